What follows belongs to an exercise in optimizing a design on an open flow for small area; a production flow would make more cautious choices. At most, simulation tests tie the RTL to the original design; equivalence was not proved. Runs are listed by start time; runs that overlapped did not see each other's results, and the first one shown may already differ from the original design. Some runs may be left out. An edit can pass the tests and still lose a function that they never use. For runs 3 to 5 and 9, only the layout was checked, not whether the RTL still works. The clock cells of runs 8 to 18 come from the design's own scripts or RTL, not from TritonCTS. The clock port is modelled as an ideal driver, which makes a skipped or thinned clock tree look cheaper than it is; a real chip needs a root buffer or a tree. Power figures rest on the tool's default switching activity, not on a simulated workload.

**config.mk**
```make
export PLATFORM = sky130hd
export DESIGN_NAME = Top
export DESIGN_NICKNAME = Top
export VERILOG_FILES = /design/flow/design.v
export SDC_FILE = /design/flow/constraint.sdc
export NUM_CORES = 4
export LEC_CHECK = 0
export CAP_MARGIN = 20
export CORE_MARGIN = 2
export CORE_UTILIZATION = 40
export SLEW_MARGIN = 20
```
**run.sh**
```bash
#!/bin/bash
# synth_recipe.tcl (not shown) runs the flow's synth.tcl, then flattens the netlist and writes it again
# the make line also repeats each setting of config.mk as NAME=value (left out here)
make -C /OpenROAD-flow-scripts/flow DESIGN_CONFIG=/design/flow/config.mk WORK_HOME=/design/flow/orfs CLKGATE_MAP_FILE= SYNTH_SCRIPT=/design/flow/synth_recipe.tcl finish
```
**constraint.sdc**
```tcl
create_clock -name core_clock -period 10.0 [get_ports {clk}]
set_input_delay 2.0000 -clock core_clock [delete_from_list [all_inputs] [get_ports {clk}]]
set_output_delay 2.0000 -clock core_clock [all_outputs]
set_load 0.01 [all_outputs]
```
**design.v**
```verilog
`timescale 1ns / 1ps
module Top(
    clk, rst_switch, play_switch, signal_out1, signal_out2, signal_out3, LED, LED_state, mode4_handout_count, LED_switch
);
    input clk, rst_switch, play_switch;
    output [4-1:0] signal_out1, signal_out2, signal_out3;
    output reg [4-1:0] LED;
    output [5-1:0] LED_state;
    output[3-1:0]  mode4_handout_count;
    output LED_switch;
    wire [2-1:0] random_mode;
    wire [2-1:0] mode;
    wire db_rst;
    wire rst;
    wire enable1, enable2 ,direction1, direction2;
    wire play_switch_db;
    assign LED_switch = play_switch;
    debounce db(.pb_debounced(db_rst), .pb(rst_switch), .clk(clk));
    onepulse op(.PB_debounced(db_rst), .clk(clk), .PB_one_pulse(rst));
    GameControl game(
        .clk(clk), .rst(rst), .switch_signal(~play_switch),  .mode(mode), .state(LED_state), .mode4_handout_count(mode4_handout_count),.enable1(enable1), .enable2(enable2) , .direction1(direction1), .direction2(direction2)
    );
    pmod_step_interface_lid_1 lid1(
        .clk(clk), .rst(rst), .direction(~direction1), .en(enable1), .mode(mode), .signal_out(signal_out1)
    );
    pmod_step_interface_lid_2 lid2(
        .clk(clk), .rst(rst), .direction(~direction1), .en(enable1), .mode(mode), .signal_out(signal_out3)
    );
    pmod_step_interface_hand hand(
        .clk(clk), .rst(rst), .direction(direction2), .en(enable2), .mode(mode), .signal_out(signal_out2)
    );
    always@(*)begin
        case(mode)
            2'b00 : LED = 4'b1000;
            2'b01 : LED = 4'b0100;
            2'b10 : LED = 4'b0010;
            2'b11 : LED = 4'b0001;
            default : LED = 4'b1111;
        endcase
    end
endmodule  
module debounce(pb_debounced, pb, clk);
    output pb_debounced;
    input pb;
    input clk;
    reg [3:0] DFF;
    always @(posedge clk ) begin
        DFF[3:1] <= DFF[2:0];
        DFF[0] <= pb;
    end
    assign pb_debounced = &DFF;
endmodule  
module onepulse(PB_debounced, clk, PB_one_pulse);
    input PB_debounced;
    input clk;
    output reg PB_one_pulse;
    reg PB_debounced_delay;
    always @(posedge clk ) begin
        PB_one_pulse <= PB_debounced & (!PB_debounced_delay);
        PB_debounced_delay <= PB_debounced;
    end
endmodule  
`timescale 1ns / 1ps
module counter(
    clk, rst, start, delay, done
);
    input clk;
    input rst;
    input start;
    input [8-1:0] delay;
    output reg done;
    reg [10-1:0] signal, next_signal;
    reg [8-1:0] count, next_count;
    always@(posedge clk) begin
        if (rst == 1) begin
            signal <= 0;
            count <= 0;
        end
        else begin
            signal <= next_signal;
            count <= next_count;
        end
    end
    always@(*) begin
        next_signal = signal;
        if (start) begin
            if (signal == 10'd1000) begin
                next_count = count + 1;
                next_signal = 0;
            end
            else begin
                next_count = count;
                next_signal = signal + 1;   
            end
            if (count == delay) done = 1;
            else done = 0;
        end
        else begin
            done = 0;
            next_signal = 0;
            next_count = 0;
        end
    end
endmodule  
`timescale 1ns / 1ps
module GameControl(
    clk, rst, switch_signal, mode, enable1, enable2 ,direction1, direction2, state, mode4_handout_count
);
    input clk;
    input rst;
    input switch_signal;
    output reg enable1;
    output reg enable2;
    output reg direction1;
    output reg direction2;
    output [3-1:0] mode4_handout_count;
    wire [2-1:0] random_mode; 
    reg [5-1:0] random_mode_count;
    wire [5-1:0] next_random_mode_count;
    parameter mode1 = 2'b00;  
    parameter mode2 = 2'b01; 
    parameter mode3 = 2'b10; 
    parameter mode4 = 2'b11; 
    parameter Wait = 3'b000;
    parameter Open_lid = 3'b001;
    parameter Hand_out = 3'b010;
    parameter Hand_in = 3'b011;
    parameter Close_lid = 3'b100;
    parameter open = 0; 
    parameter close = 1;
    parameter on = 1;
    parameter off = 0;
    output reg [5-1:0] state;
    reg [5-1:0] next_state;
    output reg [2-1:0] mode;
    reg [2-1:0] next_mode;
    reg [3-1:0] mode3_open_count;
    reg [3-1:0] next_mode3_open_count;
    reg [3-1:0] mode4_handout_count;
    reg [3-1:0] next_mode4_handout_count;
    reg start, start_motor, next_start, next_start_motor;
    wire done, done_motor;
    reg [8-1:0] delay, motor_delay;
    reg next_enable1, next_enable2;
    reg next_direction1, next_direction2;
    reg complete, next_complete;
    reg [8-1:0] open_lid_delay, handout_delay, handin_delay, close_lid_delay;
    reg finish_mode3, next_finish_mode3;
    reg finish_mode4, next_finish_mode4;
    counter c(
        clk, rst, start, delay, done
    );
    counter m(
        clk, rst, start_motor, motor_delay, done_motor
    );
    always @(posedge clk ) begin
        if (rst == 1) random_mode_count <= 5'b0;
        else random_mode_count <= next_random_mode_count;
    end 
    assign next_random_mode_count = random_mode_count + 1;
    assign random_mode = random_mode_count % 4;
    always @(posedge clk ) begin
        if (rst == 1) begin
            state <= {2'b00, Wait};
            mode <= 2'b00;
        end else begin
            state <= next_state;
            mode <= next_mode;
        end
    end
    always @(posedge clk ) begin
        if (rst == 1) begin
            enable1 <= 0;
            enable2 <= 0;
            direction1 <= 0;
            direction2 <= 0;
            complete <= 0;
            start <= 0;
            start_motor <= 0;
        end else begin
            enable1 <= next_enable1;
            enable2 <= next_enable2;
            direction1 <= next_direction1;
            direction2 <= next_direction2;
            complete <= next_complete;
            start <= next_start;
            start_motor <= next_start_motor;
        end
    end
    always@(posedge clk)begin
        if(rst == 1)begin
            finish_mode3 <= 1'b0;
            mode3_open_count <= 3'b000;
        end
        else begin
            finish_mode3 <= next_finish_mode3;
            mode3_open_count <= next_mode3_open_count;
        end
    end
    always @(posedge clk ) begin
        if (rst == 1) begin
            finish_mode4 <= 1'b0;
            mode4_handout_count <= 3'b000;
        end else begin
            finish_mode4 <= next_finish_mode4;
            mode4_handout_count <= next_mode4_handout_count;
        end
    end
    always @(*) begin
        case (state[2:0])
            Hand_out: delay = handout_delay;
            Hand_in: delay = handin_delay;
            Close_lid: delay = close_lid_delay;
            default: delay = open_lid_delay;
        endcase
        next_mode3_open_count = mode3_open_count;
        next_mode4_handout_count = mode4_handout_count;
        next_finish_mode3 = finish_mode3;
        next_finish_mode4 = finish_mode4;
        case (state)
            {mode, Wait}: begin
                if (switch_signal == on) begin
                    next_mode = random_mode;
                    next_state = {random_mode, Open_lid};
                    next_start = 0;
                end else begin
                    next_mode = mode;
                    next_state = {mode, Wait};
                    next_start = 0;
                end
                next_mode3_open_count = 3'b000;
                next_mode4_handout_count = 3'b000;
                next_finish_mode3 = 0;
                next_finish_mode4 = 0;
            end
            {mode1, Open_lid}: begin
                if (done == 1) begin 
                    next_state = {mode1, Hand_out};
                    next_start = 0;
                end else begin
                    next_state = {mode1, Open_lid};
                    next_start = 1;
                end  
                next_mode = mode1;
            end
            {mode1, Hand_out}: begin
                if (done == 1) begin
                    next_state = {mode1, Hand_in};
                    next_start = 0;
                end else begin
                    next_state = {mode1, Hand_out};
                    next_start = 1;
                end
                next_mode = mode1;
            end
            {mode1, Hand_in}: begin
                if (done == 1) begin
                    next_state = {mode1, Close_lid};
                    next_start = 0;
                end else begin
                    next_state = {mode1, Hand_in};
                    next_start = 1;
                end
                next_mode = mode1;
            end
            {mode1, Close_lid}: begin
                if (done == 1) begin  
                    next_state = {mode1, Wait};
                    next_start = 0;
                end else begin
                    next_state = {mode1, Close_lid};
                    next_start = 1;
                end
                next_mode = mode1;
            end
            {mode2, Open_lid}: begin
                if (done == 1) begin 
                    next_state = {mode2, Hand_out};
                    next_start = 0;
                end else begin
                    next_state = {mode2, Open_lid};
                    next_start = 1;
                end  
                next_mode = mode2;
            end
            {mode2, Hand_out}: begin
                if (done == 1) begin
                    next_state = {mode2, Hand_in};
                    next_start = 0;
                end else begin
                    next_state = {mode2, Hand_out};
                    next_start = 1;
                end
                next_mode = mode2;
            end
            {mode2, Hand_in}: begin
                if (done == 1) begin
                    next_state = {mode2, Close_lid};
                    next_start = 0;
                end else begin
                    next_state = {mode2, Hand_in};
                    next_start = 1;
                end
                next_mode = mode2;
            end
            {mode2, Close_lid}: begin
                if (done == 1) begin  
                    next_state = {mode2, Wait};
                    next_start = 0;
                end else begin
                    next_state = {mode2, Close_lid};
                    next_start = 1;
                end
                next_mode = mode2;
            end
            {mode3, Open_lid}: begin
                next_finish_mode3 = 1'b0;
                next_mode = mode3;
                if (done == 1) begin 
                    next_state = ((mode3_open_count == 3'b101) || (mode3_open_count == 3'b100) || (mode3_open_count == 3'b011))? {mode3, Hand_out}: {mode3, Close_lid};
                    next_start = 0;
                    next_mode3_open_count = mode3_open_count + 1;
                end else begin
                    next_state = {mode3, Open_lid};
                    next_start = 1;
                end  
            end
            {mode3, Hand_out}: begin
                next_mode3_open_count = 3'b000;
                next_finish_mode3 = 1'b1;
                if (done == 1) begin
                    next_state = {mode3, Hand_in};
                    next_start = 0;
                end else begin
                    next_state = {mode3, Hand_out};
                    next_start = 1;
                end
                next_mode = mode3;
            end
            {mode3, Hand_in}: begin
                next_mode3_open_count = 3'b000;
                next_finish_mode3 = 1'b1;
                if (done == 1) begin
                    next_state = {mode3, Close_lid};
                    next_start = 0;
                end else begin
                    next_state = {mode3, Hand_in};
                    next_start = 1;
                end
                next_mode = mode3;
            end
            {mode3, Close_lid}: begin
                next_finish_mode3 = finish_mode3;
                next_mode3_open_count = mode3_open_count;
                if (done == 1) begin 
                    next_state = (finish_mode3 == 1'b1)? {mode3, Wait}: {mode3, Open_lid};
                    next_start = 0;
                end else begin
                    next_state = {mode3, Close_lid};
                    next_start = 1;
                end
                next_mode = mode3;
            end
            {mode4, Open_lid}: begin
                next_mode4_handout_count = 3'b000;
                next_finish_mode4 = 0;
                next_mode = mode4;
                if (done == 1) begin 
                    next_state = {mode4, Hand_out};
                    next_start = 0;
                end else begin
                    next_state = {mode4, Open_lid};
                    next_start = 1;
                end  
            end
            {mode4, Hand_out}: begin
                if (done == 1) begin
                    next_mode4_handout_count = mode4_handout_count + 1;
                    next_state = {mode4, Hand_in};
                    next_start = 0;
                    next_finish_mode4 = ((mode4_handout_count == 3'b011) || (mode4_handout_count == 3'b100))? 1'b1 : 1'b0;
                end else begin
                    next_state = {mode4, Hand_out};
                    next_start = 1;
                    next_finish_mode4 = finish_mode4;
                end
                next_mode = mode4;
            end
            {mode4, Hand_in}: begin
                next_mode4_handout_count = mode4_handout_count;
                if (done == 1) begin
                    next_state = (finish_mode4 == 1'b1)? {mode4, Close_lid} : {mode4, Hand_out};                                                                        
                    next_start = 0;
                end else begin
                    next_state = {mode4, Hand_in};
                    next_start = 1;
                end
                next_mode = mode4;
            end
            {mode4, Close_lid}: begin
                next_mode4_handout_count = 3'b000;
                next_finish_mode4 = 1'b0;
                if (done == 1) begin 
                    next_state = {mode4, Wait};
                    next_start = 0;
                end else begin
                    next_state = {mode4, Close_lid};
                    next_start = 1;
                end
                next_mode = mode4;
            end
            default: begin
                next_mode = mode;
                next_state = state;
                next_start = 0;
                next_mode3_open_count = mode3_open_count;
                next_mode4_handout_count = mode4_handout_count;
                next_finish_mode3 = finish_mode3;
                next_finish_mode4 = finish_mode4;
            end
        endcase
    end
    always@(*)begin
        motor_delay = ((state[2:0] == Hand_out) || (state[2:0] == Hand_in)) ? 8'd6 : 8'd3;
        case(state)
            {mode, Wait} : begin
                next_enable1 = 1'b0;
                next_enable2 = 1'b0;
                next_direction1 = open;
                next_direction2 = open;
                next_complete = 0;
                next_start_motor = 0;
            end
            {mode1, Open_lid} : begin
                if (done_motor == 1 || complete == 1) begin
                    next_enable1 = 0;
                    next_direction1 = open;
                    next_start_motor = 0;
                    next_complete = (state == next_state)? 1: 0;
                end else begin
                    next_enable1 = 1;
                    next_direction1 = open;
                    next_start_motor = 1;
                    next_complete = 0;
                end
                next_enable2 = 1'b0;
                next_direction2 = open;
            end
            {mode1, Hand_out}: begin
                if (done_motor == 1 || complete == 1) begin
                    next_enable2 = 0;
                    next_direction2 = open;
                    next_start_motor = 0;
                    next_complete = (state == next_state)? 1: 0;
                end else begin
                    next_enable2 = 1;
                    next_direction2 = open;
                    next_start_motor = 1;
                    next_complete = 0;
                end
                next_enable1 = 0;
                next_direction1 = open;
            end
            {mode1, Hand_in}: begin
                if (done_motor == 1 || complete == 1) begin
                    next_enable2 = 0;
                    next_direction2 = open;
                    next_start_motor = 0;
                    next_complete = (state == next_state)? 1: 0;
                end else begin
                    next_enable2 = 1;
                    next_direction2 = close;
                    next_start_motor = 1;
                    next_complete = 0;
                end
                next_enable1 = 0;
                next_direction1 = open;
            end
            {mode1, Close_lid} : begin
                if (done_motor == 1 || complete == 1) begin
                    next_enable1 = 0;
                    next_direction1 = open;
                    next_start_motor = 0;
                    next_complete = (state == next_state)? 1: 0;
                end else begin
                    next_enable1 = 1;
                    next_direction1 = close;
                    next_start_motor = 1;
                    next_complete = 0;
                end
                next_enable2 = 1'b0;
                next_direction2 = open;
            end
            {mode2, Open_lid} : begin
                if (done_motor == 1 || complete == 1) begin
                    next_enable1 = 0;
                    next_direction1 = open;
                    next_start_motor = 0;
                    next_complete = (state == next_state)? 1: 0;
                end else begin
                    next_enable1 = 1;
                    next_direction1 = open;
                    next_start_motor = 1;
                    next_complete = 0;
                end
                next_enable2 = 1'b0;
                next_direction2 = open;
            end
            {mode2, Hand_out}: begin
                if (done_motor == 1 || complete == 1) begin
                    next_enable2 = 0;
                    next_direction2 = open;
                    next_start_motor = 0;
                    next_complete = (state == next_state)? 1: 0;
                end else begin
                    next_enable2 = 1;
                    next_direction2 = open;
                    next_start_motor = 1;
                    next_complete = 0;
                end
                next_enable1 = 0;
                next_direction1 = open;
            end
            {mode2, Hand_in}: begin
                if (done_motor == 1 || complete == 1) begin
                    next_enable2 = 0;
                    next_direction2 = open;
                    next_start_motor = 0;
                    next_complete = (state == next_state)? 1: 0;
                end else begin
                    next_enable2 = 1;
                    next_direction2 = close;
                    next_start_motor = 1;
                    next_complete = 0;
                end
                next_enable1 = 0;
                next_direction1 = open;
            end
            {mode2, Close_lid} : begin
                if (done_motor == 1 || complete == 1) begin
                    next_enable1 = 0;
                    next_direction1 = open;
                    next_start_motor = 0;
                    next_complete = (state == next_state)? 1: 0;
                end else begin
                    next_enable1 = 1;
                    next_direction1 = close;
                    next_start_motor = 1;
                    next_complete = 0;
                end
                next_enable2 = 1'b0;
                next_direction2 = open;
            end
            {mode3, Open_lid} : begin
                if (done_motor == 1 || complete == 1) begin
                    next_enable1 = 0;
                    next_direction1 = open;
                    next_start_motor = 0;
                    next_complete = (state == next_state)? 1: 0;
                end else begin
                    next_enable1 = 1;
                    next_direction1 = open;
                    next_start_motor = 1;
                    next_complete = 0;
                end
                next_enable2 = 1'b0;
                next_direction2 = open;
            end
            {mode3, Hand_out}: begin
                if (done_motor == 1 || complete == 1) begin
                    next_enable2 = 0;
                    next_direction2 = open;
                    next_start_motor = 0;
                    next_complete = (state == next_state)? 1: 0;
                end else begin
                    next_enable2 = 1;
                    next_direction2 = open;
                    next_start_motor = 1;
                    next_complete = 0;
                end
                next_enable1 = 0;
                next_direction1 = open;
            end
            {mode3, Hand_in}: begin
                if (done_motor == 1 || complete == 1) begin
                    next_enable2 = 0;
                    next_direction2 = open;
                    next_start_motor = 0;
                    next_complete = (state == next_state)? 1: 0;
                end else begin
                    next_enable2 = 1;
                    next_direction2 = close;
                    next_start_motor = 1;
                    next_complete = 0;
                end
                next_enable1 = 0;
                next_direction1 = open;
            end
            {mode3, Close_lid} : begin
                if (done_motor == 1 || complete == 1) begin
                    next_enable1 = 0;
                    next_direction1 = open;
                    next_start_motor = 0;
                    next_complete = (state == next_state)? 1: 0;
                end else begin
                    next_enable1 = 1;
                    next_direction1 = close;
                    next_start_motor = 1;
                    next_complete = 0;
                end
                next_enable2 = 1'b0;
                next_direction2 = open;
            end
            {mode4, Open_lid} : begin
                if (done_motor == 1 || complete == 1) begin
                    next_enable1 = 0;
                    next_direction1 = open;
                    next_start_motor = 0;
                    next_complete = (state == next_state)? 1: 0;
                end else begin
                    next_enable1 = 1;
                    next_direction1 = open;
                    next_start_motor = 1;
                    next_complete = 0;
                end
                next_enable2 = 1'b0;
                next_direction2 = open;
            end
            {mode4, Hand_out}: begin
                if (done_motor == 1 || complete == 1) begin
                    next_enable2 = 0;
                    next_direction2 = open;
                    next_start_motor = 0;
                    next_complete = (state == next_state)? 1: 0;
                end else begin
                    next_enable2 = 1;
                    next_direction2 = open;
                    next_start_motor = 1;
                    next_complete = 0;
                end
                next_enable1 = 0;
                next_direction1 = open;
            end
            {mode4, Hand_in}: begin
                if (done_motor == 1 || complete == 1) begin
                    next_enable2 = 0;
                    next_direction2 = open;
                    next_start_motor = 0;
                    next_complete = (state == next_state)? 1: 0;
                end else begin
                    next_enable2 = 1;
                    next_direction2 = close;
                    next_start_motor = 1;
                    next_complete = 0;
                end
                next_enable1 = 0;
                next_direction1 = open;
            end
            {mode4, Close_lid} : begin
                if (done_motor == 1 || complete == 1) begin
                    next_enable1 = 0;
                    next_direction1 = open;
                    next_start_motor = 0;
                    next_complete = (state == next_state)? 1: 0;
                end else begin
                    next_enable1 = 1;
                    next_direction1 = close;
                    next_start_motor = 1;
                    next_complete = 0;
                end
                next_enable2 = 1'b0;
                next_direction2 = open;
            end
            default : begin
                next_enable1 = enable1;
                next_enable2 = enable2;
                next_direction1 = direction1;
                next_direction2 = direction2;
                next_complete = 0;
                next_start_motor = start_motor;
            end
        endcase
    end
    always @(*) begin
        case (mode)
            mode1: begin
                open_lid_delay = 3;
                close_lid_delay = 3;
                handout_delay = 6;
                handin_delay = 6;
            end
            mode2: begin
                open_lid_delay = 15;
                close_lid_delay = 3;
                handout_delay = 10;
                handin_delay = 10;
            end
            mode3: begin
                open_lid_delay = 3;
                close_lid_delay = 3;
                handout_delay = 6;
                handin_delay = 6;
            end
            mode4: begin
                open_lid_delay = 3;
                close_lid_delay = 3;
                handout_delay = 6;
                handin_delay = 6;
            end
            default: begin
                open_lid_delay = 3;
                close_lid_delay = 3;
                handout_delay = 6;
                handin_delay = 6;
            end
        endcase
    end
endmodule  
`timescale 1ns / 1ps
module pmod_step_interface_lid_1(
    input clk,
    input rst,
    input direction,
    input en,
    input [2-1:0] mode,
    output [3:0] signal_out
    );
    wire new_clk_net;
    wire tick_net;
    clock_div_lid_1 div_lid1(
        .clk(clk), 
        .rst(rst),
        .mode(mode),
        .new_clk(new_clk_net),
        .tick(tick_net)
    );
    pmod_step_driver_lid_1 control_lid1(
        .rst(rst),
        .dir(direction),
        .clk(clk),
        .tick(tick_net),
        .en(en),
        .signal(signal_out)
        );    
endmodule
module clock_div_lid_1(
    input clk,
    input rst,
    input [2-1:0] mode,
    output reg new_clk,
    output tick
);
    localparam mode1_speed = 4'd9;
    localparam mode2_speed = 4'd9;
    localparam mode3_speed = 4'd9;
    localparam mode4_speed = 4'd9;
    reg [4-1:0] define_speed;
    reg [4-1:0] count;
    assign tick = (count == define_speed) && (new_clk == 1'b0);
    always @(posedge clk) begin
        if (rst == 1) begin
            count <= {4{1'b0}};
            new_clk <= 1'b0;
        end else if (count == define_speed) begin
            count <= {4{1'b0}};
            new_clk <= ~new_clk;
        end else begin
            count <= count + 1'b1;
            new_clk <= new_clk;
        end
    end
    always @(*) begin
        case (mode)
            2'b00: define_speed = mode1_speed;
            2'b01: define_speed = mode2_speed;
            2'b10: define_speed = mode3_speed;
            2'b11: define_speed = mode4_speed; 
            default: define_speed = mode1_speed;
        endcase
    end
endmodule  
module pmod_step_driver_lid_1(
    input rst,
    input dir,
    input clk,
    input tick,
    input en,
    output reg [3:0] signal
    );
    localparam sig4 = 3'b001;
    localparam sig3 = 3'b011;
    localparam sig2 = 3'b010;
    localparam sig1 = 3'b110;
    localparam sig0 = 3'b000;
    reg [2:0] present_state, next_state;
    always @ (present_state, dir, en)begin
        case(present_state)
        sig4 : begin
            if (dir == 1'b0 && en == 1'b1)
                next_state = sig3;
            else if (dir == 1'b1 && en == 1'b1)
                next_state = sig1;
            else 
                next_state = sig0;
        end  
        sig3 : begin
            if (dir == 1'b0&& en == 1'b1)
                next_state = sig2;
            else if (dir == 1'b1 && en == 1'b1)
                next_state = sig4;
            else 
                next_state = sig0;
        end 
        sig2 : begin
            if (dir == 1'b0&& en == 1'b1)
                next_state = sig1;
            else if (dir == 1'b1 && en == 1'b1)
                next_state = sig3;
            else 
                next_state = sig0;
        end 
        sig1 : begin
            if (dir == 1'b0&& en == 1'b1)
                next_state = sig4;
            else if (dir == 1'b1 && en == 1'b1)
                next_state = sig2;
            else 
                next_state = sig0;
        end
        sig0 : begin
            if (en == 1'b1)
                next_state = sig1;
            else 
                next_state = sig0;
        end
        default:
            next_state = sig0; 
        endcase
    end 
    always @ (posedge clk)begin
        if (rst == 1'b1)
            present_state <= sig0;
        else if (tick)
            present_state <= next_state;
    end
    always @ (posedge clk)
    begin
        if (rst == 1'b1)
            signal <= 4'b0000;
        else if (!tick)
            signal <= signal;
        else if (present_state == sig4)
            signal <= 4'b1000;
        else if (present_state == sig3)
            signal <= 4'b0100;
        else if (present_state == sig2)
            signal <= 4'b0010;
        else if (present_state == sig1)
            signal <= 4'b0001;
        else
            signal <= 4'b0000;
    end
endmodule
`timescale 1ns / 1ps
module pmod_step_interface_lid_2(
    input clk,
    input rst,
    input direction,
    input en,
    input [2-1:0] mode,
    output [3:0] signal_out
    );
    wire new_clk_net;
    wire tick_net;
    clock_div_lid_2 div_lid2(
        .clk(clk), 
        .rst(rst),
        .mode(mode),
        .new_clk(new_clk_net),
        .tick(tick_net)
    );
    pmod_step_driver_lid_2 control_lid2(
        .rst(rst),
        .dir(direction),
        .clk(clk),
        .tick(tick_net),
        .en(en),
        .signal(signal_out)
        );    
endmodule
module clock_div_lid_2(
    input clk,
    input rst,
    input [2-1:0] mode,
    output reg new_clk,
    output tick
);
    localparam mode1_speed = 4'd9;
    localparam mode2_speed = 4'd9;
    localparam mode3_speed = 4'd9;
    localparam mode4_speed = 4'd9;
    reg [4-1:0] define_speed;
    reg [4-1:0] count;
    assign tick = (count == define_speed) && (new_clk == 1'b0);
    always @(posedge clk) begin
        if (rst == 1) begin
            count <= {4{1'b0}};
            new_clk <= 1'b0;
        end else if (count == define_speed) begin
            count <= {4{1'b0}};
            new_clk <= ~new_clk;
        end else begin
            count <= count + 1'b1;
            new_clk <= new_clk;
        end
    end
    always @(*) begin
        case (mode)
            2'b00: define_speed = mode1_speed;
            2'b01: define_speed = mode2_speed;
            2'b10: define_speed = mode3_speed;
            2'b11: define_speed = mode4_speed; 
            default: define_speed = mode1_speed;
        endcase
    end
endmodule  
module pmod_step_driver_lid_2(
    input rst,
    input dir,
    input clk,
    input tick,
    input en,
    output reg [3:0] signal
    );
    localparam sig4 = 3'b001;
    localparam sig3 = 3'b011;
    localparam sig2 = 3'b010;
    localparam sig1 = 3'b110;
    localparam sig0 = 3'b000;
    reg [2:0] present_state, next_state;
    always @ (present_state, dir, en)begin
        case(present_state)
        sig4 : begin
            if (dir == 1'b0 && en == 1'b1)
                next_state = sig3;
            else if (dir == 1'b1 && en == 1'b1)
                next_state = sig1;
            else 
                next_state = sig0;
        end  
        sig3 : begin
            if (dir == 1'b0&& en == 1'b1)
                next_state = sig2;
            else if (dir == 1'b1 && en == 1'b1)
                next_state = sig4;
            else 
                next_state = sig0;
        end 
        sig2 : begin
            if (dir == 1'b0&& en == 1'b1)
                next_state = sig1;
            else if (dir == 1'b1 && en == 1'b1)
                next_state = sig3;
            else 
                next_state = sig0;
        end 
        sig1 : begin
            if (dir == 1'b0&& en == 1'b1)
                next_state = sig4;
            else if (dir == 1'b1 && en == 1'b1)
                next_state = sig2;
            else 
                next_state = sig0;
        end
        sig0 : begin
            if (en == 1'b1)
                next_state = sig1;
            else 
                next_state = sig0;
        end
        default:
            next_state = sig0; 
        endcase
    end 
    always @ (posedge clk)begin
        if (rst == 1'b1)
            present_state <= sig0;
        else if (tick)
            present_state <= next_state;
    end
    always @ (posedge clk)
    begin
        if (rst == 1'b1)
            signal <= 4'b0000;
        else if (!tick)
            signal <= signal;
        else if (present_state == sig4)
            signal <= 4'b1000;
        else if (present_state == sig3)
            signal <= 4'b0100;
        else if (present_state == sig2)
            signal <= 4'b0010;
        else if (present_state == sig1)
            signal <= 4'b0001;
        else
            signal <= 4'b0000;
    end
endmodule
`timescale 1ns / 1ps
module pmod_step_interface_hand(
    input clk,
    input rst,
    input direction,
    input en,
    input [2-1:0] mode,
    output [3:0] signal_out
    );
    wire new_clk_net;
    wire tick_net;
    clock_div_hand div_hand(
        .clk(clk), 
        .rst(rst),
        .mode(mode),
        .new_clk(new_clk_net),
        .tick(tick_net)
    );
    pmod_step_driver_hand control_hand(
        .rst(rst),
        .dir(direction),
        .clk(clk),
        .tick(tick_net),
        .en(en),
        .signal(signal_out)
        );    
endmodule
module clock_div_hand(
    input clk,
    input rst,
    input [2-1:0] mode,
    output reg new_clk,
    output tick
);
    localparam mode1_speed = 4'd9;
    localparam mode2_speed = 4'd9;
    localparam mode3_speed = 4'd9;
    localparam mode4_speed = 4'd9;
    reg [4-1:0] define_speed;
    reg [4-1:0] count;
    assign tick = (count == define_speed) && (new_clk == 1'b0);
    always @(posedge clk) begin
        if (rst == 1) begin
            count <= {4{1'b0}};
            new_clk <= 1'b0;
        end else if (count == define_speed) begin
            count <= {4{1'b0}};
            new_clk <= ~new_clk;
        end else begin
            count <= count + 1'b1;
            new_clk <= new_clk;
        end
    end
    always @(*) begin
        case (mode)
            2'b00: define_speed = mode1_speed;
            2'b01: define_speed = mode2_speed;
            2'b10: define_speed = mode3_speed;
            2'b11: define_speed = mode4_speed; 
            default: define_speed = mode1_speed;
        endcase
    end
endmodule  
module pmod_step_driver_hand(
    input rst,
    input dir,
    input clk,
    input tick,
    input en,
    output reg [3:0] signal
    );
    localparam sig4 = 3'b001;
    localparam sig3 = 3'b011;
    localparam sig2 = 3'b010;
    localparam sig1 = 3'b110;
    localparam sig0 = 3'b000;
    reg [2:0] present_state, next_state;
    always @ (present_state, dir, en)begin
        case(present_state)
        sig4 : begin
            if (dir == 1'b0 && en == 1'b1)
                next_state = sig3;
            else if (dir == 1'b1 && en == 1'b1)
                next_state = sig1;
            else 
                next_state = sig0;
        end  
        sig3 : begin
            if (dir == 1'b0&& en == 1'b1)
                next_state = sig2;
            else if (dir == 1'b1 && en == 1'b1)
                next_state = sig4;
            else 
                next_state = sig0;
        end 
        sig2 : begin
            if (dir == 1'b0&& en == 1'b1)
                next_state = sig1;
            else if (dir == 1'b1 && en == 1'b1)
                next_state = sig3;
            else 
                next_state = sig0;
        end 
        sig1 : begin
            if (dir == 1'b0&& en == 1'b1)
                next_state = sig4;
            else if (dir == 1'b1 && en == 1'b1)
                next_state = sig2;
            else 
                next_state = sig0;
        end
        sig0 : begin
            if (en == 1'b1)
                next_state = sig1;
            else 
                next_state = sig0;
        end
        default:
            next_state = sig0; 
        endcase
    end 
    always @ (posedge clk)begin
        if (rst == 1'b1)
            present_state <= sig0;
        else if (tick)
            present_state <= next_state;
    end
    always @ (posedge clk)
    begin
        if (rst == 1'b1)
            signal <= 4'b0000;
        else if (!tick)
            signal <= signal;
        else if (present_state == sig4)
            signal <= 4'b1000;
        else if (present_state == sig3)
            signal <= 4'b0100;
        else if (present_state == sig2)
            signal <= 4'b0010;
        else if (present_state == sig1)
            signal <= 4'b0001;
        else
            signal <= 4'b0000;
    end
endmodule
```
==> summary.txt, run 1 <==
outcome=complete, no violations; first-pass GRT wire length=15950 um; Rel. slew slack=0.5094; synthesized area per cell=8.607 um2; row count=39; hold crit path type=reg2reg; Hold Fails Final Rpt=0; synth warn=11; Overflow after GRT=0; max incr delay on CP=0.67 ns; Max Slew Vio Count=0; die height=113.2 um; commonest non-fill, non-tap cells in the layout=102 x dfxtp_1, 92 x nor2_1, 36 x a21oi_1; CP max FO=9; Die ar.=0.01281 mm2; critical path depth=2; pin count of the biggest net entering global routing=45; CTS clock-pin slew for the worst setup and hold paths=0.06 ns; vias in the first global route=3521; final setup violation count=0; vias=3733; antenna diode count=0; clock buffer depth=2; Routed Antenna Nets=0; Synth Instances=554; root buf cell=clkbuf_16; Worst EP required=8.00 ns; Power Dens Cells=247.6 mW/mm2; nets@finish=585; Initial Utilization=0.4141; CP arrival=3.29 ns; worst r2r path cells=6; FF-to-FF Start=game.state[2]; CTS tree=built; async set or reset register ratio after synthesis=0; Top delay family on crit path=buffers and inverters; largest area contributor in the netlist=dfxtp_1; WHS=0.3461 ns; gpl congestion=0.7611; Tmin final=5.290 ns; critical path endpoint category=primary output; initial antenna violation count=0; post-synthesis sequential area ratio=0.4282; R2R Path End=game.state[1]; Yosys reg bits=102; most common cell after layout, fill and taps aside=dfxtp_1; CTS Buf Count=9; largest cells by area after synthesis=dfxtp_1 43%, nor2_1 7.2%, ha_1 4.7%, a21oi_1 3.8%, xor2_1 3.5%; CP Class=in2out; worst slew pin tran=0.7291 ns; crit path capture=LED_switch; Max Cap Viol=0; H-tree depth=3; Setup Fix Bufs, Post-CTS=0; Post-synth top flop=dfxtp_1; Total Routed Length=8774 um; R2R Setup Slk=7.35 ns; CP Buf/Inv Count=2; syn nets=575; hold buffers post-CTS=0; vias per cell=5.243; Core ar.=0.01152 mm2; Top cell by count, worst path=clkdlybuf4s50_1; GRT Util Overall=0.1506; top cell type's share of synthesized area=0.4282; fraction of layout cells with a size suffix above 1=0.04921; critical-path cell list=clkdlybuf4s50_1, clkdlybuf4s50_1; Distinct cells, synth=64; first drt pass iteration count=21; fin crit share=0.5290; area delta synth->final=13.64%; CP max-delay cell=clkdlybuf4s50_1; VDD IR max=0.1401 mV; Post-synth EDFFs=0; top-level port count=28; synthesized cell area=0.004768 mm2; RSZ-0062 raised after global routing=no; clock sinks=102; Layout Skew=0.008434 ns; launch point of the worst path=play_switch; HPWL after DPL=6190 um; number of I/O port buffers=27; final setup TNS=0 ns; Highest Clock Rate=0.1890 GHz; Post-route DRC=0; average wire per standard cell=12.32 um; 1st-iter DRT viols=222; leak pwr=0.002077 uW; post_cts resized=0; CP Launch Type=input pin; Clk Latency, worst-skew pair=0.35 ns; die width=113.2 um
[worst min-delay path by stage]
stage / cells after the start / end / slack, ns / from
3_3_place_gp: 0 / db.DFF[2] / 0.33 / db.DFF[1]
3_5_place_dp: 0 / db.DFF[3] / 0.33 / db.DFF[2]
5_1_grt: 0 / db.DFF[3] / 0.35 / db.DFF[2]
6_report: 0 / db.DFF[3] / 0.35 / db.DFF[2]
4_1_cts: 0 / db.DFF[3] / 0.35 / db.DFF[2]
2_1_floorplan: 0 / db.DFF[2] / 0.32 / db.DFF[1]
[cell families after synthesis]
family                   count (synthesis)  synth area share
multiplexers                            10           0.02178
AO/OA/AOI/OAI                           99            0.1357
buffers and inverters                   48           0.03988
XOR/XNOR                                34           0.06245
adder cells (fa/ha/maj)                 18           0.04723
flip-flops                             102            0.4282
AND/OR/NAND/NOR                        243            0.2648
[synth_stat cells, types with 3 or more instances]
master,instances
a211oi_1,6
nand4bb_1,3
nor4b_1,6
nand2b_1,14
o21a_1,4
o22ai_1,5
or3_1,5
inv_1,19
nor3_1,17
nand3b_1,5
a22oi_1,9
mux2i_1,7
ha_1,18
nor2b_1,7
dfxtp_1,102
o31a_1,3
nand4b_1,5
xor2_1,19
nand3_1,20
nor2_1,92
nand2_1,35
o21ai_0,14
clkbuf_1,24
a21oi_1,36
xnor2_1,15
nor3b_1,5
nand4_1,5
mux2_2,3
and3_1,7
[metrics by stage]
stage	area, um2	std cells	setup slack (ns)	utilization	total power (uW)
after floorplan	4768	554	5.881	-	876.5
after global placement	5106	696	4.705	0.4434	977.0
after detailed placement	5106	696	4.695	0.4434	993.1
after CTS	5419	712	4.695	0.4706	1362
after global routing	5419	712	4.651	0.4706	1450
final	5419	712	4.710	0.4706	1342
[where the power goes]
| part | switching [uW] | leakage [uW] | internal (uW) |
|---|---|---|---|
| Sequential | 102 | 0.000835 | 496 |
| Clock | 145 | 0.000153 | 215 |
| Combinational | 195 | 0.00109 | 188 |
| Total | 442 | 0.00208 | 900 |
[layer usage]
metal  GRT usage  wire, um
met4     0.05122       154
met1      0.1894      4277
met3     0.05249       309
met5           0         0
met2      0.2411      4032
[state kept, by name, indices dropped and copies added, names as in the netlist, 5 cells and up]
name / flops
game.m.signal: 10
game.m.count: 8
game.c.signal: 10
game.state: 5
game.c.count: 8
[area by class of cell]
| class | count | area [um2] |
|---|---|---|
| flip-flops and latches | 102 | 2042 |
| repair buffers | 28 | 277.8 |
| inverters | 19 | 71.32 |
| clock buffers | 14 | 274.0 |
| fillers | 1115 | 6097 |
| clock inverters | 2 | 38.79 |
| well taps | 143 | 178.9 |
| multi-input cells | 404 | 2536 |
==> run 2, diff against run 1 <==
==> design.v (replaced) <==
`timescale 1ns / 1ps
module Top(
    clk, rst_switch, play_switch, signal_out1, signal_out2, signal_out3, LED, LED_state, mode4_handout_count, LED_switch
);
    input clk, rst_switch, play_switch;
    output [4-1:0] signal_out1, signal_out2, signal_out3;
    output [4-1:0] LED;
    output [5-1:0] LED_state;
    output [3-1:0] mode4_handout_count;
    output LED_switch;
    assign LED_switch = play_switch;
    reg [3:0] db;
    reg db_d, rst;
    wire db_lvl = &db;
    always @(posedge clk) begin
        db <= {db[2:0], rst_switch};
        db_d <= db_lvl;
        rst <= db_lvl & ~db_d;
    end
    reg [3:0] dcnt;
    reg dhalf;
    wire dwrap = (dcnt[3] & dcnt[0]);            
    wire tick = dwrap & ~dhalf;
    wire [1:0] rnd = {dcnt[1] ^ dhalf, dcnt[0]};
    always @(posedge clk) begin
        if (rst) begin
            dcnt <= 4'd0;
            dhalf <= 1'b0;
        end else if (dwrap) begin
            dcnt <= 4'd0;
            dhalf <= ~dhalf;
        end else begin
            dcnt <= dcnt + 4'd1;
        end
    end
    localparam Wait = 3'd0, Open_lid = 3'd1, Hand_out = 3'd2, Hand_in = 3'd3, Close_lid = 3'd4;
    reg [4:0] state;
    wire [1:0] mode = state[4:3];
    wire [2:0] ph = state[2:0];
    reg start;
    reg [9:0] sig;
    reg [3:0] cnt;
    reg [2:0] m4cnt;
    reg [1:0] m3cnt;
    wire swon = ~play_switch;
    wire wrap = sig[9] & sig[8] & sig[7] & sig[6] & sig[5] & sig[3];   
    reg hit;
    always @(*) begin
        case (ph)
            Open_lid:  hit = (mode == 2'b01) ? (&cnt) : (cnt[1] & cnt[0]);                
            Hand_out,
            Hand_in:   hit = (mode == 2'b01) ? (cnt[3] & cnt[1]) : (cnt[2] & cnt[1]);    
            default:   hit = cnt[1] & cnt[0];                                               
        endcase
    end
    wire done = start & hit;
    reg [4:0] nstate;
    always @(*) begin
        nstate = state;
        case (ph)
            Wait:      if (swon) nstate = {rnd, Open_lid};
            Open_lid:  if (done) nstate = {mode, (mode == 2'b10 && m3cnt != 2'd3) ? Close_lid : Hand_out};
            Hand_out:  if (done) nstate = {mode, Hand_in};
            Hand_in:   if (done) nstate = {mode, (mode == 2'b11 && !m4cnt[2]) ? Hand_out : Close_lid};
            default:   if (done) nstate = {mode, (mode == 2'b10 && m3cnt != 2'd0) ? Open_lid : Wait};
        endcase
    end
    always @(posedge clk) begin
        if (rst) begin
            state <= 5'd0;
            start <= 1'b0;
            sig <= 10'd0;
            cnt <= 4'd0;
            m4cnt <= 3'd0;
            m3cnt <= 2'd0;
        end else begin
            state <= nstate;
            start <= (ph != Wait) & ~done;
            if (start & ~done) begin
                sig <= wrap ? 10'd0 : sig + 10'd1;
                if (wrap) cnt <= cnt + 4'd1;
            end else begin
                sig <= 10'd0;
                cnt <= 4'd0;
            end
            if (ph == Close_lid)
                m4cnt <= 3'd0;
            else if (ph == Hand_out && mode == 2'b11 && done)
                m4cnt <= m4cnt + 3'd1;
            if (ph == Open_lid && mode == 2'b10 && done)
                m3cnt <= m3cnt + 2'd1;
        end
    end
    assign LED_state = state;
    assign mode4_handout_count = m4cnt;
    assign LED = {mode == 2'd0, mode == 2'd1, mode == 2'd2, mode == 2'd3};
    wire s0 = (sig == 10'd0);
    wire lid_ph = (ph == Open_lid) | (ph == Close_lid);
    wire hand_ph = (ph == Hand_out) | (ph == Hand_in);
    wire en_lid = start & lid_ph & ((cnt < 4'd3) | ((cnt == 4'd3) & s0));
    wire en_hand = start & hand_ph & ((cnt < 4'd6) | ((cnt == 4'd6) & s0));
    wire dir_lid = (ph != Close_lid);    
    wire dir_hand = (ph == Hand_in);
    stepper lid(.clk(clk), .rst(rst), .tick(tick), .en(en_lid), .dir(dir_lid), .signal(signal_out1));
    stepper hand(.clk(clk), .rst(rst), .tick(tick), .en(en_hand), .dir(dir_hand), .signal(signal_out2));
    assign signal_out3 = signal_out1;
endmodule  
module stepper(
    input clk,
    input rst,
    input tick,
    input en,
    input dir,
    output [3:0] signal
);
    reg v, e, d;
    reg [1:0] p;
    always @(posedge clk) begin
        if (rst) begin
            v <= 1'b0;
            e <= 1'b0;
            d <= 1'b0;
            p <= 2'd0;
        end else if (tick) begin
            v <= e;
            p[0] <= v & ~p[0];
            p[1] <= v & (p[1] ^ p[0] ^ ~d);
            e <= en;
            d <= dir;
        end
    end
    assign signal = {v & p[1] & p[0], v & p[1] & ~p[0], v & ~p[1] & p[0], v & ~p[1] & ~p[0]};
endmodule
==> run 2 against run 1 <==
  * Count of clock-buffer cells in the layout down 9
  * Cell count down 53%
  * Setup slack better by 0.28 ns
  * Clock skew down 0.0053 ns
  * Cell area down 54%
  * Synthesized area down 55%
  * Largest cell class unchanged
  * Critical path type unchanged
  * Worst hold slack better by 0.0034 ns
==> summary.txt, run 2 <==
Hold Fails Final Rpt=0; largest registers=sig x10, state x5; CTS Buf Count=5; R2R Setup Slk=7.86 ns; area delta synth->final=17.18%; fraction of layout cells with a size suffix above 1=0.04887; leak pwr=0.0009833 uW; nets@finish=276; hold crit path type=reg2reg; row count=26; post-synthesis sequential area ratio=0.4302; fin crit share=0.5010; most common cell after layout, fill and taps aside=dfxtp_1; Tmin final=5.010 ns; HPWL after DPL=2760 um; H-tree depth=2; Tot Pwr=550.1 uW; Highest Clock Rate=0.1996 GHz; Max Cap Viol=0; die height=77.16 um; root buf cell=clkbuf_8; 1st-iter DRT viols=49; Switching Share=0.3395; largest cells by area after synthesis=dfxtp_1 43%, nor2_1 6.0%, ha_1 4.7%, nand2_1 3.7%, xor2_1 3.7%; number of I/O port buffers=27; commonest non-fill, non-tap cells in the layout=46 x dfxtp_1, 34 x nor2_1, 27 x clkdlybuf4s50_1; GRT Util Overall=0.1407; hold buffers post-CTS=0; vias per cell=4.982; top cell type's share of synthesized area=0.4302; Distinct cells, synth=49; Max Slew Vio Count=0; Post-route DRC=0; Clock power frac=0.204; Clk Latency, worst-skew pair=0.29 ns; Rel. slew slack=0.3952; average wire per standard cell=11.42 um; RSZ-0062 raised after global routing=no; max FFs per register=10; sequential power share=0.512; synthesized area per cell=8.738 um2; Top delay family on crit path=buffers and inverters; Setup Fix Bufs, Post-CTS=0; CP max FO=2; syn nets=256; antenna diode count=0; CP arrival=3.01 ns; Overflow after GRT=0; clock sinks=46; clock buffer depth=2; CTS clock-pin slew for the worst setup and hold paths=0.08 ns; count leader, synth=dfxtp_1; Yosys reg bits=46; initial antenna violation count=0; VDD IR max=0.1303 mV; placed instance area=0.002419 mm2; synthesized cell area=0.002141 mm2; Int Power=363.3 uW; Layout Skew=0.003108 ns; worst slew pin tran=0.9059 ns; first drt pass iteration count=4; CP Class=in2out; Worst EP required=8.00 ns; Post-Layout Inst Area=0.002509 mm2; sequential cell area=920.9 um2; die width=77.16 um; Initial Utilization=0.4165; synth warn=2; Psw=186.7 uW; Top cell by count, worst path=clkdlybuf4s50_1; Core ar.=0.005140 mm2; Post-synth EDFFs=0; Synth Instances=245; CP max-delay cell=clkdlybuf4s50_1; Post-synth top flop=dfxtp_1; CP Launch Type=input pin; critical path endpoint category=primary output; vias in the first global route=1635; vias=1674; Total Routed Length=3836 um; Power Dens Cells=219.3 mW/mm2; Fillers=546; largest register by flop count=sig; critical-path cell list=clkdlybuf4s50_1, clkdlybuf4s50_1; final setup TNS=0 ns; final setup violation count=0; CP Buf/Inv Count=2; post_cts resized=0; Synth top cells by count=46 x dfxtp_1, 34 x nor2_1, 21 x nand2_1; first-pass GRT wire length=6996 um; CTS tree=built; Combinational Power Share=0.284; top-level port count=28; async set or reset register ratio after synthesis=0; Die ar.=0.005953 mm2; area of the multi-input gates=0.001087 mm2; pin count of the biggest net entering global routing=27; max incr delay on CP=0.53 ns; largest area contributor in the netlist=dfxtp_1; outcome=complete, no violations; gpl congestion=0.7782; Routed Antenna Nets=0
run 2: final cells by class:
| cell class | instances | share of cell area |
|---|---|---|
| clock inverter | 3 | 0.008479 |
| inverter | 14 | 0.02095 |
| timing repair buffer | 27 | 0.1077 |
| multi-input combinational | 171 | 0.4334 |
| tap | 70 | 0.03491 |
| clock buffer | 5 | 0.02743 |
| sequential | 46 | 0.3671 |
run 2: cells by family (layout without fill, tap and decap cells):
logic type | count (synthesis) | in the layout | share of synthesized area
fa+ha+maj | 8 | 8 | 0.04676
buf+inv | 28 | 49 | 0.06195
compound gates | 32 | 32 | 0.1087
simple gates | 111 | 111 | 0.2671
flops | 46 | 46 | 0.4302
xor+xnor | 15 | 15 | 0.06137
mux | 5 | 5 | 0.02396
run 2: worst register-to-register path: stages (launching register included):
cell and delay, ns:
dfxtp_1 0.57, nand2b_1 0.21, a211oi_2 0.07, o32ai_1 0.54, and3_1 0.32, mux2_1 0.33
run 2: per-stage QoR:
stage / util / std cells / hold WS, ns / setup WS, ns
6_report: 0.4881 / 336 / 0.3494 / 4.990
5_1_grt: 0.4881 / 336 / 0.3627 / 4.967
4_1_cts: 0.4881 / 336 / 0.3513 / 4.988
3_5_place_dp: 0.4705 / 328 / 0.3307 / 4.992
3_3_place_gp: 0.4705 / 328 / 0.3293 / 4.994
2_1_floorplan: - / 245 / 0.3236 / 5.881
run 2: worst paths after layout:
check               end  cells after the start         from
max reg2reg    m3cnt[0]                      5     state[2]
min               db[3]                      0        db[2]
min reg2reg       db[3]                      0        db[2]
max          LED_switch                      2  play_switch
run 2: power groups by stage:
stage	sequential (uW)	combinational, uW	clock (uW)
after global placement	286	154	0
after CTS	282	159	117
final	282	156	112
after detailed placement	287	158	0
after global routing	292	179	124
after floorplan	271	114	0
run 2: layer usage:
metal	global-route usage	wire length (um)
met1	0.1754	1791
met2	0.2443	1902
met3	0.02824	106
met4	0.04107	36
met5	0	0
==> run 3, diff against run 2 <==
==> design.v (replaced) <==
`timescale 1ns / 1ps
module Top(
    clk, rst_switch, play_switch, signal_out1, signal_out2, signal_out3, LED, LED_state, mode4_handout_count, LED_switch
);
    input clk, rst_switch, play_switch;
    output [4-1:0] signal_out1, signal_out2, signal_out3;
    output [4-1:0] LED;
    output [5-1:0] LED_state;
    output [3-1:0] mode4_handout_count;
    output LED_switch;
    assign LED_switch = play_switch;
    reg [3:0] db;
    reg db_d, rst;
    wire db_lvl = &db;
    always @(posedge clk) begin
        db <= {db[2:0], rst_switch};
        db_d <= db_lvl;
        rst <= db_lvl & ~db_d;
    end
    reg [1:0] rnd;
    reg [2:0] q5;
    always @(posedge clk) begin
        if (rst) begin
            rnd <= 2'd0;
            q5 <= 3'b100;
        end else begin
            rnd <= rnd + 2'd1;
            q5 <= {q5[1:0], ~(q5[1] & (q5[2] | ~q5[0]))};
        end
    end
    wire tick = ~rnd[1] & rnd[0] & q5[1] & ~q5[0];
    localparam Wait = 3'd0, Open_lid = 3'd1, Hand_out = 3'd2, Hand_in = 3'd3, Close_lid = 3'd4;
    reg [4:0] state;
    wire [1:0] mode = state[4:3];
    wire [2:0] ph = state[2:0];
    reg start;
    reg [9:0] pre;      
    reg [3:0] cnt;      
    reg [2:0] hcnt;     
    wire swon = ~play_switch;
    wire wrap = (pre == 10'b0101100100);     
    wire s0 = (pre == 10'd0);
    reg done;
    always @(*) begin
        case (ph)
            Open_lid:  done = (mode == 2'b01) ? (&cnt) : (cnt[1] & cnt[0]);                
            Hand_out,
            Hand_in:   done = (mode == 2'b01) ? (cnt[3] & cnt[1]) : (cnt[2] & cnt[1]);    
            default:   done = cnt[1] & cnt[0];                                               
        endcase
    end
    wire m3 = (mode == 2'b10);
    wire m4 = (mode == 2'b11);
    reg [4:0] nstate;
    always @(*) begin
        nstate = state;
        case (ph)
            Wait:      if (swon) nstate = {rnd, Open_lid};
            Open_lid:  if (done) nstate = {mode, (m3 && hcnt[1:0] != 2'd3) ? Close_lid : Hand_out};
            Hand_out:  if (done) nstate = {mode, Hand_in};
            Hand_in:   if (done) nstate = {mode, (m4 && !hcnt[2]) ? Hand_out : Close_lid};
            default:   if (done) nstate = {mode, (m3 && hcnt[1:0] != 2'd0) ? Open_lid : Wait};
        endcase
    end
    wire run = start & ~done;
    always @(posedge clk) begin
        start <= (ph != Wait) & ~done;
        if (run & ~wrap)
            pre <= {pre[8:0], ~(pre[9] ^ pre[6])};
        else
            pre <= 10'd0;
        if (~run)
            cnt <= 4'd0;
        else if (wrap)
            cnt <= cnt + 4'd1;
    end
    wire hinc = done & ((ph == Hand_out & m4) | (ph == Open_lid & m3));
    always @(posedge clk) begin
        if (rst) begin
            state <= 5'd0;
            hcnt <= 3'd0;
        end else begin
            state <= nstate;
            if (ph == Close_lid & mode[0])
                hcnt <= 3'd0;
            else if (hinc)
                hcnt <= {hcnt[2] | (mode[0] & hcnt[1] & hcnt[0]), hcnt[1:0] + 2'd1};
        end
    end
    assign LED_state = state;
    assign mode4_handout_count = {hcnt[2], hcnt[1:0] & {2{mode[0]}}};
    assign LED = {mode == 2'd0, mode == 2'd1, m3, m4};
    wire lid_ph = (ph == Open_lid) | (ph == Close_lid);
    wire hand_ph = (ph == Hand_out) | (ph == Hand_in);
    wire lid_over = (cnt[3] | cnt[2] | (cnt[1] & cnt[0] & ~s0));
    wire hand_over = (cnt[3] | (cnt[2] & cnt[1] & ~s0) | (cnt[2] & cnt[1] & cnt[0]));
    wire en = start & ((lid_ph & ~lid_over) | (hand_ph & ~hand_over));
    wire which = ph[1];
    wire fwd = ph[0];
    reg v, w, e, ew, d;
    reg [1:0] p;
    always @(posedge clk) begin
        if (rst) begin
            v <= 1'b0;
            e <= 1'b0;
        end else if (tick) begin
            v <= e;
            e <= en;
        end
    end
    always @(posedge clk) begin
        if (tick) begin
            w <= ew;
            p[0] <= v & (w == ew) & ~p[0];
            p[1] <= v & (w == ew) & (p[1] ^ p[0] ^ ~d);
            ew <= which;
            d <= fwd;
        end
    end
    wire [3:0] onehot = {p[1] & p[0], p[1] & ~p[0], ~p[1] & p[0], ~p[1] & ~p[0]};
    assign signal_out1 = onehot & {4{v & ~w}};
    assign signal_out2 = onehot & {4{v & w}};
    assign signal_out3 = signal_out1;
endmodule  
==> flow/run.sh (new file) <==
#!/bin/bash
# Standard ORFS layout, except that the port buffers are the smallest
# buffer (buf_1) instead of the cell buffer_ports picks by default.
set -euo pipefail
bash standard.sh BUFFER_PORTS_ARGS="-buffer_cell sky130_fd_sc_hd__buf_1" finish > standard.log 2>&1
==> standard.sh (new file) <==
#!/bin/bash
# synth_recipe.tcl (not shown) runs the flow's synth.tcl, then flattens the netlist and writes it again
# the make line also repeats each setting of config.mk as NAME=value (left out here)
make -C /OpenROAD-flow-scripts/flow DESIGN_CONFIG=/design/flow/config.mk WORK_HOME=/design/flow/orfs CLKGATE_MAP_FILE= SYNTH_SCRIPT=/design/flow/synth_recipe.tcl "${@:-finish}"
removed: run.sh
==> run 3 against run 2 <==
  * Sequential share of layout area is 8.1 points higher
  * Combinational power is about 50% lower
  * Core utilization is 4.2 points lower
  * Clock power is 9% lower
  * Sequential cell count is 5 lower
  * Worst hold slack better by 0.00053 ns
  * Critical path type unchanged
  * Critical endpoint unchanged
==> summary.txt, run 3 <==
outcome=complete, no violations; hold crit path type=reg2reg; H-tree depth=2; gpl congestion=0.7452; Core ar.=0.004354 mm2; Layout Skew=0.005201 ns; Post-route DRC=0; Tmin final=4.279 ns; sequential cell area=870.8 um2; Initial Utilization=0.4147; CP Launch Type=input pin; top cell type's share of synthesized area=0.3992; CTS tree=built; Worst Hold Depth=0; Distinct cells, synth=40; Post-synth EDFFs=5; Top delay family on crit path=buffers and inverters; Hold Fails Final Rpt=0; vias per cell=4.923; largest area contributor in the netlist=dfxtp_1; min-delay src=db[1]; commonest non-fill, non-tap cells in the layout=36 x dfxtp_1, 27 x buf_1, 19 x nor2_1; Max Slew Vio Count=0; syn nets=201; Die ar.=0.005067 mm2; Fillers=437; synth warn=1; synthesized area per cell=9.503 um2; nets@finish=218; Overflow after GRT=0; area delta synth->final=7.692%; VDD IR max=0.1089 mV; largest cells by area after synthesis=dfxtp_1 40%, edfxtp_1 8.3%, ha_1 5.5%, buf_4 4.2%, nor2_1 4.0%; CP max-delay cell=buf_1; first drt pass iteration count=4; final setup TNS=0 ns; post_cts resized=0; worst r2r path cells=5; Yosys reg bits=41; leak pwr=0.0008405 uW; root buf cell=clkbuf_8; hold buffers post-CTS=0; top-level port count=28; row count=24; Synth top cells by count=36 x dfxtp_1, 19 x nor2_1, 14 x inv_1, 14 x nand2_1; Hold EP=db[2]; post-layout util=0.4466; Final Non-Filler Cells=260; clock buffer depth=2; CTS Buf Count=5; Highest Clock Rate=0.2337 GHz; antenna diode count=0; vias in the first global route=1157; number of I/O port buffers=27; most common cell after layout, fill and taps aside=dfxtp_1; Routed Antenna Nets=0; fraction of layout cells with a size suffix above 1=0.06250; Rel. slew slack=0.6310; post-synthesis sequential area ratio=0.4823; synthesized cell area=0.001805 mm2; Synth Instances=190; area of the multi-input gates=772.0 um2; Power Dens Cells=211.0 mW/mm2; placed cell count=252; Top cell by count, worst path=buf_1; count leader, synth=dfxtp_1; CTS clock-pin slew for the worst setup and hold paths=0.07 ns; average wire per standard cell=11.41 um; Total Routed Length=2967 um; Setup Fix Bufs, Post-CTS=0; die width=71.19 um; Clk Latency, worst-skew pair=0.29 ns; Tot Pwr=410.3 uW; GRT Util Overall=0.1322; async set or reset register ratio after synthesis=0; CP arrival=2.28 ns; clock sinks=41; worst slew pin tran=0.5485 ns; Post-synth top flop=dfxtp_1; initial antenna violation count=0; critical path endpoint category=primary output; largest register by flop count=pre; RSZ-0062 raised after global routing=no; R2R Setup Slk=7.92 ns; max FFs per register=10; CP max FO=3; max incr delay on CP=0.16 ns; WHS=0.3500 ns; pin count of the biggest net entering global routing=14; vias=1280; FF-to-FF Start=state[3]; 1st-iter DRT viols=25; fin crit share=0.4279; Max Cap Viol=0; HPWL after DPL=2135 um; CP Buf/Inv Count=2; die height=71.19 um; launch point of the worst path=play_switch; R2R Path End=hcnt[0]; CP Class=in2out; Worst EP required=8.00 ns; critical-path cell list=buf_1, buf_1; final setup violation count=0; first-pass GRT wire length=5244 um; largest registers=pre x10, state x5; critical path depth=2
==> run 3: cell count changes in the layout (fill, tap and decap cells not counted), moves of 9 or more <==
cell             delta
nor2_1             -15
clkdlybuf4s50_1    -27
dfxtp_1            -10
and2_1              +9
buf_1              +27
nor3_1              -9
==> run 3: worst max path at each step <==
stage,endpoint,slack [ns]
2_1_floorplan,LED_switch,5.88
3_3_place_gp,LED_switch,5.73
3_5_place_dp,LED_switch,5.72
4_1_cts,LED_switch,5.71
5_1_grt,LED_switch,5.71
6_report,LED_switch,5.72
==> run 3: where the power goes <==
| group | switching, uW | internal [uW] |
|---|---|---|
| Sequential | 26.2 | 204 |
| Combinational | 37.2 | 41.2 |
| Clock | 53.6 | 48.3 |
| Total | 117 | 293 |
==> run 3: stage by stage <==
stage          instance area (um2)  setup slack (ns)
2_1_floorplan                 1805             5.881
3_3_place_gp                  1862             5.734
3_5_place_dp                  1862             5.717
4_1_cts                       1944             5.714
5_1_grt                       1944             5.711
6_report                      1944             5.721
==> run 3: final cells by class <==
class,count,share of cell area
clock buffer,6,0.03732
clock inverter,2,0.005148
inverter,14,0.02703
multi-input combinational,118,0.3970
sequential,41,0.4479
tap,52,0.03346
timing repair buffer,27,0.05212
==> run 3: routing by layer <==
| metal | track usage | vias up | wire [um] |
|---|---|---|---|
| met5 | 0 | - | 0 |
| met4 | 0.05660 | 0 | 60 |
| met3 | 0.05128 | 6 | 175 |
| met2 | 0.1955 | 34 | 1318 |
| met1 | 0.1720 | 578 | 1412 |
| li1 | - | 662 | - |
==> run 3: logic make-up (layout without fill, tap and decap cells) <==
| family | count (synthesis) | after routing | synth area share |
|---|---|---|---|
| xor gates and xnor gates | 6 | 6 | 0.02911 |
| muxes | 7 | 7 | 0.03881 |
| AOI/OAI and AO/OA | 21 | 21 | 0.07623 |
| and+or+nand+nor | 76 | 76 | 0.2280 |
| DFF | 41 | 41 | 0.4823 |
| buffers and inverters | 31 | 49 | 0.09009 |
| adders and majority gates | 8 | 8 | 0.05544 |
==> run 4, diff against run 3 <==
==> run.sh (new file) <==
#!/bin/bash
# synth_recipe.tcl (not shown) runs the flow's synth.tcl, then flattens the netlist and writes it again
# the make line also repeats each setting of config.mk as NAME=value (left out here)
make -C /OpenROAD-flow-scripts/flow DESIGN_CONFIG=/design/flow/config.mk WORK_HOME=/design/flow/orfs CLKGATE_MAP_FILE= SYNTH_SCRIPT=/design/flow/synth_recipe.tcl finish
removed: flow/run.sh
removed: standard.sh
==> run 4 against run 3 <==
  * Sequential power about the same
  * Combinational power up 19%
  * Cell area rose by 9.0%
  * Register-to-register slack worse by 0.18 ns
  * Clock power is 4% higher
  * Sequential cell count did not move
  * Worst hold slack better by 0.0036 ns
  * Setup slack worse by 0.77 ns
  * Sequential share of layout area fell by 3.7 points
  * Fmax decreased by 15%
  * Non-clock buffer count unchanged
==> summary.txt, run 4 <==
outcome=complete, no violations; Max Slew Vio Count=0; Core ar.=0.004354 mm2; post_cts resized=0; CP Class=in2out; Tot Pwr=433.2 uW; Total Routed Length=3198 um; fraction of layout cells with a size suffix above 1=0.06731; Synth Instances=190; Final Worst Setup Slack=4.947 ns; count leader, synth=dfxtp_1; Top cell by count, worst path=clkdlybuf4s50_1; top-level port count=28; most common cell after layout, fill and taps aside=dfxtp_1; largest register by flop count=pre; hold buffers post-CTS=0; synth warn=1; vias in the first global route=1256; max FFs per register=10; CTS clock-pin slew for the worst setup and hold paths=0.08 ns; final setup TNS=0 ns; CP arrival=3.05 ns; clock sinks=41; async set or reset register ratio after synthesis=0; Setup WS pre-CTS=4.946 ns; max incr delay on CP=0.55 ns; CTS Buf Count=5; row count=24; vias=1309; root buf cell=clkbuf_8; met3 usage=0.04274; worst slew pin tran=0.6217 ns; first drt pass iteration count=4; Max Cap Viol=0; synthesized area per cell=9.503 um2; top cell type's share of synthesized area=0.3992; Initial Utilization=0.4147; 1st-iter DRT viols=38; RSZ-0062 raised after global routing=no; Rel. slew slack=0.5748; Yosys reg bits=41; area delta synth->final=17.39%; CP max FO=3; die height=71.19 um; Tmin final=5.053 ns; post-synthesis sequential area ratio=0.4823; Clk Latency, worst-skew pair=0.29 ns; antenna diode count=0; Overflow after GRT=0; Power Dens Cells=204.4 mW/mm2; GRT Util Overall=0.1386; CP max-delay cell=clkdlybuf4s50_1; initial antenna violation count=0; critical path endpoint category=primary output; Post-synth top flop=dfxtp_1; CP Buf/Inv Count=2; Hold Fails Final Rpt=0; vias per cell=5.035; average wire per standard cell=12.30 um; Post-route DRC=0; Synth top cells by count=36 x dfxtp_1, 19 x nor2_1, 14 x inv_1, 14 x nand2_1; gr busiest metal=met2; Setup Fix Bufs, Post-CTS=0; H-tree depth=2; gpl congestion=0.7910; number of I/O port buffers=27; Post-synth EDFFs=5; HPWL after DPL=2397 um; Distinct cells, synth=40; largest registers=pre x10, state x5; R2R Setup Slk=7.74 ns; CTS tree=built; die width=71.19 um; commonest non-fill, non-tap cells in the layout=36 x dfxtp_1, 27 x clkdlybuf4s50_1, 19 x nor2_1; nets@finish=218; Highest Clock Rate=0.1979 GHz; Fillers=400; first-pass GRT wire length=5582 um; Routed Antenna Nets=0; Top delay family on crit path=buffers and inverters; pin count of the biggest net entering global routing=15; met1 Resource Use GR=0.1644; CP Launch Type=input pin; GR Util met2=0.2315; final setup violation count=0; largest cells by area after synthesis=dfxtp_1 40%, edfxtp_1 8.3%, ha_1 5.5%, buf_4 4.2%, nor2_1 4.0%; fin crit share=0.5053; clock buffer depth=2; largest area contributor in the netlist=dfxtp_1; critical-path cell list=clkdlybuf4s50_1, clkdlybuf4s50_1; VDD IR max=0.09615 mV; Worst EP required=8.00 ns; Layout Skew=0.004771 ns; leak pwr=0.0009083 uW; syn nets=201; Die ar.=0.005067 mm2; hold crit path type=reg2reg; synthesized cell area=0.001805 mm2
==> run 4: stage by stage <==
step | hold WS [ns] | utilization | cells | cell area (um2)
floorplan | 0.3236 | - | 190 | 1805
global placement | 0.3257 | 0.4664 | 252 | 2031
detailed placement | 0.3400 | 0.4664 | 252 | 2031
CTS | 0.3567 | 0.4868 | 260 | 2120
global route | 0.3626 | 0.4868 | 260 | 2120
finish | 0.3535 | 0.4868 | 260 | 2120
==> run 4: cell families after synthesis <==
group | synth area share
AOI/OAI and AO/OA | 0.07623
xor gates and xnor gates | 0.02911
adders and majority gates | 0.05544
buffers and inverters | 0.09009
DFF | 0.4823
muxes | 0.03881
and+or+nand+nor | 0.2280
==> run 4: final timing paths <==
path                    start    endpoint  depth (start not counted)
setup reg to reg     state[3]     hcnt[0]                          5
hold reg to reg         db[1]       db[2]                          0
setup / recovery  play_switch  LED_switch                          2
hold / removal          db[1]       db[2]                          0
==> run 4: where the power goes <==
group          switching [uW]  total (uW)  internal, uW
Sequential               29.5         233           204
Clock                    56.7         106          49.6
Combinational            38.3        93.6          55.3
==> run 4: layout make-up <==
| cell class | count | area, um2 | area share |
|---|---|---|---|
| flip-flops and latches | 41 | 870.8 | 0.4109 |
| multi-input cells | 118 | 772.0 | 0.3642 |
| repair buffers | 27 | 270.3 | 0.1275 |
| inverters | 14 | 52.55 | 0.02479 |
| clock inverters | 3 | 20.02 | 0.009445 |
| well taps | 52 | 65.06 | 0.03070 |
| clock buffers | 5 | 68.82 | 0.03247 |
==> run 4: per-layer routing <==
layer / wire length (um) / vias to the layer above
li1: - / 663
met1: 1444 / 602
met2: 1525 / 40
met3: 184 / 4
met4: 42 / 0
met5: 0 / -
==> run 5, diff against run 4 <==
==> flow/run.sh (new file) <==
#!/bin/bash
# Standard ORFS layout with two changes:
# - after the standard synthesis, the combinational logic is re-mapped for
#   area by yosys/abc (registers untouched: same cells and names);
# - the port buffers are the smallest buffer (buf_1).
set -euo pipefail
HERE=$(pwd)
RES=$HERE/orfs/results/$FLOW_PLATFORM/Top/base
YOSYS=yosys
[ -x "$FLOW_HOME/../tools/install/yosys/bin/yosys" ] && YOSYS=$FLOW_HOME/../tools/install/yosys/bin/yosys

bash standard.sh synth > synth.log 2>&1

mkdir -p resynth
cp $RES/1_2_yosys.v resynth/in.v
cp $FLOW_HOME/platforms/$FLOW_PLATFORM/lib/sky130_fd_sc_hd__tt_025C_1v80.lib resynth/lib.lib
cp flow/resynth.ys flow/abc.script resynth/
(cd resynth && $YOSYS -s resynth.ys > resynth.log 2>&1)
rm -f resynth/lib.lib
cp resynth/out.v $RES/1_2_yosys.v
touch $RES/1_2_yosys.v

bash standard.sh BUFFER_PORTS_ARGS="-buffer_cell sky130_fd_sc_hd__buf_1" finish > standard.log 2>&1
==> flow/abc.script (new file) <==
strash
&get -n
&st
&dch
&nf -R 1000
&put
==> flow/resynth.ys (new file) <==
# Re-map the combinational logic of the standard synthesis netlist for area.
# Registers are kept as they are (same cells, same instance names); every
# other cell is dissolved into its liberty function and re-mapped by abc.
read_liberty -ignore_miss_func lib.lib
read_verilog in.v
hierarchy -top Top
setattr -mod -set keep_hierarchy 1 sky130_fd_sc_hd__dfxtp_1 sky130_fd_sc_hd__edfxtp_1 sky130_fd_sc_hd__dfrtp_1 sky130_fd_sc_hd__dfstp_1 sky130_fd_sc_hd__dfbbp_1
flatten
opt -purge
abc -liberty lib.lib -dont_use *lpflow* -dont_use *probe* -script abc.script
opt_clean -purge
tee -o resynth_stat.txt stat -liberty lib.lib
select Top
write_verilog -noattr -selected out.v
==> standard.sh (new file) <==
#!/bin/bash
# synth_recipe.tcl (not shown) runs the flow's synth.tcl, then flattens the netlist and writes it again
# the make line also repeats each setting of config.mk as NAME=value (left out here)
make -C /OpenROAD-flow-scripts/flow DESIGN_CONFIG=/design/flow/config.mk WORK_HOME=/design/flow/orfs CLKGATE_MAP_FILE= SYNTH_SCRIPT=/design/flow/synth_recipe.tcl "${@:-finish}"
removed: run.sh
==> run 5 against run 4 <==
  * Still clean on timing, DRC and antenna
  * Sequential share of layout area grew 6.5 points
  * Combinational power is 25% lower
  * Synthesized area shrank 14%
  * Core utilization increased by 0.91 points
  * Total power fell by 2.9%
  * Cell count shrank 4.2%
  * Count of clock-buffer cells in the layout is 1 higher
  * Clock power is 14% higher
  * Fmax rose by 18%
  * Critical endpoint unchanged
  * Largest power group unchanged
==> summary.txt, run 5 <==
max incr delay on CP=0.16 ns; CTS clock-pin slew for the worst setup and hold paths=0.08 ns; clock buffer depth=2; vias=1263; critical-path cell list=buf_1, buf_1; Top delay family on crit path=buffers and inverters; synthesized cell area=0.001551 mm2; RSZ-0062 raised after global routing=no; antenna diode count=0; gpl congestion=0.8028; Top cell by count, worst path=buf_1; CP Class=in2out; CP max FO=3; post_cts resized=0; Max Slew Vio Count=0; fraction of layout cells with a size suffix above 1=0.04478; number of I/O port buffers=27; final setup violation count=0; Layout Skew=0.009077 ns; outcome=complete, no violations; syn nets=168; Total Routed Length=2849 um; synth warn=1; max FFs per register=10; worst slew pin tran=0.6901 ns; top-level port count=28; GRT Util Overall=0.1460; Post-route DRC=0; most common cell after layout, fill and taps aside=dfxtp_1; nets@finish=203; H-tree depth=2; critical path endpoint category=primary output; CP Launch Type=input pin; 1st-iter DRT viols=44; VDD IR max=0.1296 mV; Die ar.=0.004393 mm2; CP Buf/Inv Count=2; Hold Fails Final Rpt=0; HPWL after DPL=2075 um; row count=22; Clk Latency, worst-skew pair=0.29 ns; vias in the first global route=1143; die width=66.28 um; root buf cell=clkbuf_8; Worst EP required=8.00 ns; Routed Antenna Nets=0; Highest Clock Rate=0.2340 GHz; commonest non-fill, non-tap cells in the layout=36 x dfxtp_1, 28 x nor2_1, 27 x buf_1; Tmin final=4.274 ns; Final Worst Setup Slack=5.726 ns; largest register by flop count=pre; Core ar.=0.003689 mm2; average wire per standard cell=11.44 um; Initial Utilization=0.4206; placed instance area=0.001720 mm2; fin crit share=0.4274; die height=66.28 um; Power Dens Cells=229.8 mW/mm2; initial antenna violation count=0; pin count of the biggest net entering global routing=16; post-layout util=0.4959; Setup Fix Bufs, Post-CTS=0; final setup TNS=0 ns; clock sinks=41; hold buffers post-CTS=0; Post-Layout Inst Area=0.001829 mm2; hold crit path type=reg2reg; synthesized area per cell=9.403 um2; Rel. slew slack=0.5350; first-pass GRT wire length=4892 um; Overflow after GRT=0; largest registers=pre x10, state x5; Tot Pwr=420.4 uW; CTS Buf Count=5; leak pwr=0.0006671 uW; CP arrival=2.27 ns; first drt pass iteration count=4; CP max-delay cell=buf_1; area delta synth->final=17.90%; CTS tree=built; Max Cap Viol=0; vias per cell=5.072; Synth Instances=165; Setup WS pre-CTS=5.726 ns
==> run 5: cell type report <==
type	count	area, um2
Timing Repair Buffer	28	108.9
Clock buffer	6	93.84
Sequential cell	41	870.8
Fill cell	382	1859
Clock inverter	2	15.01
Multi-Input combinational cell	120	665.6
Inverter	4	15.01
Tap cell	48	60.06
==> run 5: power by group <==
part           switching [uW]  internal (uW)  total, uW
clock network            56.1           64.8        121
registers                25.7            204        230
logic                    37.0           33.0       70.0
==> run 5: path summary, 6_finish.rpt <==
path / depth (start not counted) / endpoint / slack, ns / startpoint
setup / recovery: 2 / LED_switch / 5.73 / play_switch
hold / removal: 0 / db[2] / 0.34 / db[1]
setup reg to reg: 8 / hcnt[0] / 7.71 / state[3]
hold reg to reg: 0 / db[2] / 0.34 / db[1]
==> run 5: per-layer routing <==
layer  wire length (um)  vias to the layer above  GRT usage
li1                   -                      649          -
met1               1292                      577     0.1645
met2               1359                       27     0.2475
met3                126                       10    0.04600
met4                 70                        0    0.07143
met5                  0                        -          0
==> run 5: metrics by stage <==
step | cells | hold WS, ns
3_5_place_dp | 241 | 0.3329
5_1_grt | 249 | 0.3498
2_1_floorplan | 165 | 0.3238
6_report | 249 | 0.3413
3_3_place_gp | 241 | 0.3327
4_1_cts | 249 | 0.3413
==> run 6, diff against run 5 <==
--- a/design.v
+++ b/design.v
@@ -9,13 +9,12 @@
     output [3-1:0] mode4_handout_count;
     output LED_switch;
     assign LED_switch = play_switch;
-    reg [3:0] db;
-    reg db_d, rst;
-    wire db_lvl = &db;
+    reg [2:0] ds;
+    wire rst = ds[2] & ~ds[1];
     always @(posedge clk) begin
-        db <= {db[2:0], rst_switch};
-        db_d <= db_lvl;
-        rst <= db_lvl & ~db_d;
+        ds[2] <= rst_switch ? ((ds[1] & ~ds[0]) | (ds[2] & ds[0])) : (ds[2] & ds[1] & ~ds[0]);
+        ds[1] <= rst_switch & (ds[0] | (ds[1] & ~ds[2]));
+        ds[0] <= rst_switch & (ds[2] | ~ds[1]);
     end
     reg [1:0] rnd;
     reg [2:0] q5;
@@ -64,7 +63,7 @@
     end
     wire run = start & ~done;
     always @(posedge clk) begin
-        start <= (ph != Wait) & ~done;
+        start <= ~rst & (ph != Wait) & ~done;
         if (run & ~wrap)
             pre <= {pre[8:0], ~(pre[9] ^ pre[6])};
         else
--- a/flow/run.sh
+++ b/flow/run.sh
@@ -20,4 +20,4 @@
 cp resynth/out.v $RES/1_2_yosys.v
 touch $RES/1_2_yosys.v
 
-bash standard.sh BUFFER_PORTS_ARGS="-buffer_cell sky130_fd_sc_hd__buf_1" finish > standard.log 2>&1
+bash standard.sh BUFFER_PORTS_ARGS="-buffer_cell sky130_fd_sc_hd__buf_1" CTS_ARGS="-sink_clustering_enable -sink_clustering_size 50 -sink_clustering_max_diameter 1000 -buf_list sky130_fd_sc_hd__clkbuf_8 -root_buf sky130_fd_sc_hd__clkbuf_8 -repair_clock_nets" finish > standard.log 2>&1
==> run 6 against run 5 <==
  * Setup slack better by 0.043 ns
  * Clock skew down 0.00075 ns
  * Global-route usage up 1.4 points
  * Register-to-register slack worse by 0.37 ns
  * Fmax up 1.0%
  * Synthesized cell count up 1.8%
  * Routed wire length up 3.4%
  * Cell area up 0.27%
  * Cell count up 1.2%
  * Sequential power up 5%
  * Die area down 1.4%
  * Total power up 23%
==> summary.txt, run 6 <==
root buf cell=clkbuf_8; max FFs per register=10; CP max FO=2; die height=65.80 um; antenna diode count=0; worst r2r path cells=8; average wire per standard cell=11.69 um; vias per cell=5.179; Synth Instances=168; leak pwr=0.0006669 uW; Top delay family on crit path=buffers and inverters; CP Buf/Inv Count=2; Max Slew Vio Count=0; Clk Latency, worst-skew pair=0.29 ns; post_cts resized=0; Power Dens Cells=282.6 mW/mm2; most common cell after layout, fill and taps aside=dfxtp_1; Worst EP required=8.00 ns; Tmin final=4.231 ns; Rel. slew slack=0.4960; Setup WS pre-CTS=5.768 ns; CTS tree=built; Total Routed Length=2947 um; clock sinks=38; CP max-delay cell=buf_1; outcome=complete, no violations; CP arrival=2.23 ns; worst slew pin tran=0.7369 ns; GRT Util Overall=0.1596; placed cell count=244; HPWL after DPL=2172 um; area delta synth->final=20.07%; Post-route DRC=0; Top cell by count, worst path=buf_1; Final Worst Setup Slack=5.769 ns; Core ar.=0.003661 mm2; synth warn=1; first-pass GRT wire length=5244 um; fin crit share=0.4231; initial antenna violation count=0; critical path endpoint category=primary output; VDD IR max=0.1314 mV; commonest non-fill, non-tap cells in the layout=32 x dfxtp_1, 27 x buf_1, 25 x nor2_1; Routed Antenna Nets=0; Die ar.=0.004330 mm2; hold buffers post-CTS=0; vias in the first global route=1213; H-tree depth=2; fraction of layout cells with a size suffix above 1=0.04412; clock buffer depth=2; synthesized area per cell=9.094 um2; syn nets=171; die width=65.80 um; Worst Hold Depth=1; synthesized cell area=0.001528 mm2; CTS Buf Count=5; CTS clock-pin slew for the worst setup and hold paths=0.08 ns; hold crit path type=reg2reg; RSZ-0062 raised after global routing=no; Layout Skew=0.008327 ns; WHS=0.4427 ns; top-level port count=28; Initial Utilization=0.4173; Setup Fix Bufs, Post-CTS=0; final setup TNS=0 ns; number of I/O port buffers=27; Overflow after GRT=0; Highest Clock Rate=0.2363 GHz; critical path depth=2; Hold Fails Final Rpt=0; 1st-iter DRT viols=20; Final Non-Filler Cells=252; gpl congestion=0.7733; Max Cap Viol=0; largest registers=pre x10, state x5, cnt x4; CP Class=in2out; first drt pass iteration count=4; row count=22; CP Launch Type=input pin; Fillers=364; largest register by flop count=pre; final setup violation count=0; vias=1305; max incr delay on CP=0.15 ns; critical-path cell list=buf_1, buf_1; pin count of the biggest net entering global routing=14; nets@finish=206
run 6: final cells by class:
| class | instances | area [um2] | area share |
|---|---|---|---|
| Clock buffer | 5 | 68.82 | 0.03752 |
| Clock inverter | 3 | 68.82 | 0.03752 |
| Inverter | 6 | 22.52 | 0.01228 |
| Multi-Input combinational cell | 124 | 684.4 | 0.3731 |
| Sequential cell | 38 | 820.8 | 0.4475 |
| Tap cell | 48 | 60.06 | 0.03274 |
| Timing Repair Buffer | 28 | 108.9 | 0.05934 |
run 6: worst paths after layout:
| path | start | to | slack (ns) |
|---|---|---|---|
| worst max-delay path | play_switch | LED_switch | 5.77 |
| worst min register to register | q5[2] | q5[0] | 0.44 |
| worst min-delay path | q5[2] | q5[0] | 0.44 |
| worst max register to register | state[3] | hcnt[1] | 7.34 |
run 6: layer usage:
metal	up-vias	wire length, um	track usage
met1	604	1364	0.1800
met4	0	70	0.08594
met2	34	1331	0.2664
li1	660	-	-
met5	-	0	0
met3	7	181	0.05111
run 6: report_power, final:
group          leakage (uW)  switching (uW)  internal, uW  total (uW)
Combinational      0.000278            71.1          52.0         123
Sequential         0.000321            40.6           202         242
Clock             0.0000683            53.1          99.9         153
Total              0.000667             165           354         518
run 6: per-stage QoR:
| stage | instance area, um2 | util | power [uW] |
|---|---|---|---|
| 6_report | 1834 | 0.5010 | 518.4 |
| 5_1_grt | 1834 | 0.5010 | 556.9 |
| 4_1_cts | 1834 | 0.5010 | 522.8 |
| 3_5_place_dp | 1697 | 0.4634 | 369.4 |
| 3_3_place_gp | 1697 | 0.4634 | 363.4 |
| 2_1_floorplan | 1528 | - | 325.9 |
==> run 7, diff against run 6 <==
--- a/flow/run.sh
+++ b/flow/run.sh
@@ -20,4 +20,4 @@
 cp resynth/out.v $RES/1_2_yosys.v
 touch $RES/1_2_yosys.v
 
-bash standard.sh BUFFER_PORTS_ARGS="-buffer_cell sky130_fd_sc_hd__buf_1" CTS_ARGS="-sink_clustering_enable -sink_clustering_size 50 -sink_clustering_max_diameter 1000 -buf_list sky130_fd_sc_hd__clkbuf_8 -root_buf sky130_fd_sc_hd__clkbuf_8 -repair_clock_nets" finish > standard.log 2>&1
+bash standard.sh BUFFER_PORTS_ARGS="-buffer_cell sky130_fd_sc_hd__buf_1" CTS_ARGS="-sink_clustering_enable -sink_clustering_size 50 -sink_clustering_max_diameter 1000 -buf_list sky130_fd_sc_hd__clkbuf_4 -root_buf sky130_fd_sc_hd__clkbuf_4 -repair_clock_nets" finish > standard.log 2>&1
==> run 7 against run 6 <==
  * Critical path depth stayed put
  * Non-clock buffer count stayed put
  * Die area stayed put
  * Register-to-register slack hardly changed
  * Largest power group unchanged
  * Cell area is 1.7% lower
  * Total power is 4.9% lower
  * Combinational power hardly changed
  * Critical endpoint unchanged
  * Sequential cell count stayed put
  * Still clean on timing, DRC and antenna
  * Sequential share of layout area is 0.78 points higher
  * Worst hold slack better by 0.0089 ns
  * Count of clock-buffer cells in the layout stayed put
  * Clock power is 16% lower
==> summary.txt, run 7 <==
nets@finish=206; Setup Fix Bufs, Post-CTS=0; synthesized area per cell=9.094 um2; Overflow after GRT=0; CP Launch Type=input pin; Final Non-Filler Cells=252; final setup TNS=0 ns; synth warn=1; Total Routed Length=2901 um; number of I/O port buffers=27; Top delay family on crit path=buffers and inverters; hold crit path type=reg2reg; 1st-iter DRT viols=15; Rel. slew slack=0.4976; outcome=complete, no violations; worst slew pin tran=0.7346 ns; most common cell after layout, fill and taps aside=dfxtp_1; commonest non-fill, non-tap cells in the layout=32 x dfxtp_1, 27 x buf_1, 25 x nor2_1; leak pwr=0.0006540 uW; clock sinks=38; Fillers=365; Highest Clock Rate=0.2364 GHz; CTS Buf Count=5; max incr delay on CP=0.15 ns; Psw=161.3 uW; CP Class=in2out; placed cell count=244; Int Power=331.6 uW; sequential power share=0.492; synthesized cell area=0.001528 mm2; average wire per standard cell=11.51 um; Die ar.=0.004330 mm2; first-pass GRT wire length=5244 um; Hold Fails Final Rpt=0; antenna diode count=0; vias in the first global route=1217; Switching Share=0.3272; vias per cell=5.254; fraction of layout cells with a size suffix above 1=0.04412; gr busiest metal=met2; H-tree depth=2; Tot Pwr=492.9 uW; WHS=0.4517 ns; hold buffers post-CTS=0; area delta synth->final=18.02%; root buf cell=clkbuf_4; CP arrival=2.23 ns; Max Cap Viol=0; Core ar.=0.003661 mm2; final setup violation count=0; CP max FO=2; HPWL after DPL=2172 um; syn nets=171; Max Slew Vio Count=0; vias=1324; Routed Antenna Nets=0; first drt pass iteration count=4; Worst EP required=8.00 ns; GR Util met2=0.2677; largest registers=pre x10, state x5, cnt x4; die width=65.80 um; die height=65.80 um; top-level port count=28; Post-route DRC=0; CTS clock-pin slew for the worst setup and hold paths=0.11 ns; Initial Utilization=0.4173; Clk Latency, worst-skew pair=0.34 ns; critical-path cell list=buf_1, buf_1; largest register by flop count=pre; fin crit share=0.4230; RSZ-0062 raised after global routing=no; CP Buf/Inv Count=2; critical path endpoint category=primary output; row count=22; Top cell by count, worst path=buf_1; Layout Skew=0.01290 ns; Combinational Power Share=0.249; VDD IR max=0.1169 mV; initial antenna violation count=0; met3 usage=0.04600; Clock power frac=0.259; CP max-delay cell=buf_1; Synth Instances=168; gpl congestion=0.7733; CTS tree=built; GRT Util Overall=0.1575; Power Dens Cells=273.4 mW/mm2; max FFs per register=10; pin count of the biggest net entering global routing=14; clock buffer depth=2; post_cts resized=0; Tmin final=4.230 ns; met1 Resource Use GR=0.1791
[run 7: per-stage QoR]
stage / setup WS [ns] / instance area, um2 / util
5_1_grt: 5.739 / 1803 / 0.4925
2_1_floorplan: 6.000 / 1528 / -
4_1_cts: 5.766 / 1803 / 0.4925
3_5_place_dp: 5.768 / 1697 / 0.4634
6_report: 5.770 / 1803 / 0.4925
3_3_place_gp: 5.771 / 1697 / 0.4634
[run 7: path summary, 6_finish.rpt]
| check | end | slack, ns | startpoint | cells after the start |
|---|---|---|---|---|
| hold reg to reg | q5[0] | 0.45 | q5[2] | 1 |
| setup / recovery | LED_switch | 5.77 | play_switch | 2 |
| setup reg to reg | hcnt[1] | 7.33 | state[3] | 8 |
| hold / removal | q5[0] | 0.45 | q5[2] | 1 |
[run 7: power by group through the flow]
stage	combinational, uW	sequential (uW)	clock [uW]
2_1_floorplan	88.1	238	0
3_3_place_gp	119	244	0
3_5_place_dp	123	246	0
4_1_cts	124	243	132
5_1_grt	142	251	139
6_report	123	243	128
[run 7: metal layers]
layer,share of wire,up-vias
met2,0.45,39
met3,0.061,6
met4,0.022,0
met5,0,-
met1,0.46,615
li1,-,664
[run 7: final cells by class]
cell class | count | area [um2] | area share
Sequential cell | 38 | 820.8 | 0.4552
Multi-Input combinational cell | 124 | 684.4 | 0.3796
Timing Repair Buffer | 28 | 108.9 | 0.06037
Clock inverter | 3 | 68.82 | 0.03817
Tap cell | 48 | 60.06 | 0.03331
Clock buffer | 5 | 37.54 | 0.02082
Inverter | 6 | 22.52 | 0.01249
==> run 8, diff against run 7 <==
==> flow/run.sh (replaced) <==
#!/bin/bash
# Standard ORFS layout with three changes:
# - after the standard synthesis, the combinational logic is re-mapped for
#   area by yosys/abc (registers untouched: same cells and names), and kept
#   only if yosys proves it equal to the standard netlist;
# - the port buffers are the smallest buffer (buf_1);
# - the clock tree is two clkbuf_8 fed from the clock port (cts_hook.tcl).
set -euo pipefail
HERE=$(pwd)
RES=$HERE/orfs/results/$FLOW_PLATFORM/Top/base
YOSYS=yosys
[ -x "$FLOW_HOME/../tools/install/yosys/bin/yosys" ] && YOSYS=$FLOW_HOME/../tools/install/yosys/bin/yosys

bash standard.sh synth > synth.log 2>&1

mkdir -p resynth
cp $RES/1_2_yosys.v resynth/in.v
cp $FLOW_HOME/platforms/$FLOW_PLATFORM/lib/sky130_fd_sc_hd__tt_025C_1v80.lib resynth/lib.lib
cp flow/resynth.ys flow/equiv.ys flow/abc.script resynth/
if (cd resynth && $YOSYS -s resynth.ys > resynth.log 2>&1 && $YOSYS -s equiv.ys > equiv.log 2>&1) \
   && ! grep -q '^ *assign .*[&|^~]' resynth/out.v; then
  cp resynth/out.v $RES/1_2_yosys.v
  touch $RES/1_2_yosys.v
  echo "resynth: used" > resynth/status.txt
else
  echo "resynth: failed, standard netlist kept" > resynth/status.txt
fi
rm -f resynth/lib.lib

bash standard.sh BUFFER_PORTS_ARGS="-buffer_cell sky130_fd_sc_hd__buf_1" \
  PRE_CTS_TCL=$HERE/flow/cts_hook.tcl finish > standard.log 2>&1
==> flow/abc.script (replaced) <==
strash
&get -n
&st
&deepsyn -T 60
&put
strash
&get -n
&dch
&nf -R 1000
&put
==> flow/cts_hook.tcl (new file) <==
# Clock tree of K buffers fed straight from the clock port: the clock sinks are
# split into K groups by position (k-means) and each group gets one buffer at
# its centroid.
proc my_simple_cts { clk_net_name buf_cell k } {
  set block [ord::get_db_block]
  set net [$block findNet $clk_net_name]
  set pts {}
  foreach it [$net getITerms] {
    if { [$it isInputSignal] || [$it getIoType] == "INPUT" } {
      set i [$it getInst]
      set bb [$i getBBox]
      lappend pts [list [expr {([$bb xMin]+[$bb xMax])/2.0}] [expr {([$bb yMin]+[$bb yMax])/2.0}] [$i getName] [[$it getMTerm] getName]]
    }
  }
  set n [llength $pts]
  if { $k > $n } { set k $n }
  # initial centres: sinks sorted by x+y, evenly spaced
  set sorted [lsort -real -index 0 $pts]
  set cs {}
  for {set j 0} {$j < $k} {incr j} {
    set p [lindex $sorted [expr {int(($j + 0.5) * $n / $k)}]]
    lappend cs [list [lindex $p 0] [lindex $p 1]]
  }
  for {set iter 0} {$iter < 50} {incr iter} {
    set asg {}
    foreach p $pts {
      set best 0; set bd 1e30
      for {set j 0} {$j < $k} {incr j} {
        set c [lindex $cs $j]
        set d [expr {abs([lindex $p 0]-[lindex $c 0]) + abs([lindex $p 1]-[lindex $c 1])}]
        if { $d < $bd } { set bd $d; set best $j }
      }
      lappend asg $best
    }
    set ncs {}
    for {set j 0} {$j < $k} {incr j} {
      set sx 0; set sy 0; set m 0
      foreach p $pts a $asg { if { $a == $j } { set sx [expr {$sx + [lindex $p 0]}]; set sy [expr {$sy + [lindex $p 1]}]; incr m } }
      if { $m > 0 } { lappend ncs [list [expr {$sx/$m}] [expr {$sy/$m}]] } else { lappend ncs [lindex $cs $j] }
    }
    set cs $ncs
  }
  set dbu [$block getDbUnitsPerMicron]
  for {set j 0} {$j < $k} {incr j} {
    set pins {}
    foreach p $pts a $asg { if { $a == $j } { lappend pins [get_pins "[lindex $p 2]/[lindex $p 3]"] } }
    if { [llength $pins] == 0 } { continue }
    set c [lindex $cs $j]
    insert_buffer -buffer_cell $buf_cell -net $clk_net_name -load_pins $pins \
      -location [list [expr {[lindex $c 0]/$dbu}] [expr {[lindex $c 1]/$dbu}]] \
      -buffer_name clkbuf_leaf_$j -net_name clknet_leaf_$j
    puts "clock buffer $j: [llength $pins] sinks"
  }
}

# Used in place of TritonCTS: the design has few registers, so two clkbuf_8
# fed from the clock port, each driving the registers near it, meet the
# clock slew limit with less area than an H-tree with dummy loads.
rename clock_tree_synthesis __tritoncts_clock_tree_synthesis
proc clock_tree_synthesis { args } {
  my_simple_cts clk sky130_fd_sc_hd__clkbuf_8 2
}
==> flow/equiv.ys (new file) <==
# Prove the re-mapped netlist equal to the standard synthesis netlist.
read_liberty -ignore_miss_func lib.lib
read_verilog in.v
rename Top gold
read_verilog out.v
rename Top gate
flatten gold gate
hierarchy -check
opt_clean
equiv_make gold gate equiv
hierarchy -top equiv
equiv_simple -undef
equiv_induct -undef
equiv_status -assert
--- a/flow/resynth.ys
+++ b/flow/resynth.ys
@@ -6,6 +6,7 @@
 hierarchy -top Top
 setattr -mod -set keep_hierarchy 1 sky130_fd_sc_hd__dfxtp_1 sky130_fd_sc_hd__edfxtp_1 sky130_fd_sc_hd__dfrtp_1 sky130_fd_sc_hd__dfstp_1 sky130_fd_sc_hd__dfbbp_1
 flatten
+rename -hide w:*.*
 opt -purge
 abc -liberty lib.lib -dont_use *lpflow* -dont_use *probe* -script abc.script
 opt_clean -purge
==> run 8 against run 7 <==
  * Cell count down 2.4%
  * Global-route usage fell by 1.7 points
  * Via count fell by 8.1%
  * Clock skew is 0.0051 ns lower
  * Largest cell class unchanged
  * Highest routed layer unchanged
==> summary.txt, run 8 <==
outcome=complete, no violations; CP Launch Type=input pin; largest register by flop count=pre; CTS clock-pin slew for the worst setup and hold paths=0.10 ns; Tot Pwr=441.4 uW; synth warn=1; Layout Skew=0.007753 ns; final setup TNS=0 ns; Top delay family on crit path=buffers and inverters; Final Non-Filler Cells=246; Power Dens Cells=259.4 mW/mm2; synthesized area per cell=8.959 um2; largest registers=pre x10, state x5, cnt x4; initial antenna violation count=0; max FFs per register=10; worst r2r path cells=9; Max Cap Viol=0; max incr delay on CP=0.16 ns; Setup Fix Bufs, Post-CTS=0; Total Routed Length=2826 um; 1st-iter DRT viols=23; sequential cell area=820.8 um2; pin count of the biggest net entering global routing=21; syn nets=171; CP max FO=3; hold crit path type=reg2reg; antenna diode count=0; critical path endpoint category=primary output; Core ar.=0.003633 mm2; first drt pass iteration count=4; Hold EP=q5[0]; Worst Hold Depth=1; vias=1217; commonest non-fill, non-tap cells in the layout=32 x dfxtp_1, 31 x nor2_1, 27 x buf_1; Fillers=391; Worst EP required=8.00 ns; fin crit share=0.4288; area of the multi-input gates=661.9 um2; Clk Latency, worst-skew pair=0.16 ns; WHS=0.4353 ns; R2R Setup Slk=7.81 ns; most common cell after layout, fill and taps aside=dfxtp_1; nets@finish=203; Overflow after GRT=0; FF-to-FF Start=state[1]; Initial Utilization=0.4143; VDD IR max=0.09531 mV; vias per cell=4.947; top-level port count=28; vias in the first global route=1183; CP Buf/Inv Count=2; CP arrival=2.29 ns; placed instance area=0.001674 mm2; synthesized cell area=0.001505 mm2; RSZ-0062 raised after global routing=no; fraction of layout cells with a size suffix above 1=0.01515; Tmin final=4.288 ns; post_cts resized=0; Rel. slew slack=0.7334; Top cell by count, worst path=buf_1; Synth Instances=168; placed cell count=244; min-delay src=q5[2]; Routed Antenna Nets=0; Die ar.=0.004270 mm2; Post-Layout Inst Area=0.001702 mm2; first-pass GRT wire length=5050 um; CP max-delay cell=buf_1; HPWL after DPL=2095 um; gpl congestion=0.8542; leak pwr=0.0006368 uW; average wire per standard cell=11.49 um; R2R Path End=pre[3]; final setup violation count=0; worst slew pin tran=0.3994 ns; Hold Fails Final Rpt=0; die height=65.35 um; GRT Util Overall=0.1404; Highest Clock Rate=0.2332 GHz; die width=65.35 um; area delta synth->final=13.05%; row count=22; Post-route DRC=0; number of I/O port buffers=27; critical-path cell list=buf_1, buf_1; Max Slew Vio Count=0; hold buffers post-CTS=0; CP Class=in2out
## run 8: cell count changes in the layout (fill, tap and decap cells not counted), moves of 2 or more
cell,before,now
a211oi_1,2,0
a21oi_1,8,10
a31oi_1,3,1
and2_0,13,10
bufinv_16,2,0
clkbuf_4,5,0
clkbuf_8,0,2
nand2_1,16,18
nor2_1,25,31
nor3_1,7,5
nor4_1,1,3
xnor2_1,2,4
## run 8: metal layers
| layer | track usage | wire length [um] | share of wire |
|---|---|---|---|
| met5 | 0 | 0 | 0 |
| met3 | 0.006849 | 120 | 0.042 |
| met2 | 0.2602 | 1231 | 0.44 |
| met1 | 0.1852 | 1439 | 0.51 |
| met4 | 0.01823 | 35 | 0.012 |
## run 8: worst max-delay path by stage
stage                       endpoint  slack [ns]  cells past startpoint   startpoint
final                     LED_switch        5.71                      2  play_switch
after global routing      LED_switch        5.68                      2  play_switch
after CTS                 LED_switch        5.71                      2  play_switch
after detailed placement  LED_switch        5.71                      2  play_switch
after global placement    LED_switch        5.74                      2  play_switch
after floorplan           LED_switch        6.00                      0  play_switch
## run 8: area by class of cell, without the clock buffers
type | count | area share
sequential | 38 | 0.4824
multi-input combinational | 124 | 0.3890
timing repair buffer | 28 | 0.06397
tap | 48 | 0.03529
inverter | 6 | 0.01324
## run 8: report_power, final
group / internal (uW) / switching (uW) / leakage (uW)
logic: 57.7 / 81.3 / 0.000301
clock network: 18.6 / 35.1 / 0.0000144
registers: 204 / 44.8 / 0.000322
## run 8: per-stage QoR
step,utilization,setup WS (ns)
floorplan,-,6.000
global route,0.4683,5.679
global placement,0.4607,5.739
finish,0.4683,5.712
CTS,0.4683,5.710
detailed placement,0.4607,5.710
==> run 9, diff against run 8 <==
==> design.v (replaced) <==
`timescale 1ns / 1ps
module Top(
    clk, rst_switch, play_switch, signal_out1, signal_out2, signal_out3, LED, LED_state, mode4_handout_count, LED_switch
);
    input clk, rst_switch, play_switch;
    output [4-1:0] signal_out1, signal_out2, signal_out3;
    output [4-1:0] LED;
    output [5-1:0] LED_state;
    output [3-1:0] mode4_handout_count;
    output LED_switch;
    assign LED_switch = play_switch;
    reg [2:0] ds;
    wire rst = ds[2] & ~ds[1];
    always @(posedge clk) begin
        ds[2] <= rst_switch ? ((ds[1] & ~ds[0]) | (ds[2] & ds[0])) : (ds[2] & ds[1] & ~ds[0]);
        ds[1] <= rst_switch & (ds[0] | (ds[1] & ~ds[2]));
        ds[0] <= rst_switch & (ds[2] | ~ds[1]);
    end
    reg [1:0] rnd;
    reg [2:0] q5;
    always @(posedge clk) begin
        if (rst) begin
            rnd <= 2'd0;
            q5 <= 3'b100;
        end else begin
            rnd <= rnd + 2'd1;
            q5 <= {q5[1:0], ~(q5[1] & (q5[2] | ~q5[0]))};
        end
    end
    wire tick = ~rnd[1] & rnd[0] & q5[1] & ~q5[0];
    reg [4:0] state;
    wire [1:0] mode = state[4:3];
    wire P2 = state[2], P1 = state[1], P0 = state[0];
    wire ph_wait = ~(P2 | P1 | P0);
    wire ph_open = P0 & ~P1;
    wire ph_close = P2;
    wire m2 = ~mode[1] & mode[0];
    wire m3 = mode[1] & ~mode[0];
    wire m4 = mode[1] & mode[0];
    reg start;
    localparam [9:0] INV = 10'b1010101010;
    reg [9:0] pn;
    wire [9:0] pre = pn ^ INV;
    reg [3:0] cnt;      
    reg [2:0] hcnt;     
    wire swon = ~play_switch;
    wire wrap = (pre == 10'b0101100100);     
    wire s0 = (pre == 10'd0);
    wire done = P1 ? (cnt[1] & (m2 ? cnt[3] : cnt[2]))
                   : (cnt[1] & cnt[0] & (~m2 | P2 | (cnt[3] & cnt[2])));
    wire h_ne3 = ~(hcnt[1] & hcnt[0]);
    wire h_ne0 = hcnt[1] | hcnt[0];
    reg [2:0] np;
    always @(*) begin
        np[2] = P2 ? ~done
              : P1 ? (P0 & done & ~(m4 & ~hcnt[2]))
              : (P0 & done & m3 & h_ne3);
        np[1] = P1 ? (~(P0 & done) | (m4 & ~hcnt[2]))
              : (ph_open & done & ~(m3 & h_ne3));
        np[0] = P1 ? (P0 ^ done)
              : P2 ? (done & m3 & h_ne0)
              : P0 ? ~done
              : swon;
    end
    wire take = ph_wait & swon;
    wire run = start & ~done;
    wire step = run & ~wrap;
    always @(posedge clk) begin
        start <= ~rst & ~ph_wait & ~done;
        pn <= ({pre[8:0], ~(pre[9] ^ pre[6])} & {10{step}}) ^ INV;
        if (~run)
            cnt <= 4'd0;
        else if (wrap)
            cnt <= cnt + 4'd1;
    end
    wire hinc = done & ((P1 & ~P0 & m4) | (ph_open & m3));
    always @(posedge clk) begin
        if (rst) begin
            state <= 5'd0;
            hcnt <= 3'd0;
        end else begin
            state[2:0] <= np;
            if (take)
                state[4:3] <= rnd;
            if (ph_close & mode[0])
                hcnt <= 3'd0;
            else if (hinc)
                hcnt <= {hcnt[2] | (mode[0] & hcnt[1] & hcnt[0]), hcnt[1:0] + 2'd1};
        end
    end
    assign LED_state = state;
    assign mode4_handout_count = {hcnt[2], hcnt[1:0] & {2{mode[0]}}};
    assign LED = {~mode[1] & ~mode[0], m2, m3, m4};
    wire lid_over = (cnt[3] | cnt[2] | (cnt[1] & cnt[0] & ~s0));
    wire hand_over = (cnt[3] | (cnt[2] & cnt[1] & (cnt[0] | ~s0)));
    wire en_lid = start & ~P1 & ~lid_over;
    wire en_hand = start & P1 & ~hand_over;
    wire fwd = P0;
    reg vl, vh, el, eh, d;
    reg [1:0] p;
    always @(posedge clk) begin
        if (rst) begin
            vl <= 1'b0;
            vh <= 1'b0;
            el <= 1'b0;
            eh <= 1'b0;
        end else if (tick) begin
            vl <= el;
            vh <= eh;
            el <= en_lid;
            eh <= en_hand;
        end
    end
    wire cont = el ? vl : vh;
    always @(posedge clk) begin
        if (tick) begin
            p[0] <= cont & ~p[0];
            p[1] <= cont & (p[1] ^ p[0] ^ ~d);
            d <= fwd;
        end
    end
    wire [3:0] onehot = {p[1] & p[0], p[1] & ~p[0], ~p[1] & p[0], ~p[1] & ~p[0]};
    assign signal_out1 = onehot & {4{vl}};
    assign signal_out2 = onehot & {4{vh}};
    assign signal_out3 = signal_out1;
endmodule  
==> run 9 against run 8 <==
  * Cell count fell by 5.3%
  * Still clean
  * Die area fell by 2.7%
  * Setup slack improved by 0.026 ns
  * Clock skew rose by 0.010 ns
  * Register-to-register slack improved by 0.13 ns
  * Routed wire length fell by 4.8%
  * Synthesized cell count fell by 6.0%
  * Via count fell by 4.0%
  * Critical path depth did not move
  * Synthesized area fell by 2.9%
==> summary.txt, run 9 <==
launch point of the worst path=play_switch; commonest non-fill, non-tap cells in the layout=34 x dfxtp_1, 27 x nor2_1, 27 x buf_1; GRT Util Overall=0.1325; Core ar.=0.003416 mm2; Top delay family on crit path=buffers and inverters; Die ar.=0.004153 mm2; final setup TNS=0 ns; Power Dens Cells=218.7 mW/mm2; Worst EP required=8.00 ns; Rel. slew slack=0.3271; Setup Fix Bufs, Post-CTS=0; R2R Setup Slk=7.94 ns; synthesized cell area=0.001461 mm2; Final Worst Setup Slack=5.738 ns; first-pass GRT wire length=4754 um; die width=64.45 um; critical-path cell list=buf_1, buf_1; Max Slew Vio Count=0; CTS clock-pin slew for the worst setup and hold paths=0.12 ns; RSZ-0062 raised after global routing=no; Initial Utilization=0.4278; fin crit share=0.4262; R2R Path End=pn[0]; fraction of layout cells with a size suffix above 1=0.01070; worst slew pin tran=0.9958 ns; area of the multi-input gates=641.9 um2; number of I/O port buffers=27; leak pwr=0.0005901 uW; placed instance area=0.001620 mm2; Layout Skew=0.01772 ns; Worst Hold Depth=1; post_cts resized=0; worst r2r path cells=6; final setup violation count=0; vias per cell=5.013; Clk Latency, worst-skew pair=0.17 ns; pin count of the biggest net entering global routing=22; Synth Instances=158; die height=64.45 um; vias=1168; critical path endpoint category=primary output; Highest Clock Rate=0.2346 GHz; largest register by flop count=pn; CP arrival=2.26 ns; Tmin final=4.262 ns; sequential cell area=800.8 um2; gpl congestion=0.8017; Post-Layout Inst Area=0.001648 mm2; hold buffers post-CTS=0; Overflow after GRT=0; Hold Fails Final Rpt=0; CP max FO=3; Post-route DRC=0; antenna diode count=0; top-level port count=28; initial antenna violation count=0; outcome=complete, no violations; most common cell after layout, fill and taps aside=dfxtp_1; vias in the first global route=1086; min-delay src=pn[4]; hold crit path type=reg2reg; CP max-delay cell=buf_1; average wire per standard cell=11.55 um; max FFs per register=10; Routed Antenna Nets=0; largest registers=pn x10, state x5, cnt x4; FF-to-FF Start=state[1]; 1st-iter DRT viols=35; row count=21; HPWL after DPL=2079 um; synth warn=1; Top cell by count, worst path=buf_1; Fillers=359; syn nets=161; max incr delay on CP=0.16 ns; Total Routed Length=2690 um; Setup WS pre-CTS=5.737 ns; nets@finish=192; CP Launch Type=input pin; VDD IR max=0.1422 mV; Max Cap Viol=0; CP Class=in2out; CP Buf/Inv Count=2; Hold EP=pn[5]; synthesized area per cell=9.249 um2; area delta synth->final=12.76%; first drt pass iteration count=4
run 9: cell count changes in the layout (fill, tap and decap cells not counted), sizes merged, moves of 3 or more:
cell    previous run  this run
nand2b             6         1
nand2             18        12
a21oi             10         6
a211oi             0         4
nor3               5         8
o21ai             11         7
nor2              31        27
run 9: worst max-delay path by stage:
stage,endpoint,cells after the start
4_1_cts,LED_switch,2
3_5_place_dp,LED_switch,2
5_1_grt,LED_switch,2
3_3_place_gp,LED_switch,2
6_report,LED_switch,2
2_1_floorplan,LED_switch,0
run 9: cell type report, without the clock buffers:
cell class | instances | area share
Multi-Input combinational cell | 115 | 0.3895
Timing Repair Buffer | 27 | 0.06150
Sequential cell | 38 | 0.4860
Tap cell | 46 | 0.03493
Inverter | 5 | 0.01139
run 9: where the power goes:
group | total [uW] | switching, uW | internal [uW]
sequential | 215 | 28.2 | 186
clock | 54.2 | 35.5 | 18.7
combinational | 91.7 | 54.3 | 37.4
total | 360 | 118 | 242
run 9: per-layer routing:
layer  up-vias  GRT usage  routed length, um
met1       532     0.1807               1340
li1        615          -                  -
met5         -          0                  0
met2        19     0.2422               1236
met4         0   0.007979                 23
met3         2   0.008681                 90
run 9: through the flow:
stage          power [uW]  std cells  hold slack [ns]    util
3_5_place_dp        311.6        231           0.3620  0.4744
5_1_grt             388.3        233           0.4074  0.4824
2_1_floorplan       279.3        158           0.3527       -
4_1_cts             353.2        233           0.3614  0.4824
6_report            360.4        233           0.3881  0.4824
3_3_place_gp        307.5        231           0.3631  0.4744
==> run 10, diff against run 9 <==
==> design.v (replaced) <==
`timescale 1ns / 1ps
module Top(
    clk, rst_switch, play_switch, signal_out1, signal_out2, signal_out3, LED, LED_state, mode4_handout_count, LED_switch
);
    input clk, rst_switch, play_switch;
    output [4-1:0] signal_out1, signal_out2, signal_out3;
    output [4-1:0] LED;
    output [5-1:0] LED_state;
    output [3-1:0] mode4_handout_count;
    output LED_switch;
    assign LED_switch = play_switch;
    localparam [2:0] I_DS = 3'b100;
    reg [2:0] ds_q;
    wire [2:0] ds = ds_q ^ I_DS;
    wire rst = ds[2] & ~ds[1];
    wire [2:0] ds_n;
    assign ds_n[2] = rst_switch ? ((ds[1] & ~ds[0]) | (ds[2] & ds[0])) : (ds[2] & ds[1] & ~ds[0]);
    assign ds_n[1] = rst_switch & (ds[0] | (ds[1] & ~ds[2]));
    assign ds_n[0] = rst_switch & (ds[2] | ~ds[1]);
    always @(posedge clk)
        ds_q <= ds_n ^ I_DS;
    localparam [1:0] I_RND = 2'b10;
    localparam [2:0] I_Q5 = 3'b000;
    reg [1:0] rnd_q;
    reg [2:0] q5_q;
    wire [1:0] rnd = rnd_q ^ I_RND;
    wire [2:0] q5 = q5_q ^ I_Q5;
    always @(posedge clk) begin
        if (rst) begin
            rnd_q <= 2'd0 ^ I_RND;
            q5_q <= 3'b100 ^ I_Q5;
        end else begin
            rnd_q <= (rnd + 2'd1) ^ I_RND;
            q5_q <= {q5[1:0], ~(q5[1] & (q5[2] | ~q5[0]))} ^ I_Q5;
        end
    end
    wire tick = ~rnd[1] & rnd[0] & q5[1] & ~q5[0];
    reg [4:0] state;
    wire [1:0] mode = state[4:3];
    wire P2 = state[2], P1 = state[1], P0 = state[0];
    wire ph_wait = ~(P2 | P1 | P0);
    wire ph_open = P0 & ~P1;
    wire ph_close = P2;
    wire m2 = ~mode[1] & mode[0];
    wire m3 = mode[1] & ~mode[0];
    wire m4 = mode[1] & mode[0];
    localparam I_START = 1'b0;
    reg start_q;
    wire start = start_q ^ I_START;
    localparam [9:0] PSEED = 10'd65;
    localparam [9:0] PLAST = 10'd128;        
    localparam [9:0] I_PRE = 10'b1010101010;
    reg [9:0] pre_q;
    wire [9:0] pre = pre_q ^ I_PRE;
    localparam [3:0] I_CNT = 4'b0000;
    reg [3:0] cnt_q;    
    wire [3:0] cnt = cnt_q ^ I_CNT;
    localparam [2:0] I_HC = 3'b000;
    reg [2:0] hcnt_q;   
    wire [2:0] hcnt = hcnt_q ^ I_HC;
    wire swon = ~play_switch;
    wire wrap = (((pre ^ PLAST) & 10'b1101110111) == 10'd0);    
    wire s0 = (((pre ^ PSEED) & 10'b1110111110) == 10'd0);      
    wire done = P1 ? (cnt[1] & (m2 ? cnt[3] : cnt[2]))
                   : (cnt[1] & cnt[0] & (~m2 | P2 | (cnt[3] & cnt[2])));
    wire h_ne3 = ~(hcnt[1] & hcnt[0]);
    wire h_ne0 = hcnt[1] | hcnt[0];
    reg [2:0] np;
    always @(*) begin
        np[2] = P2 ? ~done
              : P1 ? (P0 & done & ~(m4 & ~hcnt[2]))
              : (P0 & done & m3 & h_ne3);
        np[1] = P1 ? (~(P0 & done) | (m4 & ~hcnt[2]))
              : (ph_open & done & ~(m3 & h_ne3));
        np[0] = P1 ? (P0 ^ done)
              : P2 ? (done & m3 & h_ne0)
              : P0 ? ~done
              : swon;
    end
    wire take = ph_wait & swon;
    wire run = start & ~done;
    wire step = run & ~wrap;
    always @(posedge clk) begin
        start_q <= (~rst & ~ph_wait & ~done) ^ I_START;
        pre_q <= (step ? {pre[8:0], pre[9] ^ pre[6]} : PSEED) ^ I_PRE;
        cnt_q <= (~run ? 4'd0 : wrap ? cnt + 4'd1 : cnt) ^ I_CNT;
    end
    wire hinc = done & ((P1 & ~P0 & m4) | (ph_open & m3));
    wire [2:0] hcnt_n = (ph_close & mode[0]) ? 3'd0
                      : hinc ? {hcnt[2] | (mode[0] & hcnt[1] & hcnt[0]), hcnt[1:0] + 2'd1}
                      : hcnt;
    always @(posedge clk) begin
        if (rst) begin
            state <= 5'd0;
            hcnt_q <= 3'd0 ^ I_HC;
        end else begin
            state[2:0] <= np;
            if (take)
                state[4:3] <= rnd;
            hcnt_q <= hcnt_n ^ I_HC;
        end
    end
    assign LED_state = state;
    assign mode4_handout_count = {hcnt[2], hcnt[1:0] & {2{mode[0]}}};
    assign LED = {~mode[1] & ~mode[0], m2, m3, m4};
    wire lid_over = (cnt[3] | cnt[2] | (cnt[1] & cnt[0] & ~s0));
    wire hand_over = (cnt[3] | (cnt[2] & cnt[1] & (cnt[0] | ~s0)));
    wire en_lid = start & ~P1 & ~lid_over;
    wire en_hand = start & P1 & ~hand_over;
    wire fwd = P0;
    localparam [6:0] I_DRV = 7'b0000000;     
    reg vl_q, vh_q, el_q, eh_q, d_q;
    reg [1:0] p_q;
    wire vl = vl_q ^ I_DRV[6], vh = vh_q ^ I_DRV[5], el = el_q ^ I_DRV[4], eh = eh_q ^ I_DRV[3];
    wire d = d_q ^ I_DRV[2];
    wire [1:0] p = p_q ^ I_DRV[1:0];
    always @(posedge clk) begin
        if (rst) begin
            vl_q <= I_DRV[6];
            vh_q <= I_DRV[5];
            el_q <= I_DRV[4];
            eh_q <= I_DRV[3];
        end else if (tick) begin
            vl_q <= el ^ I_DRV[6];
            vh_q <= eh ^ I_DRV[5];
            el_q <= en_lid ^ I_DRV[4];
            eh_q <= en_hand ^ I_DRV[3];
        end
    end
    wire cont = el ? vl : vh;
    always @(posedge clk) begin
        if (tick) begin
            p_q <= {cont & (p[1] ^ p[0] ^ ~d), cont & ~p[0]} ^ I_DRV[1:0];
            d_q <= fwd ^ I_DRV[2];
        end
    end
    wire [3:0] onehot = {p[1] & p[0], p[1] & ~p[0], ~p[1] & p[0], ~p[1] & ~p[0]};
    assign signal_out1 = onehot & {4{vl}};
    assign signal_out2 = onehot & {4{vh}};
    assign signal_out3 = signal_out1;
endmodule  
==> flow/run.sh (replaced) <==
#!/bin/bash
# Standard ORFS layout with three changes:
# - after the standard synthesis, the combinational logic is re-mapped for
#   area by yosys/abc (registers untouched: same cells and names); four abc
#   runs with different seeds, and the smallest netlist that yosys proves
#   equal to the standard netlist is used (else the standard netlist);
# - the port buffers are the smallest buffer (buf_1);
# - the clock tree is two clkbuf_8 fed from the clock port (cts_hook.tcl).
# Each tool's output goes to its own log file in this folder.
set -euo pipefail
HERE=$(pwd)
RES=$HERE/orfs/results/$FLOW_PLATFORM/Top/base
YOSYS=yosys
[ -x "$FLOW_HOME/../tools/install/yosys/bin/yosys" ] && YOSYS=$FLOW_HOME/../tools/install/yosys/bin/yosys
LIB=$FLOW_HOME/platforms/$FLOW_PLATFORM/lib/sky130_fd_sc_hd__tt_025C_1v80.lib

bash standard.sh synth > synth.log 2>&1

resynth_one() {
  local d=resynth/s$1
  mkdir -p $d
  cp $RES/1_2_yosys.v $d/in.v
  cp $LIB $d/lib.lib
  cp flow/resynth.ys flow/equiv.ys $d/
  printf 'strash\n&get -n\n&st\n&deepsyn -T 60 -S %s\n&put\nstrash\n&get -n\n&dch\n&nf -R 1000\n&put\n' $1 > $d/abc.script
  if (cd $d && $YOSYS -s resynth.ys > resynth.log 2>&1 && $YOSYS -s equiv.ys > equiv.log 2>&1) \
     && ! grep -q '^ *assign .*[&|^~]' $d/out.v; then
    grep 'Chip area for top' $d/resynth_stat.txt | awk '{print $NF}' > $d/area.txt
  fi
  rm -f $d/lib.lib
}
mkdir -p resynth
for s in 1 2 3 4; do resynth_one $s & done
wait
best=""; barea=""
for s in 1 2 3 4; do
  f=resynth/s$s/area.txt
  [ -s $f ] || continue
  a=$(cat $f)
  if [ -z "$barea" ] || awk -v a=$a -v b=$barea 'BEGIN{exit !(a<b)}'; then best=$s; barea=$a; fi
done
if [ -n "$best" ]; then
  cp resynth/s$best/out.v $RES/1_2_yosys.v
  touch $RES/1_2_yosys.v
  echo "resynth: used seed $best, area $barea" > resynth/status.txt
else
  echo "resynth: failed, standard netlist kept" > resynth/status.txt
fi

bash standard.sh BUFFER_PORTS_ARGS="-buffer_cell sky130_fd_sc_hd__buf_1" \
  PRE_CTS_TCL=$HERE/flow/cts_hook.tcl finish > standard.log 2>&1
--- a/flow/cts_hook.tcl
+++ b/flow/cts_hook.tcl
@@ -59,4 +59,23 @@
 rename clock_tree_synthesis __tritoncts_clock_tree_synthesis
 proc clock_tree_synthesis { args } {
   my_simple_cts clk sky130_fd_sc_hd__clkbuf_8 2
+  # upsize a buffer whose registers would see a slow clock edge
+  estimate_parasitics -placement
+  foreach j {0 1} {
+    set inst [get_cells -quiet clkbuf_leaf_$j]
+    if { [llength $inst] == 0 } { continue }
+    set maxs 0
+    foreach pin [get_pins -of_objects [get_nets clknet_leaf_$j]] {
+      foreach rf {rise fall} {
+        set s [get_property $pin slew_max_$rf]
+        if { $s > $maxs } { set maxs $s }
+      }
+    }
+    set ps [expr {$maxs < 1e-6 ? $maxs * 1e12 : $maxs * 1e3}]
+    puts "clock buffer $j: estimated slew [format %.1f $ps] ps"
+    if { $ps > 118 } {
+      replace_cell $inst sky130_fd_sc_hd__clkbuf_16
+      puts "clock buffer $j: upsized to clkbuf_16"
+    }
+  }
 }
removed: flow/abc.script
==> run 10 against run 9 <==
  * Cell count fell by 1.7%
  * Total power rose by 10%
  * Sequential cell count stayed put
  * Synthesized cell count shrank 2.5%
  * Cell area fell by 0.84%
  * Synthesized area is 0.94% lower
  * Worst hold slack got worse by 0.0042 ns
  * Combinational power rose by 19%
==> summary.txt, run 10 <==
most common cell after layout, fill and taps aside=dfxtp_1; syn nets=157; Total Routed Length=2683 um; Int Power=259.8 uW; min-delay src=pre_q[8]; Overflow after GRT=0; CP max FO=2; average wire per standard cell=11.72 um; Setup WS pre-CTS=5.750 ns; Final Worst Setup Slack=5.753 ns; RSZ-0062 raised after global routing=no; top-level port count=28; post-layout util=0.4784; hold crit path type=reg2reg; R2R Setup Slk=7.77 ns; Die ar.=0.004117 mm2; fraction of layout cells with a size suffix above 1=0.01093; Tmin final=4.247 ns; sequential power share=0.588; Worst Hold Depth=1; CP max-delay cell=buf_1; commonest non-fill, non-tap cells in the layout=34 x dfxtp_1, 27 x buf_1, 26 x nor2_1; post_cts resized=0; pin count of the biggest net entering global routing=20; Post-route DRC=0; critical path endpoint category=primary output; Rel. slew slack=0.5540; Clock power frac=0.138; first drt pass iteration count=4; vias=1185; FF-to-FF Start=state[4]; Top cell by count, worst path=buf_1; gpl congestion=0.7940; synthesized cell area=0.001448 mm2; Top delay family on crit path=buffers and inverters; VDD IR max=0.1035 mV; Synth Instances=154; 1st-iter DRT viols=51; CP Buf/Inv Count=2; Fillers=334; antenna diode count=0; Worst EP required=8.00 ns; largest register by flop count=pre_q; Clk Latency, worst-skew pair=0.16 ns; Switching Share=0.3469; final setup violation count=0; hold buffers post-CTS=0; fin crit share=0.4247; sequential cell area=800.8 um2; CP Class=in2out; Routed Antenna Nets=0; nets@finish=188; die width=64.16 um; CTS clock-pin slew for the worst setup and hold paths=0.10 ns; worst r2r path cells=10; max incr delay on CP=0.15 ns; Power Dens Cells=243.4 mW/mm2; initial antenna violation count=0; worst slew pin tran=0.6629 ns; synthesized area per cell=9.400 um2; critical-path cell list=buf_1, buf_1; CP Launch Type=input pin; die height=64.16 um; Initial Utilization=0.4238; GRT Util Overall=0.1247; leak pwr=0.0006238 uW; area of the multi-input gates=631.9 um2; vias per cell=5.175; max FFs per register=10; synth warn=1; HPWL after DPL=2016 um; vias in the first global route=1034; Highest Clock Rate=0.2355 GHz; final setup TNS=0 ns; R2R Path End=state[2]; number of I/O port buffers=27; Max Slew Vio Count=0; Core ar.=0.003416 mm2; Psw=138.0 uW; Layout Skew=0.007583 ns; Max Cap Viol=0; first-pass GRT wire length=4443 um; area delta synth->final=12.88%; CP arrival=2.25 ns; outcome=complete, no violations; Hold Fails Final Rpt=0; Setup Fix Bufs, Post-CTS=0; largest registers=pre_q x10, state x5, cnt_q x4; row count=21; Combinational Power Share=0.274; Hold EP=pre_q[9]
## run 10: worst max-delay path by stage
stage | from | to | slack, ns | cells past startpoint
floorplan | play_switch | LED_switch | 6.00 | 0
global placement | play_switch | LED_switch | 5.76 | 2
detailed placement | play_switch | LED_switch | 5.75 | 2
CTS | play_switch | LED_switch | 5.75 | 2
global route | play_switch | LED_switch | 5.72 | 2
finish | play_switch | LED_switch | 5.75 | 2
## run 10: power groups by stage
stage,sequential [uW],combinational (uW),clock [uW]
floorplan,230,80.8,0
global placement,236,108,0
detailed placement,237,109,0
CTS,238,110,41.4
global route,241,124,60.8
finish,234,109,54.8
## run 10: metrics by stage
stage / std cells / instance area [um2] / hold slack [ns] / total power (uW)
6_report: 229 / 1634 / 0.3839 / 397.8
3_3_place_gp: 227 / 1607 / 0.3564 / 343.9
3_5_place_dp: 227 / 1607 / 0.3604 / 346.9
2_1_floorplan: 154 / 1448 / 0.3527 / 310.4
4_1_cts: 229 / 1634 / 0.3604 / 389.5
5_1_grt: 229 / 1634 / 0.4115 / 425.8
## run 10: cell type report, without the clock buffers
cell class                 instances  area share
timing repair buffer              27     0.06202
multi-input combinational        112      0.3867
tap                               46     0.03522
inverter                           4    0.009188
sequential                        38      0.4900
## run 10: per-layer routing
| layer | track usage | part of all wire |
|---|---|---|
| met5 | 0 | 0 |
| met4 | 0.01330 | 0.012 |
| met3 | 0.008803 | 0.043 |
| met2 | 0.2057 | 0.42 |
| met1 | 0.1846 | 0.52 |
==> run 11, diff against run 10 <==
--- a/flow/cts_hook.tcl
+++ b/flow/cts_hook.tcl
@@ -60,22 +60,28 @@
 proc clock_tree_synthesis { args } {
   my_simple_cts clk sky130_fd_sc_hd__clkbuf_8 2
   # upsize a buffer whose registers would see a slow clock edge
+  set_propagated_clock [all_clocks]
   estimate_parasitics -placement
-  foreach j {0 1} {
-    set inst [get_cells -quiet clkbuf_leaf_$j]
-    if { [llength $inst] == 0 } { continue }
-    set maxs 0
-    foreach pin [get_pins -of_objects [get_nets clknet_leaf_$j]] {
-      foreach rf {rise fall} {
-        set s [get_property $pin slew_max_$rf]
-        if { $s > $maxs } { set maxs $s }
+  set block [ord::get_db_block]
+  foreach it [[$block findNet clk] getITerms] {
+    set inst [$it getInst]
+    foreach ot [$inst getITerms] {
+      if { ![$ot isOutputSignal] } { continue }
+      set onet [$ot getNet]
+      if { $onet == "NULL" } { continue }
+      set maxs 0
+      foreach pin [get_pins -of_objects [get_nets [$onet getName]]] {
+        foreach rf {rise fall} {
+          set s [get_property $pin slew_max_$rf]
+          if { $s > $maxs } { set maxs $s }
+        }
       }
-    }
-    set ps [expr {$maxs < 1e-6 ? $maxs * 1e12 : $maxs * 1e3}]
-    puts "clock buffer $j: estimated slew [format %.1f $ps] ps"
-    if { $ps > 118 } {
-      replace_cell $inst sky130_fd_sc_hd__clkbuf_16
-      puts "clock buffer $j: upsized to clkbuf_16"
+      set ps [expr {$maxs < 1e-6 ? $maxs * 1e12 : $maxs * 1e3}]
+      puts "clock buffer [$inst getName]: estimated slew [format %.1f $ps] ps"
+      if { $ps > 118 } {
+        replace_cell [get_cells [$inst getName]] sky130_fd_sc_hd__clkbuf_16
+        puts "clock buffer [$inst getName]: upsized to clkbuf_16"
+      }
     }
   }
 }
==> run 11 against run 10 <==
  * Still clean
  * First-iteration DRC count did not move
  * Sequential power barely moved
  * Fmax did not move
  * Setup slack did not move
  * Cell count did not move
  * Combinational power barely moved
  * Via count did not move
  * Clock skew did not move
  * Critical path depth did not move
  * Synthesized cell count did not move
  * Die area did not move
  * Global-route usage did not move
  * Largest cell class unchanged
  * Largest power group unchanged
==> summary.txt, run 11 <==
outcome=complete, no violations; Post-route DRC=0; area delta synth->final=12.88%; Tot Pwr=397.8 uW; CP max FO=2; CP Launch Type=input pin; largest register by flop count=pre_q; GRT Util Overall=0.1247; final setup violation count=0; Core ar.=0.003416 mm2; vias per cell=5.175; critical-path cell list=buf_1, buf_1; met1 Resource Use GR=0.1846; Worst EP required=8.00 ns; HPWL after DPL=2016 um; top-level port count=28; Rel. slew slack=0.5540; max incr delay on CP=0.15 ns; first-pass GRT wire length=4443 um; initial antenna violation count=0; die height=64.16 um; die width=64.16 um; Die ar.=0.004117 mm2; Power Dens Cells=243.4 mW/mm2; CP arrival=2.25 ns; 1st-iter DRT viols=51; fin crit share=0.4247; final setup TNS=0 ns; largest registers=pre_q x10, state x5, cnt_q x4; post_cts resized=0; Hold Fails Final Rpt=0; worst slew pin tran=0.6629 ns; Max Cap Viol=0; nets@finish=188; gpl congestion=0.7940; Overflow after GRT=0; synthesized area per cell=9.400 um2; leak pwr=0.0006238 uW; Clk Latency, worst-skew pair=0.16 ns; Top delay family on crit path=buffers and inverters; CP Buf/Inv Count=2; number of I/O port buffers=27; RSZ-0062 raised after global routing=no; fraction of layout cells with a size suffix above 1=0.01093; Top cell by count, worst path=buf_1; GR Util met2=0.2057; pin count of the biggest net entering global routing=20; Synth Instances=154; CP Class=in2out; hold buffers post-CTS=0; vias=1185; critical path endpoint category=primary output; synth warn=1; CP max-delay cell=buf_1; Initial Utilization=0.4238; VDD IR max=0.1035 mV; first drt pass iteration count=4; met3 usage=0.008803; Max Slew Vio Count=0; Tmin final=4.247 ns; Setup Fix Bufs, Post-CTS=0; Layout Skew=0.007583 ns; commonest non-fill, non-tap cells in the layout=34 x dfxtp_1, 27 x buf_1, 26 x nor2_1; gr busiest metal=met2; hold crit path type=reg2reg; Highest Clock Rate=0.2355 GHz; max FFs per register=10; Routed Antenna Nets=0; Total Routed Length=2683 um; vias in the first global route=1034; synthesized cell area=0.001448 mm2; row count=21; syn nets=157; average wire per standard cell=11.72 um; CTS clock-pin slew for the worst setup and hold paths=0.10 ns; most common cell after layout, fill and taps aside=dfxtp_1; antenna diode count=0
## run 11: cell counts in the layout (fill, tap and decap cells not counted)
Identical to the previous run, type by type.
## run 11: final cells by class, without the clock buffers
class                   instances  area [um2]
inverters                       4       15.01
flip-flops and latches         38       800.8
well taps                      46       57.56
fillers                       334        1782
multi-input cells             112       631.9
repair buffers                 27       101.3
## run 11: report_power, final
group / internal, uW / leakage (uW) / switching, uW
sequential: 195 / 0.000316 / 38.8
combinational: 46.1 / 0.000293 / 63.0
clock: 18.7 / 0.0000144 / 36.2
## run 11: metal layers
metal / routed length, um / part of all wire / up-vias
li1: - / - / 602
met1: 1399 / 0.52 / 553
met2: 1135 / 0.42 / 26
met3: 115 / 0.043 / 4
met4: 33 / 0.012 / 0
met5: 0 / 0 / -
## run 11: final timing paths
check | start | to | slack [ns] | cells after the start
max | play_switch | LED_switch | 5.75 | 2
min reg2reg | pre_q[8] | pre_q[9] | 0.38 | 1
min | pre_q[8] | pre_q[9] | 0.38 | 1
max reg2reg | state[4] | state[2] | 7.77 | 10
## run 11: through the flow
step           worst slack (ns)    util  hold slack, ns  instance area (um2)  cells
3_3_place_gp              5.758  0.4703          0.3564                 1607    227
2_1_floorplan             6.000       -          0.3527                 1448    154
4_1_cts                   5.748  0.4784          0.3861                 1634    229
6_report                  5.753  0.4784          0.3839                 1634    229
3_5_place_dp              5.750  0.4703          0.3604                 1607    227
5_1_grt                   5.722  0.4784          0.4115                 1634    229
==> run 12, diff against run 11 <==
--- a/design.v
+++ b/design.v
@@ -44,11 +44,9 @@
     wire m2 = ~mode[1] & mode[0];
     wire m3 = mode[1] & ~mode[0];
     wire m4 = mode[1] & mode[0];
-    localparam I_START = 1'b0;
-    reg start_q;
-    wire start = start_q ^ I_START;
-    localparam [9:0] PSEED = 10'd65;
-    localparam [9:0] PLAST = 10'd128;        
+    localparam [9:0] PZERO = 10'd2;
+    localparam [9:0] PSEED = 10'd4;
+    localparam [9:0] PLAST = 10'd520;        
     localparam [9:0] I_PRE = 10'b1010101010;
     reg [9:0] pre_q;
     wire [9:0] pre = pre_q ^ I_PRE;
@@ -59,8 +57,9 @@
     reg [2:0] hcnt_q;   
     wire [2:0] hcnt = hcnt_q ^ I_HC;
     wire swon = ~play_switch;
-    wire wrap = (((pre ^ PLAST) & 10'b1101110111) == 10'd0);    
-    wire s0 = (((pre ^ PSEED) & 10'b1110111110) == 10'd0);      
+    wire wrap = (((pre ^ PLAST) & 10'b0111110111) == 10'd0);    
+    wire s0 = (((pre ^ PSEED) & 10'b0111111011) == 10'd0);      
+    wire t0 = (((pre ^ PZERO) & 10'b1011111101) == 10'd0);      
     wire done = P1 ? (cnt[1] & (m2 ? cnt[3] : cnt[2]))
                    : (cnt[1] & cnt[0] & (~m2 | P2 | (cnt[3] & cnt[2])));
     wire h_ne3 = ~(hcnt[1] & hcnt[0]);
@@ -78,12 +77,10 @@
               : swon;
     end
     wire take = ph_wait & swon;
-    wire run = start & ~done;
-    wire step = run & ~wrap;
+    wire clear = ph_wait | done;
     always @(posedge clk) begin
-        start_q <= (~rst & ~ph_wait & ~done) ^ I_START;
-        pre_q <= (step ? {pre[8:0], pre[9] ^ pre[6]} : PSEED) ^ I_PRE;
-        cnt_q <= (~run ? 4'd0 : wrap ? cnt + 4'd1 : cnt) ^ I_CNT;
+        pre_q <= (clear ? PZERO : wrap ? PSEED : {pre[8:0], pre[9] ^ pre[2]}) ^ I_PRE;
+        cnt_q <= (clear ? 4'd0 : wrap ? cnt + 4'd1 : cnt) ^ I_CNT;
     end
     wire hinc = done & ((P1 & ~P0 & m4) | (ph_open & m3));
     wire [2:0] hcnt_n = (ph_close & mode[0]) ? 3'd0
@@ -105,8 +102,8 @@
     assign LED = {~mode[1] & ~mode[0], m2, m3, m4};
     wire lid_over = (cnt[3] | cnt[2] | (cnt[1] & cnt[0] & ~s0));
     wire hand_over = (cnt[3] | (cnt[2] & cnt[1] & (cnt[0] | ~s0)));
-    wire en_lid = start & ~P1 & ~lid_over;
-    wire en_hand = start & P1 & ~hand_over;
+    wire en_lid = ~t0 & ~P1 & ~lid_over;
+    wire en_hand = ~t0 & P1 & ~hand_over;
     wire fwd = P0;
     localparam [6:0] I_DRV = 7'b0000000;     
     reg vl_q, vh_q, el_q, eh_q, d_q;
==> run 12 against run 11 <==
  * Core utilization about the same
  * Total power down 0.92%
  * Cell area down 0.84%
  * Clock power down 4.2%
==> summary.txt, run 12 <==
average wire per standard cell=12.05 um; Max Slew Vio Count=0; Final Non-Filler Cells=233; most common cell after layout, fill and taps aside=dfxtp_1; Core ar.=0.003390 mm2; placed cell count=231; Fillers=337; fraction of layout cells with a size suffix above 1=0.01070; nets@finish=192; antenna diode count=0; Layout Skew=0.003631 ns; CP max FO=2; row count=21; CTS clock-pin slew for the worst setup and hold paths=0.10 ns; Total Routed Length=2807 um; fin crit share=0.4241; Post-Layout Inst Area=0.001620 mm2; first drt pass iteration count=4; syn nets=161; placed instance area=0.001593 mm2; area of the multi-input gates=641.9 um2; post_cts resized=0; worst r2r path cells=8; Synth Instances=158; VDD IR max=0.1593 mV; final setup violation count=0; pin count of the biggest net entering global routing=20; CP Launch Type=input pin; HPWL after DPL=2136 um; synthesized area per cell=9.075 um2; critical path endpoint category=primary output; RSZ-0062 raised after global routing=no; hold buffers post-CTS=0; Clk Latency, worst-skew pair=0.16 ns; Routed Antenna Nets=0; initial antenna violation count=0; critical-path cell list=buf_1, buf_1; CP Class=in2out; Power Dens Cells=243.3 mW/mm2; worst slew pin tran=0.6961 ns; sequential cell area=780.7 um2; final setup TNS=0 ns; max incr delay on CP=0.15 ns; vias per cell=5.107; leak pwr=0.0005827 uW; Worst Hold Depth=1; first-pass GRT wire length=4781 um; outcome=complete, no violations; Highest Clock Rate=0.2358 GHz; CP max-delay cell=buf_1; vias=1190; Overflow after GRT=0; 1st-iter DRT viols=74; Worst EP required=8.00 ns; die height=63.87 um; die width=63.87 um; hold crit path type=reg2reg; largest registers=pre_q x10, state x5, cnt_q x4; Post-route DRC=0; Die ar.=0.004079 mm2; CP arrival=2.24 ns; area delta synth->final=13.00%; Hold Fails Final Rpt=0; Final Worst Setup Slack=5.759 ns; commonest non-fill, non-tap cells in the layout=33 x dfxtp_1, 27 x nor2_1, 27 x buf_1; Setup Fix Bufs, Post-CTS=0; Setup WS pre-CTS=5.752 ns; GRT Util Overall=0.1382; Top delay family on crit path=buffers and inverters; synthesized cell area=0.001434 mm2; synth warn=1; Rel. slew slack=0.5320; Top cell by count, worst path=buf_1; number of I/O port buffers=27; critical path depth=2; Tmin final=4.241 ns; max FFs per register=10; gpl congestion=0.7951; Max Cap Viol=0; CP Buf/Inv Count=2; largest register by flop count=pre_q; top-level port count=28; Tot Pwr=394.2 uW; Initial Utilization=0.4230; vias in the first global route=1075
[run 12: power breakdown]
part	internal [uW]	switching, uW	total [uW]
Clock	18.6	33.9	52.5
Combinational	44.1	71.8	116
Sequential	188	37.5	226
[run 12: metrics by stage]
| step | utilization | hold WS, ns |
|---|---|---|
| final | 0.4780 | 0.3888 |
| after global routing | 0.4780 | 0.4076 |
| after CTS | 0.4780 | 0.3939 |
| after detailed placement | 0.4699 | 0.3732 |
| after global placement | 0.4699 | 0.3599 |
| after floorplan | - | 0.3528 |
[run 12: worst paths after layout]
kind	start	endpoint	slack, ns
max	play_switch	LED_switch	5.76
min	pre_q[8]	pre_q[9]	0.39
max reg2reg	state[3]	cnt_q[3]	7.85
min reg2reg	pre_q[8]	pre_q[9]	0.39
[run 12: layer usage]
metal / GRT usage / part of all wire
met1: 0.1933 / 0.48
met4: 0.01087 / 0.0096
met3: 0.01232 / 0.049
met5: 0 / 0
met2: 0.2409 / 0.46
[run 12: final cells by class, without the clock buffers]
type / count / area share
flip-flops and latches: 37 / 0.4819
inverters: 3 / 0.006950
repair buffers: 27 / 0.06255
well taps: 46 / 0.03552
multi-input cells: 118 / 0.3961
==> run 13, diff against run 12 <==
--- a/design.v
+++ b/design.v
@@ -47,7 +47,7 @@
     localparam [9:0] PZERO = 10'd2;
     localparam [9:0] PSEED = 10'd4;
     localparam [9:0] PLAST = 10'd520;        
-    localparam [9:0] I_PRE = 10'b1010101010;
+    localparam [9:0] I_PRE = 10'b0010101010;
     reg [9:0] pre_q;
     wire [9:0] pre = pre_q ^ I_PRE;
     localparam [3:0] I_CNT = 4'b0000;
==> run 13 against run 12 <==
  * Still clean
  * Routed wire length is 2.1% lower
  * Combinational power is essentially flat
  * Synthesized area is 0.70% lower
  * Clock power increased by 6.1%
  * Sequential power up 2%
  * Largest cell class unchanged
  * Largest power group unchanged
==> summary.txt, run 13 <==
outcome=complete, no violations; synth warn=1; leak pwr=0.0005579 uW; syn nets=156; Top delay family on crit path=buffers and inverters; pin count of the biggest net entering global routing=20; area of the multi-input gates=620.6 um2; max FFs per register=10; CP Buf/Inv Count=2; CP Launch Type=input pin; CP Class=in2out; hold crit path type=reg2reg; row count=21; max incr delay on CP=0.16 ns; Highest Clock Rate=0.2340 GHz; critical-path cell list=buf_1, buf_1; Hold Fails Final Rpt=0; Worst EP required=8.00 ns; die width=63.66 um; most common cell after layout, fill and taps aside=dfxtp_1; Power Dens Cells=247.7 mW/mm2; largest registers=pre_q x10, state x5, cnt_q x4; initial antenna violation count=0; RSZ-0062 raised after global routing=no; critical path endpoint category=primary output; Rel. slew slack=0.4233; CP max-delay cell=buf_1; Routed Antenna Nets=0; Die ar.=0.004053 mm2; fraction of layout cells with a size suffix above 1=0.01099; average wire per standard cell=12.05 um; nets@finish=187; 1st-iter DRT viols=26; sequential cell area=780.7 um2; Setup Fix Bufs, Post-CTS=0; Tmin final=4.274 ns; R2R Setup Slk=7.60 ns; Total Routed Length=2748 um; vias per cell=5.048; Initial Utilization=0.4201; Core ar.=0.003390 mm2; Overflow after GRT=0; Max Slew Vio Count=0; synthesized area per cell=9.306 um2; largest register by flop count=pre_q; first-pass GRT wire length=4864 um; worst slew pin tran=0.8535 ns; area delta synth->final=13.09%; final setup violation count=0; synthesized cell area=0.001424 mm2; Layout Skew=0.006477 ns; Clk Latency, worst-skew pair=0.17 ns; commonest non-fill, non-tap cells in the layout=33 x dfxtp_1, 27 x buf_1, 26 x nor2_1; Fillers=357; hold buffers post-CTS=0; antenna diode count=0; HPWL after DPL=2102 um; vias=1151; Synth Instances=153; GRT Util Overall=0.1413; Top cell by count, worst path=buf_1; Max Cap Viol=0; final setup TNS=0 ns; vias in the first global route=1109; VDD IR max=0.09586 mV; gpl congestion=0.7336; die height=63.66 um; CP max FO=3; Setup WS pre-CTS=5.723 ns; number of I/O port buffers=27; Final Worst Setup Slack=5.726 ns; Post-route DRC=0; first drt pass iteration count=2; fin crit share=0.4274; post_cts resized=0; CTS clock-pin slew for the worst setup and hold paths=0.11 ns; CP arrival=2.27 ns; top-level port count=28
run 13: cell types whose count changed in the layout (fill, tap and decap cells not counted), sizes merged, moves of 2 or more:
| cell | change |
|---|---|
| nand2 | -8 |
| o21ai | -7 |
| nor3 | +6 |
| a211oi | +3 |
| clkinv | +3 |
| nor2b | -3 |
| o211ai | +3 |
| o22ai | +3 |
| nand3 | -2 |
| o21a | +2 |
| o31ai | -2 |
run 13: path summary, 6_finish.rpt:
path	startpoint	end	cells past startpoint
worst max-delay path	play_switch	LED_switch	2
worst min-delay path	pre_q[6]	pre_q[7]	1
worst min register to register	pre_q[6]	pre_q[7]	1
worst max register to register	pre_q[0]	cnt_q[2]	7
run 13: area by class of cell, without the clock buffers:
type | count | area share
inverter | 6 | 0.01399
multi-input combinational | 110 | 0.3854
sequential | 37 | 0.4848
tap | 46 | 0.03574
timing repair buffer | 27 | 0.06294
run 13: routing by layer:
layer	share of wire	GRT usage	vias up
met5	0	0	-
met4	0.0051	0.008152	0
met3	0.041	0.01071	2
met2	0.44	0.2434	26
met1	0.51	0.2029	516
li1	-	-	607
run 13: per-stage QoR:
| stage | cell area [um2] | total power, uW | cells | hold slack (ns) | utilization |
|---|---|---|---|---|---|
| after CTS | 1610 | 401.9 | 228 | 0.4020 | 0.4751 |
| after global placement | 1583 | 344.4 | 226 | 0.3637 | 0.4670 |
| after detailed placement | 1583 | 347.5 | 226 | 0.3744 | 0.4670 |
| after global routing | 1610 | 431.3 | 228 | 0.4117 | 0.4751 |
| after floorplan | 1424 | 310.1 | 153 | 0.3581 | - |
| final | 1610 | 398.9 | 228 | 0.3961 | 0.4751 |
run 13: power breakdown:
part	internal [uW]	switching, uW
clock	18.7	37.0
sequential	190	40.2
combinational	46.5	66.4
total	255	144
==> run 14, diff against run 13 <==
--- a/flow/run.sh
+++ b/flow/run.sh
@@ -1,7 +1,7 @@
 #!/bin/bash
 # Standard ORFS layout with three changes:
 # - after the standard synthesis, the combinational logic is re-mapped for
-#   area by yosys/abc (registers untouched: same cells and names); four abc
+#   area by yosys/abc (registers untouched: same cells and names); eight abc
 #   runs with different seeds, and the smallest netlist that yosys proves
 #   equal to the standard netlist is used (else the standard netlist);
 # - the port buffers are the smallest buffer (buf_1);
@@ -22,7 +22,7 @@
   cp $RES/1_2_yosys.v $d/in.v
   cp $LIB $d/lib.lib
   cp flow/resynth.ys flow/equiv.ys $d/
-  printf 'strash\n&get -n\n&st\n&deepsyn -T 60 -S %s\n&put\nstrash\n&get -n\n&dch\n&nf -R 1000\n&put\n' $1 > $d/abc.script
+  printf 'strash\n&get -n\n&st\n&deepsyn -T 30 -S %s\n&put\nstrash\n&get -n\n&dch\n&nf -R 1000 -p -F 10 -A 10 -C 32\n&put\n' $1 > $d/abc.script
   if (cd $d && $YOSYS -s resynth.ys > resynth.log 2>&1 && $YOSYS -s equiv.ys > equiv.log 2>&1) \
      && ! grep -q '^ *assign .*[&|^~]' $d/out.v; then
     grep 'Chip area for top' $d/resynth_stat.txt | awk '{print $NF}' > $d/area.txt
@@ -32,8 +32,10 @@
 mkdir -p resynth
 for s in 1 2 3 4; do resynth_one $s & done
 wait
+for s in 5 6 7 8; do resynth_one $s & done
+wait
 best=""; barea=""
-for s in 1 2 3 4; do
+for s in 1 2 3 4 5 6 7 8; do
   f=resynth/s$s/area.txt
   [ -s $f ] || continue
   a=$(cat $f)
==> run 14 against run 13 <==
  * Still clean on timing, DRC and antenna
  * Core utilization up 0.22 points
  * Clock power down 5.9%
  * Sequential share of layout area up 0.15 points
  * Clock skew down 0.0041 ns
  * Synthesized area down 0.35%
  * Cell count up 1.8%
  * Critical path depth unchanged
  * Setup slack better by 0.027 ns
  * Largest power group unchanged
  * Highest routed layer unchanged
==> summary.txt, run 14 <==
Switching Share=0.3768; first-pass GRT wire length=4629 um; hold buffers post-CTS=0; RSZ-0062 raised after global routing=no; number of I/O port buffers=27; post_cts resized=0; Int Power=262.9 uW; max FFs per register=10; 1st-iter DRT viols=48; Post-Layout Inst Area=0.001605 mm2; Rel. slew slack=0.5384; synthesized area per cell=9.037 um2; Top cell by count, worst path=buf_1; final setup TNS=0 ns; Overflow after GRT=0; Synth Instances=157; hold crit path type=reg2reg; Initial Utilization=0.4219; outcome=complete, no violations; CP Buf/Inv Count=2; most common cell after layout, fill and taps aside=dfxtp_1; initial antenna violation count=0; Combinational Power Share=0.314; first drt pass iteration count=4; fin crit share=0.4248; worst slew pin tran=0.6861 ns; syn nets=160; fraction of layout cells with a size suffix above 1=0.01075; top-level port count=28; CTS clock-pin slew for the worst setup and hold paths=0.10 ns; post-layout util=0.4773; pin count of the biggest net entering global routing=20; vias in the first global route=1086; Power Dens Cells=262.7 mW/mm2; sequential power share=0.562; placed instance area=0.001578 mm2; Clk Latency, worst-skew pair=0.16 ns; Core ar.=0.003363 mm2; final setup violation count=0; area delta synth->final=13.14%; Clock power frac=0.124; Hold Fails Final Rpt=0; Fillers=379; commonest non-fill, non-tap cells in the layout=33 x dfxtp_1, 27 x buf_1, 26 x nor2_1; Post-route DRC=0; FF-to-FF Start=state[3]; largest register by flop count=pre_q; WHS=0.4079 ns; Psw=158.9 uW; Highest Clock Rate=0.2354 GHz; CP max FO=2; Die ar.=0.004039 mm2; average wire per standard cell=11.36 um; antenna diode count=0; launch point of the worst path=play_switch; Layout Skew=0.002330 ns; CP Class=in2out; critical-path cell list=buf_1, buf_1; die width=63.56 um; Top delay family on crit path=buffers and inverters; Total Routed Length=2635 um; gpl congestion=0.7827; max incr delay on CP=0.15 ns; row count=21; Routed Antenna Nets=0; Setup Fix Bufs, Post-CTS=0; vias=1188; leak pwr=0.0005603 uW; CP Launch Type=input pin; sequential cell area=780.7 um2; nets@finish=191; min-delay src=pre_q[4]; critical path endpoint category=primary output; HPWL after DPL=2076 um; CP max-delay cell=buf_1; Worst EP required=8.00 ns; CP arrival=2.25 ns; vias per cell=5.121; area of the multi-input gates=623.1 um2; die height=63.56 um; largest registers=pre_q x10, state x5, cnt_q x4; Max Cap Viol=0; Max Slew Vio Count=0; synthesized cell area=0.001419 mm2; VDD IR max=0.1244 mV; Tmin final=4.248 ns; synth warn=1; GRT Util Overall=0.1334
run 14: final cells by class, without the clock buffers:
cell class,instances,share of cell area
multi-input cells,116,0.3882
well taps,46,0.03585
flip-flops and latches,37,0.4864
inverters,4,0.009353
repair buffers,27,0.06313
run 14: through the flow:
step / total power (uW) / instances / setup WS (ns)
after global routing: 456.6 / 232 / 5.728
final: 421.8 / 232 / 5.752
after floorplan: 329.7 / 157 / 6.000
after detailed placement: 373.1 / 230 / 5.746
after CTS: 426.5 / 232 / 5.742
after global placement: 369.7 / 230 / 5.760
run 14: power groups by stage:
stage | combinational (uW) | sequential (uW) | clock, uW
2_1_floorplan | 98.1 | 232 | 0
3_3_place_gp | 131 | 239 | 0
3_5_place_dp | 133 | 240 | 0
4_1_cts | 134 | 237 | 55.5
5_1_grt | 152 | 245 | 59.7
6_report | 132 | 237 | 52.4
run 14: metal layers:
metal,wire length [um],track usage
met5,0,0
met4,18,0.008152
met3,103,0.01071
met2,1214,0.2368
met1,1299,0.1848
run 14: path summary, 6_finish.rpt:
path / cells past startpoint / slack, ns / to
min: 1 / 0.41 / pre_q[5]
max: 2 / 5.75 / LED_switch
max reg2reg: 9 / 7.63 / cnt_q[2]
min reg2reg: 1 / 0.41 / pre_q[5]
==> run 15, diff against run 14 <==
--- a/design.v
+++ b/design.v
@@ -14,7 +14,7 @@
     wire [2:0] ds = ds_q ^ I_DS;
     wire rst = ds[2] & ~ds[1];
     wire [2:0] ds_n;
-    assign ds_n[2] = rst_switch ? ((ds[1] & ~ds[0]) | (ds[2] & ds[0])) : (ds[2] & ds[1] & ~ds[0]);
+    assign ds_n[2] = (rst_switch & ds[1] & ~ds[0]) | (rst_switch & ds[2] & ds[0]) | (~rst_switch & ds[2] & ds[1] & ~ds[0]);
     assign ds_n[1] = rst_switch & (ds[0] | (ds[1] & ~ds[2]));
     assign ds_n[0] = rst_switch & (ds[2] | ~ds[1]);
     always @(posedge clk)
==> run 15 against run 14 <==
  * Largest power group unchanged
  * Synthesized cell count rose by 24%
  * Critical endpoint unchanged
  * Cell count rose by 12%
  * Core utilization fell by 3.7 points
  * Sequential power rose by 8%
==> summary.txt, run 15 <==
number of I/O port buffers=27; CTS clock-pin slew for the worst setup and hold paths=0.08 ns; fin crit share=0.4306; max FFs per register=10; row count=24; CP Class=in2out; largest registers=pre_q x10, state x5, cnt_q x4; count leader, synth=dfxtp_1; initial antenna violation count=0; Yosys reg bits=37; Layout Skew=0.01451 ns; leak pwr=0.0007701 uW; synthesized area per cell=9.455 um2; max incr delay on CP=0.17 ns; HPWL after DPL=2363 um; CP max FO=3; 1st-iter DRT viols=47; GRT Util Overall=0.1212; CP arrival=2.31 ns; Synth Instances=194; pin count of the biggest net entering global routing=21; post_cts resized=0; hold crit path type=reg2reg; Highest Clock Rate=0.2322 GHz; average wire per standard cell=12.16 um; Final Worst Setup Slack=5.694 ns; Power Dens Cells=260.1 mW/mm2; Worst EP required=8.00 ns; synthesized cell area=0.001834 mm2; top cell type's share of synthesized area=0.3711; Clk Latency, worst-skew pair=0.16 ns; CP Launch Type=input pin; Hold Fails Final Rpt=0; post-synthesis sequential area ratio=0.4202; Initial Utilization=0.4184; outcome=complete, no violations; most common cell after layout, fill and taps aside=dfxtp_1; VDD IR max=0.1402 mV; top-level port count=28; first drt pass iteration count=4; Overflow after GRT=0; nets@finish=222; CP Buf/Inv Count=2; Total Routed Length=3162 um; Post-synth EDFFs=3; antenna diode count=0; worst slew pin tran=0.5165 ns; critical-path cell list=buf_1, buf_1; Die ar.=0.005143 mm2; vias in the first global route=1187; largest cells by area after synthesis=dfxtp_1 37%, ha_1 6.1%, buf_4 4.9%, edfxtp_1 4.9%, and2_1 4.1%; largest register by flop count=pre_q; Setup WS pre-CTS=5.689 ns; die height=71.72 um; fraction of layout cells with a size suffix above 1=0.09135; Setup Fix Bufs, Post-CTS=0; Max Slew Vio Count=0; Max Cap Viol=0; first-pass GRT wire length=5313 um; final setup violation count=0; Synth top cells by count=34 x dfxtp_1, 19 x nor2_1, 17 x nand2_1; vias=1258; synth warn=1; Tmin final=4.306 ns; area delta synth->final=5.320%; gpl congestion=0.8012; Post-route DRC=0; die width=71.72 um; Distinct cells, synth=48; async set or reset register ratio after synthesis=0; Post-synth top flop=dfxtp_1; Routed Antenna Nets=0; CP max-delay cell=buf_1; Rel. slew slack=0.6525; final setup TNS=0 ns; largest area contributor in the netlist=dfxtp_1; Top delay family on crit path=buffers and inverters; Core ar.=0.004384 mm2; critical path endpoint category=primary output; Top cell by count, worst path=buf_1; syn nets=206; commonest non-fill, non-tap cells in the layout=34 x dfxtp_1, 27 x buf_1, 19 x nor2_1; post-layout util=0.4406; vias per cell=4.838; RSZ-0062 raised after global routing=no; hold buffers post-CTS=0; Tot Pwr=502.6 uW
[run 15: kinds of logic (layout without fill, tap and decap cells)]
| group | after synthesis | in the layout | synth area share |
|---|---|---|---|
| xor gates and xnor gates | 5 | 5 | 0.02388 |
| and+or+nand+nor | 73 | 73 | 0.2237 |
| buffers and inverters | 30 | 44 | 0.09140 |
| AOI/OAI and AO/OA | 34 | 34 | 0.1398 |
| muxes | 6 | 6 | 0.03956 |
| adders and majority gates | 9 | 9 | 0.06139 |
| DFF | 37 | 37 | 0.4202 |
[run 15: power by group]
| group | internal [uW] | switching (uW) | total [uW] |
|---|---|---|---|
| registers | 201 | 54.0 | 255 |
| logic | 86.8 | 97.6 | 184 |
| clock network | 27.4 | 35.6 | 63.0 |
| total | 315 | 187 | 503 |
[run 15: final timing paths]
check | startpoint | endpoint | slack [ns] | cells past startpoint
max reg2reg | state[4] | state[0] | 8.16 | 7
min | pre_q[2] | pre_q[3] | 0.43 | 1
max | play_switch | LED_switch | 5.69 | 2
min reg2reg | pre_q[2] | pre_q[3] | 0.43 | 1
[run 15: area by class of cell, without the clock buffers]
class | instances | area (um2)
multi-input combinational | 127 | 895.9
timing repair buffer | 28 | 108.9
fill | 451 | 2452
inverter | 14 | 52.55
sequential | 37 | 770.7
tap | 52 | 65.06
[run 15: routing by layer]
| metal | wire, um | up-vias | GRT usage |
|---|---|---|---|
| met2 | 1436 | 23 | 0.2088 |
| met3 | 120 | 2 | 0.008439 |
| met5 | 0 | - | 0 |
| met4 | 43 | 0 | 0.01468 |
| met1 | 1562 | 556 | 0.1719 |
| li1 | - | 677 | - |
[run 15: through the flow]
step                std cells  hold slack, ns  area (um2)
floorplan                 194          0.3911        1834
global placement          258          0.4134        1893
detailed placement        258          0.4141        1893
CTS                       260          0.4347        1932
global route              260          0.4613        1932
finish                    260          0.4339        1932
==> run 16, diff against run 15 <==
--- a/flow/run.sh
+++ b/flow/run.sh
@@ -2,8 +2,8 @@
 # Standard ORFS layout with three changes:
 # - after the standard synthesis, the combinational logic is re-mapped for
 #   area by yosys/abc (registers untouched: same cells and names); eight abc
-#   runs with different seeds, and the smallest netlist that yosys proves
-#   equal to the standard netlist is used (else the standard netlist);
+#   runs with different seeds, and the smallest netlist that abc's cec
+#   proves equal to the standard netlist (registers cut into ports) is used (else the standard netlist);
 # - the port buffers are the smallest buffer (buf_1);
 # - the clock tree is two clkbuf_8 fed from the clock port (cts_hook.tcl).
 # Each tool's output goes to its own log file in this folder.
@@ -11,7 +11,9 @@
 HERE=$(pwd)
 RES=$HERE/orfs/results/$FLOW_PLATFORM/Top/base
 YOSYS=yosys
+ABC=yosys-abc
 [ -x "$FLOW_HOME/../tools/install/yosys/bin/yosys" ] && YOSYS=$FLOW_HOME/../tools/install/yosys/bin/yosys
+[ -x "$FLOW_HOME/../tools/install/yosys/bin/yosys-abc" ] && ABC=$FLOW_HOME/../tools/install/yosys/bin/yosys-abc
 LIB=$FLOW_HOME/platforms/$FLOW_PLATFORM/lib/sky130_fd_sc_hd__tt_025C_1v80.lib
 
 bash standard.sh synth > synth.log 2>&1
@@ -21,9 +23,9 @@
   mkdir -p $d
   cp $RES/1_2_yosys.v $d/in.v
   cp $LIB $d/lib.lib
-  cp flow/resynth.ys flow/equiv.ys $d/
+  cp flow/resynth.ys flow/equiv.sh flow/aig.ys flow/cut_ffs.py $d/
   printf 'strash\n&get -n\n&st\n&deepsyn -T 30 -S %s\n&put\nstrash\n&get -n\n&dch\n&nf -R 1000 -p -F 10 -A 10 -C 32\n&put\n' $1 > $d/abc.script
-  if (cd $d && $YOSYS -s resynth.ys > resynth.log 2>&1 && $YOSYS -s equiv.ys > equiv.log 2>&1) \
+  if (cd $d && $YOSYS -s resynth.ys > resynth.log 2>&1 && bash equiv.sh $YOSYS $ABC > equiv.log 2>&1) \
      && ! grep -q '^ *assign .*[&|^~]' $d/out.v; then
     grep 'Chip area for top' $d/resynth_stat.txt | awk '{print $NF}' > $d/area.txt
   fi
==> flow/aig.ys (new file) <==
# One cut netlist (registers turned into ports) as an AIG, for abc's cec.
read_liberty -ignore_miss_func lib.lib
read_verilog cut.v
hierarchy -top cut
flatten
opt_clean
techmap
opt -fast
aigmap
write_aiger -zinit cut.aig
==> flow/cut_ffs.py (new file) <==
#!/usr/bin/env python3
"""Cut every register of a gate netlist (as yosys writes it) into ports:
its Q net becomes driven by a new input and its D/DE nets drive new outputs.
usage: cut_ffs.py IN.v OUT.v MODULE_NAME
Two netlists with the same register instances then have the same ports, and
their combinational logic can be compared by a SAT miter."""
import re, sys
src, dst, name = sys.argv[1], sys.argv[2], sys.argv[3]
txt = open(src).read()
inst_re = re.compile(r'\n(\s*)(sky130_fd_sc_hd__(?:e?dfxtp|dfrtp|dfstp|dfbbp|sdf\w*)_\d+)\s+(\\\S+\s|\S+)\s*\((.*?)\);', re.S)
ffs = []
def repl(m):
    cell, inst, body = m.group(2), m.group(3).strip(), m.group(4)
    pins = dict((p, n.strip()) for p, n in re.findall(r'\.(\w+)\(((?:[^()]|\([^()]*\))*)\)', body))
    ffs.append((inst, cell, pins))
    return '\n'
txt = inst_re.sub(repl, txt)
ffs.sort()
ports, decls = [], []
for i, (inst, cell, pins) in enumerate(ffs):
    for p, n in sorted(pins.items()):
        if p == 'CLK' or n == '':
            continue
        pn = 'ff%d_%s' % (i, p)
        ports.append(pn)
        if p in ('Q', 'Q_N'):
            decls.append('  input %s;\n  assign %s = %s ;\n' % (pn, n, pn))
        else:
            decls.append('  output %s;\n  assign %s = %s ;\n' % (pn, pn, n))
m = re.search(r'module\s+(\w+)\s*\((.*?)\);', txt, re.S)
txt = txt[:m.start()] + 'module %s(%s, %s);\n' % (name, m.group(2), ', '.join(ports)) + txt[m.end():]
e = txt.rindex('endmodule')
txt = txt[:e] + ''.join(decls) + txt[e:]
open(dst, 'w').write(txt)
print('%d registers cut' % len(ffs))
==> flow/equiv.sh (new file) <==
#!/bin/bash
# Prove the re-mapped netlist out.v equal to the standard netlist in.v:
# both keep the same registers, so cutting every register into ports leaves
# two combinational circuits with the same ports, which abc's cec compares.
# usage (in the resynth folder): equiv.sh YOSYS ABC
set -euo pipefail
YOSYS=$1; ABC=$2
mkdir -p gold gate
python3 cut_ffs.py in.v gold/cut.v cut > gold/cut.log
python3 cut_ffs.py out.v gate/cut.v cut > gate/cut.log
cmp -s gold/cut.log gate/cut.log
# identical port lists, in the same order
[ "$(grep -m1 '^module cut' gold/cut.v)" = "$(grep -m1 '^module cut' gate/cut.v)" ]
for x in gold gate; do cp lib.lib aig.ys $x/; (cd $x && $YOSYS -s aig.ys > aig.log 2>&1); rm -f $x/lib.lib; done
$ABC -c "cec gold/cut.aig gate/cut.aig" > cec.log 2>&1
grep -q 'Networks are equivalent' cec.log
removed: flow/equiv.ys
==> run 16 against run 15 <==
  * Clock power decreased by 2%
  * Synthesized area decreased by 23%
  * Cell count decreased by 12%
  * Setup slack better by 0.0067 ns
  * Sequential power barely moved
  * Via count fell by 5.5%
  * Clock skew is 0.011 ns lower
  * Fmax rose by 0.15%
  * Critical path type unchanged
==> summary.txt, run 16 <==
number of I/O port buffers=27; Highest Clock Rate=0.2326 GHz; fraction of layout cells with a size suffix above 1=0.01087; critical-path cell list=buf_1, buf_1; Initial Utilization=0.4222; Post-route DRC=0; CP Buf/Inv Count=2; hold buffers post-CTS=0; outcome=complete, no violations; crit path capture=LED_switch; sequential cell area=770.7 um2; Routed Antenna Nets=0; Synth Instances=155; post-layout util=0.4810; initial antenna violation count=0; synthesized cell area=0.001420 mm2; CP max-delay cell=buf_1; post_cts resized=0; die height=63.59 um; R2R Setup Slk=7.56 ns; Die ar.=0.004043 mm2; first drt pass iteration count=4; vias per cell=5.170; Final Worst Setup Slack=5.700 ns; Max Cap Viol=0; Power Dens Cells=285.9 mW/mm2; vias in the first global route=1127; Tmin final=4.300 ns; gpl congestion=0.8189; Fillers=360; Total Routed Length=2760 um; Clk Latency, worst-skew pair=0.15 ns; CP arrival=2.30 ns; FF-to-FF Start=state[3]; area of the multi-input gates=630.6 um2; CP max FO=3; Setup WS pre-CTS=5.705 ns; synthesized area per cell=9.162 um2; synth warn=1; HPWL after DPL=2080 um; vias=1189; Core ar.=0.003363 mm2; largest register by flop count=pre_q; 1st-iter DRT viols=39; CP Launch Type=input pin; max incr delay on CP=0.17 ns; critical path endpoint category=primary output; first-pass GRT wire length=4802 um; Top cell by count, worst path=buf_1; RSZ-0062 raised after global routing=no; max FFs per register=10; launch point of the worst path=play_switch; die width=63.59 um; VDD IR max=0.1305 mV; final setup TNS=0 ns; fin crit share=0.4300; final setup violation count=0; Rel. slew slack=0.5917; hold crit path type=reg2reg; Top delay family on crit path=buffers and inverters; Worst EP required=8.00 ns; worst r2r path cells=7; nets@finish=189; largest registers=pre_q x10, state x5, cnt_q x4; leak pwr=0.0005915 uW; worst slew pin tran=0.6068 ns; syn nets=158; commonest non-fill, non-tap cells in the layout=34 x dfxtp_1, 27 x buf_1, 22 x nor2_1; GRT Util Overall=0.1386; CP Class=in2out; pin count of the biggest net entering global routing=23; CTS clock-pin slew for the worst setup and hold paths=0.09 ns; row count=21; Overflow after GRT=0; Hold Fails Final Rpt=0; Max Slew Vio Count=0; average wire per standard cell=12.00 um; Layout Skew=0.003110 ns; R2R Path End=pre_q[0]; WHS=0.3901 ns; most common cell after layout, fill and taps aside=dfxtp_1; top-level port count=28; area delta synth->final=13.92%; Setup Fix Bufs, Post-CTS=0; critical path depth=2; antenna diode count=0
==> run 16: cell types whose count changed in the layout (fill, tap and decap cells not counted), sizes merged, moves of 5 or more <==
| cell | before | now |
|---|---|---|
| clkinv | 0 | 5 |
| ha | 9 | 0 |
| inv | 14 | 0 |
| mux2i | 6 | 1 |
| nand2 | 18 | 13 |
==> run 16: final cells by class, without the clock buffers <==
type	count	area share
multi-input combinational	113	0.3898
tap	46	0.03558
sequential	37	0.4764
inverter	5	0.01160
timing repair buffer	27	0.06264
==> run 16: layer usage <==
layer,vias up,global-route usage,routed length [um]
li1,607,-,-
met3,4,0.008929,122
met5,-,0,0
met1,551,0.1832,1371
met4,0,0.02446,34
met2,27,0.2500,1231
==> run 16: power by group <==
part           switching, uW  total, uW  internal [uW]  leakage [uW]
combinational           85.3        147           62.1      0.000264
clock                   34.6       62.0           27.4     0.0000195
sequential              52.4        253            201      0.000308
==> run 16: metrics by stage <==
| stage | cells | cell area, um2 | total power (uW) |
|---|---|---|---|
| 6_report | 230 | 1618 | 462.5 |
| 5_1_grt | 230 | 1618 | 501.2 |
| 4_1_cts | 230 | 1618 | 467.4 |
| 3_5_place_dp | 228 | 1579 | 404.8 |
| 3_3_place_gp | 228 | 1579 | 397.4 |
| 2_1_floorplan | 155 | 1420 | 353.8 |
==> run 16: worst min path at each step <==
stage | from | slack [ns] | endpoint | cells past startpoint
3_5_place_dp | pre_q[6] | 0.37 | pre_q[7] | 1
3_3_place_gp | pre_q[6] | 0.37 | pre_q[7] | 1
2_1_floorplan | pre_q[6] | 0.36 | pre_q[7] | 1
6_report | pre_q[6] | 0.39 | pre_q[7] | 1
5_1_grt | pre_q[6] | 0.41 | pre_q[7] | 1
4_1_cts | pre_q[6] | 0.40 | pre_q[7] | 1
==> run 17, diff against run 16 <==
--- a/flow/run.sh
+++ b/flow/run.sh
@@ -2,7 +2,7 @@
 # Standard ORFS layout with three changes:
 # - after the standard synthesis, the combinational logic is re-mapped for
 #   area by yosys/abc (registers untouched: same cells and names); eight abc
-#   runs with different seeds, and the smallest netlist that abc's cec
+#   runs with different seeds, then four more from the best of them, and the smallest netlist that abc's cec
 #   proves equal to the standard netlist (registers cut into ports) is used (else the standard netlist);
 # - the port buffers are the smallest buffer (buf_1);
 # - the clock tree is two clkbuf_8 fed from the clock port (cts_hook.tcl).
@@ -18,31 +18,46 @@
 
 bash standard.sh synth > synth.log 2>&1
 
+# resynth_one SEED START: re-map netlist START with abc seed SEED into
+# resynth/sSEED; keep its area if the result is proven equal to the
+# standard netlist.
 resynth_one() {
   local d=resynth/s$1
   mkdir -p $d
+  cp $2 $d/start.v
   cp $RES/1_2_yosys.v $d/in.v
   cp $LIB $d/lib.lib
   cp flow/resynth.ys flow/equiv.sh flow/aig.ys flow/cut_ffs.py $d/
-  printf 'strash\n&get -n\n&st\n&deepsyn -T 30 -S %s\n&put\nstrash\n&get -n\n&dch\n&nf -R 1000 -p -F 10 -A 10 -C 32\n&put\n' $1 > $d/abc.script
+  printf 'strash\n&get -n\n&st\n&deepsyn -T 30 -S %s\n&put\nstrash\n&get -n\n&dch\n&nf -R 1000 -p -F 10 -A 10 -C 32\n&put\n' $(( $1 % 100 )) > $d/abc.script
   if (cd $d && $YOSYS -s resynth.ys > resynth.log 2>&1 && bash equiv.sh $YOSYS $ABC > equiv.log 2>&1) \
      && ! grep -q '^ *assign .*[&|^~]' $d/out.v; then
     grep 'Chip area for top' $d/resynth_stat.txt | awk '{print $NF}' > $d/area.txt
   fi
   rm -f $d/lib.lib
 }
+# pick_best SEEDS...: sets best/barea to the smallest proven result
+pick_best() {
+  for s in "$@"; do
+    f=resynth/s$s/area.txt
+    [ -s $f ] || continue
+    a=$(cat $f)
+    if [ -z "$barea" ] || awk -v a=$a -v b=$barea 'BEGIN{exit !(a<b)}'; then best=$s; barea=$a; fi
+  done
+}
 mkdir -p resynth
-for s in 1 2 3 4; do resynth_one $s & done
+cp $RES/1_2_yosys.v resynth/standard.v
+best=""; barea=""
+for s in 1 2 3 4; do resynth_one $s resynth/standard.v & done
 wait
-for s in 5 6 7 8; do resynth_one $s & done
+for s in 5 6 7 8; do resynth_one $s resynth/standard.v & done
 wait
-best=""; barea=""
-for s in 1 2 3 4 5 6 7 8; do
-  f=resynth/s$s/area.txt
-  [ -s $f ] || continue
-  a=$(cat $f)
-  if [ -z "$barea" ] || awk -v a=$a -v b=$barea 'BEGIN{exit !(a<b)}'; then best=$s; barea=$a; fi
-done
+pick_best 1 2 3 4 5 6 7 8
+if [ -n "$best" ]; then
+  cp resynth/s$best/out.v resynth/round1.v
+  for s in 11 12 13 14; do resynth_one $s resynth/round1.v & done
+  wait
+  pick_best 11 12 13 14
+fi
 if [ -n "$best" ]; then
   cp resynth/s$best/out.v $RES/1_2_yosys.v
   touch $RES/1_2_yosys.v
--- a/flow/cts_hook.tcl
+++ b/flow/cts_hook.tcl
@@ -1,5 +1,5 @@
 # Clock tree of K buffers fed straight from the clock port: the clock sinks are
-# split into K groups by position (k-means) and each group gets one buffer at
+# split into K equal groups by position and each group gets one buffer at
 # its centroid.
 proc my_simple_cts { clk_net_name buf_cell k } {
   set block [ord::get_db_block]
@@ -14,31 +14,27 @@
   }
   set n [llength $pts]
   if { $k > $n } { set k $n }
-  # initial centres: sinks sorted by x+y, evenly spaced
-  set sorted [lsort -real -index 0 $pts]
+  # equal-size groups: sinks sorted along the wider side of their bounding
+  # box and cut into k runs
+  set xs [lmap p $pts {lindex $p 0}]
+  set ys [lmap p $pts {lindex $p 1}]
+  set wx [expr {[tcl::mathfunc::max {*}$xs] - [tcl::mathfunc::min {*}$xs]}]
+  set wy [expr {[tcl::mathfunc::max {*}$ys] - [tcl::mathfunc::min {*}$ys]}]
+  set axis [expr {$wx >= $wy ? 0 : 1}]
+  set sorted [lsort -real -index $axis $pts]
+  set pts {}
+  set asg {}
+  set i 0
+  foreach p $sorted {
+    lappend pts $p
+    lappend asg [expr {$i * $k / $n}]
+    incr i
+  }
   set cs {}
   for {set j 0} {$j < $k} {incr j} {
-    set p [lindex $sorted [expr {int(($j + 0.5) * $n / $k)}]]
-    lappend cs [list [lindex $p 0] [lindex $p 1]]
-  }
-  for {set iter 0} {$iter < 50} {incr iter} {
-    set asg {}
-    foreach p $pts {
-      set best 0; set bd 1e30
-      for {set j 0} {$j < $k} {incr j} {
-        set c [lindex $cs $j]
-        set d [expr {abs([lindex $p 0]-[lindex $c 0]) + abs([lindex $p 1]-[lindex $c 1])}]
-        if { $d < $bd } { set bd $d; set best $j }
-      }
-      lappend asg $best
-    }
-    set ncs {}
-    for {set j 0} {$j < $k} {incr j} {
-      set sx 0; set sy 0; set m 0
-      foreach p $pts a $asg { if { $a == $j } { set sx [expr {$sx + [lindex $p 0]}]; set sy [expr {$sy + [lindex $p 1]}]; incr m } }
-      if { $m > 0 } { lappend ncs [list [expr {$sx/$m}] [expr {$sy/$m}]] } else { lappend ncs [lindex $cs $j] }
-    }
-    set cs $ncs
+    set sx 0; set sy 0; set m 0
+    foreach p $pts a $asg { if { $a == $j } { set sx [expr {$sx + [lindex $p 0]}]; set sy [expr {$sy + [lindex $p 1]}]; incr m } }
+    lappend cs [list [expr {$sx/$m}] [expr {$sy/$m}]]
   }
   set dbu [$block getDbUnitsPerMicron]
   for {set j 0} {$j < $k} {incr j} {
@@ -78,7 +74,7 @@
       }
       set ps [expr {$maxs < 1e-6 ? $maxs * 1e12 : $maxs * 1e3}]
       puts "clock buffer [$inst getName]: estimated slew [format %.1f $ps] ps"
-      if { $ps > 118 } {
+      if { $ps > 122 } {
         replace_cell [get_cells [$inst getName]] sky130_fd_sc_hd__clkbuf_16
         puts "clock buffer [$inst getName]: upsized to clkbuf_16"
       }
--- a/flow/resynth.ys
+++ b/flow/resynth.ys
@@ -2,7 +2,7 @@
 # Registers are kept as they are (same cells, same instance names); every
 # other cell is dissolved into its liberty function and re-mapped by abc.
 read_liberty -ignore_miss_func lib.lib
-read_verilog in.v
+read_verilog start.v
 hierarchy -top Top
 setattr -mod -set keep_hierarchy 1 sky130_fd_sc_hd__dfxtp_1 sky130_fd_sc_hd__edfxtp_1 sky130_fd_sc_hd__dfrtp_1 sky130_fd_sc_hd__dfstp_1 sky130_fd_sc_hd__dfbbp_1
 flatten
==> run 17 against run 16 <==
  * Cell count is 0.43% higher
  * Worst hold slack better by 0.0036 ns
  * Die area down 0.25%
  * Fmax grew 0.74%
  * Critical path depth unchanged
  * Combinational power down 9%
  * Via count up 1.0%
  * Critical path type unchanged
  * Largest cell class unchanged
==> summary.txt, run 17 <==
area of the multi-input gates=623.1 um2; synthesized cell area=0.001416 mm2; antenna diode count=0; met3 usage=0.01071; hold crit path type=reg2reg; Fillers=351; Tmin final=4.268 ns; pin count of the biggest net entering global routing=20; Die ar.=0.004033 mm2; final setup violation count=0; gr busiest metal=met1; CP Launch Type=input pin; 1st-iter DRT viols=33; CP arrival=2.27 ns; Clk Latency, worst-skew pair=0.16 ns; syn nets=159; Setup Fix Bufs, Post-CTS=0; first drt pass iteration count=4; Max Cap Viol=0; die width=63.51 um; gpl congestion=0.7780; Total Routed Length=2768 um; Initial Utilization=0.4211; RSZ-0062 raised after global routing=no; critical path depth=2; top-level port count=28; Combinational Power Share=0.309; leak pwr=0.0005656 uW; worst slew pin tran=0.5817 ns; average wire per standard cell=11.98 um; final setup TNS=0 ns; nets@finish=190; VDD IR max=0.09984 mV; vias per cell=5.199; Top delay family on crit path=buffers and inverters; CP Class=in2out; synth warn=1; most common cell after layout, fill and taps aside=dfxtp_1; critical path endpoint category=primary output; Post-route DRC=0; initial antenna violation count=0; critical-path cell list=buf_1, buf_1; Max Slew Vio Count=0; Clock power frac=0.124; CP max-delay cell=buf_1; die height=63.51 um; Switching Share=0.3865; commonest non-fill, non-tap cells in the layout=34 x dfxtp_1, 27 x buf_1, 20 x nor2_1; CP Buf/Inv Count=2; CTS clock-pin slew for the worst setup and hold paths=0.11 ns; Hold Fails Final Rpt=0; Int Power=266.0 uW; Highest Clock Rate=0.2343 GHz; first-pass GRT wire length=4912 um; fraction of layout cells with a size suffix above 1=0.01081; worst r2r path cells=7; row count=21; HPWL after DPL=2113 um; max FFs per register=10; max incr delay on CP=0.16 ns; sequential power share=0.567; post_cts resized=0; vias in the first global route=1084; area delta synth->final=13.16%; Worst Hold Depth=1; Overflow after GRT=0; Final Worst Setup Slack=5.732 ns; Top cell by count, worst path=buf_1; met1 Resource Use GR=0.2255; Power Dens Cells=270.5 mW/mm2; Psw=167.6 uW; post-layout util=0.4766; Layout Skew=0.005768 ns; largest register by flop count=pre_q; Rel. slew slack=0.6086; Tot Pwr=433.5 uW; GRT Util Overall=0.1420; synthesized area per cell=9.079 um2; fin crit share=0.4268; CP max FO=3; largest registers=pre_q x10, state x5, cnt_q x4; number of I/O port buffers=27; Setup WS pre-CTS=5.726 ns; Synth Instances=156; hold buffers post-CTS=0; sequential cell area=770.7 um2; vias=1201; outcome=complete, no violations; Core ar.=0.003363 mm2; Worst EP required=8.00 ns; WHS=0.3937 ns; Routed Antenna Nets=0; GR Util met2=0.2197
[run 17: stage by stage]
stage               cell area [um2]  instances
global route                   1603        231
global placement               1575        229
detailed placement             1575        229
floorplan                      1416        156
finish                         1603        231
CTS                            1603        231
[run 17: final cells by class, without the clock buffers]
type,instances,area share
sequential,37,0.4809
multi-input combinational,113,0.3888
timing repair buffer,27,0.06323
tap,46,0.03591
inverter,6,0.01405
[run 17: metal layers]
| layer | routed length (um) | vias up |
|---|---|---|
| met2 | 1173 | 28 |
| met1 | 1442 | 550 |
| met3 | 129 | 3 |
| met4 | 21 | 0 |
| li1 | - | 620 |
| met5 | 0 | - |
[run 17: power groups by stage]
stage,combinational (uW),sequential (uW),clock [uW]
final,134,246,53.9
after detailed placement,135,249,0
after floorplan,97.9,238,0
after CTS,135,245,56.0
after global routing,155,255,61.2
after global placement,131,247,0
[run 17: final timing paths]
path                    start    endpoint  slack (ns)
hold / removal       pre_q[6]    pre_q[7]        0.39
hold reg to reg      pre_q[6]    pre_q[7]        0.39
setup / recovery  play_switch  LED_switch        5.73
setup reg to reg     state[3]    pre_q[0]        7.61
==> run 18, diff against run 17 <==
--- a/design.v
+++ b/design.v
@@ -105,7 +105,7 @@
     wire en_lid = ~t0 & ~P1 & ~lid_over;
     wire en_hand = ~t0 & P1 & ~hand_over;
     wire fwd = P0;
-    localparam [6:0] I_DRV = 7'b0000000;     
+    localparam [6:0] I_DRV = 7'b1100000;     
     reg vl_q, vh_q, el_q, eh_q, d_q;
     reg [1:0] p_q;
     wire vl = vl_q ^ I_DRV[6], vh = vh_q ^ I_DRV[5], el = el_q ^ I_DRV[4], eh = eh_q ^ I_DRV[3];
==> run 18 against run 17 <==
  * Sequential cell count unchanged
  * Synthesized area fell by 0.97%
  * First-iteration DRC count decreased by 15%
  * Total power increased by 8.3%
  * Still clean
  * Critical path depth did not move
  * Sequential power grew 2%
  * Cell count is 1.7% higher
  * Setup slack better by 0.028 ns
  * Critical endpoint unchanged
  * Synthesized cell count is 2.6% higher
  * Worst hold slack got worse by 0.0021 ns
==> summary.txt, run 18 <==
critical-path cell list=buf_1, buf_1; CP Class=in2out; CP Buf/Inv Count=2; CP Launch Type=input pin; gr busiest metal=met2; Total Routed Length=2800 um; Setup WS pre-CTS=5.753 ns; nets@finish=194; 1st-iter DRT viols=28; initial antenna violation count=0; hold crit path type=reg2reg; pin count of the biggest net entering global routing=20; Combinational Power Share=0.350; Clk Latency, worst-skew pair=0.16 ns; Routed Antenna Nets=0; Fillers=362; die width=63.22 um; outcome=complete, no violations; vias in the first global route=1093; Worst EP required=8.00 ns; Max Cap Viol=0; Core ar.=0.003363 mm2; Clock power frac=0.114; RSZ-0062 raised after global routing=no; largest register by flop count=pre_q; Power Dens Cells=295.4 mW/mm2; most common cell after layout, fill and taps aside=dfxtp_1; WHS=0.3916 ns; worst slew pin tran=0.7152 ns; min-delay src=pre_q[4]; hold buffers post-CTS=0; Psw=188.7 uW; Setup Fix Bufs, Post-CTS=0; first-pass GRT wire length=4919 um; final setup violation count=0; Top delay family on crit path=buffers and inverters; Rel. slew slack=0.5188; max incr delay on CP=0.15 ns; Tmin final=4.240 ns; largest registers=pre_q x10, state x5, cnt_q x4; Tot Pwr=469.4 uW; Int Power=280.7 uW; GRT Util Overall=0.1427; synthesized area per cell=8.766 um2; synthesized cell area=0.001403 mm2; post_cts resized=0; antenna diode count=0; CP max-delay cell=buf_1; vias per cell=5.187; average wire per standard cell=11.91 um; max FFs per register=10; Hold Fails Final Rpt=0; CP max FO=2; Post-route DRC=0; area delta synth->final=13.29%; fin crit share=0.4240; row count=21; VDD IR max=0.1026 mV; syn nets=163; met1 Resource Use GR=0.2018; leak pwr=0.0005589 uW; commonest non-fill, non-tap cells in the layout=34 x dfxtp_1, 29 x nor2_1, 27 x buf_1; met3 usage=0.01071; vias=1219; FF-to-FF Start=state[3]; Max Slew Vio Count=0; first drt pass iteration count=4; Initial Utilization=0.4170; Synth Instances=160; final setup TNS=0 ns; critical path endpoint category=primary output; HPWL after DPL=2161 um; number of I/O port buffers=27; top-level port count=28; Overflow after GRT=0; Highest Clock Rate=0.2358 GHz; synth warn=1; launch point of the worst path=play_switch; gpl congestion=0.7447; fraction of layout cells with a size suffix above 1=0.01058; Die ar.=0.003996 mm2; Switching Share=0.4020; GR Util met2=0.2487; Final Worst Setup Slack=5.760 ns; Top cell by count, worst path=buf_1; die height=63.22 um; Layout Skew=0.01197 ns; sequential power share=0.536; CTS clock-pin slew for the worst setup and hold paths=0.10 ns; CP arrival=2.24 ns
-- run 18: routing by layer --
layer	share of wire	up-vias
met1	0.47	562
met5	0	-
li1	-	624
met3	0.039	4
met2	0.47	29
met4	0.012	0
-- run 18: path summary, 6_finish.rpt --
check | end | slack [ns] | depth (start not counted)
max | LED_switch | 5.76 | 2
min | pre_q[5] | 0.39 | 1
max reg2reg | cnt_q[3] | 7.73 | 7
min reg2reg | pre_q[5] | 0.39 | 1
-- run 18: through the flow --
| stage | instances | util | cell area (um2) |
|---|---|---|---|
| after floorplan | 160 | - | 1403 |
| after global placement | 233 | 0.4643 | 1562 |
| after detailed placement | 233 | 0.4643 | 1562 |
| after CTS | 235 | 0.4725 | 1589 |
| after global routing | 235 | 0.4725 | 1589 |
| final | 235 | 0.4725 | 1589 |
-- run 18: power by group through the flow --
stage | clock network (uW) | registers [uW] | logic [uW]
after floorplan | 0 | 245 | 120
final | 53.5 | 252 | 164
after global placement | 0 | 253 | 162
after CTS | 56.2 | 251 | 166
after detailed placement | 0 | 255 | 165
after global routing | 61.9 | 262 | 190
-- run 18: area by class of cell, without the clock buffers --
type,instances,area (um2),share of cell area
Sequential cell,37,770.7,0.4850
Timing Repair Buffer,27,101.3,0.06378
Multi-Input combinational cell,119,616.8,0.3882
Tap cell,46,57.56,0.03622
Inverter,4,15.01,0.009449

## re-timing with driven ports
How much do the figures lean on ideal ports? The routed layouts below were timed once more, with nothing changed but the port constraints.
Step 1 sets driving cells, clkbuf_16 on the clock port and buf_2 on the other inputs (assumed; they add their load-dependent delay and slew).
Step 2 times the ports against the registers' clock, not the clock port: input delays grow and output delays shrink by t, the midpoint of the rising clock arrivals with the driver on.
Three values: ideal ports, drivers, drivers and shift; two values: the first two.
run	t, ns	slack for setup (ns)	latest minus earliest clock arrival (ns)	worst slew at a driven data input, ns	pins driven straight from the clock port
run 1	0.377	4.710 / 4.688 / 4.688	0.008 / 0.008	0.03	1
run 2	0.317	4.990 / 4.963 / 4.963	0.003 / 0.003	0.03	1
run 3	0.315	5.721 / 5.700 / 5.700	0.005 / 0.005	0.03	1
run 4	0.311	4.947 / 4.922 / 4.922	0.005 / 0.005	0.03	1
run 5	0.310	5.726 / 5.703 / 5.703	0.009 / 0.009	0.03	1
run 6	0.314	5.769 / 5.746 / 5.746	0.008 / 0.008	0.03	1
run 7	0.361	5.770 / 5.747 / 5.747	0.013 / 0.013	0.03	1
run 8	0.196	5.712 / 5.690 / 5.690	0.007 / 0.008	0.04	2
run 9	0.194	5.738 / 5.716 / 5.716	0.017 / 0.018	0.03	2
run 10	0.195	5.753 / 5.718 / 5.718	0.008 / 0.008	0.04	2
run 11	0.195	5.753 / 5.718 / 5.718	0.008 / 0.008	0.04	2
run 12	0.191	5.759 / 5.735 / 5.735	0.005 / 0.005	0.03	2
run 13	0.198	5.726 / 5.701 / 5.701	0.007 / 0.007	0.03	2
run 14	0.190	5.752 / 5.730 / 5.730	0.003 / 0.003	0.03	2
run 15	0.191	5.694 / 5.666 / 5.666	0.014 / 0.015	0.03	2
run 16	0.184	5.700 / 5.678 / 5.678	0.003 / 0.004	0.03	2
run 17	0.191	5.732 / 5.707 / 5.707	0.006 / 0.006	0.03	2
run 18	0.194	5.760 / 5.733 / 5.733	0.012 / 0.012	0.03	2
After both steps every run listed still meets setup and hold.
